This is an optimization exercise on Yosys and OpenROAD, whose aim is small area, not a production implementation.
Where RTL was checked, it was by simulation tests only, not by an equivalence proof against the original.
Order is by start time. A run may have started before the one above it ended, and the first run may already hold edits.
Some runs may be left out. An edit can pass the tests and still lose a function that they never use.
The RTL of runs 2 and 8 was laid out without a check of its function.
Power is estimated from default activity; no workload was simulated.

[run.sh]
#!/bin/bash
# synth_recipe.tcl (not shown) runs the flow's synth.tcl, then flattens the netlist and writes it again
# the make line also repeats each setting of config.mk as NAME=value (left out here)
make -C /OpenROAD-flow-scripts/flow DESIGN_CONFIG=/design/flow/config.mk WORK_HOME=/design/flow/orfs CLKGATE_MAP_FILE= SYNTH_SCRIPT=/design/flow/synth_recipe.tcl finish
[config.mk]
export PLATFORM = sky130hd
export DESIGN_NAME = calculator
export DESIGN_NICKNAME = calculator
export VERILOG_FILES = /design/flow/design.v
export SDC_FILE = /design/flow/constraint.sdc
export NUM_CORES = 4
export LEC_CHECK = 0
export CAP_MARGIN = 20
export CORE_MARGIN = 2
export CORE_UTILIZATION = 40
export SLEW_MARGIN = 20
[constraint.sdc]
create_clock -name core_clock -period 10.0 [get_ports {clk_i}]
set_input_delay 2.0000 -clock core_clock [delete_from_list [all_inputs] [get_ports {clk_i}]]
set_output_delay 2.0000 -clock core_clock [all_outputs]
set_load 0.01 [all_outputs]
[design.v]
module calculator (
    input   logic           clk_i,
    input   logic           rst_i,
    input   logic [22:0]    buttons_i,
    output  logic [63:0]    display_segments_o,
    output  logic [36:0]    display_o,
    output  logic [7:0]     segments_cathode_o,
    output  logic [7:0]     segments_anode_o
);
logic [2:0]  cnt;            
logic        pnz;            
logic        d_err, d_sign;
logic [2:0]  d_exp;
logic [31:0] d_sig;
logic        u_sign;
logic [2:0]  u_exp;
logic [31:0] u_sig;          
logic [3:0]  cc;             
logic        dot, minus, pend, lock;
logic [3:0]  ph;             
logic        run;            
logic [3:0]  tmp;            
logic        cy;             
localparam logic [3:0] P_IDLE  = 4'd0,
                       P_DIGK = 4'd1,    
                       P_DIGC = 4'd2,    
                       P_CLR  = 4'd3,    
                       P_SWAP = 4'd4,    
                       P_ADD  = 4'd5,    
                       P_COMP = 4'd6,    
                       P_RSH  = 4'd7,    
                       P_LSH  = 4'd8;    
assign display_o = {d_err, d_sign, d_exp, d_sig};
wire any_btn = |buttons_i;
wire press   = any_btn && !pnz && (ph == P_IDLE) && !lock;
wire k_on   = buttons_i[22];
wire hi_nop = |buttons_i[21:16];
wire k_md   = !k_on && !hi_nop && (buttons_i[15] || buttons_i[14]);
wire above13 = k_on || hi_nop || buttons_i[15] || buttons_i[14];
wire k_sub  = !above13 && buttons_i[13];
wire k_add  = !above13 && !buttons_i[13] && buttons_i[12];
wire k_eq   = !above13 && !(|buttons_i[13:12]) && buttons_i[11];
wire k_dot  = !above13 && !(|buttons_i[13:11]) && buttons_i[10];
wire k_dig  = !above13 && !(|buttons_i[13:10]);
logic [3:0] kval;
always_comb begin
    kval = 4'd0;
    for (int i = 1; i <= 9; i++)
        if (buttons_i[i]) kval = 4'(10 - i);
end
wire [3:0] d_out = d_sig[3:0];
wire [3:0] u_out = u_sig[3:0];
wire       sub  = d_sign ^ u_sign;
wire [2:0] dd   = d_exp - u_exp;             
wire       d_lt = d_exp < u_exp;
wire [2:0] cnt_n = cnt + 3'd1;
logic [7:0] nz;
always_comb for (int k = 0; k < 8; k++) nz[k] = |d_sig[4*k +: 4];
wire d_zero = ~|nz;
logic [2:0] z;
always_comb begin
    logic stop;
    z = 3'd0;
    stop = 1'b0;
    for (int i = 0; i < 7; i++) begin
        if (!stop && (3'(i) < d_exp) && !nz[7-i]) z = 3'(i + 1);
        else stop = 1'b1;
    end
end
logic st;            
logic [2:0] fin;     
always_comb begin
    st  = 1'b0;
    fin = 3'd0;
    unique case (ph)
        P_DIGK, P_DIGC, P_CLR, P_SWAP: st = (cnt == 3'd0);
        P_ADD:  begin st = !d_lt && (cnt == dd); fin = dd; end
        P_COMP: begin st = (cnt == dd); fin = dd; end
        P_LSH:  st = (z != 3'd0) && (cnt == z);
        default: ;
    endcase
end
wire rot  = run || st;
wire last = rot && (cnt_n == fin);
wire first = st && !run;
logic       p_en, p_inv, q_u, q_t, cin;
always_comb begin
    p_en = 1'b0; p_inv = 1'b0; q_u = 1'b0; q_t = 1'b0; cin = 1'b0;
    unique case (ph)
        P_DIGK, P_DIGC: begin
            if (cnt == 3'(-cc[2:0])) q_t = 1'b1;
            else p_en = (cc[3:1] != 3'd0);
        end
        P_SWAP: q_u = 1'b1;
        P_ADD: if (run || !d_lt) begin
            p_en = 1'b1; p_inv = sub; q_u = (cnt >= dd); cin = run ? cy : sub;
        end
        P_COMP: begin p_en = 1'b1; p_inv = 1'b1; cin = run ? cy : 1'b1; end
        P_RSH:  cin = 1'b1;
        P_LSH:  p_en = 1'b1;
        default: ;
    endcase
end
wire [3:0] pd = p_en ? (p_inv ? 4'd9 - d_out : d_out) : 4'd0;
wire [3:0] qd = q_u ? u_out : (q_t ? tmp : 4'd0);
wire [4:0] s5 = {1'b0, pd} + {1'b0, qd} + {4'd0, cin};
wire       co = (s5 >= 5'd10);
wire [3:0] top_in = co ? 4'(s5 + 5'd6) : s5[3:0];
wire d_shift = rot || (ph == P_ADD && d_lt) || (ph == P_RSH);
logic [3:0] u_in;
always_comb begin
    u_in = u_out;
    if (rot && (ph == P_DIGC || ph == P_SWAP)) u_in = d_out;
    if (ph == P_CLR) u_in = 4'd0;
end
always_ff @(posedge clk_i) begin
    cnt <= rst_i ? 3'd0 : cnt_n;
    pnz <= !rst_i && any_btn;
    u_sig <= {u_in, u_sig[31:4]};
    if (d_shift) d_sig <= {top_in, d_sig[31:4]};
    if (rot) cy <= co;
end
always_ff @(posedge clk_i) begin
    if (rst_i) begin
        ph <= P_CLR;
        run <= 1'b0;
        d_err <= 1'b0; d_sign <= 1'b0; d_exp <= 3'd0;
        u_sign <= 1'b0; u_exp <= 3'd0;
        cc <= 4'd0;
        dot <= 1'b0; minus <= 1'b0; pend <= 1'b0; lock <= 1'b0;
    end else begin
        if (ph != P_IDLE) run <= rot && !last;
        if (press) begin
            if (k_on) begin
                ph <= P_CLR;
                d_err <= 1'b0; d_sign <= 1'b0; d_exp <= 3'd0;
                u_sign <= 1'b0; u_exp <= 3'd0;
                cc <= 4'd0;
                dot <= 1'b0; minus <= 1'b0; pend <= 1'b0;
            end else if (d_err) begin
            end else if (k_dig) begin
                if (cc != 4'd8) begin
                    tmp <= kval;
                    ph <= pend ? P_DIGC : P_DIGK;
                    if (pend) begin
                        u_sign <= d_sign;
                        u_exp <= d_exp;
                    end
                    if (cc == 4'd0) begin
                        d_sign <= 1'b0;
                        d_exp <= 3'd0;
                        if (kval != 4'd0) cc <= 4'd1;
                    end else begin
                        if (!dot) d_exp <= d_exp + 3'd1;
                        cc <= cc + 4'd1;
                    end
                end
            end else if (k_dot) begin
                if (!dot) begin
                    dot <= 1'b1;
                    if (cc == 4'd0) begin
                        tmp <= 4'd0;
                        ph <= P_DIGK;
                        d_sign <= 1'b0;
                        d_exp <= 3'd0;
                        cc <= 4'd1;
                    end
                end
            end else if (k_md) begin
                d_sign <= d_sign ^ minus;
                cc <= 4'd0;
                lock <= 1'b1;
            end else if (k_add || k_sub || k_eq) begin
                d_sign <= d_sign ^ minus;
                cc <= 4'd0;
                dot <= 1'b0;
                minus <= k_sub;
                pend <= !k_eq;
                if (pend) ph <= P_SWAP;
                else if (k_eq) ph <= P_ADD;
            end
        end
        unique case (ph)
            P_DIGK, P_DIGC, P_CLR: if (last) ph <= P_IDLE;
            P_SWAP: begin
                if (first) begin
                    d_sign <= u_sign; u_sign <= d_sign;
                    d_exp <= u_exp;   u_exp <= d_exp;
                end
                if (last) ph <= P_ADD;
            end
            P_ADD: begin
                if (!run && d_lt) d_exp <= d_exp + 3'd1;
                if (last) begin
                    if (sub) begin
                        if (co) begin
                            d_sign <= !d_sign;
                            ph <= P_LSH;
                        end else begin
                            ph <= P_COMP;
                        end
                    end else begin
                        ph <= co ? P_RSH : P_LSH;
                    end
                end
            end
            P_COMP: if (last) ph <= P_LSH;
            P_RSH: begin
                d_exp <= d_exp + 3'd1;
                if (d_exp == 3'd7) d_err <= 1'b1;
                ph <= P_IDLE;
            end
            P_LSH: begin
                if (!run) begin
                    if (d_zero) d_sign <= 1'b0;
                    if (z == 3'd0) ph <= P_IDLE;
                    else if (st) d_exp <= d_exp - z;
                end
                if (last) ph <= P_IDLE;
            end
            default: ;
        endcase
    end
end
wire [2:0] nfd = ~d_exp;         
logic [2:0] shamt;
always_comb begin
    if (cc != 4'd0) begin
        shamt = 3'(-cc[2:0]);
    end else begin
        shamt = nfd;
        for (int i = 7; i >= 0; i--)
            if (nz[i] && (3'(i) < nfd)) shamt = 3'(i);
    end
end
wire [2:0] dp = nfd - shamt;
wire [31:0] sh1 = shamt[2] ? {16'hffff, d_sig[31:16]} : d_sig;
wire [31:0] sh2 = shamt[1] ? {8'hff, sh1[31:8]} : sh1;
wire [31:0] sh3 = shamt[0] ? {4'hf, sh2[31:4]} : sh2;
function automatic logic [6:0] seg7(input logic [3:0] b);
    case (b)
        4'd0: seg7 = 7'b1111110;
        4'd1: seg7 = 7'b0110000;
        4'd2: seg7 = 7'b1101101;
        4'd3: seg7 = 7'b1111001;
        4'd4: seg7 = 7'b0110011;
        4'd5: seg7 = 7'b1011011;
        4'd6: seg7 = 7'b1011111;
        4'd7: seg7 = 7'b1110000;
        4'd8: seg7 = 7'b1111111;
        4'd9: seg7 = 7'b1111011;
        4'd15: seg7 = 7'b0000000;
        default: seg7 = 7'bxxxxxxx;
    endcase
endfunction
always_comb begin
    for (int i = 0; i < 8; i++)
        display_segments_o[8*i +: 8] = {3'(i) == dp, seg7(sh3[4*i +: 4])};
end
wire [3:0] cur = sh3[4*cnt +: 4];
assign segments_cathode_o = ~{cnt == dp, seg7(cur)};
always_comb
    for (int i = 0; i < 8; i++)
        segments_anode_o[i] = rst_i || (cnt != 3'(i));
endmodule
==> summary.txt, run 1 <==
Route
  – Antenna violation net count after detailed routing: 0
  – 1st-iter DRT viols: 764
  – Drt first pass iters: 5
  – Via count: 8481
  – Detailed-route vias per instance: 5.90
  – Per-cell routed wire length: 19.2 microns
  – Post-route DRC violation count: 0
  – Drt total wl: 27700 microns

Clock network
  – Clock tree from TritonCTS: done
  – Number of buffers created by CTS: 9
  – Clock sinks: 95
  – Clock latency reported for the late side of the worst-skew pair: 0.36 ns
  – Count of instances resized after the clock tree is built: 0
  – Cell at the root of the clock tree: clkbuf_16
  – H-tree depth: 3
  – Clock Path Buffers: 2
  – Register clock-pin slew on the reported worst setup and hold paths: 0.08 ns
  – Post-CTS Setup Inserts: 0
  – CTS Hold Bufs: 0

Logic synthesis
  – Gate count after technology mapping: 1051
  – Yosys top cell by area: dfxtp_1
  – Dominant synthesized flop cell: dfxtp_1
  – Mux share of post-synthesis cell area: 5.10%
  – Yosys warning count: 1
  – Top post-synthesis cells by count: nor2_1 (115), nand2_1 (84), ha_1 (78)
  – Number of enable flip-flop cells after synthesis: 37
  – Sequential share of the synthesized area: 26.7%
  – Most frequent cell after synthesis: nor2_1
  – Adder and majority gate portion of the synthesized area: 12.7%
  – Top-area cell type share of the netlist area: 13.7%
  – Count of unique library cells instantiated by Yosys: 97
  – Per-instance average area after synthesis: 8.09 sq um
  – Syn nets: 1159
  – Post-synth design cell area: 8510 sq um
  – Largest family of logic cells by synthesized area: compound AO/OA/AOI/OAI gates
  – Simple-Gate Fraction of Synth Area: 22.1%
  – Top cells by area, synth: dfxtp_1 (14%), edfxtp_1 (13%), ha_1 (11%)
  – Yosys reg bits: 95
  – Share of synthesized flip-flops with an asynchronous set or reset: 0%
  – Xor/xnor cell area share of the yosys netlist: 2.59%
  – Synthesized-area fraction occupied by ao, oa, aoi and oai cells: 24.6%

Min path
  – Hold Crit Start: u_sig[12]
  – Min-Delay Path Depth: 0
  – Endpoint of the worst hold path: u_sig[8]
  – Tightest Hold Check Type: register to register

Job
  – Max Cap Violations: 0

Place
  – GPL Wtd Cong: 0.945
  – Number of placed instances, taps included: 1422
  – Placed wire-length estimate: 20700 microns
  – Port bufs: 141

Setup path
  – Cell breakdown of the critical path: inv_1 -> ha_1 -> or3b_1 -> nand2_1 -> o31a_1 -> nor2_4 -> inv_4 -> o211ai_1 -> and2_1 -> a21o_1 -> inv_1 -> a21oi_1 -> nand2_1 -> nand4_1 -> inv_1 -> ha_1 -> o31a_1 -> a2bb2oi_1 -> nor2_1 -> clkdlybuf4s50_1
  – Worst stage delay on the critical path: 0.55 ns
  – Reg2Reg Launch Point: d_exp[0]
  – Arrival time worst endpoint: 5.35 ns
  – Endpoint of the most critical register-to-register path: ph[2]
  – Depth of the worst register-to-register path: 20
  – Timing startpoint of the critical path: cc[0]
  – Kind of end point of the critical path: output pin
  – Top fanout value on the critical path: 19
  – Slowest cell on the critical path: clkdlybuf4s50_1
  – Type of the setup path with the least slack: register to output pin
  – Crit path buf inv count: 5
  – Slack of the worst reg-to-reg path: 3.82 ns
  – Most common cell type on the critical path: inv_1
  – Worst setup SP type: register
  – Required @ worst endpoint: 8.00 ns
  – Top cell family by delay on the critical path: simple AND/OR/NAND/NOR gates

Global route
  – Wire length of the first global-routing pass: 43400 microns
  – Via count of the first global-routing pass: 7962
  – Total global-route track usage: 24.2%
  – Pin count of the biggest net entering global routing: 42
  – Global route overflow: 0
  – Initial antenna violation count: 0

STA
  – Smallest hold slack: 0.330 ns
  – Final number of hold-violating endpoints: 0
  – Min cycle time layout: 7.35 ns
  – Worst-Margin Slew: 0.941 ns
  – Final clock skew: 0.00706 ns
  – Period utilisation layout: 73.5%
  – Fmax achieved: 0.136 GHz
  – Rel. slew slack: 36.7%
  – Setup repair after global routing missed its margin: false
  – Final slew viol count: 0
  – Final Setup Violations: 0
  – Total Neg Setup Slack: 0 ns

Power
  – Peak VDD IR: 105 uV
  – Net switching power figure: 1.54 mW
  – Share of total power in sequential cells: 22.8%
  – Internal cell power: 1.75 mW
  – Switching portion of total power: 46.7%
  – Cell leakage power: 4.06 nW
  – Clock power frac: 10.9%
  – Pwr dens: 317 nW/um^2
  – Logic pwr share: 66.3%

Final layout
  – Number of standard cells in the layout, taps in and fillers out: 1438
  – Fraction of the core area covered by cells at the end of the flow: 49.5%
  – Synth-to-Final Area Change: 22.0%
  – Antenna diodes: 0
  – Number of filler instances in the final layout: 2082
  – Fraction of layout cells with a size suffix above 1: 6.45%
  – Total Nets Final: 1266

Floorplanning
  – Core region area: 21000 sq um
  – Number of placed I/O pins: 142
  – Height of the die: 150 microns
  – DIE AREA: 22400 sq um
  – Initial core utilization: 40.6%
  – Die Wd: 150 microns
  – Row count: 53

Outcome
  – Status: complete, no violations
## cell families after synthesis
group	count (synthesis)
buf+inv	121
xor+xnor	23
flops	95
mux	41
simple gates	378
compound gates	310
fa+ha+maj	83
## layout make-up
cell class	instances	area [sq um]	area share, %
Tap cell	275	344	3.32
Multi-Input combinational cell	835	5700	55.0
Clock inverter	7	91.3	0.880
Clock buffer	9	225	2.17
Sequential cell	95	2270	21.9
Inverter	66	253	2.44
Timing Repair Buffer	151	1490	14.3
## layout by cell type (no fill, tap or decap), drive strengths merged, types with 6 or more instances in the layout
master,count
mux2i,34
o211ai,6
nand4,9
clkbuf,9
a22o,11
and2,13
o21a,10
buf,10
clkdlybuf4s50,141
a21o,16
a21oi,76
nand2b,10
xor2,7
nor2,117
nor3,33
inv,70
a22oi,7
or4,9
or3,8
o21ai,75
xnor2,16
a221oi,8
nand2,86
dfxtp,58
o22ai,9
o21bai,7
a31oi,16
a211oi,14
nor4,20
edfxtp,37
nor2b,14
ha,78
nand3,37
mux2,6
## power by group through the flow
stage,clock [mW],sequential (mW),combinational [mW]
2_1_floorplan,0,0.659,1.22
3_3_place_gp,0,0.745,2.16
3_5_place_dp,0,0.748,2.17
4_1_cts,0.369,0.740,2.18
5_1_grt,0.382,0.758,2.39
6_report,0.360,0.749,2.18
## stage by stage
| stage | setup WS [ns] | area, sq um | power (mW) |
|---|---|---|---|
| after floorplan | 4.24 | 8510 | 1.88 |
| after global placement | 3.19 | 10100 | 2.91 |
| after detailed placement | 3.12 | 10100 | 2.91 |
| after CTS | 2.72 | 10400 | 3.29 |
| after global routing | 2.18 | 10400 | 3.53 |
| final | 2.65 | 10400 | 3.29 |
## flip-flops by register name, indices dropped and copies added, names as in the netlist
register	flops
lock	1
d_err	1
pend	1
cc	4
minus	1
d_exp	3
d_sign	1
cnt	3
cy	1
u_sign	1
pnz	1
ph	4
tmp	4
u_sig	32
u_exp	3
dot	1
d_sig	32
run	1
## worst register-to-register path: stages (launching register included)
cell,delay [ns]
dfxtp_1,0.72
inv_1,0.33
ha_1,0.32
fa_1,0.49
ha_1,0.32
a21o_1,0.11
a21oi_1,0.10
o21ai_0,0.17
and2_1,0.29
a22oi_1,0.13
fa_1,0.47
fa_1,0.42
xor2_1,0.26
ha_1,0.23
nand2_1,0.06
a21oi_1,0.50
inv_1,0.17
ha_1,0.35
o21ai_0,0.25
o21ai_0,0.13
a221oi_1,0.28
## layer usage
metal,vias to the layer above,global-route usage (%),part of all wire [%]
li1,4045,-,-
met1,4015,33.4,45
met2,368,39.7,46
met3,53,2.65,6.0
met4,0,7.78,2.7
met5,-,0,0
## worst max path at each step
| stage | depth (start not counted) | endpoint | slack, ns |
|---|---|---|---|
| floorplan | 15 | display_segments_o[15] | 4.24 |
| global placement | 16 | segments_cathode_o[2] | 3.19 |
| detailed placement | 19 | segments_cathode_o[2] | 3.12 |
| CTS | 16 | segments_cathode_o[2] | 2.72 |
| global route | 18 | segments_cathode_o[2] | 2.18 |
| finish | 20 | segments_cathode_o[2] | 2.65 |
==> inputs of run 2 (changes only) <==
--- a/design.v
+++ b/design.v
@@ -56,2 +56,10 @@
 wire [2:0] cnt_n = cnt + 3'd1;
+wire [7:1] ge;
+assign ge[1] = |d_exp;
+assign ge[2] = d_exp[2] | d_exp[1];
+assign ge[3] = d_exp[2] | (d_exp[1] & d_exp[0]);
+assign ge[4] = d_exp[2];
+assign ge[5] = d_exp[2] & (d_exp[1] | d_exp[0]);
+assign ge[6] = d_exp[2] & d_exp[1];
+assign ge[7] = &d_exp;
 logic [7:0] nz;
@@ -59,12 +67,14 @@
 wire d_zero = ~|nz;
-logic [2:0] z;
-always_comb begin
-    logic stop;
-    z = 3'd0;
-    stop = 1'b0;
-    for (int i = 0; i < 7; i++) begin
-        if (!stop && (3'(i) < d_exp) && !nz[7-i]) z = 3'(i + 1);
-        else stop = 1'b1;
-    end
-end
+wire [7:1] zl;       
+assign zl[1] = ge[1] & !nz[7];
+assign zl[2] = zl[1] & ge[2] & !nz[6];
+assign zl[3] = zl[2] & ge[3] & !nz[5];
+assign zl[4] = zl[3] & ge[4] & !nz[4];
+assign zl[5] = zl[4] & ge[5] & !nz[3];
+assign zl[6] = zl[5] & ge[6] & !nz[2];
+assign zl[7] = zl[6] & ge[7] & !nz[1];
+wire [2:0] z;
+assign z[0] = (zl[1] & !zl[2]) | (zl[3] & !zl[4]) | (zl[5] & !zl[6]) | zl[7];
+assign z[1] = (zl[2] & !zl[4]) | zl[6];
+assign z[2] = zl[4];
 logic st;            
@@ -78,3 +88,3 @@
         P_COMP: begin st = (cnt == dd); fin = dd; end
-        P_LSH:  st = (z != 3'd0) && (cnt == z);
+        P_LSH:  st = zl[1] && (cnt == z);
         default: ;
@@ -90,3 +100,3 @@
         P_DIGK, P_DIGC: begin
-            if (cnt == 3'(-cc[2:0])) q_t = 1'b1;
+            if (cnt == ncc) q_t = 1'b1;
             else p_en = (cc[3:1] != 3'd0);
@@ -103,7 +113,15 @@
 end
-wire [3:0] pd = p_en ? (p_inv ? 4'd9 - d_out : d_out) : 4'd0;
+logic [3:0] pd;
+assign pd[0] = p_en & (d_out[0] ^ p_inv);
+assign pd[1] = p_en & d_out[1];
+assign pd[2] = p_en & (d_out[2] ^ (p_inv & d_out[1]));
+assign pd[3] = p_en & (p_inv ? !(d_out[3] | d_out[2] | d_out[1]) : d_out[3]);
 wire [3:0] qd = q_u ? u_out : (q_t ? tmp : 4'd0);
 wire [4:0] s5 = {1'b0, pd} + {1'b0, qd} + {4'd0, cin};
-wire       co = (s5 >= 5'd10);
-wire [3:0] top_in = co ? 4'(s5 + 5'd6) : s5[3:0];
+wire       co = s5[4] | (s5[3] & (s5[2] | s5[1]));
+wire [3:0] top_in;
+assign top_in[0] = s5[0];
+assign top_in[1] = s5[1] ^ co;
+assign top_in[2] = s5[2] ^ (co & !s5[1]);
+assign top_in[3] = s5[3] ^ (co & (s5[2] | s5[1]));
 wire d_shift = rot || (ph == P_ADD && d_lt) || (ph == P_RSH);
@@ -225,16 +243,19 @@
 wire [2:0] nfd = ~d_exp;         
-logic [2:0] shamt;
-always_comb begin
-    if (cc != 4'd0) begin
-        shamt = 3'(-cc[2:0]);
-    end else begin
-        shamt = nfd;
-        for (int i = 7; i >= 0; i--)
-            if (nz[i] && (3'(i) < nfd)) shamt = 3'(i);
-    end
-end
+wire [7:0] m;
+assign m[7] = 1'b1;
+generate for (genvar i = 0; i < 7; i++) begin : g_m
+    assign m[i] = nz[i] | ge[7-i];
+end endgenerate
+wire [2:0] tz;
+assign tz[0] = !m[0] & (m[1] | (!m[2] & (m[3] | (!m[4] & (m[5] | !m[6])))));
+assign tz[1] = !m[0] & !m[1] & (m[2] | m[3] | (!m[4] & !m[5]));
+assign tz[2] = !m[0] & !m[1] & !m[2] & !m[3];
+wire typing = (cc != 4'd0);
+wire [2:0] ncc = 3'(-cc[2:0]);
+wire [2:0] shamt = typing ? ncc : tz;
 wire [2:0] dp = nfd - shamt;
-wire [31:0] sh1 = shamt[2] ? {16'hffff, d_sig[31:16]} : d_sig;
-wire [31:0] sh2 = shamt[1] ? {8'hff, sh1[31:8]} : sh1;
-wire [31:0] sh3 = shamt[0] ? {4'hf, sh2[31:4]} : sh2;
+localparam logic [3:0] BLANK = 4'd14;
+wire [31:0] sh1 = shamt[2] ? {{4{BLANK}}, d_sig[31:16]} : d_sig;
+wire [31:0] sh2 = shamt[1] ? {{2{BLANK}}, sh1[31:8]} : sh1;
+wire [31:0] sh3 = shamt[0] ? {BLANK, sh2[31:4]} : sh2;
 function automatic logic [6:0] seg7(input logic [3:0] b);
@@ -251,4 +272,8 @@
         4'd9: seg7 = 7'b1111011;
-        4'd15: seg7 = 7'b0000000;
-        default: seg7 = 7'bxxxxxxx;
+        4'd10: seg7 = 7'b1101101;
+        4'd11: seg7 = 7'b1100001;
+        4'd12: seg7 = 7'b0111011;
+        4'd13: seg7 = 7'b0011011;
+        4'd14: seg7 = 7'b0000000;
+        default: seg7 = 7'b0100000;
     endcase
==> flow/run.sh (new file) <==
#!/bin/bash
# Layout flow: the standard flow (standard.sh) with two changes:
#  - synthesis skips Yosys's extract_fa step (ORFS's synth.tcl otherwise unchanged,
#    the standard flow's synth_recipe.tcl wrapper otherwise unchanged);
#  - input/output ports are buffered with sky130_fd_sc_hd__buf_1 cells.
set -euo pipefail
W=$PWD
# synthesis script: ORFS's synth.tcl without the extract_fa call
sed 's/^\(\s*\)extract_fa /\1# extract_fa /' "$FLOW_HOME/scripts/synth.tcl" > "$W/synth_nofa.tcl"
grep -q '# extract_fa ' "$W/synth_nofa.tcl"
sed "s#source \$::env(SCRIPTS_DIR)/synth.tcl#source $W/synth_nofa.tcl#" "$W/synth_recipe.tcl" > "$W/synth_recipe_nofa.tcl"
grep -q "source $W/synth_nofa.tcl" "$W/synth_recipe_nofa.tcl"
# the standard flow, pointed at that synthesis script
sed "s#SYNTH_SCRIPT=[^ ]*#SYNTH_SCRIPT=$W/synth_recipe_nofa.tcl#" "$W/standard.sh" > "$W/standard_nofa.sh"
grep -q "SYNTH_SCRIPT=$W/synth_recipe_nofa.tcl" "$W/standard_nofa.sh"
export BUFFER_PORTS_ARGS="-buffer_cell sky130_fd_sc_hd__buf_1"
bash "$W/standard_nofa.sh" > "$W/flow.log" 2>&1
==> standard.sh (new file) <==
#!/bin/bash
# synth_recipe.tcl (not shown) runs the flow's synth.tcl, then flattens the netlist and writes it again
# the make line also repeats each setting of config.mk as NAME=value (left out here)
make -C /OpenROAD-flow-scripts/flow DESIGN_CONFIG=/design/flow/config.mk WORK_HOME=/design/flow/orfs CLKGATE_MAP_FILE= SYNTH_SCRIPT=/design/flow/synth_recipe.tcl "${@:-finish}"
removed: run.sh
==> run 2 against run 1 <==
  * Flip-flop and latch count did not move
  * Largest power group unchanged
  * Register-to-register slack improved by 1.4 ns
  * Via count rose by 2.6%
  * Worst hold slack got worse by 0.0022 ns
  * Sequential power fell by 25%
  * Largest cell class unchanged
  * Global-route usage rose by 0.96 points
  * Design area fell by 13%
  * Core utilization fell by 4.5 points
==> summary.txt, run 2 <==
Outcome
  – Status: complete, no violations

Route
  – Drt total wl: 27500 microns (-0.82%)
  – Per-cell routed wire length: 19.0 microns (-1.3%)
  – Antenna violation net count after detailed routing: 0 (unchanged)
  – Detailed-route vias per instance: 6.02 (+2.1%)
  – 1st-iter DRT viols: 824 (+7.9%)
  – Drt first pass iters: 5 (unchanged)
  – Post-route DRC violation count: 0 (unchanged)
  – Via count: 8704 (+2.6%)

STA
  – Period utilisation layout: 75.3% (+1.8 points)
  – Rel. slew slack: 26.4% (-10 points)
  – Setup repair after global routing missed its margin: false
  – Worst-Margin Slew: 1.10 ns (+0.163 ns)
  – Final number of hold-violating endpoints: 0 (unchanged)
  – Final slew viol count: 0 (unchanged)
  – Setup slack of the critical path after layout: 2.47 ns (-0.183 ns)
  – Final clock skew: 0.00631 ns (-0.000751 ns)
  – Final Setup Violations: 0 (unchanged)
  – Min cycle time layout: 7.53 ns (+0.183 ns)
  – Total Neg Setup Slack: 0 ns (unchanged)
  – Fmax achieved: 0.133 GHz (-2.4%)

Logic synthesis
  – Dominant synthesized flop cell: dfxtp_1
  – Share of synthesized flip-flops with an asynchronous set or reset: 0% (unchanged)
  – Count of unique library cells instantiated by Yosys: 94 (-3.1%)
  – Top cells by area, synth: dfxtp_1 (14%), edfxtp_1 (14%), nor2_1 (6.3%)
  – Top-area cell type share of the netlist area: 14.3% (+0.70 points)
  – Most frequent cell after synthesis: nor2_1
  – Post-synth design cell area: 8090 sq um (-4.9%)
  – Number of enable flip-flop cells after synthesis: 37 (unchanged)
  – Gate count after technology mapping: 1081 (+2.9%)
  – Yosys reg bits: 95 (unchanged)
  – Per-instance average area after synthesis: 7.49 sq um (-7.5%)
  – Top post-synthesis cells by count: nor2_1 (136), nand2_1 (112), a21oi_1 (95)
  – Yosys top cell by area: dfxtp_1
  – Syn nets: 1106 (-4.6%)
  – Sequential share of the synthesized area: 28.1% (+1.4 points)
  – Yosys warning count: 1 (unchanged)

Floorplanning
  – Initial core utilization: 40.4% (-0.21 points)
  – Row count: 52 (-1.9%)
  – DIE AREA: 21400 sq um (-4.7%)
  – Number of placed I/O pins: 142 (unchanged)
  – Die Wd: 146 microns (-2.4%)
  – Core region area: 20000 sq um (-4.4%)
  – Height of the die: 146 microns (-2.4%)

Clock network
  – Register clock-pin slew on the reported worst setup and hold paths: 0.08 ns (about the same)
  – Count of instances resized after the clock tree is built: 0 (unchanged)
  – Clock sinks: 95 (unchanged)
  – Number of buffers created by CTS: 9 (unchanged)
  – Clock tree from TritonCTS: done
  – Cell at the root of the clock tree: clkbuf_16
  – Clock latency reported for the late side of the worst-skew pair: 0.36 ns (about the same)
  – Clock Path Buffers: 2 (unchanged)
  – Post-CTS Setup Inserts: 0 (unchanged)
  – CTS Hold Bufs: 0 (unchanged)
  – H-tree depth: 3 (unchanged)

Final layout
  – Most common cell after layout, fill and taps aside: buf_1
  – Fraction of layout cells with a size suffix above 1: 5.53% (-0.92 points)
  – Total Nets Final: 1195 (-5.6%)
  – Synth-to-Final Area Change: 11.5%
  – Number of standard cells in the layout, taps in and fillers out: 1445 (+0.49%)
  – Largest registers: d_sig (32), u_sig (32)
  – Commonest cells after routing, fill and taps aside: buf_1 (141), nor2_1 (136), nand2_1 (112)
  – Antenna diodes: 0 (unchanged)

Place
  – GPL Wtd Cong: 0.927 (-1.9%)
  – Port bufs: 141 (unchanged)
  – Number of placed instances, taps included: 1429 (+0.49%)
  – Worst slack at placement: 2.82 ns (-0.302 ns)
  – Placed wire-length estimate: 20500 microns (-1.3%)

Setup path
  – Top cell family by delay on the critical path: simple AND/OR/NAND/NOR gates
  – Crit path buf inv count: 1 (-4)
  – Worst stage delay on the critical path: 0.72 ns (+0.17 ns)
  – Top fanout value on the critical path: 24 (+5)
  – Most common cell type on the critical path: a21oi_1
  – Required @ worst endpoint: 8.00 ns (about the same)
  – Slowest cell on the critical path: or4_1
  – Arrival time worst endpoint: 5.53 ns (+0.18 ns)
  – Worst setup SP type: register
  – Depth of the critical timing path with buffers and inverters included: 12 (-40%)
  – Cell breakdown of the critical path: or4_1 -> nor3_4 -> a211o_1 -> nand2_1 -> or3_1 -> a21oi_2 -> a21oi_1 -> a21oi_1 -> nor4b_2 -> or3b_1 -> mux2i_1 -> buf_1
  – Kind of end point of the critical path: output pin
  – Depth of the worst register-to-register path: 11 (-45%)
  – Type of the setup path with the least slack: register to output pin

Global route
  – Wire length of the first global-routing pass: 43600 microns (+0.40%)
  – Total global-route track usage: 25.2% (+0.96 points)
  – Global route overflow: 0 (unchanged)
  – Initial antenna violation count: 0 (unchanged)
  – Via count of the first global-routing pass: 7857 (-1.3%)
  – Pin count of the biggest net entering global routing: 39 (-7.1%)

Min path
  – Min-Delay Path Depth: 0 (unchanged)
  – Tightest Hold Check Type: register to register

Power
  – Logic pwr share: 50.6% (-16 points)
  – Internal cell power: 972 uW (-45%)
  – Cell leakage power: 3.02 nW (-26%)
  – Net switching power figure: 900 uW (-41%)
  – Final total power: 1.87 mW (-43%)
  – Pwr dens: 207 nW/um^2 (-35%)
  – Switching portion of total power: 48.1% (+1.4 points)
  – Share of total power in sequential cells: 30.2% (+7.4 points)
  – Clock power frac: 19.3% (+8.4 points)
  – Peak VDD IR: 143 uV (+36%)

Job
  – Max Cap Violations: 0 (unchanged)
-- run 2: changes by cell type in the layout (fill, tap and decap cells not counted), moves of 21 or more --
cell / before / now
ha_1: 78 / 0
inv_1: 63 / 23
a21oi_1: 72 / 95
clkdlybuf4s50_1: 141 / 0
buf_1: 0 / 141
nor2_1: 115 / 136
nand2_1: 84 / 112
-- run 2: logic make-up after synthesis --
kind of cell             count (synthesis)  share of synthesized area (%)
flip-flops                              95                           28.1
buffers and inverters                   96                           5.07
XOR/XNOR                                35                           3.96
AND/OR/NAND/NOR                        460                           28.0
AO/OA/AOI/OAI                          358                           29.6
multiplexers                            33                           4.73
adder cells (fa/ha/maj)                  4                          0.495
-- run 2: power groups by stage --
stage	clock network [mW]	logic [mW]	registers, mW
final	0.361	0.947	0.565
after global routing	0.387	1.04	0.572
after CTS	0.371	0.935	0.561
after detailed placement	0	0.932	0.569
after global placement	0	0.929	0.567
after floorplan	0	0.668	0.530
-- run 2: layout make-up --
| cell class | instances | area (sq um) |
|---|---|---|
| clock inverter | 7 | 91.3 |
| inverter | 25 | 93.8 |
| timing repair buffer | 149 | 589 |
| sequential | 95 | 2270 |
| multi-input combinational | 890 | 5420 |
| tap | 270 | 338 |
| clock buffer | 9 | 225 |
| fill | 2135 | 11000 |
-- run 2: layer usage --
metal / share of wire [%] / track usage, % / vias to the layer above
met5: 0 / 0 / -
met1: 45 / 35.3 / 4057
li1: - / - / 4215
met2: 45 / 40.0 / 384
met3: 7.4 / 3.94 / 48
met4: 2.8 / 8.11 / 0
-- run 2: path summary, 6_finish.rpt --
check / startpoint / endpoint / slack [ns]
setup / recovery: d_sig[13] / segments_cathode_o[6] / 2.47
hold / removal: u_sig[10] / u_sig[6] / 0.33
setup reg to reg: d_exp[1] / d_sig[29] / 5.20
hold reg to reg: u_sig[10] / u_sig[6] / 0.33
-- run 2: per-stage QoR --
stage / cell area [sq um] / utilization (%) / hold slack [ns]
2_1_floorplan: 8090 / - / 0.310
3_3_place_gp: 8700 / 43.4 / 0.310
3_5_place_dp: 8700 / 43.4 / 0.312
4_1_cts: 9020 / 45.0 / 0.329
5_1_grt: 9030 / 45.0 / 0.330
6_report: 9030 / 45.0 / 0.328
==> inputs of run 3 (changes only) <==
==> design.v (replaced) <==
module calc_keys (
    input  logic [22:0] b,
    output logic        k_on,
    output logic        k_md,        
    output logic        k_sub,
    output logic        k_add,
    output logic        k_eq,
    output logic        k_dot,
    output logic        k_dig,
    output logic [3:0]  kval         
);
    wire above13 = |b[22:14];
    assign k_on  = b[22];
    assign k_md  = !(|b[22:16]) && (b[15] || b[14]);
    assign k_sub = !above13 && b[13];
    assign k_add = !above13 && !b[13] && b[12];
    assign k_eq  = !above13 && !(|b[13:12]) && b[11];
    assign k_dot = !above13 && !(|b[13:11]) && b[10];
    assign k_dig = !above13 && !(|b[13:10]);
    always_comb begin
        kval = 4'd0;
        for (int i = 1; i <= 9; i++)
            if (b[i]) kval = 4'(10 - i);
    end
endmodule
module calc_bcd (
    input  logic [3:0] d,        
    input  logic       p_en,
    input  logic       p_inv,
    input  logic [3:0] q,
    input  logic       cin,
    output logic [3:0] s,
    output logic       co
);
    logic [3:0] p;
    assign p[0] = p_en & (d[0] ^ p_inv);
    assign p[1] = p_en & d[1];
    assign p[2] = p_en & (d[2] ^ (p_inv & d[1]));
    assign p[3] = p_en & (p_inv ? !(d[3] | d[2] | d[1]) : d[3]);
    wire [4:0] t = {1'b0, p} + {1'b0, q} + {4'd0, cin};
    assign co = t[4] | (t[3] & (t[2] | t[1]));
    assign s[0] = t[0];
    assign s[1] = t[1] ^ co;
    assign s[2] = t[2] ^ (co & !t[1]);
    assign s[3] = t[3] ^ (co & (t[2] | t[1]));
endmodule
module calc_disp (
    input  logic [31:0] sig,
    input  logic [2:0]  exp_i,
    input  logic [7:0]  nz,
    input  logic [7:1] ge,
    input  logic [3:0]  cc,
    input  logic [2:0]  cnt,
    output logic [63:0] segs,
    output logic [7:0]  cathode
);
    wire [2:0] nfd = ~exp_i;         
    wire [7:0] m;
    assign m[7] = 1'b1;
    for (genvar i = 0; i < 7; i++) begin : g_m
        assign m[i] = nz[i] | ge[7-i];
    end
    wire [2:0] tz;
    assign tz[0] = !m[0] & (m[1] | (!m[2] & (m[3] | (!m[4] & (m[5] | !m[6])))));
    assign tz[1] = !m[0] & !m[1] & (m[2] | m[3] | (!m[4] & !m[5]));
    assign tz[2] = !m[0] & !m[1] & !m[2] & !m[3];
    wire typing = (cc != 4'd0);
    wire [2:0] shamt = typing ? 3'(-cc[2:0]) : tz;
    wire [2:0] dp = nfd - shamt;
    localparam logic [3:0] BLANK = 4'd15;
    wire [31:0] sh1 = shamt[2] ? {{4{BLANK}}, sig[31:16]} : sig;
    wire [31:0] sh2 = shamt[1] ? {{2{BLANK}}, sh1[31:8]} : sh1;
    wire [31:0] sh3 = shamt[0] ? {BLANK, sh2[31:4]} : sh2;
    function automatic logic [6:0] seg7(input logic [3:0] b);
        case (b)
            4'd0: seg7 = 7'b1111110;
            4'd1: seg7 = 7'b0110000;
            4'd2: seg7 = 7'b1101101;
            4'd3: seg7 = 7'b1111001;
            4'd4: seg7 = 7'b0110011;
            4'd5: seg7 = 7'b1011011;
            4'd6: seg7 = 7'b1011111;
            4'd7: seg7 = 7'b1110000;
            4'd8: seg7 = 7'b1111111;
            4'd9: seg7 = 7'b1111011;
            BLANK: seg7 = 7'b0000000;
            default: seg7 = 7'bxxxxxxx;
        endcase
    endfunction
    always_comb
        for (int i = 0; i < 8; i++)
            segs[8*i +: 8] = {3'(i) == dp, seg7(sh3[4*i +: 4])};
    wire [3:0] cur = sh3[4*cnt +: 4];
    assign cathode = ~{cnt == dp, seg7(cur)};
endmodule
module calculator (
    input   logic           clk_i,
    input   logic           rst_i,
    input   logic [22:0]    buttons_i,
    output  logic [63:0]    display_segments_o,
    output  logic [36:0]    display_o,
    output  logic [7:0]     segments_cathode_o,
    output  logic [7:0]     segments_anode_o
);
logic [2:0]  cnt;            
logic        pnz;            
logic        d_err, d_sign;
logic [2:0]  d_exp;
logic [31:0] d_sig;
logic        u_sign;
logic [2:0]  u_exp;
logic [31:0] u_sig;          
logic [3:0]  cc;             
logic        dot, minus, pend, lock;
logic [3:0]  ph;             
logic        run;            
logic [3:0]  tmp;            
logic        cy;             
localparam logic [3:0] P_IDLE  = 4'd0,
                       P_DIGK = 4'd1,    
                       P_DIGC = 4'd2,    
                       P_CLR  = 4'd3,    
                       P_SWAP = 4'd4,    
                       P_ADD  = 4'd5,    
                       P_COMP = 4'd6,    
                       P_RSH  = 4'd7,    
                       P_LSH  = 4'd8;    
assign display_o = {d_err, d_sign, d_exp, d_sig};
logic k_on, k_md, k_sub, k_add, k_eq, k_dot, k_dig;
logic [3:0] kval;
calc_keys keys (
    .b(buttons_i), .k_on, .k_md, .k_sub, .k_add, .k_eq, .k_dot, .k_dig, .kval
);
wire any_btn = |buttons_i;
wire press   = any_btn && !pnz && (ph == P_IDLE) && !lock;
wire [3:0] d_out = d_sig[3:0];
wire [3:0] u_out = u_sig[3:0];
wire       sub  = d_sign ^ u_sign;
wire [2:0] dd   = d_exp - u_exp;             
wire       d_lt = d_exp < u_exp;
wire [2:0] cnt_n = cnt + 3'd1;
wire [2:0] ncc  = 3'(-cc[2:0]);
wire [7:1] ge;
assign ge[1] = |d_exp;
assign ge[2] = d_exp[2] | d_exp[1];
assign ge[3] = d_exp[2] | (d_exp[1] & d_exp[0]);
assign ge[4] = d_exp[2];
assign ge[5] = d_exp[2] & (d_exp[1] | d_exp[0]);
assign ge[6] = d_exp[2] & d_exp[1];
assign ge[7] = &d_exp;
logic [7:0] nz;
always_comb for (int k = 0; k < 8; k++) nz[k] = |d_sig[4*k +: 4];
wire d_zero = ~|nz;
wire [7:1] zl;       
assign zl[1] = ge[1] & !nz[7];
assign zl[2] = zl[1] & ge[2] & !nz[6];
assign zl[3] = zl[2] & ge[3] & !nz[5];
assign zl[4] = zl[3] & ge[4] & !nz[4];
assign zl[5] = zl[4] & ge[5] & !nz[3];
assign zl[6] = zl[5] & ge[6] & !nz[2];
assign zl[7] = zl[6] & ge[7] & !nz[1];
wire [2:0] z;
assign z[0] = (zl[1] & !zl[2]) | (zl[3] & !zl[4]) | (zl[5] & !zl[6]) | zl[7];
assign z[1] = (zl[2] & !zl[4]) | zl[6];
assign z[2] = zl[4];
logic st;            
logic [2:0] fin;     
always_comb begin
    st  = 1'b0;
    fin = 3'd0;
    unique case (ph)
        P_DIGK, P_DIGC, P_CLR, P_SWAP: st = (cnt == 3'd0);
        P_ADD:  begin st = !d_lt && (cnt == dd); fin = dd; end
        P_COMP: begin st = (cnt == dd); fin = dd; end
        P_LSH:  st = zl[1] && (cnt == z);
        default: ;
    endcase
end
wire rot  = run || st;
wire last = rot && (cnt_n == fin);
wire first = st && !run;
logic       p_en, p_inv, q_u, q_t, cin;
always_comb begin
    p_en = 1'b0; p_inv = 1'b0; q_u = 1'b0; q_t = 1'b0; cin = 1'b0;
    unique case (ph)
        P_DIGK, P_DIGC: begin
            if (cnt == ncc) q_t = 1'b1;
            else p_en = (cc[3:1] != 3'd0);
        end
        P_SWAP: q_u = 1'b1;
        P_ADD: if (run || !d_lt) begin
            p_en = 1'b1; p_inv = sub; q_u = (cnt >= dd); cin = run ? cy : sub;
        end
        P_COMP: begin p_en = 1'b1; p_inv = 1'b1; cin = run ? cy : 1'b1; end
        P_RSH:  cin = 1'b1;
        P_LSH:  p_en = 1'b1;
        default: ;
    endcase
end
wire [3:0] qd = q_u ? u_out : (q_t ? tmp : 4'd0);
logic [3:0] top_in;
logic       co;
calc_bcd bcd (.d(d_out), .p_en, .p_inv, .q(qd), .cin, .s(top_in), .co);
wire d_shift = rot || (ph == P_ADD && d_lt) || (ph == P_RSH);
logic [3:0] u_in;
always_comb begin
    u_in = u_out;
    if (rot && (ph == P_DIGC || ph == P_SWAP)) u_in = d_out;
    if (ph == P_CLR) u_in = 4'd0;
end
wire idle   = (ph == P_IDLE);
wire newnum = (cc == 4'd0);
wire pr     = press;                             
wire pe     = pr && !d_err;                      
wire e_on   = pr && k_on;
wire e_dig  = pe && k_dig && !cc[3];
wire e_dot  = pe && k_dot && !dot;
wire e_md   = pe && k_md;
wire e_op   = pe && (k_add || k_sub || k_eq);
wire is_dig  = (ph == P_DIGK) || (ph == P_DIGC) || (ph == P_CLR);
wire is_swap = (ph == P_SWAP);
wire is_add  = (ph == P_ADD);
wire is_comp = (ph == P_COMP);
wire is_rsh  = (ph == P_RSH);
wire is_lsh  = (ph == P_LSH);
wire swp     = is_swap && first;
wire a_last  = is_add && last;
wire lsh_go  = is_lsh && !run;
wire exp_clr = e_on || ((e_dig || e_dot) && newnum);
wire exp_inc = (e_dig && !newnum && !dot) || (is_add && !run && d_lt) || is_rsh;
wire exp_dec = lsh_go && st;
wire sgn_clr = exp_clr || (lsh_go && d_zero);
wire sgn_flp = ((e_op || e_md) && minus) || (a_last && sub && co);
wire u_ld    = (e_dig && pend) || swp;
logic [3:0] ph_n;
always_comb begin
    ph_n = ph;
    if (e_on) ph_n = P_CLR;
    if (e_dig) ph_n = pend ? P_DIGC : P_DIGK;
    if (e_dot && newnum) ph_n = P_DIGK;
    if (e_op && pend) ph_n = P_SWAP;
    if (e_op && !pend && k_eq) ph_n = P_ADD;
    if (is_dig && last) ph_n = P_IDLE;
    if (is_swap && last) ph_n = P_ADD;
    if (a_last) ph_n = sub ? (co ? P_LSH : P_COMP) : (co ? P_RSH : P_LSH);
    if (is_comp && last) ph_n = P_LSH;
    if (is_rsh) ph_n = P_IDLE;
    if ((lsh_go && (z == 3'd0)) || (is_lsh && last)) ph_n = P_IDLE;
end
always_ff @(posedge clk_i) begin
    cnt <= rst_i ? 3'd0 : cnt_n;
    pnz <= !rst_i && any_btn;
    u_sig <= {u_in, u_sig[31:4]};
    if (d_shift) d_sig <= {top_in, d_sig[31:4]};
    if (rot) cy <= co;
    if (pr) tmp <= k_dig ? kval : 4'd0;
end
always_ff @(posedge clk_i) begin
    if (rst_i) begin
        ph <= P_CLR;
        run <= 1'b0;
        d_err <= 1'b0; d_sign <= 1'b0; d_exp <= 3'd0;
        u_sign <= 1'b0; u_exp <= 3'd0;
        cc <= 4'd0;
        dot <= 1'b0; minus <= 1'b0; pend <= 1'b0; lock <= 1'b0;
    end else begin
        ph  <= ph_n;
        run <= rot && !last;
        if (exp_clr) d_exp <= 3'd0;
        else if (exp_inc) d_exp <= d_exp + 3'd1;
        else if (swp) d_exp <= u_exp;
        else if (exp_dec) d_exp <= d_exp - z;
        if (sgn_clr) d_sign <= 1'b0;
        else if (swp) d_sign <= u_sign;
        else if (sgn_flp) d_sign <= !d_sign;
        if (e_on) d_err <= 1'b0;
        else if (is_rsh && (d_exp == 3'd7)) d_err <= 1'b1;
        if (e_on) begin
            u_exp <= 3'd0; u_sign <= 1'b0;
        end else if (u_ld) begin
            u_exp <= d_exp; u_sign <= d_sign;
        end
        if (e_on || e_op || e_md) cc <= 4'd0;
        else if (e_dig) cc <= newnum ? {3'd0, kval != 4'd0} : cc + 4'd1;
        else if (e_dot && newnum) cc <= 4'd1;
        if (e_on || e_op) dot <= 1'b0;
        else if (e_dot) dot <= 1'b1;
        if (e_on) minus <= 1'b0;
        else if (e_op) minus <= k_sub;
        if (e_on) pend <= 1'b0;
        else if (e_op) pend <= !k_eq;
        if (e_md) lock <= 1'b1;
    end
end
calc_disp disp (
    .sig(d_sig), .exp_i(d_exp), .nz, .ge, .cc, .cnt,
    .segs(display_segments_o), .cathode(segments_cathode_o)
);
always_comb
    for (int i = 0; i < 8; i++)
        segments_anode_o[i] = rst_i || (cnt != 3'(i));
endmodule
==> flow/run.sh (replaced) <==
#!/bin/bash
# Layout flow: the standard flow (standard.sh) with these changes:
#  - synthesis (ORFS's synth.tcl inside the standard flow's synth_recipe.tcl wrapper) skips
#    Yosys's extract_fa step and maps the logic with the area-oriented ABC
#    script flow/area.abc instead of ORFS's ABC script;
#  - input/output ports are buffered with sky130_fd_sc_hd__buf_1 cells.
# Everything else (floorplan, power grid, placement, CTS, routing, finish)
# is the standard flow.
set -euo pipefail
W=$PWD
sed -e 's/^\(\s*\)extract_fa /\1# extract_fa /' \
    -e 's#^\(\s*\)log_cmd abc {\*}$abc_args#\1log_cmd abc -script '"$W"'/flow/area.abc {*}[lrange $abc_args 2 end]#' \
    "$FLOW_HOME/scripts/synth.tcl" > "$W/synth_area.tcl"
grep -q '# extract_fa ' "$W/synth_area.tcl"
grep -q "log_cmd abc -script $W/flow/area.abc" "$W/synth_area.tcl"
sed "s#source \$::env(SCRIPTS_DIR)/synth.tcl#source $W/synth_area.tcl#" "$W/synth_recipe.tcl" > "$W/synth_recipe_area.tcl"
grep -q "source $W/synth_area.tcl" "$W/synth_recipe_area.tcl"
sed "s#SYNTH_SCRIPT=[^ ]*#SYNTH_SCRIPT=$W/synth_recipe_area.tcl#" "$W/standard.sh" > "$W/standard_area.sh"
grep -q "SYNTH_SCRIPT=$W/synth_recipe_area.tcl" "$W/standard_area.sh"
export BUFFER_PORTS_ARGS="-buffer_cell sky130_fd_sc_hd__buf_1"
bash "$W/standard_area.sh" > "$W/flow.log" 2>&1
==> flow/area.abc (new file) <==
&get -n
&st
&deepsyn -T 20
&dch -f
&nf -a -R 1000
&put
topo
==> run 3 against run 2 <==
  * Worst hold slack worse by 0.0024 ns
  * Count of clock-buffer cells in the layout stayed put
  * Critical path type unchanged
  * First-iteration DRC count is 41% lower
  * Still clean on timing, DRC and antenna
==> summary.txt, run 3 <==
Logic synthesis
  – Top post-synthesis cells by count: nor2_1 (136), nand2_1 (79), a21oi_1 (69)
  – Sequential share of the synthesized area: 39.0% (+11 points)
  – Yosys reg bits: 95 (unchanged)
  – Largest family of logic cells by synthesized area: simple AND/OR/NAND/NOR gates
  – Gate count after technology mapping: 734 (-32%)
  – Count of unique library cells instantiated by Yosys: 56 (-40%)
  – Yosys warning count: 3 (+2)
  – Yosys top cell by area: dfxtp_1
  – Post-synth design cell area: 5820 sq um (-28%)
  – Mux share of post-synthesis cell area: 2.75% (-2.0 points)
  – Adder and majority gate portion of the synthesized area: 0.516% (+0.021 points)
  – Syn nets: 759 (-31%)
  – Top cells by area, synth: dfxtp_1 (20%), edfxtp_1 (19%), nor2_1 (8.8%)
  – Top-area cell type share of the netlist area: 19.9% (+5.6 points)
  – Xor/xnor cell area share of the yosys netlist: 4.36% (+0.40 points)
  – Dominant synthesized flop cell: dfxtp_1
  – Per-instance average area after synthesis: 7.93 sq um (+6.0%)
  – Share of synthesized flip-flops with an asynchronous set or reset: 0% (unchanged)
  – Number of enable flip-flop cells after synthesis: 37 (unchanged)
  – Simple-Gate Fraction of Synth Area: 26.6% (-1.5 points)
  – Most frequent cell after synthesis: nor2_1
  – Synthesized-area fraction occupied by ao, oa, aoi and oai cells: 24.4% (-5.3 points)

Power
  – Internal cell power: 810 uW (-17%)
  – Peak VDD IR: 141 uV (-1.4%)
  – Switching portion of total power: 40.8% (-7.3 points)
  – Clock power frac: 26.5% (+7.2 points)
  – Pwr dens: 197 nW/um^2 (-4.9%)
  – Final total power: 1.37 mW (-27%)
  – Cell leakage power: 2.47 nW (-18%)
  – Share of total power in sequential cells: 36.5% (+6.3 points)
  – Net switching power figure: 558 uW (-38%)
  – Logic pwr share: 37.0% (-14 points)

Final layout
  – Fraction of layout cells with a size suffix above 1: 2.58% (-3.0 points)
  – Total area of multi-input combinational cells: 3430 sq um (-37%)
  – Commonest cells after routing, fill and taps aside: buf_1 (141), nor2_1 (136), nand2_1 (79)
  – Antenna diodes: 0 (unchanged)
  – Number of filler instances in the final layout: 1444 (-32%)
  – Synth-to-Final Area Change: 19.0%
  – Number of standard cells in the layout, taps in and fillers out: 1077 (-25%)
  – Area taken by flip-flops and latches: 2270 sq um (unchanged)
  – Total Nets Final: 913 (-24%)
  – Fraction of the core area covered by cells at the end of the flow: 48.2% (+3.2 points)
  – Largest registers: d_sig (32), u_sig (32)
  – Most common cell after layout, fill and taps aside: buf_1

Setup path
  – Critical Path End: segments_cathode_o[4]
  – Depth of the worst register-to-register path: 23 (+12)
  – Timing startpoint of the critical path: d_sig[9]
  – Reg2Reg Launch Point: ph[2]
  – Arrival time worst endpoint: 5.47 ns (-0.06 ns)
  – Type of the setup path with the least slack: register to output pin
  – Endpoint of the most critical register-to-register path: d_sign
  – Top fanout value on the critical path: 22 (-8.3%)
  – Kind of end point of the critical path: output pin
  – Worst setup SP type: register
  – Required @ worst endpoint: 8.00 ns (about the same)
  – Slack of the worst reg-to-reg path: 3.86 ns (-1.34 ns)

STA
  – Fmax achieved: 0.134 GHz (+0.73%)
  – Total Neg Setup Slack: 0 ns (unchanged)
  – Final clock skew: 0.0108 ns (+0.00445 ns)
  – Final number of hold-violating endpoints: 0 (unchanged)
  – Worst-Margin Slew: 0.945 ns (-0.158 ns)
  – Setup slack of the critical path after layout: 2.53 ns (+0.0548 ns)
  – Rel. slew slack: 36.4% (+9.9 points)
  – Final slew viol count: 0 (unchanged)
  – Final Setup Violations: 0 (unchanged)
  – Setup repair after global routing missed its margin: false
  – Min cycle time layout: 7.47 ns (-0.0548 ns)
  – Period utilisation layout: 74.7% (-0.55 points)

Route
  – 1st-iter DRT viols: 490 (-41%)
  – Met2 wire length: 8610 microns (-30%)
  – Antenna violation net count after detailed routing: 0 (unchanged)
  – Per-cell routed wire length: 17.4 microns (-8.5%)
  – Drt first pass iters: 7 (+2)
  – Detailed-route vias per instance: 5.75 (-4.5%)
  – Drt total wl: 18700 microns (-32%)
  – Topmost layer with routed signal wires: met4
  – Via count: 6195 (-29%)
  – Wire length on met1: 8180 microns (-34%)
  – Met3 layer wire length in the routed design: 1530 microns (-25%)
  – Post-route DRC violation count: 0 (unchanged)

Min path
  – Tightest Hold Check Type: register to register

Global route
  – Global route overflow: 0 (unchanged)
  – Initial antenna violation count: 0 (unchanged)
  – Wire length of the first global-routing pass: 30100 microns (-31%)
  – Total global-route track usage: 24.1% (-1.2 points)
  – Pin count of the biggest net entering global routing: 47 (+21%)
  – Via count of the first global-routing pass: 5663 (-28%)

Clock network
  – Cell at the root of the clock tree: clkbuf_16
  – Clock latency reported for the late side of the worst-skew pair: 0.36 ns (about the same)
  – CTS Hold Bufs: 0 (unchanged)
  – H-tree depth: 3 (unchanged)
  – Count of instances resized after the clock tree is built: 0 (unchanged)
  – Post-CTS Setup Inserts: 0 (unchanged)
  – Register clock-pin slew on the reported worst setup and hold paths: 0.07 ns (about the same)
  – Clock tree from TritonCTS: done
  – Number of buffers created by CTS: 9 (unchanged)
  – Clock sinks: 95 (unchanged)
  – Clock Path Buffers: 2 (unchanged)

Floorplanning
  – Row count: 44 (-15%)
  – Die Wd: 125 microns (-15%)
  – Height of the die: 125 microns (-15%)
  – Core region area: 14400 sq um (-28%)
  – Number of placed I/O pins: 142 (unchanged)
  – DIE AREA: 15500 sq um (-27%)
  – Initial core utilization: 40.5% (+0.14 points)

Place
  – Placed wire-length estimate: 14200 microns (-31%)
  – Number of placed instances, taps included: 1061 (-26%)
  – GPL Wtd Cong: 0.945 (+1.9%)
  – Port bufs: 141 (unchanged)
  – Worst slack at placement: 3.01 ns (+0.192 ns)

Outcome
  – Status: complete, no violations

Job
  – Max Cap Violations: 0 (unchanged)
run 3: layout make-up:
cell class	count	area share (%)
Clock buffer	9	3.25
Sequential cell	95	32.8
Clock inverter	7	1.25
Inverter	33	1.79
Timing Repair Buffer	145	8.07
Multi-Input combinational cell	604	49.5
Tap cell	184	3.32
run 3: power by group through the flow:
stage | sequential [mW] | combinational (mW) | clock [mW]
2_1_floorplan | 0.492 | 0.320 | 0
3_3_place_gp | 0.504 | 0.504 | 0
3_5_place_dp | 0.505 | 0.502 | 0
4_1_cts | 0.496 | 0.504 | 0.372
5_1_grt | 0.503 | 0.561 | 0.384
6_report | 0.499 | 0.506 | 0.362
run 3: metal layers:
metal	vias up	track usage, %
met4	0	7.14
met3	37	5.28
met5	-	0
met1	2878	32.7
li1	3017	-
met2	263	38.5
run 3: how the worst min path moves through the flow:
| stage | start | end | slack, ns | cells after the start |
|---|---|---|---|---|
| after floorplan | u_sig[4] | u_sig[0] | 0.31 | 0 |
| after global placement | u_sig[30] | u_sig[26] | 0.31 | 0 |
| after detailed placement | u_sig[24] | u_sig[20] | 0.31 | 0 |
| after CTS | u_sig[29] | u_sig[25] | 0.33 | 0 |
| after global routing | u_sig[10] | u_sig[6] | 0.33 | 0 |
| final | u_sig[15] | u_sig[11] | 0.33 | 0 |
run 3: logic make-up after synthesis:
| family | Yosys count |
|---|---|
| buffers and inverters | 35 |
| XOR/XNOR | 29 |
| AND/OR/NAND/NOR | 337 |
| AO/OA/AOI/OAI | 221 |
| adder cells (fa/ha/maj) | 3 |
| flip-flops | 95 |
| multiplexers | 14 |
run 3: worst max-delay path, cell delays in order (launching register included):
cell and delay, ns:
edfxtp_1 0.48, nor4_1 0.63, nand2b_1 0.26, a211oi_1 0.28, o21ai_1 0.08, buf_4 0.21, or3_1 0.60, o22ai_1 0.32
nor2_1 0.06, a21oi_1 0.30, clkinv_1 0.21, a222oi_1 0.35, a21oi_1 0.22, o21ai_0 0.28, o31ai_1 0.13, or2_0 0.24
nand2_1 0.12, nor2_1 0.06, nor2_1 0.12, buf_1 0.15
run 3: metrics by stage:
step	hold slack [ns]	instance area, sq um
after global routing	0.334	6930
final	0.326	6930
after detailed placement	0.312	6610
after floorplan	0.310	5820
after global placement	0.310	6610
after CTS	0.328	6920
==> inputs of run 4 (changes only) <==
--- a/config.mk
+++ b/config.mk
@@ -10,2 +10,3 @@
 export CORE_UTILIZATION = 40
+export CTS_BUF_LIST = sky130_fd_sc_hd__clkbuf_8
 export SLEW_MARGIN = 20
==> run 4 against run 3 <==
  * Still clean on timing, DRC and antenna
  * Clock power shrank 25%
  * Via count about the same
  * Routed wire length shrank 0.19%
  * Largest power group unchanged
==> summary.txt, run 4 <==
Logic synthesis
  – Most frequent cell after synthesis: nor2_1
  – Top-area cell type share of the netlist area: 19.9% (unchanged)
  – Top cells by area, synth: dfxtp_1 (20%), edfxtp_1 (19%), nor2_1 (8.8%)
  – Share of synthesized flip-flops with an asynchronous set or reset: 0% (unchanged)
  – Sequential share of the synthesized area: 39.0% (unchanged)
  – Syn nets: 759 (unchanged)
  – Count of unique library cells instantiated by Yosys: 56 (unchanged)
  – Number of enable flip-flop cells after synthesis: 37 (unchanged)
  – Post-synth design cell area: 5820 sq um (unchanged)
  – Dominant synthesized flop cell: dfxtp_1
  – Yosys reg bits: 95 (unchanged)
  – Yosys top cell by area: dfxtp_1
  – Gate count after technology mapping: 734 (unchanged)
  – Yosys warning count: 3 (unchanged)
  – Per-instance average area after synthesis: 7.93 sq um (unchanged)
  – Top post-synthesis cells by count: nor2_1 (136), nand2_1 (79), a21oi_1 (69)

Setup path
  – Worst stage delay on the critical path: 0.62 ns (about the same)
  – Slack of the worst reg-to-reg path: 3.86 ns (about the same)
  – Top fanout value on the critical path: 22 (unchanged)
  – Crit path buf inv count: 3 (unchanged)
  – Worst setup SP type: register
  – Top cell family by delay on the critical path: simple AND/OR/NAND/NOR gates
  – Cell breakdown of the critical path: nor4_1 -> nand2b_1 -> a211oi_1 -> o21ai_1 -> buf_4 -> or3_1 -> o22ai_1 -> nor2_1 -> a21oi_1 -> clkinv_1 -> a222oi_1 -> a21oi_1 -> o21ai_0 -> o31ai_1 -> or2_0 -> nand2_1 -> nor2_1 -> nor2_1 -> buf_1
  – Most common cell type on the critical path: nor2_1
  – Type of the setup path with the least slack: register to output pin
  – Depth of the critical timing path with buffers and inverters included: 19 (unchanged)
  – Slowest cell on the critical path: nor4_1
  – Kind of end point of the critical path: output pin
  – Required @ worst endpoint: 8.00 ns (about the same)
  – Arrival time worst endpoint: 5.52 ns (+0.05 ns)
  – Depth of the worst register-to-register path: 23 (unchanged)

Power
  – Logic pwr share: 39.6% (+2.6 points)
  – Switching portion of total power: 42.8% (+2.0 points)
  – Net switching power figure: 546 uW (-2.0%)
  – Internal cell power: 731 uW (-9.7%)
  – Cell leakage power: 2.42 nW (-1.9%)
  – Clock power frac: 21.4% (-5.1 points)
  – Peak VDD IR: 130 uV (-7.5%)
  – Pwr dens: 187 nW/um^2 (-5.2%)
  – Share of total power in sequential cells: 39.0% (+2.5 points)

STA
  – Rel. slew slack: 34.8% (-1.6 points)
  – Setup repair after global routing missed its margin: false
  – Total Neg Setup Slack: 0 ns (unchanged)
  – Worst-Margin Slew: 0.969 ns (+0.0240 ns)
  – Fmax achieved: 0.133 GHz (-0.66%)
  – Min cycle time layout: 7.52 ns (+0.0498 ns)
  – Final number of hold-violating endpoints: 0 (unchanged)
  – Period utilisation layout: 75.2% (+0.50 points)
  – Final Setup Violations: 0 (unchanged)
  – Final clock skew: 0.0172 ns (+0.00645 ns)
  – Final slew viol count: 0 (unchanged)
  – Setup slack of the critical path after layout: 2.48 ns (-0.0498 ns)

Global route
  – Initial antenna violation count: 0 (unchanged)
  – Global route overflow: 0 (unchanged)
  – Via count of the first global-routing pass: 5635 (-0.49%)
  – Wire length of the first global-routing pass: 30000 microns (-0.30%)
  – Total global-route track usage: 24.1% (about the same)
  – Pin count of the biggest net entering global routing: 47 (unchanged)

Final layout
  – Commonest cells after routing, fill and taps aside: buf_1 (141), nor2_1 (136), nand2_1 (79)
  – Total Nets Final: 913 (unchanged)
  – Largest registers: d_sig (32), u_sig (32)
  – Antenna diodes: 0 (unchanged)
  – Number of filler instances in the final layout: 1462 (+1.2%)
  – Cell area after layout: 6830 sq um (-1.5%)
  – Fraction of layout cells with a size suffix above 1: 2.58% (unchanged)
  – Most common cell after layout, fill and taps aside: buf_1
  – Synth-to-Final Area Change: 17.3%

Place
  – Area post-placement: 6610 sq um (unchanged)
  – GPL Wtd Cong: 0.945 (unchanged)
  – Port bufs: 141 (unchanged)
  – Worst slack at placement: 3.01 ns (unchanged)
  – Placed wire-length estimate: 14200 microns (unchanged)

Floorplanning
  – Row count: 44 (unchanged)
  – Initial core utilization: 40.5% (unchanged)
  – Number of placed I/O pins: 142 (unchanged)
  – Height of the die: 125 microns (unchanged)
  – Die Wd: 125 microns (unchanged)
  – Core region area: 14400 sq um (unchanged)
  – DIE AREA: 15500 sq um (unchanged)

Route
  – Drt first pass iters: 6 (-1)
  – Detailed-route vias per instance: 5.75 (about the same)
  – Via count: 6189 (-0.097%)
  – Antenna violation net count after detailed routing: 0 (unchanged)
  – 1st-iter DRT viols: 525 (+7.1%)
  – Drt total wl: 18700 microns (-0.19%)
  – Per-cell routed wire length: 17.4 microns (-0.19%)
  – Post-route DRC violation count: 0 (unchanged)

Clock network
  – Count of instances resized after the clock tree is built: 0 (unchanged)
  – CTS Hold Bufs: 0 (unchanged)
  – Clock sinks: 95 (unchanged)
  – Register clock-pin slew on the reported worst setup and hold paths: 0.10 ns (+0.03 ns)
  – H-tree depth: 3 (unchanged)
  – Number of buffers created by CTS: 9 (unchanged)
  – Post-CTS Setup Inserts: 0 (unchanged)
  – Clock latency reported for the late side of the worst-skew pair: 0.39 ns (+0.03 ns)
  – Clock tree from TritonCTS: done
  – Clock Path Buffers: 2 (unchanged)
  – Cell at the root of the clock tree: clkbuf_8

Min path
  – Tightest Hold Check Type: register to register
  – Min-Delay Path Depth: 0 (unchanged)

Job
  – Max Cap Violations: 0 (unchanged)

Outcome
  – Status: complete, no violations
-- run 4: layout make-up --
class | count | area [sq um] | area share [%]
clock buffers | 9 | 124 | 1.81
clock inverters | 7 | 86.3 | 1.26
inverters | 33 | 124 | 1.81
multi-input cells | 604 | 3430 | 50.3
flip-flops and latches | 95 | 2270 | 33.3
well taps | 184 | 230 | 3.37
repair buffers | 145 | 559 | 8.19
-- run 4: final timing paths --
check	endpoint	startpoint
worst max-delay path	segments_cathode_o[4]	d_sig[9]
worst max register to register	d_sign	ph[2]
worst min register to register	u_sig[8]	u_sig[12]
worst min-delay path	u_sig[8]	u_sig[12]
-- run 4: stage by stage --
stage                     util, %  hold WS, ns  std cells  total power, mW
final                        47.5        0.334       1077             1.28
after CTS                    47.5        0.336       1077             1.28
after global placement       46.0        0.310       1061             1.01
after detailed placement     46.0        0.312       1061             1.01
after global routing         47.5        0.342       1077             1.36
after floorplan                 -        0.310        734            0.812
-- run 4: power by group through the flow --
stage                     clock [mW]  sequential, mW  combinational [mW]
after floorplan                    0           0.492               0.320
after global placement             0           0.504               0.504
after detailed placement           0           0.505               0.502
after CTS                      0.283           0.496               0.504
after global routing           0.296           0.503               0.561
final                          0.273           0.498               0.506
-- run 4: cell families after synthesis --
| logic type | synth area share, % |
|---|---|
| flops | 39.0 |
| fa+ha+maj | 0.516 |
| xor+xnor | 4.36 |
| simple gates | 26.6 |
| mux | 2.75 |
| compound gates | 24.4 |
| buf+inv | 2.38 |
-- run 4: per-layer routing --
metal	routed length (microns)	global-route usage (%)	part of all wire (%)	vias up
met5	0	0	0	-
met4	329	6.94	1.8	0
met3	1560	6.06	8.3	26
met2	8660	38.5	46	263
met1	8140	32.3	44	2896
li1	-	-	-	3004
==> inputs of run 5 (changes only) <==
--- a/design.v
+++ b/design.v
@@ -113,3 +113,3 @@
 logic [3:0]  cc;             
-logic        dot, minus, pend, lock;
+logic        dot, minus, pend;
 logic [3:0]  ph;             
@@ -126,3 +126,5 @@
                        P_RSH  = 4'd7,    
-                       P_LSH  = 4'd8;    
+                       P_LSHW = 4'd8,    
+                       P_LSH  = 4'd9,    
+                       P_LOCK = 4'd10;   
 assign display_o = {d_err, d_sign, d_exp, d_sig};
@@ -134,3 +136,5 @@
 wire any_btn = |buttons_i;
-wire press   = any_btn && !pnz && (ph == P_IDLE) && !lock;
+wire idle    = (ph == P_IDLE);
+wire pr      = any_btn && !pnz && idle;      
+wire pe      = pr && !d_err;                 
 wire [3:0] d_out = d_sig[3:0];
@@ -153,14 +157,11 @@
 wire d_zero = ~|nz;
-wire [7:1] zl;       
-assign zl[1] = ge[1] & !nz[7];
-assign zl[2] = zl[1] & ge[2] & !nz[6];
-assign zl[3] = zl[2] & ge[3] & !nz[5];
-assign zl[4] = zl[3] & ge[4] & !nz[4];
-assign zl[5] = zl[4] & ge[5] & !nz[3];
-assign zl[6] = zl[5] & ge[6] & !nz[2];
-assign zl[7] = zl[6] & ge[7] & !nz[1];
-wire [2:0] z;
-assign z[0] = (zl[1] & !zl[2]) | (zl[3] & !zl[4]) | (zl[5] & !zl[6]) | zl[7];
-assign z[1] = (zl[2] & !zl[4]) | zl[6];
-assign z[2] = zl[4];
+wire is_dig  = (ph == P_DIGK) || (ph == P_DIGC) || (ph == P_CLR);
+wire is_clr  = (ph == P_CLR);
+wire is_swap = (ph == P_SWAP);
+wire is_add  = (ph == P_ADD);
+wire is_comp = (ph == P_COMP);
+wire is_rsh  = (ph == P_RSH);
+wire is_lshw = (ph == P_LSHW);
+wire is_lsh  = (ph == P_LSH);
+wire lsh_skip = is_lsh && !run && ge[1] && !nz[~cnt];
 logic st;            
@@ -174,3 +175,3 @@
         P_COMP: begin st = (cnt == dd); fin = dd; end
-        P_LSH:  st = zl[1] && (cnt == z);
+        P_LSH:  st = !lsh_skip;
         default: ;
@@ -180,3 +181,2 @@
 wire last = rot && (cnt_n == fin);
-wire first = st && !run;
 logic       p_en, p_inv, q_u, q_t, cin;
@@ -203,3 +203,3 @@
 calc_bcd bcd (.d(d_out), .p_en, .p_inv, .q(qd), .cin, .s(top_in), .co);
-wire d_shift = rot || (ph == P_ADD && d_lt) || (ph == P_RSH);
+wire d_shift = rot || (is_add && d_lt) || is_rsh;
 logic [3:0] u_in;
@@ -207,9 +207,6 @@
     u_in = u_out;
-    if (rot && (ph == P_DIGC || ph == P_SWAP)) u_in = d_out;
-    if (ph == P_CLR) u_in = 4'd0;
-end
-wire idle   = (ph == P_IDLE);
+    if (rot && (ph == P_DIGC || is_swap)) u_in = d_out;
+    if (is_clr) u_in = 4'd0;
+end
 wire newnum = (cc == 4'd0);
-wire pr     = press;                             
-wire pe     = pr && !d_err;                      
 wire e_on   = pr && k_on;
@@ -219,17 +216,10 @@
 wire e_op   = pe && (k_add || k_sub || k_eq);
-wire is_dig  = (ph == P_DIGK) || (ph == P_DIGC) || (ph == P_CLR);
-wire is_swap = (ph == P_SWAP);
-wire is_add  = (ph == P_ADD);
-wire is_comp = (ph == P_COMP);
-wire is_rsh  = (ph == P_RSH);
-wire is_lsh  = (ph == P_LSH);
-wire swp     = is_swap && first;
-wire a_last  = is_add && last;
-wire lsh_go  = is_lsh && !run;
-wire exp_clr = e_on || ((e_dig || e_dot) && newnum);
+wire e_swp  = e_op && pend;                  
+wire a_last = is_add && last;
+wire exp_clr = is_clr || ((e_dig || e_dot) && newnum);
 wire exp_inc = (e_dig && !newnum && !dot) || (is_add && !run && d_lt) || is_rsh;
-wire exp_dec = lsh_go && st;
-wire sgn_clr = exp_clr || (lsh_go && d_zero);
-wire sgn_flp = ((e_op || e_md) && minus) || (a_last && sub && co);
-wire u_ld    = (e_dig && pend) || swp;
+wire exp_dec = lsh_skip;
+wire sgn_clr = exp_clr || (is_lshw && d_zero);
+wire sgn_flp = ((e_op && !pend) || e_md) && minus || (a_last && sub && co);
+wire u_ld    = (e_dig && pend) || e_swp;
 logic [3:0] ph_n;
@@ -240,3 +230,4 @@
     if (e_dot && newnum) ph_n = P_DIGK;
-    if (e_op && pend) ph_n = P_SWAP;
+    if (e_md) ph_n = P_LOCK;
+    if (e_swp) ph_n = P_SWAP;
     if (e_op && !pend && k_eq) ph_n = P_ADD;
@@ -244,6 +235,7 @@
     if (is_swap && last) ph_n = P_ADD;
-    if (a_last) ph_n = sub ? (co ? P_LSH : P_COMP) : (co ? P_RSH : P_LSH);
-    if (is_comp && last) ph_n = P_LSH;
+    if (a_last) ph_n = sub ? (co ? P_LSHW : P_COMP) : (co ? P_RSH : P_LSHW);
+    if (is_comp && last) ph_n = P_LSHW;
     if (is_rsh) ph_n = P_IDLE;
-    if ((lsh_go && (z == 3'd0)) || (is_lsh && last)) ph_n = P_IDLE;
+    if (is_lshw) ph_n = (ge[1] && !nz[7]) ? ((cnt_n == 3'd0) ? P_LSH : P_LSHW) : P_IDLE;
+    if (is_lsh && last) ph_n = P_IDLE;
 end
@@ -259,8 +251,4 @@
     if (rst_i) begin
-        ph <= P_CLR;
+        ph  <= P_CLR;
         run <= 1'b0;
-        d_err <= 1'b0; d_sign <= 1'b0; d_exp <= 3'd0;
-        u_sign <= 1'b0; u_exp <= 3'd0;
-        cc <= 4'd0;
-        dot <= 1'b0; minus <= 1'b0; pend <= 1'b0; lock <= 1'b0;
     end else begin
@@ -268,27 +256,28 @@
         run <= rot && !last;
-        if (exp_clr) d_exp <= 3'd0;
-        else if (exp_inc) d_exp <= d_exp + 3'd1;
-        else if (swp) d_exp <= u_exp;
-        else if (exp_dec) d_exp <= d_exp - z;
-        if (sgn_clr) d_sign <= 1'b0;
-        else if (swp) d_sign <= u_sign;
-        else if (sgn_flp) d_sign <= !d_sign;
-        if (e_on) d_err <= 1'b0;
-        else if (is_rsh && (d_exp == 3'd7)) d_err <= 1'b1;
-        if (e_on) begin
-            u_exp <= 3'd0; u_sign <= 1'b0;
-        end else if (u_ld) begin
-            u_exp <= d_exp; u_sign <= d_sign;
-        end
-        if (e_on || e_op || e_md) cc <= 4'd0;
-        else if (e_dig) cc <= newnum ? {3'd0, kval != 4'd0} : cc + 4'd1;
-        else if (e_dot && newnum) cc <= 4'd1;
-        if (e_on || e_op) dot <= 1'b0;
-        else if (e_dot) dot <= 1'b1;
-        if (e_on) minus <= 1'b0;
-        else if (e_op) minus <= k_sub;
-        if (e_on) pend <= 1'b0;
-        else if (e_op) pend <= !k_eq;
-        if (e_md) lock <= 1'b1;
-    end
+    end
+end
+always_ff @(posedge clk_i) begin
+    if (exp_clr) d_exp <= 3'd0;
+    else if (exp_inc) d_exp <= d_exp + 3'd1;
+    else if (exp_dec) d_exp <= d_exp - 3'd1;
+    else if (e_swp) d_exp <= u_exp;
+    if (sgn_clr) d_sign <= 1'b0;
+    else if (e_swp) d_sign <= u_sign;
+    else if (sgn_flp) d_sign <= !d_sign;
+    if (is_clr) d_err <= 1'b0;
+    else if (is_rsh && (d_exp == 3'd7)) d_err <= 1'b1;
+    if (is_clr) begin
+        u_exp <= 3'd0; u_sign <= 1'b0;
+    end else if (u_ld) begin
+        u_exp <= d_exp; u_sign <= d_sign ^ (e_op && minus);
+    end
+    if (is_clr || e_op || e_md) cc <= 4'd0;
+    else if (e_dig) cc <= newnum ? {3'd0, kval != 4'd0} : cc + 4'd1;
+    else if (e_dot && newnum) cc <= 4'd1;
+    if (is_clr || e_op) dot <= 1'b0;
+    else if (e_dot) dot <= 1'b1;
+    if (is_clr) minus <= 1'b0;
+    else if (e_op) minus <= k_sub;
+    if (is_clr) pend <= 1'b0;
+    else if (e_op) pend <= !k_eq;
 end
==> run 5 against run 4 <==
  * Fmax is 0.77% higher
  * Largest cell class unchanged
  * Critical path depth decreased by 5
  * Global-route usage grew 1.3 points
  * Via count is 0.55% higher
  * Largest power group unchanged
  * Cell count down 1.9%
  * Still clean
  * Sequential share of layout area rose by 0.24 points
  * Worst hold slack worse by 0.0064 ns
  * Highest routed layer unchanged
  * Design area is 1.6% lower
  * Register-to-register slack improved by 0.41 ns
==> summary.txt, run 5 <==
Outcome
  – Status: complete, no violations

Route
  – Met3 layer wire length in the routed design: 1220 microns (-21%)
  – Topmost layer with routed signal wires: met4
  – Detailed-route vias per instance: 5.89 (+2.5%)
  – 1st-iter DRT viols: 495 (-5.7%)
  – Via count: 6223 (+0.55%)
  – Wire length on met1: 8430 microns (+3.5%)
  – Met2 wire length: 9350 microns (+7.9%)
  – Post-route DRC violation count: 0 (unchanged)
  – Drt total wl: 19400 microns (+4.0%)
  – Drt first pass iters: 5 (-1)
  – Antenna violation net count after detailed routing: 0 (unchanged)
  – Per-cell routed wire length: 18.4 microns (+6.1%)

Clock network
  – Register clock-pin slew on the reported worst setup and hold paths: 0.09 ns (about the same)
  – CTS Hold Bufs: 0 (unchanged)
  – Clock Path Buffers: 2 (unchanged)
  – Post-CTS Setup Inserts: 0 (unchanged)
  – Clock latency reported for the late side of the worst-skew pair: 0.38 ns (about the same)
  – H-tree depth: 3 (unchanged)
  – Number of buffers created by CTS: 9 (unchanged)
  – Clock tree from TritonCTS: done
  – Cell at the root of the clock tree: clkbuf_8
  – Clock sinks: 94 (-1.1%)
  – Count of instances resized after the clock tree is built: 0 (unchanged)

Global route
  – Via count of the first global-routing pass: 5699 (+1.1%)
  – Total global-route track usage: 25.3% (+1.3 points)
  – Pin count of the biggest net entering global routing: 52 (+11%)
  – Wire length of the first global-routing pass: 29600 microns (-1.2%)
  – Global route overflow: 0 (unchanged)
  – Initial antenna violation count: 0 (unchanged)

Logic synthesis
  – Gate count after technology mapping: 716 (-2.5%)
  – Number of enable flip-flop cells after synthesis: 37 (unchanged)
  – Per-instance average area after synthesis: 7.99 sq um (+0.73%)
  – Top post-synthesis cells by count: nor2_1 (121), nand2_1 (79), a21oi_1 (65)
  – Most frequent cell after synthesis: nor2_1
  – Post-synth design cell area: 5720 sq um (-1.7%)
  – Top-area cell type share of the netlist area: 19.9% (about the same)
  – Yosys reg bits: 94 (-1.1%)
  – Share of synthesized flip-flops with an asynchronous set or reset: 0% (unchanged)
  – Syn nets: 741 (-2.4%)
  – Yosys top cell by area: dfxtp_1
  – Count of unique library cells instantiated by Yosys: 53 (-5.4%)
  – Yosys warning count: 3 (unchanged)
  – Sequential share of the synthesized area: 39.4% (+0.34 points)
  – Dominant synthesized flop cell: dfxtp_1
  – Top cells by area, synth: dfxtp_1 (20%), edfxtp_1 (19%), nor2_1 (7.9%)

STA
  – Min cycle time layout: 7.47 ns (-0.0574 ns)
  – Final Setup Violations: 0 (unchanged)
  – Setup slack of the critical path after layout: 2.53 ns (+0.0574 ns)
  – Fmax achieved: 0.134 GHz (+0.77%)
  – Final number of hold-violating endpoints: 0 (unchanged)
  – Total Neg Setup Slack: 0 ns (unchanged)
  – Final clock skew: 0.0121 ns (-0.00508 ns)
  – Rel. slew slack: 41.7% (+7.0 points)
  – Final slew viol count: 0 (unchanged)
  – Smallest hold slack: 0.328 ns (-0.00640 ns)
  – Setup repair after global routing missed its margin: false
  – Period utilisation layout: 74.7% (-0.57 points)
  – Worst-Margin Slew: 0.874 ns (-0.0956 ns)

Floorplanning
  – Height of the die: 124 microns (-0.85%)
  – Core region area: 13900 sq um (-3.0%)
  – Number of placed I/O pins: 142 (unchanged)
  – Die Wd: 124 microns (-0.85%)
  – DIE AREA: 15300 sq um (-1.7%)
  – Initial core utilization: 41.1% (+0.54 points)
  – Row count: 43 (-2.3%)

Setup path
  – Slowest cell on the critical path: a21oi_1
  – Top cell family by delay on the critical path: compound AO/OA/AOI/OAI gates
  – Depth of the worst register-to-register path: 17 (-26%)
  – Reg2Reg Launch Point: d_exp[1]
  – Worst setup SP type: register
  – Required @ worst endpoint: 8.00 ns (about the same)
  – Kind of end point of the critical path: output pin
  – Cell breakdown of the critical path: or4_1 -> nor3_1 -> o21ai_0 -> a21oi_1 -> nand2_1 -> o22a_1 -> o22ai_1 -> o22ai_1 -> a211oi_1 -> a21oi_1 -> or3_1 -> o211ai_1 -> o21ai_0 -> buf_1
  – Slack of the worst reg-to-reg path: 4.27 ns (+0.41 ns)
  – Top fanout value on the critical path: 16 (-27%)
  – Type of the setup path with the least slack: register to output pin
  – Arrival time worst endpoint: 5.47 ns (-0.05 ns)
  – Crit path buf inv count: 1 (-2)
  – Worst stage delay on the critical path: 0.71 ns (+0.09 ns)
  – Endpoint of the most critical register-to-register path: ph[3]

Job
  – Max Cap Violations: 0 (unchanged)

Final layout
  – Fraction of layout cells with a size suffix above 1: 2.51% (-0.064 points)
  – Number of standard cells in the layout, taps in and fillers out: 1056 (-1.9%)
  – Total Nets Final: 896 (-1.9%)
  – Commonest cells after routing, fill and taps aside: buf_1 (141), nor2_1 (121), nand2_1 (79)
  – Largest registers: d_sig (32), u_sig (32)
  – Most common cell after layout, fill and taps aside: buf_1
  – Synth-to-Final Area Change: 17.5%
  – Fraction of the core area covered by cells at the end of the flow: 48.2% (+0.70 points)
  – Antenna diodes: 0 (unchanged)
  – Cell area after layout: 6720 sq um (-1.6%)

Power
  – Peak VDD IR: 71.9 uV (-45%)
  – Pwr dens: 189 nW/um^2 (+1.0%)
  – Final total power: 1.27 mW (-0.58%)
  – Cell leakage power: 2.37 nW (-2.3%)

Place
  – Number of placed instances, taps included: 1040 (-2.0%)
  – Port bufs: 141 (unchanged)
  – Worst slack at placement: 3.00 ns (-0.00921 ns)
  – Placed wire-length estimate: 14900 microns (+4.9%)
  – Area post-placement: 6510 sq um (-1.6%)
  – GPL Wtd Cong: 0.965 (+2.1%)

Min path
  – Hold Crit Start: u_sig[20]
  – Min-Delay Path Depth: 0 (unchanged)
  – Endpoint of the worst hold path: u_sig[16]
  – Tightest Hold Check Type: register to register
-- run 5: report_power, final --
part | total (mW) | switching [mW] | internal, mW
clock | 0.269 | 0.147 | 0.122
combinational | 0.502 | 0.335 | 0.168
sequential | 0.499 | 0.0637 | 0.436
total | 1.27 | 0.545 | 0.725
-- run 5: kinds of logic (layout without fill, tap and decap cells) --
kind of cell             Yosys count  after routing  share of synthesized area (%)
AND/OR/NAND/NOR                  328            328                           26.4
flip-flops                        94             94                           39.4
adder cells (fa/ha/maj)            4              4                          0.700
buffers and inverters             29            189                           2.03
multiplexers                      19             19                           3.39
AO/OA/AOI/OAI                    221            221                           24.7
XOR/XNOR                          21             21                           3.48
-- run 5: how the worst max path moves through the flow --
stage                     startpoint               endpoint  cells past startpoint
after global routing       d_sig[11]  segments_cathode_o[5]                     16
after floorplan            d_sig[24]  segments_cathode_o[5]                     14
after detailed placement   d_sig[12]  segments_cathode_o[5]                     14
after CTS                  d_sig[12]  segments_cathode_o[5]                     14
final                      d_sig[12]  segments_cathode_o[5]                     14
after global placement     d_sig[12]  segments_cathode_o[5]                     14
-- run 5: final cells by class --
class                      instances  area, sq um
fill                            1351         7210
multi-input combinational        593         3360
sequential                        94         2250
timing repair buffer             146          567
tap                              180          225
clock buffer                       9          124
inverter                          27          101
clock inverter                     7         86.3
-- run 5: metal layers --
layer	vias up	global-route usage, %
met4	0	9.45
li1	2980	-
met2	249	43.6
met3	34	3.39
met5	-	0
met1	2960	32.4
==> inputs of run 6 (changes only) <==
--- a/config.mk
+++ b/config.mk
@@ -7,3 +7,3 @@
 export LEC_CHECK = 0
-export CAP_MARGIN = 20
+export CAP_MARGIN = 0
 export CORE_MARGIN = 2
@@ -11,2 +11,2 @@
 export CTS_BUF_LIST = sky130_fd_sc_hd__clkbuf_8
-export SLEW_MARGIN = 20
+export SLEW_MARGIN = 0
==> run 6 against run 5 <==
  * Design area did not move
  * Setup slack did not move
  * Combinational power barely moved
  * Core utilization did not move
  * Worst hold slack did not move
  * Synthesized cell count did not move
  * Fmax did not move
  * Non-clock buffer count did not move
  * Count of clock-buffer cells in the layout did not move
  * Total power did not move
==> summary.txt, run 6 <==
Outcome
  – Status: complete, no violations

Clock network
  – Number of buffers created by CTS: 9 (unchanged)
  – CTS Hold Bufs: 0 (unchanged)
  – Clock sinks: 94 (unchanged)
  – Count of instances resized after the clock tree is built: 0 (unchanged)
  – H-tree depth: 3 (unchanged)
  – Clock latency reported for the late side of the worst-skew pair: 0.38 ns (about the same)
  – Clock tree from TritonCTS: done
  – Cell at the root of the clock tree: clkbuf_8
  – Post-CTS Setup Inserts: 0 (unchanged)
  – Register clock-pin slew on the reported worst setup and hold paths: 0.09 ns (about the same)
  – Clock Path Buffers: 2 (unchanged)

Final layout
  – Most common cell after layout, fill and taps aside: buf_1
  – Antenna diodes: 0 (unchanged)
  – Commonest cells after routing, fill and taps aside: buf_1 (141), nor2_1 (121), nand2_1 (79)
  – Synth-to-Final Area Change: 17.5% (unchanged)
  – Largest registers: d_sig (32), u_sig (32)
  – Fraction of the core area covered by cells at the end of the flow: 48.2% (unchanged)
  – Fraction of layout cells with a size suffix above 1: 2.51% (unchanged)
  – Total Nets Final: 896 (unchanged)
  – Cell area after layout: 6720 sq um (unchanged)

Power
  – Pwr dens: 189 nW/um^2 (unchanged)
  – Cell leakage power: 2.37 nW (unchanged)
  – Peak VDD IR: 71.9 uV (unchanged)
  – Final total power: 1.27 mW (unchanged)
  – Net switching power figure: 545 uW (unchanged)
  – Logic pwr share: 39.5% (about the same)
  – Internal cell power: 725 uW (unchanged)
  – Share of total power in sequential cells: 39.3% (about the same)
  – Clock power frac: 21.1% (about the same)
  – Switching portion of total power: 42.9% (unchanged)

Route
  – Drt total wl: 19400 microns (unchanged)
  – Via count: 6223 (unchanged)
  – Drt first pass iters: 5 (unchanged)
  – Post-route DRC violation count: 0 (unchanged)
  – Per-cell routed wire length: 18.4 microns (unchanged)
  – Detailed-route vias per instance: 5.89 (unchanged)
  – 1st-iter DRT viols: 495 (unchanged)
  – Antenna violation net count after detailed routing: 0 (unchanged)

Setup path
  – Type of the setup path with the least slack: register to output pin
  – Worst setup SP type: register
  – Depth of the worst register-to-register path: 17 (unchanged)
  – Endpoint of the most critical register-to-register path: ph[3]
  – Arrival time worst endpoint: 5.47 ns (about the same)
  – Worst stage delay on the critical path: 0.71 ns (about the same)
  – Top fanout value on the critical path: 16 (unchanged)
  – Reg2Reg Launch Point: d_exp[1]
  – Required @ worst endpoint: 8.00 ns (about the same)
  – Slack of the worst reg-to-reg path: 4.27 ns (about the same)
  – Kind of end point of the critical path: output pin
  – Critical Path End: segments_cathode_o[5]
  – Cell breakdown of the critical path: or4_1 -> nor3_1 -> o21ai_0 -> a21oi_1 -> nand2_1 -> o22a_1 -> o22ai_1 -> o22ai_1 -> a211oi_1 -> a21oi_1 -> or3_1 -> o211ai_1 -> o21ai_0 -> buf_1
  – Slowest cell on the critical path: a21oi_1
  – Timing startpoint of the critical path: d_sig[12]

STA
  – Min cycle time layout: 7.47 ns (unchanged)
  – Setup repair after global routing missed its margin: false
  – Fmax achieved: 0.134 GHz (unchanged)
  – Final Setup Violations: 0 (unchanged)
  – Smallest hold slack: 0.328 ns (unchanged)
  – Final slew viol count: 0 (unchanged)
  – Final clock skew: 0.0121 ns (unchanged)
  – Total Neg Setup Slack: 0 ns (unchanged)
  – Final number of hold-violating endpoints: 0 (unchanged)
  – Rel. slew slack: 41.7% (unchanged)
  – Period utilisation layout: 74.7% (unchanged)
  – Worst-Margin Slew: 0.874 ns (unchanged)

Global route
  – Via count of the first global-routing pass: 5699 (unchanged)
  – Pin count of the biggest net entering global routing: 52 (unchanged)
  – Initial antenna violation count: 0 (unchanged)
  – Wire length of the first global-routing pass: 29600 microns (unchanged)
  – Global route overflow: 0 (unchanged)
  – Total global-route track usage: 25.3% (unchanged)

Logic synthesis
  – Per-instance average area after synthesis: 7.99 sq um (unchanged)
  – Share of synthesized flip-flops with an asynchronous set or reset: 0% (unchanged)
  – Post-synth design cell area: 5720 sq um (unchanged)
  – Gate count after technology mapping: 716 (unchanged)
  – Adder and majority gate portion of the synthesized area: 0.700% (unchanged)
  – Xor/xnor cell area share of the yosys netlist: 3.48% (unchanged)
  – Syn nets: 741 (unchanged)
  – Simple-Gate Fraction of Synth Area: 26.4% (unchanged)
  – Top post-synthesis cells by count: nor2_1 (121), nand2_1 (79), a21oi_1 (65)
  – Synthesized-area fraction occupied by ao, oa, aoi and oai cells: 24.7% (unchanged)
  – Yosys reg bits: 94 (unchanged)
  – Most frequent cell after synthesis: nor2_1
  – Dominant synthesized flop cell: dfxtp_1
  – Count of unique library cells instantiated by Yosys: 53 (unchanged)
  – Top-area cell type share of the netlist area: 19.9% (unchanged)
  – Yosys warning count: 3 (unchanged)
  – Largest family of logic cells by synthesized area: simple AND/OR/NAND/NOR gates
  – Yosys top cell by area: dfxtp_1
  – Number of enable flip-flop cells after synthesis: 37 (unchanged)
  – Sequential share of the synthesized area: 39.4% (unchanged)
  – Top cells by area, synth: dfxtp_1 (20%), edfxtp_1 (19%), nor2_1 (7.9%)
  – Mux share of post-synthesis cell area: 3.39% (unchanged)

Min path
  – Hold Crit Start: u_sig[20]
  – Tightest Hold Check Type: register to register

Floorplanning
  – Row count: 43 (unchanged)
  – Core region area: 13900 sq um (unchanged)
  – Height of the die: 124 microns (unchanged)
  – Die Wd: 124 microns (unchanged)
  – Initial core utilization: 41.1% (unchanged)
  – Number of placed I/O pins: 142 (unchanged)
  – DIE AREA: 15300 sq um (unchanged)

Place
  – GPL Wtd Cong: 0.965 (unchanged)
  – Area post-placement: 6510 sq um (unchanged)
  – Port bufs: 141 (unchanged)
  – Placed wire-length estimate: 14900 microns (unchanged)

Job
  – Max Cap Violations: 0 (unchanged)
==> run 6: metal layers <==
layer / part of all wire, % / global-route usage, % / vias up
li1: - / - / 2980
met1: 43 / 32.4 / 2960
met2: 48 / 43.6 / 249
met3: 6.3 / 3.39 / 34
met4: 2.2 / 9.45 / 0
met5: 0 / 0 / -
==> run 6: power by group through the flow <==
stage	combinational, mW	clock, mW	sequential (mW)
2_1_floorplan	0.320	0	0.489
3_3_place_gp	0.489	0	0.506
3_5_place_dp	0.499	0	0.505
4_1_cts	0.500	0.276	0.497
5_1_grt	0.563	0.290	0.502
6_report	0.502	0.269	0.499
==> run 6: layout make-up <==
cell class                      count  area [sq um]
Sequential cell                    94          2250
Clock buffer                        9           124
Clock inverter                      7          86.3
Inverter                           27           101
Tap cell                          180           225
Timing Repair Buffer              146           567
Multi-Input combinational cell    593          3360
Fill cell                        1351          7210
==> run 6: stage by stage <==
step | worst slack (ns) | cells
2_1_floorplan | 1.28 | 716
3_3_place_gp | 3.20 | 1040
3_5_place_dp | 3.00 | 1040
4_1_cts | 2.58 | 1056
5_1_grt | 1.98 | 1056
6_report | 2.53 | 1056
==> run 6: kinds of logic (layout without fill, tap and decap cells) <==
group,count (synthesis),after routing
adders and majority gates,4,4
AOI/OAI and AO/OA,221,221
muxes,19,19
buffers and inverters,29,189
xor gates and xnor gates,21,21
and+or+nand+nor,328,328
DFF,94,94
==> run 6: worst min path at each step <==
stage                      endpoint  slack, ns  cells past startpoint
final                     u_sig[16]       0.33                      0
after detailed placement  u_sig[20]       0.31                      0
after CTS                 u_sig[16]       0.33                      0
after floorplan            u_sig[0]       0.31                      0
after global placement    u_sig[22]       0.31                      0
after global routing       u_sig[8]       0.33                      0
==> run 6: worst max-delay path: cells and delay by family (launching register included) <==
| kind | cells | cell delay [ns] |
|---|---|---|
| and+or+nand+nor | 4 | 1.88 |
| AOI/OAI and AO/OA | 9 | 2.59 |
| buffers and inverters | 1 | 0.13 |
| DFF | 1 | 0.50 |
==> inputs of run 7 (changes only) <==
--- a/flow/run.sh
+++ b/flow/run.sh
@@ -5,3 +5,5 @@
 #    script flow/area.abc instead of ORFS's ABC script;
-#  - input/output ports are buffered with sky130_fd_sc_hd__buf_1 cells.
+#  - input/output ports are buffered with sky130_fd_sc_hd__buf_1 cells;
+#  - clock tree synthesis uses sky130_fd_sc_hd__clkbuf_8 buffers and inserts
+#    no dummy loads.
 # Everything else (floorplan, power grid, placement, CTS, routing, finish)
@@ -20,2 +22,3 @@
 export BUFFER_PORTS_ARGS="-buffer_cell sky130_fd_sc_hd__buf_1"
+export CTS_ARGS="-sink_clustering_enable -repair_clock_nets -buf_list sky130_fd_sc_hd__clkbuf_8 -dont_use_dummy_load"
 bash "$W/standard_area.sh" > "$W/flow.log" 2>&1
--- a/config.mk
+++ b/config.mk
@@ -7,3 +7,3 @@
 export LEC_CHECK = 0
-export CAP_MARGIN = 0
+export CAP_MARGIN = 20
 export CORE_MARGIN = 2
@@ -11,2 +11,2 @@
 export CTS_BUF_LIST = sky130_fd_sc_hd__clkbuf_8
-export SLEW_MARGIN = 0
+export SLEW_MARGIN = 20
==> run 7 against run 6 <==
  * Still clean
  * Count of clock-buffer cells in the layout is the same
  * Die area is the same
  * Non-clock buffer count is the same
  * Synthesized cell count is the same
  * Via count shrank 0.26%
  * Sequential power is essentially flat
  * Routed wire length shrank 0.10%
  * Cell count shrank 0.66%
  * Global-route usage grew 0.088 points
  * Sequential share of layout area grew 0.44 points
  * Clock skew grew 0.013 ns
  * Critical endpoint unchanged
  * Highest routed layer unchanged
==> summary.txt, run 7 <==
Outcome
  – Status: complete, no violations

Floorplanning
  – Initial core utilization: 41.1% (unchanged)
  – Height of the die: 124 microns (unchanged)
  – Die Wd: 124 microns (unchanged)
  – Row count: 43 (unchanged)
  – Number of placed I/O pins: 142 (unchanged)
  – Core region area: 13900 sq um (unchanged)
  – DIE AREA: 15300 sq um (unchanged)

Final layout
  – Number of filler instances in the final layout: 1354 (+0.22%)
  – Synth-to-Final Area Change: 15.9%
  – Fraction of the core area covered by cells at the end of the flow: 47.6% (-0.62 points)
  – Fraction of layout cells with a size suffix above 1: 1.73% (-0.79 points)
  – Largest registers: d_sig (32), u_sig (32)
  – Cell area after layout: 6630 sq um (-1.3%)
  – Antenna diodes: 0 (unchanged)
  – Commonest cells after routing, fill and taps aside: buf_1 (141), nor2_1 (121), nand2_1 (79)
  – Most common cell after layout, fill and taps aside: buf_1
  – Total Nets Final: 896 (unchanged)
  – Number of standard cells in the layout, taps in and fillers out: 1049 (-0.66%)

STA
  – Setup repair after global routing missed its margin: false
  – Final slew viol count: 0 (unchanged)
  – Smallest hold slack: 0.304 ns (-0.0240 ns)
  – Setup slack of the critical path after layout: 2.55 ns (+0.0123 ns)
  – Final number of hold-violating endpoints: 0 (unchanged)
  – Final Setup Violations: 0 (unchanged)
  – Min cycle time layout: 7.45 ns (-0.0123 ns)
  – Fmax achieved: 0.134 GHz (+0.16%)
  – Worst-Margin Slew: 0.887 ns (+0.0127 ns)
  – Period utilisation layout: 74.5% (-0.12 points)
  – Final clock skew: 0.0255 ns (+0.0134 ns)
  – Rel. slew slack: 40.9% (-0.85 points)
  – Total Neg Setup Slack: 0 ns (unchanged)

Power
  – Share of total power in sequential cells: 41.7% (+2.4 points)
  – Pwr dens: 181 nW/um^2 (-4.5%)
  – Internal cell power: 684 uW (-5.7%)
  – Logic pwr share: 42.0% (+2.5 points)
  – Switching portion of total power: 42.9% (about the same)
  – Net switching power figure: 514 uW (-5.7%)
  – Final total power: 1.20 mW (-5.7%)
  – Clock power frac: 16.4% (-4.7 points)
  – Cell leakage power: 2.32 nW (-1.9%)
  – Peak VDD IR: 66.8 uV (-7.1%)

Setup path
  – Top fanout value on the critical path: 16 (unchanged)
  – Worst stage delay on the critical path: 0.72 ns (about the same)
  – Cell breakdown of the critical path: or4_1 -> nor3_1 -> o21ai_0 -> a21oi_1 -> nand2_1 -> o22a_1 -> o22ai_1 -> o22ai_1 -> a211oi_1 -> a21oi_1 -> or3_1 -> o211ai_1 -> o21ai_0 -> buf_1
  – Slowest cell on the critical path: a21oi_1
  – Crit path buf inv count: 1 (unchanged)
  – Top cell family by delay on the critical path: compound AO/OA/AOI/OAI gates
  – Type of the setup path with the least slack: register to output pin
  – Kind of end point of the critical path: output pin
  – Arrival time worst endpoint: 5.45 ns (-0.02 ns)
  – Required @ worst endpoint: 8.00 ns (about the same)
  – Worst setup SP type: register

Logic synthesis
  – Gate count after technology mapping: 716 (unchanged)
  – Count of unique library cells instantiated by Yosys: 53 (unchanged)
  – Syn nets: 741 (unchanged)
  – Sequential share of the synthesized area: 39.4% (unchanged)
  – Dominant synthesized flop cell: dfxtp_1
  – Post-synth design cell area: 5720 sq um (unchanged)
  – Yosys warning count: 3 (unchanged)
  – Top cells by area, synth: dfxtp_1 (20%), edfxtp_1 (19%), nor2_1 (7.9%)
  – Share of synthesized flip-flops with an asynchronous set or reset: 0% (unchanged)
  – Per-instance average area after synthesis: 7.99 sq um (unchanged)
  – Top post-synthesis cells by count: nor2_1 (121), nand2_1 (79), a21oi_1 (65)
  – Top-area cell type share of the netlist area: 19.9% (unchanged)
  – Most frequent cell after synthesis: nor2_1
  – Number of enable flip-flop cells after synthesis: 37 (unchanged)
  – Yosys reg bits: 94 (unchanged)
  – Yosys top cell by area: dfxtp_1

Place
  – Number of placed instances, taps included: 1040 (unchanged)
  – Placed wire-length estimate: 14900 microns (unchanged)
  – Port bufs: 141 (unchanged)
  – Area post-placement: 6510 sq um (unchanged)
  – Worst slack at placement: 3.00 ns (unchanged)
  – GPL Wtd Cong: 0.965 (unchanged)

Route
  – Drt total wl: 19400 microns (-0.10%)
  – Drt first pass iters: 5 (unchanged)
  – Antenna violation net count after detailed routing: 0 (unchanged)
  – Post-route DRC violation count: 0 (unchanged)
  – Wire length on met1: 8400 microns (-0.38%)
  – Via count: 6207 (-0.26%)
  – Met3 layer wire length in the routed design: 1350 microns (+10%)
  – 1st-iter DRT viols: 524 (+5.9%)
  – Met2 wire length: 9250 microns (-1.1%)
  – Detailed-route vias per instance: 5.92 (+0.41%)
  – Per-cell routed wire length: 18.5 microns (+0.56%)
  – Topmost layer with routed signal wires: met4

Clock network
  – Clock Path Buffers: 2 (unchanged)
  – Count of instances resized after the clock tree is built: 0 (unchanged)
  – Clock sinks: 94 (unchanged)
  – Register clock-pin slew on the reported worst setup and hold paths: 0.09 ns (about the same)
  – Clock tree from TritonCTS: done
  – Number of buffers created by CTS: 9 (unchanged)
  – CTS Hold Bufs: 0 (unchanged)
  – Cell at the root of the clock tree: clkbuf_8
  – Post-CTS Setup Inserts: 0 (unchanged)
  – Clock latency reported for the late side of the worst-skew pair: 0.38 ns (about the same)
  – H-tree depth: 3 (unchanged)

Global route
  – Wire length of the first global-routing pass: 29700 microns (+0.12%)
  – Pin count of the biggest net entering global routing: 52 (unchanged)
  – Initial antenna violation count: 0 (unchanged)
  – Via count of the first global-routing pass: 5680 (-0.33%)
  – Global route overflow: 0 (unchanged)
  – Total global-route track usage: 25.4% (+0.088 points)

Min path
  – Tightest Hold Check Type: register to register

Job
  – Max Cap Violations: 0 (unchanged)
run 7: cell counts after synthesis:
No cell type changed its count.
run 7: power by group through the flow:
| stage | clock network [mW] | registers [mW] | logic [mW] |
|---|---|---|---|
| 2_1_floorplan | 0 | 0.489 | 0.320 |
| 3_3_place_gp | 0 | 0.506 | 0.489 |
| 3_5_place_dp | 0 | 0.505 | 0.499 |
| 4_1_cts | 0.203 | 0.497 | 0.500 |
| 5_1_grt | 0.218 | 0.502 | 0.563 |
| 6_report | 0.196 | 0.499 | 0.503 |
run 7: final timing paths:
path | startpoint | endpoint | slack (ns) | cells after the start
setup reg to reg | d_exp[0] | ph[3] | 4.14 | 17
setup / recovery | d_sig[10] | segments_cathode_o[5] | 2.55 | 14
hold / removal | u_sig[12] | u_sig[8] | 0.30 | 0
hold reg to reg | u_sig[12] | u_sig[8] | 0.30 | 0
run 7: final cells by class:
class	instances	area [sq um]	share of cell area [%]
multi-input cells	593	3360	50.7
repair buffers	146	567	8.54
well taps	180	225	3.39
flip-flops and latches	94	2250	33.9
inverters	27	101	1.53
clock buffers	9	124	1.87
run 7: cell families after synthesis:
logic type,synth area share [%]
AO/OA/AOI/OAI,24.7
multiplexers,3.39
XOR/XNOR,3.48
adder cells (fa/ha/maj),0.700
buffers and inverters,2.03
AND/OR/NAND/NOR,26.4
flip-flops,39.4
run 7: metal layers:
metal	GRT usage, %	vias to the layer above
met3	4.35	34
met4	8.74	0
met5	0	-
li1	-	2969
met2	43.3	283
met1	32.6	2921
==> inputs of run 8 (changes only) <==
--- a/design.v
+++ b/design.v
@@ -51,3 +51,3 @@
     input  logic [7:1] ge,
-    input  logic [3:0]  cc,
+    input  logic [3:0]  rem,
     input  logic [2:0]  cnt,
@@ -66,9 +66,13 @@
     assign tz[2] = !m[0] & !m[1] & !m[2] & !m[3];
-    wire typing = (cc != 4'd0);
-    wire [2:0] shamt = typing ? 3'(-cc[2:0]) : tz;
+    wire typing = !rem[3];
+    wire [2:0] shamt = typing ? rem[2:0] : tz;
     wire [2:0] dp = nfd - shamt;
     localparam logic [3:0] BLANK = 4'd15;
-    wire [31:0] sh1 = shamt[2] ? {{4{BLANK}}, sig[31:16]} : sig;
-    wire [31:0] sh2 = shamt[1] ? {{2{BLANK}}, sh1[31:8]} : sh1;
-    wire [31:0] sh3 = shamt[0] ? {BLANK, sh2[31:4]} : sh2;
+    wire [31:0] sh1 = {sig[31:16] | {16{shamt[2]}}, sig[15:0] | (sig[31:16] & {16{shamt[2]}})};
+    wire [31:0] sh2 = {sh1[31:24] | {8{shamt[1]}},
+                       shamt[1] ? sh1[31:16] : sh1[23:8],
+                       sh1[7:0] | (sh1[15:8] & {8{shamt[1]}})};
+    wire [31:0] sh3 = {sh2[31:28] | {4{shamt[0]}},
+                       shamt[0] ? sh2[31:8] : sh2[27:4],
+                       sh2[3:0] | (sh2[7:4] & {4{shamt[0]}})};
     function automatic logic [6:0] seg7(input logic [3:0] b);
@@ -112,3 +116,3 @@
 logic [31:0] u_sig;          
-logic [3:0]  cc;             
+logic [3:0]  rem;            
 logic        dot, minus, pend;
@@ -145,3 +149,2 @@
 wire [2:0] cnt_n = cnt + 3'd1;
-wire [2:0] ncc  = 3'(-cc[2:0]);
 wire [7:1] ge;
@@ -186,4 +189,4 @@
         P_DIGK, P_DIGC: begin
-            if (cnt == ncc) q_t = 1'b1;
-            else p_en = (cc[3:1] != 3'd0);
+            if (cnt == rem[2:0]) q_t = 1'b1;
+            else p_en = !rem[3] && (rem[2:0] != 3'd7);
         end
@@ -210,5 +213,5 @@
 end
-wire newnum = (cc == 4'd0);
+wire newnum = rem[3];
 wire e_on   = pr && k_on;
-wire e_dig  = pe && k_dig && !cc[3];
+wire e_dig  = pe && k_dig && (rem != 4'd0);
 wire e_dot  = pe && k_dot && !dot;
@@ -273,5 +276,5 @@
     end
-    if (is_clr || e_op || e_md) cc <= 4'd0;
-    else if (e_dig) cc <= newnum ? {3'd0, kval != 4'd0} : cc + 4'd1;
-    else if (e_dot && newnum) cc <= 4'd1;
+    if (is_clr || e_op || e_md) rem <= 4'd8;
+    else if (e_dig) rem <= newnum ? {kval == 4'd0, {3{kval != 4'd0}}} : rem - 4'd1;
+    else if (e_dot && newnum) rem <= 4'd7;
     if (is_clr || e_op) dot <= 1'b0;
@@ -284,3 +287,3 @@
 calc_disp disp (
-    .sig(d_sig), .exp_i(d_exp), .nz, .ge, .cc, .cnt,
+    .sig(d_sig), .exp_i(d_exp), .nz, .ge, .rem, .cnt,
     .segs(display_segments_o), .cathode(segments_cathode_o)
==> run 8 against run 7 <==
  * Still clean on timing, DRC and antenna
  * Core utilization barely moved
  * Clock power barely moved
  * Flip-flop and latch count did not move
  * Design area barely moved
  * Synthesized cell count fell by 0.56%
  * Total power rose by 5.5%
  * Setup slack improved by 0.42 ns
==> summary.txt, run 8 <==
Place
  – Area post-placement: 6510 sq um (about the same)
  – Worst slack at placement: 3.51 ns (+0.512 ns)
  – Placed wire-length estimate: 15000 microns (+0.40%)
  – Port bufs: 141 (unchanged)
  – GPL Wtd Cong: 0.919 (-4.7%)
  – Number of placed instances, taps included: 1036 (-0.38%)

STA
  – Smallest hold slack: 0.325 ns (+0.0207 ns)
  – Rel. slew slack: 33.5% (-7.4 points)
  – Setup slack of the critical path after layout: 2.97 ns (+0.422 ns)
  – Fmax achieved: 0.142 GHz (+6.0%)
  – Final number of hold-violating endpoints: 0 (unchanged)
  – Period utilisation layout: 70.3% (-4.2 points)
  – Setup repair after global routing missed its margin: false
  – Final slew viol count: 0 (unchanged)
  – Final Setup Violations: 0 (unchanged)
  – Worst-Margin Slew: 0.994 ns (+0.108 ns)
  – Min cycle time layout: 7.03 ns (-0.422 ns)
  – Total Neg Setup Slack: 0 ns (unchanged)
  – Final clock skew: 0.0216 ns (-0.00391 ns)

Route
  – Drt first pass iters: 6 (+1)
  – Per-cell routed wire length: 18.6 microns (+0.68%)
  – Detailed-route vias per instance: 5.92 (about the same)
  – 1st-iter DRT viols: 703 (+34%)
  – Drt total wl: 19500 microns (+0.29%)
  – Post-route DRC violation count: 0 (unchanged)
  – Via count: 6183 (-0.39%)
  – Antenna violation net count after detailed routing: 0 (unchanged)

Setup path
  – Most common cell type on the critical path: nor2_1
  – Top fanout value on the critical path: 12 (-4)
  – Cell breakdown of the critical path: nor4_1 -> nand2_1 -> nor3_1 -> nor2_1 -> a21oi_1 -> a21oi_1 -> o21ai_0 -> o22ai_1 -> a221oi_1 -> nor2_1 -> a41oi_1 -> nor2_1 -> o21ai_0 -> nand3_1 -> buf_1
  – Worst stage delay on the critical path: 0.71 ns (about the same)
  – Kind of end point of the critical path: output pin
  – Arrival time worst endpoint: 5.03 ns (-0.42 ns)
  – Crit path buf inv count: 1 (unchanged)
  – Required @ worst endpoint: 8.00 ns (about the same)
  – Slowest cell on the critical path: a21oi_1
  – Slack of the worst reg-to-reg path: 4.66 ns (+0.52 ns)
  – Worst setup SP type: register
  – Top cell family by delay on the critical path: compound AO/OA/AOI/OAI gates
  – Type of the setup path with the least slack: register to output pin

Clock network
  – Count of instances resized after the clock tree is built: 0 (unchanged)
  – Number of buffers created by CTS: 9 (unchanged)
  – Post-CTS Setup Inserts: 0 (unchanged)
  – CTS Hold Bufs: 0 (unchanged)
  – Clock latency reported for the late side of the worst-skew pair: 0.37 ns (about the same)
  – Register clock-pin slew on the reported worst setup and hold paths: 0.09 ns (about the same)
  – Clock tree from TritonCTS: done
  – Clock sinks: 94 (unchanged)
  – Clock Path Buffers: 2 (unchanged)
  – H-tree depth: 3 (unchanged)
  – Cell at the root of the clock tree: clkbuf_8

Logic synthesis
  – Sequential share of the synthesized area: 39.3% (-0.043 points)
  – Top-area cell type share of the netlist area: 19.9% (-0.022 points)
  – Post-synth design cell area: 5730 sq um (+0.11%)
  – Syn nets: 737 (-0.54%)
  – Yosys top cell by area: dfxtp_1
  – Top post-synthesis cells by count: nor2_1 (112), nand2_1 (89), a21oi_1 (64)
  – Share of synthesized flip-flops with an asynchronous set or reset: 0% (unchanged)
  – Count of unique library cells instantiated by Yosys: 54 (+1.9%)
  – Dominant synthesized flop cell: dfxtp_1
  – Number of enable flip-flop cells after synthesis: 37 (unchanged)
  – Yosys reg bits: 94 (unchanged)
  – Yosys warning count: 3 (unchanged)
  – Gate count after technology mapping: 712 (-0.56%)
  – Per-instance average area after synthesis: 8.04 sq um (+0.67%)
  – Top cells by area, synth: dfxtp_1 (20%), edfxtp_1 (19%), nor2_1 (7.3%)
  – Most frequent cell after synthesis: nor2_1

Final layout
  – Number of filler instances in the final layout: 1395 (+3.0%)
  – Fraction of layout cells with a size suffix above 1: 1.85% (+0.12 points)
  – Most common cell after layout, fill and taps aside: buf_1
  – Total area of multi-input combinational cells: 3400 sq um (+1.0%)
  – Antenna diodes: 0 (unchanged)
  – Cell area after layout: 6640 sq um (about the same)
  – Total Nets Final: 892 (-0.45%)
  – Number of standard cells in the layout, taps in and fillers out: 1045 (-0.38%)
  – Largest registers: d_sig (32), u_sig (32)
  – Fraction of the core area covered by cells at the end of the flow: 47.6% (about the same)
  – Synth-to-Final Area Change: 15.9% (about the same)
  – Area taken by flip-flops and latches: 2250 sq um (unchanged)
  – Commonest cells after routing, fill and taps aside: buf_1 (141), nor2_1 (112), nand2_1 (89)

Power
  – Pwr dens: 190 nW/um^2 (+5.4%)
  – Peak VDD IR: 63.1 uV (-5.5%)
  – Cell leakage power: 2.38 nW (+2.5%)
  – Final total power: 1.26 mW (+5.5%)

Global route
  – Via count of the first global-routing pass: 5739 (+1.0%)
  – Global route overflow: 0 (unchanged)
  – Initial antenna violation count: 0 (unchanged)
  – Wire length of the first global-routing pass: 29900 microns (+0.75%)
  – Total global-route track usage: 25.2% (-0.18 points)
  – Pin count of the biggest net entering global routing: 33 (-37%)

Outcome
  – Status: complete, no violations

Floorplanning
  – Initial core utilization: 41.1% (+0.045 points)
  – Core region area: 13900 sq um (unchanged)
  – Row count: 43 (unchanged)
  – Height of the die: 124 microns (about the same)
  – DIE AREA: 15300 sq um (+0.10%)
  – Die Wd: 124 microns (about the same)
  – Number of placed I/O pins: 142 (unchanged)

Job
  – Max Cap Violations: 0 (unchanged)

Min path
  – Tightest Hold Check Type: register to register
[run 8: logic make-up (layout without fill, tap and decap cells)]
kind of cell	count (synthesis)	count (layout)	synth area share [%]
simple gates	341	341	27.9
compound gates	209	209	23.6
flops	94	94	39.3
xor+xnor	29	29	4.43
buf+inv	21	174	1.51
mux	17	17	3.04
fa+ha+maj	1	1	0.175
[run 8: cell type report]
type                       count  area share, %
tap                          180           3.39
inverter                      19           1.07
multi-input combinational    597           51.2
timing repair buffer         146           8.54
sequential                    94           33.9
clock buffer                   9           1.87
[run 8: worst paths after layout]
path                                from               endpoint  cells after the start
worst max-delay path            d_sig[9]  segments_cathode_o[3]                     15
worst min-delay path            u_sig[5]               u_sig[1]                      0
worst max register to register  d_exp[1]                 d_sign                     23
worst min register to register  u_sig[5]               u_sig[1]                      0
[run 8: power breakdown]
part	internal, mW	total, mW	switching (mW)
clock network	0.0808	0.197	0.116
registers	0.444	0.512	0.0681
logic	0.186	0.555	0.369
[run 8: layer usage]
| layer | vias to the layer above | part of all wire (%) | wire (microns) | global-route usage, % |
|---|---|---|---|---|
| li1 | 2922 | - | - | - |
| met1 | 2973 | 45 | 8720 | 34.3 |
| met2 | 263 | 47 | 9100 | 41.2 |
| met3 | 25 | 7.0 | 1370 | 4.44 |
| met4 | 0 | 1.4 | 279 | 7.32 |
| met5 | - | 0 | 0 | 0 |
==> inputs of run 9 (changes only) <==
--- a/design.v
+++ b/design.v
@@ -249,3 +249,3 @@
     if (d_shift) d_sig <= {top_in, d_sig[31:4]};
-    if (rot) cy <= co;
+    cy <= co;
     if (pr) tmp <= k_dig ? kval : 4'd0;
==> run 9 against run 8 <==
  * Worst hold slack got worse by 0.0072 ns
  * Combinational power shrank 11%
  * Cell count increased by 2.1%
  * Fmax fell by 4.4%
  * Largest power group is now registers
==> summary.txt, run 9 <==
STA
  – Total Neg Setup Slack: 0 ns (unchanged)
  – Rel. slew slack: 28.3% (-5.2 points)
  – Setup repair after global routing missed its margin: false
  – Fmax achieved: 0.136 GHz (-4.4%)
  – Worst-Margin Slew: 1.05 ns (+0.0542 ns)
  – Final Setup Violations: 0 (unchanged)
  – Smallest hold slack: 0.318 ns (-0.00719 ns)
  – Period utilisation layout: 73.6% (+3.3 points)
  – Final clock skew: 0.0228 ns (+0.00119 ns)
  – Final number of hold-violating endpoints: 0 (unchanged)
  – Min cycle time layout: 7.36 ns (+0.326 ns)
  – Final slew viol count: 0 (unchanged)
  – Setup slack of the critical path after layout: 2.64 ns (-0.326 ns)

Setup path
  – Top fanout value on the critical path: 21 (+9)
  – Kind of end point of the critical path: output pin
  – Required @ worst endpoint: 8.00 ns (about the same)
  – Worst setup SP type: register
  – Arrival time worst endpoint: 5.36 ns (+0.33 ns)
  – Type of the setup path with the least slack: register to output pin

Floorplanning
  – Core region area: 13900 sq um (-0.39%)
  – Height of the die: 123 microns (-0.38%)
  – Number of placed I/O pins: 142 (unchanged)
  – Initial core utilization: 40.9% (-0.17 points)
  – DIE AREA: 15200 sq um (-0.76%)
  – Row count: 43 (unchanged)
  – Die Wd: 123 microns (-0.38%)

Logic synthesis
  – Number of enable flip-flop cells after synthesis: 36 (-2.7%)
  – Top cells by area, synth: dfxtp_1 (20%), edfxtp_1 (19%), nor2_1 (8.2%)
  – Syn nets: 759 (+3.0%)
  – Top-area cell type share of the netlist area: 20.4% (+0.51 points)
  – Count of unique library cells instantiated by Yosys: 49 (-9.3%)
  – Dominant synthesized flop cell: dfxtp_1
  – Yosys reg bits: 94 (unchanged)
  – Post-synth design cell area: 5680 sq um (-0.79%)
  – Gate count after technology mapping: 734 (+3.1%)
  – Top post-synthesis cells by count: nor2_1 (124), nand2_1 (108), a21oi_1 (66)
  – Share of synthesized flip-flops with an asynchronous set or reset: 0% (unchanged)
  – Yosys warning count: 3 (unchanged)
  – Most frequent cell after synthesis: nor2_1
  – Per-instance average area after synthesis: 7.74 sq um (-3.8%)
  – Yosys top cell by area: dfxtp_1
  – Sequential share of the synthesized area: 39.5% (+0.14 points)

Final layout
  – Commonest cells after routing, fill and taps aside: buf_1 (141), nor2_1 (124), nand2_1 (108)
  – Antenna diodes: 0 (unchanged)
  – Largest registers: d_sig (32), u_sig (32)
  – Total Nets Final: 914 (+2.5%)
  – Synth-to-Final Area Change: 15.9% (about the same)
  – Most common cell after layout, fill and taps aside: buf_1
  – Fraction of layout cells with a size suffix above 1: 1.58% (-0.27 points)

Power
  – Peak VDD IR: 120 uV (+90%)
  – Cell leakage power: 2.31 nW (-2.8%)
  – Share of total power in sequential cells: 41.8% (+1.3 points)
  – Pwr dens: 181 nW/um^2 (-5.0%)
  – Internal cell power: 683 uW (-4.0%)
  – Logic pwr share: 41.6% (-2.3 points)
  – Net switching power figure: 509 uW (-8.0%)
  – Clock power frac: 16.6% (+1.0 points)
  – Switching portion of total power: 42.7% (-1.0 points)

Route
  – Post-route DRC violation count: 0 (unchanged)
  – Via count: 6150 (-0.53%)
  – Per-cell routed wire length: 17.2 microns (-7.5%)
  – 1st-iter DRT viols: 488 (-31%)
  – Detailed-route vias per instance: 5.76 (-2.6%)
  – Drt first pass iters: 5 (-1)
  – Antenna violation net count after detailed routing: 0 (unchanged)
  – Drt total wl: 18400 microns (-5.5%)

Clock network
  – CTS Hold Bufs: 0 (unchanged)
  – H-tree depth: 3 (unchanged)
  – Clock latency reported for the late side of the worst-skew pair: 0.38 ns (about the same)
  – Cell at the root of the clock tree: clkbuf_8
  – Post-CTS Setup Inserts: 0 (unchanged)
  – Clock Path Buffers: 2 (unchanged)
  – Number of buffers created by CTS: 9 (unchanged)
  – Count of instances resized after the clock tree is built: 0 (unchanged)
  – Clock sinks: 94 (unchanged)
  – Clock tree from TritonCTS: done
  – Register clock-pin slew on the reported worst setup and hold paths: 0.08 ns (about the same)

Place
  – Worst slack at placement: 3.14 ns (-0.372 ns)
  – Port bufs: 141 (unchanged)
  – Placed wire-length estimate: 14000 microns (-6.4%)
  – GPL Wtd Cong: 0.897 (-2.4%)

Global route
  – Global route overflow: 0 (unchanged)
  – Total global-route track usage: 24.6% (-0.65 points)
  – Wire length of the first global-routing pass: 28600 microns (-4.3%)
  – Initial antenna violation count: 0 (unchanged)
  – Pin count of the biggest net entering global routing: 33 (unchanged)
  – Via count of the first global-routing pass: 5426 (-5.5%)

Job
  – Max Cap Violations: 0 (unchanged)

Min path
  – Tightest Hold Check Type: register to register

Outcome
  – Status: complete, no violations
## run 9: layout make-up
class | instances | area (sq um)
timing repair buffer | 146 | 567
tap | 180 | 225
multi-input combinational | 614 | 3340
sequential | 94 | 2240
clock buffer | 9 | 124
inverter | 24 | 90.1
fill | 1438 | 7300
## run 9: metrics by stage
step | area (sq um) | std cells | util (%) | total power, mW
2_1_floorplan | 5680 | 734 | - | 0.802
3_3_place_gp | 6460 | 1058 | 46.5 | 0.997
3_5_place_dp | 6460 | 1058 | 46.5 | 0.996
4_1_cts | 6580 | 1067 | 47.4 | 1.19
5_1_grt | 6580 | 1067 | 47.4 | 1.28
6_report | 6580 | 1067 | 47.4 | 1.19
## run 9: critical path, stage by stage (launching register included)
cell	delay [ns]
edfxtp_1	0.55
or4_1	0.61
or3_1	0.37
a21oi_1	0.16
o21ai_0	0.09
a211o_1	0.34
a21boi_1	0.13
buf_4	0.23
nor2_1	0.33
nand2_1	0.20
o22a_1	0.32
a221oi_1	0.34
a21oi_1	0.13
nand3b_1	0.24
nor2_1	0.16
a22oi_1	0.11
nand2_1	0.10
or2_0	0.13
nand3_1	0.14
nand3_1	0.12
nand2_1	0.05
buf_1	0.12
## run 9: metal layers
metal / track usage [%] / wire length, microns / vias to the layer above / part of all wire (%)
li1: - / - / 3013 / -
met1: 33.7 / 8140 / 2851 / 44
met2: 38.9 / 8430 / 251 / 46
met3: 4.52 / 1440 / 35 / 7.8
met4: 8.66 / 380 / 0 / 2.1
met5: 0 / 0 / - / 0
## run 9: cell families after synthesis
kind of cell | synth area share, %
compound gates | 25.6
xor+xnor | 3.70
buf+inv | 1.85
flops | 39.5
mux | 1.06
simple gates | 28.3
## run 9: power groups by stage
stage               Clock (mW)  Sequential [mW]  Combinational, mW
floorplan                    0            0.489              0.313
global placement             0            0.503              0.494
detailed placement           0            0.504              0.492
CTS                      0.205            0.495              0.494
global route             0.222            0.501              0.557
finish                   0.197            0.498              0.495
## run 9: worst paths after layout
| path | startpoint | end | slack, ns | cells past startpoint |
|---|---|---|---|---|
| worst max-delay path | d_sig[17] | segments_cathode_o[5] | 2.64 | 21 |
| worst min-delay path | u_sig[6] | u_sig[2] | 0.32 | 0 |
| worst max register to register | d_exp[1] | ph[3] | 4.46 | 21 |
| worst min register to register | u_sig[6] | u_sig[2] | 0.32 | 0 |
==> inputs of run 10 (changes only) <==
--- a/flow/run.sh
+++ b/flow/run.sh
@@ -3,4 +3,5 @@
 #  - synthesis (ORFS's synth.tcl inside the standard flow's synth_recipe.tcl wrapper) skips
-#    Yosys's extract_fa step and maps the logic with the area-oriented ABC
-#    script flow/area.abc instead of ORFS's ABC script;
+#    Yosys's extract_fa step and maps the logic with area-oriented ABC scripts
+#    (flow/area_s*.abc, which differ only in the random seed of &deepsyn),
+#    keeping the mapping with the smallest cell area (flow/abc_best.tcl);
 #  - input/output ports are buffered with sky130_fd_sc_hd__buf_1 cells;
@@ -8,4 +9,4 @@
 #    no dummy loads.
-# Everything else (floorplan, power grid, placement, CTS, routing, finish)
-# is the standard flow.
+# Everything else (floorplan, power grid, placement, routing, finish) is
+# the standard flow.
 set -euo pipefail
@@ -13,6 +14,6 @@
 sed -e 's/^\(\s*\)extract_fa /\1# extract_fa /' \
-    -e 's#^\(\s*\)log_cmd abc {\*}$abc_args#\1log_cmd abc -script '"$W"'/flow/area.abc {*}[lrange $abc_args 2 end]#' \
+    -e 's#^\(\s*\)log_cmd abc {\*}$abc_args#\1source '"$W"'/flow/abc_best.tcl\n\1abc_best [lsort [glob '"$W"'/flow/area_s*.abc]] $lib_args [lrange $abc_args 2 end]#' \
     "$FLOW_HOME/scripts/synth.tcl" > "$W/synth_area.tcl"
 grep -q '# extract_fa ' "$W/synth_area.tcl"
-grep -q "log_cmd abc -script $W/flow/area.abc" "$W/synth_area.tcl"
+grep -q "abc_best \[lsort" "$W/synth_area.tcl"
 sed "s#source \$::env(SCRIPTS_DIR)/synth.tcl#source $W/synth_area.tcl#" "$W/synth_recipe.tcl" > "$W/synth_recipe_area.tcl"
==> flow/abc_best.tcl (new file) <==
# Map the logic with each ABC script in abc_scripts and keep the mapping
# with the smallest cell area.
proc abc_best {abc_scripts lib_args other_args} {
  design -save abc_best_pre
  set best_area -1
  set best_script ""
  foreach script $abc_scripts {
    design -load abc_best_pre
    log_cmd abc -script $script {*}$other_args
    set st [tee -q -s result.string stat {*}$lib_args]
    if {![regexp {Chip area for module '[^']*': ([0-9.]+)} $st -> area]} {
      error "abc_best: no area reported for $script"
    }
    puts "abc_best: $script area $area"
    if {$best_area < 0 || $area < $best_area} {
      set best_area $area
      set best_script $script
      design -save abc_best_keep
    }
  }
  design -load abc_best_keep
  puts "abc_best: kept $best_script area $best_area"
}
==> flow/area_s0.abc (new file) <==
&get -n
&st
&deepsyn -T 20 -S 0
&dch -f
&nf -a -R 1000
&put
topo
==> flow/area_s1.abc (new file) <==
&get -n
&st
&deepsyn -T 20 -S 1
&dch -f
&nf -a -R 1000
&put
topo
==> flow/area_s2.abc (new file) <==
&get -n
&st
&deepsyn -T 20 -S 2
&dch -f
&nf -a -R 1000
&put
topo
==> flow/area_s3.abc (new file) <==
&get -n
&st
&deepsyn -T 20 -S 3
&dch -f
&nf -a -R 1000
&put
topo
removed: flow/area.abc
==> run 10 against run 9 <==
  * First-iteration DRC count increased by 19%
  * Critical endpoint is now segments_cathode_o[2]
  * Clock skew grew 0.0059 ns
  * Total power is 0.14% lower
  * Flip-flop and latch count did not move
  * Global-route usage shrank 0.28 points
==> summary.txt, run 10 <==
Floorplanning
  – Row count: 43 (unchanged)
  – Initial core utilization: 40.7% (-0.20 points)
  – Core region area: 13800 sq um (-0.78%)
  – Die Wd: 122 microns (-0.61%)
  – Height of the die: 122 microns (-0.61%)
  – DIE AREA: 15000 sq um (-1.2%)
  – Number of placed I/O pins: 142 (unchanged)

Clock network
  – Count of instances resized after the clock tree is built: 0 (unchanged)
  – Clock sinks: 94 (unchanged)
  – Register clock-pin slew on the reported worst setup and hold paths: 0.09 ns (about the same)
  – H-tree depth: 3 (unchanged)
  – Clock tree from TritonCTS: done
  – Clock Path Buffers: 2 (unchanged)
  – CTS Hold Bufs: 0 (unchanged)
  – Clock latency reported for the late side of the worst-skew pair: 0.37 ns (about the same)
  – Cell at the root of the clock tree: clkbuf_8
  – Number of buffers created by CTS: 9 (unchanged)
  – Post-CTS Setup Inserts: 0 (unchanged)

Final layout
  – Antenna diodes: 0 (unchanged)
  – Number of filler instances in the final layout: 1421 (-1.2%)
  – Most common cell after layout, fill and taps aside: buf_1
  – Total Nets Final: 883 (-3.4%)
  – Total area of multi-input combinational cells: 3260 sq um (-2.3%)
  – Cell area after layout: 6510 sq um (-1.1%)
  – Synth-to-Final Area Change: 16.1%
  – Fraction of layout cells with a size suffix above 1: 1.64% (+0.057 points)
  – Commonest cells after routing, fill and taps aside: buf_1 (141), nor2_1 (99), nand2_1 (78)
  – Area taken by flip-flops and latches: 2240 sq um (unchanged)
  – Number of standard cells in the layout, taps in and fillers out: 1036 (-2.9%)
  – Largest registers: d_sig (32), u_sig (32)

STA
  – Fmax achieved: 0.136 GHz (about the same)
  – Worst-Margin Slew: 1.01 ns (-0.0342 ns)
  – Final clock skew: 0.0288 ns (+0.00595 ns)
  – Final number of hold-violating endpoints: 0 (unchanged)
  – Final slew viol count: 0 (unchanged)
  – Setup repair after global routing missed its margin: false
  – Total Neg Setup Slack: 0 ns (unchanged)
  – Period utilisation layout: 73.5% (about the same)
  – Min cycle time layout: 7.35 ns (-0.00497 ns)
  – Final Setup Violations: 0 (unchanged)
  – Rel. slew slack: 31.7% (+3.4 points)

Logic synthesis
  – Top cells by area, synth: dfxtp_1 (21%), edfxtp_1 (19%), a21oi_1 (6.7%)
  – Share of synthesized flip-flops with an asynchronous set or reset: 0% (unchanged)
  – Number of enable flip-flop cells after synthesis: 36 (unchanged)
  – Gate count after technology mapping: 703 (-4.2%)
  – Count of unique library cells instantiated by Yosys: 53 (+8.2%)
  – Dominant synthesized flop cell: dfxtp_1
  – Top post-synthesis cells by count: nor2_1 (99), nand2_1 (78), a21oi_1 (75)
  – Most frequent cell after synthesis: nor2_1
  – Sequential share of the synthesized area: 40.0% (+0.50 points)
  – Yosys top cell by area: dfxtp_1
  – Top-area cell type share of the netlist area: 20.7% (+0.26 points)
  – Yosys warning count: 3 (unchanged)
  – Syn nets: 728 (-4.1%)
  – Per-instance average area after synthesis: 7.98 sq um (+3.1%)
  – Post-synth design cell area: 5610 sq um (-1.3%)
  – Yosys reg bits: 94 (unchanged)

Place
  – Placed wire-length estimate: 14200 microns (+1.5%)
  – GPL Wtd Cong: 0.927 (+3.3%)
  – Port bufs: 141 (unchanged)
  – Number of placed instances, taps included: 1027 (-2.9%)
  – Area post-placement: 6390 sq um (-1.1%)

Power
  – Switching portion of total power: 42.7% (about the same)
  – Internal cell power: 681 uW (-0.20%)
  – Logic pwr share: 42.1% (+0.5 points)
  – Cell leakage power: 2.26 nW (-2.3%)
  – Pwr dens: 183 nW/um^2 (+0.96%)
  – Share of total power in sequential cells: 41.2% (-0.6 points)
  – Clock power frac: 16.7% (about the same)
  – Net switching power figure: 508 uW (about the same)
  – Peak VDD IR: 65.2 uV (-46%)

Route
  – Topmost layer with routed signal wires: met4
  – Drt total wl: 18600 microns (+0.91%)
  – Antenna violation net count after detailed routing: 0 (unchanged)
  – 1st-iter DRT viols: 579 (+19%)
  – Met3 layer wire length in the routed design: 1470 microns (+2.0%)
  – Post-route DRC violation count: 0 (unchanged)
  – Drt first pass iters: 5 (unchanged)
  – Per-cell routed wire length: 17.9 microns (+3.9%)
  – Via count: 6120 (-0.49%)
  – Met2 wire length: 8760 microns (+3.9%)
  – Wire length on met1: 7910 microns (-2.9%)
  – Detailed-route vias per instance: 5.91 (+2.5%)

Global route
  – Pin count of the biggest net entering global routing: 34 (+3.0%)
  – Wire length of the first global-routing pass: 28200 microns (-1.4%)
  – Via count of the first global-routing pass: 5491 (+1.2%)
  – Initial antenna violation count: 0 (unchanged)
  – Total global-route track usage: 24.3% (-0.28 points)
  – Global route overflow: 0 (unchanged)

Outcome
  – Status: complete, no violations

Setup path
  – Arrival time worst endpoint: 5.35 ns (about the same)
  – Kind of end point of the critical path: output pin
  – Type of the setup path with the least slack: register to output pin
  – Depth of the worst register-to-register path: 21 (unchanged)
  – Worst setup SP type: register
  – Required @ worst endpoint: 8.00 ns (about the same)
  – Top fanout value on the critical path: 18 (-14%)

Min path
  – Min-Delay Path Depth: 0 (unchanged)
  – Tightest Hold Check Type: register to register

Job
  – Max Cap Violations: 0 (unchanged)
## run 10: cell count changes after synthesis, moves of 9 or more
cell     previous run  this run
a21oi_1            66        75
nand2_1           108        78
nor2_1            124        99
nor2b_1             6        16
nor4_1             15         5
## run 10: power groups by stage
stage          Clock [mW]  Combinational (mW)  Sequential, mW
4_1_cts             0.206               0.496           0.488
5_1_grt             0.220               0.555           0.494
2_1_floorplan           0               0.310           0.486
3_3_place_gp            0               0.486           0.496
3_5_place_dp            0               0.494           0.496
6_report            0.198               0.501           0.490
## run 10: cells by family (layout without fill, tap and decap cells)
family	count (synthesis)	count (layout)	share of synthesized area [%]
AND/OR/NAND/NOR	309	309	25.8
AO/OA/AOI/OAI	232	232	25.6
flip-flops	94	94	40.0
XOR/XNOR	29	29	4.53
buffers and inverters	27	180	1.94
multiplexers	11	11	1.98
adder cells (fa/ha/maj)	1	1	0.178
## run 10: per-layer routing
| layer | GRT usage, % | vias to the layer above |
|---|---|---|
| met5 | 0 | - |
| met4 | 7.04 | 0 |
| met3 | 5.20 | 39 |
| met2 | 40.2 | 254 |
| met1 | 32.0 | 2923 |
| li1 | - | 2904 |
## run 10: worst paths after layout
| kind | start | endpoint | slack [ns] |
|---|---|---|---|
| worst max-delay path | d_sig[24] | segments_cathode_o[2] | 2.65 |
| worst min-delay path | u_sig[11] | u_sig[7] | 0.33 |
| worst max register to register | cnt[1] | ph[1] | 4.11 |
| worst min register to register | u_sig[11] | u_sig[7] | 0.33 |
## run 10: critical path: stages, from the launching register on
cell	delay, ns
edfxtp_1	0.59
or4_1	0.69
a21boi_0	0.20
o21ai_0	0.09
o21ai_0	0.10
a221oi_1	0.10
nor3_1	0.28
clkinv_1	0.15
a21oi_1	0.16
buf_4	0.27
nand3_1	0.18
o22ai_1	0.48
a21oi_1	0.16
a31oi_1	0.48
clkinv_1	0.13
nor2_1	0.18
nand2_1	0.12
a21oi_1	0.19
or2_0	0.15
nand2b_1	0.11
buf_1	0.16
## run 10: area by class of cell
cell class	instances	area share (%)
multi-input cells	582	50.1
flip-flops and latches	94	34.4
repair buffers	146	8.70
well taps	180	3.46
clock buffers	9	1.90
inverters	25	1.44
## run 10: metrics by stage
stage / worst slack, ns / power (mW) / hold WS [ns] / util [%]
final: 2.65 / 1.19 / 0.325 / 47.3
after global routing: 2.15 / 1.27 / 0.333 / 47.3
after CTS: 2.75 / 1.19 / 0.324 / 47.3
after detailed placement: 3.15 / 0.990 / 0.312 / 46.4
after global placement: 3.34 / 0.981 / 0.311 / 46.4
after floorplan: 3.45 / 0.796 / 0.310 / -
==> inputs of run 11 (changes only) <==
==> flow/area_s0.abc (replaced) <==
&get -n
&st
&deepsyn -T 10 -S 0
&dch -f
&nf -a -R 1000
&put
topo
==> flow/area_s1.abc (replaced) <==
&get -n
&st
&deepsyn -T 10 -S 1
&dch -f
&nf -a -R 1000
&put
topo
==> flow/area_s2.abc (replaced) <==
&get -n
&st
&deepsyn -T 10 -S 2
&dch -f
&nf -a -R 1000
&put
topo
==> flow/area_s3.abc (replaced) <==
&get -n
&st
&deepsyn -T 10 -S 3
&dch -f
&nf -a -R 1000
&put
topo
==> flow/area_s4.abc (new file) <==
&get -n
&st
&deepsyn -T 10 -S 4
&dch -f
&nf -a -R 1000
&put
topo
==> flow/area_s5.abc (new file) <==
&get -n
&st
&deepsyn -T 10 -S 5
&dch -f
&nf -a -R 1000
&put
topo
==> flow/area_s6.abc (new file) <==
&get -n
&st
&deepsyn -T 10 -S 6
&dch -f
&nf -a -R 1000
&put
topo
==> flow/area_s7.abc (new file) <==
&get -n
&st
&deepsyn -T 10 -S 7
&dch -f
&nf -a -R 1000
&put
topo
==> run 11 against run 10 <==
  * Still clean
  * Die area fell by 0.43%
  * Critical path depth fell by 1
  * First-iteration DRC count fell by 1.2%
  * Setup slack improved by 0.25 ns
  * Worst hold slack got worse by 0.010 ns
  * Largest cell class unchanged
==> summary.txt, run 11 <==
Setup path
  – Top cell family by delay on the critical path: simple AND/OR/NAND/NOR gates
  – Timing startpoint of the critical path: d_sig[1]
  – Slack of the worst reg-to-reg path: 3.94 ns (-0.17 ns)
  – Reg2Reg Launch Point: d_exp[1]
  – Crit path buf inv count: 3 (-1)
  – Slowest cell on the critical path: nor4_1
  – Endpoint of the most critical register-to-register path: d_sign
  – Arrival time worst endpoint: 5.10 ns (-0.25 ns)
  – Top fanout value on the critical path: 13 (-5)
  – Worst stage delay on the critical path: 0.56 ns (-0.13 ns)
  – Type of the setup path with the least slack: register to output pin
  – Depth of the critical timing path with buffers and inverters included: 19 (-5.0%)
  – Most common cell type on the critical path: nand2_1
  – Worst setup SP type: register
  – Kind of end point of the critical path: output pin
  – Depth of the worst register-to-register path: 21 (unchanged)
  – Cell breakdown of the critical path: nor4_1 -> nand2_1 -> nor2_1 -> nand2_1 -> o21ai_1 -> buf_4 -> clkinv_1 -> nand2_1 -> or2_0 -> o22a_1 -> a22o_1 -> a221oi_1 -> a21oi_1 -> or2_0 -> a21oi_1 -> o21ai_0 -> nand2_1 -> o21ai_0 -> buf_1
  – Required @ worst endpoint: 8.00 ns (about the same)

Clock network
  – Clock latency reported for the late side of the worst-skew pair: 0.37 ns (about the same)
  – Clock tree from TritonCTS: done
  – Number of buffers created by CTS: 9 (unchanged)
  – Register clock-pin slew on the reported worst setup and hold paths: 0.10 ns (about the same)
  – Cell at the root of the clock tree: clkbuf_8
  – Post-CTS Setup Inserts: 0 (unchanged)
  – Count of instances resized after the clock tree is built: 0 (unchanged)
  – Clock Path Buffers: 2 (unchanged)
  – CTS Hold Bufs: 0 (unchanged)
  – H-tree depth: 3 (unchanged)
  – Clock sinks: 94 (unchanged)

Place
  – Port bufs: 141 (unchanged)
  – Placed wire-length estimate: 13300 microns (-6.3%)
  – Worst slack at placement: 3.40 ns (+0.249 ns)
  – GPL Wtd Cong: 0.913 (-1.5%)

Final layout
  – Number of filler instances in the final layout: 1402 (-1.3%)
  – Area taken by flip-flops and latches: 2240 sq um (unchanged)
  – Most common cell after layout, fill and taps aside: buf_1
  – Largest registers: d_sig (32), u_sig (32)
  – Antenna diodes: 0 (unchanged)
  – Synth-to-Final Area Change: 16.5%
  – Commonest cells after routing, fill and taps aside: buf_1 (141), nor2_1 (102), nand2_1 (74)
  – Total area of multi-input combinational cells: 3260 sq um (about the same)
  – Total Nets Final: 870 (-1.5%)
  – Fraction of layout cells with a size suffix above 1: 1.90% (+0.26 points)

STA
  – Period utilisation layout: 71.0% (-2.5 points)
  – Smallest hold slack: 0.315 ns (-0.0101 ns)
  – Fmax achieved: 0.141 GHz (+3.6%)
  – Rel. slew slack: 35.6% (+3.9 points)
  – Worst-Margin Slew: 0.964 ns (-0.0500 ns)
  – Min cycle time layout: 7.10 ns (-0.253 ns)
  – Final Setup Violations: 0 (unchanged)
  – Setup slack of the critical path after layout: 2.90 ns (+0.253 ns)
  – Final number of hold-violating endpoints: 0 (unchanged)
  – Total Neg Setup Slack: 0 ns (unchanged)
  – Final slew viol count: 0 (unchanged)
  – Final clock skew: 0.0321 ns (+0.00334 ns)
  – Setup repair after global routing missed its margin: false

Logic synthesis
  – Yosys top cell by area: dfxtp_1
  – Per-instance average area after synthesis: 8.10 sq um (+1.4%)
  – Xor/xnor cell area share of the yosys netlist: 3.92% (-0.61 points)
  – Top cells by area, synth: dfxtp_1 (21%), edfxtp_1 (19%), nor2_1 (6.9%)
  – Number of enable flip-flop cells after synthesis: 36 (unchanged)
  – Yosys reg bits: 94 (unchanged)
  – Simple-Gate Fraction of Synth Area: 25.5% (-0.31 points)
  – Synthesized-area fraction occupied by ao, oa, aoi and oai cells: 24.5% (-1.1 points)
  – Most frequent cell after synthesis: nor2_1
  – Top post-synthesis cells by count: nor2_1 (102), nand2_1 (74), a21oi_1 (70)
  – Adder and majority gate portion of the synthesized area: 0.358% (+0.18 points)
  – Yosys warning count: 3 (unchanged)
  – Dominant synthesized flop cell: dfxtp_1
  – Share of synthesized flip-flops with an asynchronous set or reset: 0% (unchanged)
  – Syn nets: 715 (-1.8%)
  – Mux share of post-synthesis cell area: 3.67% (+1.7 points)
  – Top-area cell type share of the netlist area: 20.8% (+0.093 points)
  – Count of unique library cells instantiated by Yosys: 48 (-9.4%)
  – Largest family of logic cells by synthesized area: simple AND/OR/NAND/NOR gates
  – Gate count after technology mapping: 690 (-1.8%)
  – Sequential share of the synthesized area: 40.1% (+0.18 points)
  – Post-synth design cell area: 5590 sq um (-0.45%)

Power
  – Peak VDD IR: 64.0 uV (-1.8%)
  – Logic pwr share: 45.6% (+3.5 points)
  – Switching portion of total power: 44.5% (+1.8 points)
  – Cell leakage power: 2.24 nW (-0.94%)
  – Pwr dens: 203 nW/um^2 (+11%)
  – Share of total power in sequential cells: 39.9% (-1.3 points)
  – Clock power frac: 14.6% (-2.1 points)
  – Net switching power figure: 588 uW (+16%)
  – Internal cell power: 733 uW (+7.7%)

Route
  – Detailed-route vias per instance: 5.85 (-0.98%)
  – Per-cell routed wire length: 17.1 microns (-4.4%)
  – Antenna violation net count after detailed routing: 0 (unchanged)
  – Via count: 5984 (-2.2%)
  – Drt total wl: 17500 microns (-5.6%)
  – Drt first pass iters: 5 (unchanged)
  – 1st-iter DRT viols: 572 (-1.2%)
  – Post-route DRC violation count: 0 (unchanged)

Min path
  – Endpoint of the worst hold path: u_sig[16]
  – Min-Delay Path Depth: 0 (unchanged)
  – Hold Crit Start: u_sig[20]
  – Tightest Hold Check Type: register to register

Job
  – Max Cap Violations: 0 (unchanged)

Global route
  – Total global-route track usage: 22.8% (-1.5 points)
  – Via count of the first global-routing pass: 5263 (-4.2%)
  – Initial antenna violation count: 0 (unchanged)
  – Pin count of the biggest net entering global routing: 49 (+44%)
  – Wire length of the first global-routing pass: 26900 microns (-4.6%)
  – Global route overflow: 0 (unchanged)

Floorplanning
  – Core region area: 13800 sq um (unchanged)
  – Number of placed I/O pins: 142 (unchanged)
  – Height of the die: 122 microns (-0.22%)
  – DIE AREA: 14900 sq um (-0.43%)
  – Die Wd: 122 microns (-0.22%)
  – Row count: 43 (unchanged)
  – Initial core utilization: 40.6% (-0.18 points)

Outcome
  – Status: complete, no violations
## run 11: cell count changes in the layout (fill, tap and decap cells not counted), moves of 7 or more
cell	change
nand2b_1	-11
nor4_1	+10
xnor2_1	-7
or2_0	+10
## run 11: per-stage QoR
stage	std cells	total power [mW]	area [sq um]	util [%]
floorplan	690	0.900	5590	-
global placement	1014	1.11	6390	46.4
detailed placement	1014	1.13	6390	46.4
CTS	1023	1.32	6510	47.3
global route	1023	1.42	6510	47.3
finish	1023	1.32	6510	47.3
## run 11: worst register-to-register path: stages (launching register included)
cell       delay, ns
dfxtp_1         0.54
clkinv_1        0.31
nor2_1          0.19
o21ai_0         0.15
a21oi_1         0.26
o21ai_0         0.23
o21ai_0         0.73
xor2_1          0.20
nand2_1         0.11
maj3_1          0.40
maj3_1          0.40
xnor2_1         0.28
o21ai_0         0.19
a21boi_0        0.17
nor3_1          0.24
o21ai_0         0.27
a2111oi_0       0.57
o21ai_0         0.33
mux2i_1         0.22
nand2_1         0.07
nand2_1         0.06
a21oi_1         0.06
## run 11: power groups by stage
stage	clock, mW	combinational, mW	sequential [mW]
6_report	0.193	0.602	0.527
3_3_place_gp	0	0.584	0.529
4_1_cts	0.198	0.596	0.524
3_5_place_dp	0	0.594	0.532
5_1_grt	0.215	0.670	0.533
2_1_floorplan	0	0.381	0.519
## run 11: worst max path at each step
| stage | slack [ns] | end |
|---|---|---|
| floorplan | 0.89 | segments_cathode_o[2] |
| global placement | 3.52 | segments_cathode_o[2] |
| detailed placement | 3.40 | segments_cathode_o[5] |
| CTS | 3.01 | segments_cathode_o[5] |
| global route | 2.40 | segments_cathode_o[5] |
| finish | 2.90 | segments_cathode_o[5] |
## run 11: cells by family after synthesis
logic type | count (synthesis)
DFF | 94
and+or+nand+nor | 306
adders and majority gates | 2
buffers and inverters | 27
xor gates and xnor gates | 25
muxes | 20
AOI/OAI and AO/OA | 216
## run 11: routing by layer
layer / track usage (%) / part of all wire [%]
met1: 32.0 / 46
met2: 35.9 / 45
met4: 6.11 / 1.7
met3: 4.35 / 7.0
met5: 0 / 0
## run 11: final cells by class
type,count,area share [%]
multi-input combinational,569,50.0
clock buffer,9,1.90
sequential,94,34.4
tap,180,3.46
inverter,25,1.44
timing repair buffer,146,8.71
==> inputs of run 12 (changes only) <==
--- a/flow/run.sh
+++ b/flow/run.sh
@@ -23,3 +23,3 @@
 export BUFFER_PORTS_ARGS="-buffer_cell sky130_fd_sc_hd__buf_1"
-export CTS_ARGS="-sink_clustering_enable -repair_clock_nets -buf_list sky130_fd_sc_hd__clkbuf_8 -dont_use_dummy_load"
+export CTS_ARGS="-sink_clustering_enable -repair_clock_nets -buf_list {sky130_fd_sc_hd__clkbuf_4 sky130_fd_sc_hd__clkbuf_8} -dont_use_dummy_load"
 bash "$W/standard_area.sh" > "$W/flow.log" 2>&1
==> run 12 against run 11 <==
  * Cell count unchanged
  * Core utilization unchanged
  * Design area did not move
  * Critical path depth did not move
  * First-iteration DRC count unchanged
  * Setup slack did not move
  * Worst hold slack stayed put
  * Critical endpoint unchanged
  * Highest routed layer unchanged
==> summary.txt, run 12 <==
Final layout
  – Cell area after layout: 6510 sq um (unchanged)
  – Antenna diodes: 0 (unchanged)
  – Most common cell after layout, fill and taps aside: buf_1
  – Fraction of layout cells with a size suffix above 1: 1.90% (unchanged)
  – Synth-to-Final Area Change: 16.5% (unchanged)
  – Commonest cells after routing, fill and taps aside: buf_1 (141), nor2_1 (102), nand2_1 (74)
  – Largest registers: d_sig (32), u_sig (32)
  – Total Nets Final: 870 (unchanged)

Logic synthesis
  – Mux share of post-synthesis cell area: 3.67% (unchanged)
  – Dominant synthesized flop cell: dfxtp_1
  – Adder and majority gate portion of the synthesized area: 0.358% (unchanged)
  – Most frequent cell after synthesis: nor2_1
  – Post-synth design cell area: 5590 sq um (unchanged)
  – Largest family of logic cells by synthesized area: simple AND/OR/NAND/NOR gates
  – Top post-synthesis cells by count: nor2_1 (102), nand2_1 (74), a21oi_1 (70)
  – Yosys warning count: 3 (unchanged)
  – Share of synthesized flip-flops with an asynchronous set or reset: 0% (unchanged)
  – Yosys reg bits: 94 (unchanged)
  – Count of unique library cells instantiated by Yosys: 48 (unchanged)
  – Simple-Gate Fraction of Synth Area: 25.5% (unchanged)
  – Syn nets: 715 (unchanged)
  – Per-instance average area after synthesis: 8.10 sq um (unchanged)
  – Synthesized-area fraction occupied by ao, oa, aoi and oai cells: 24.5% (unchanged)
  – Xor/xnor cell area share of the yosys netlist: 3.92% (unchanged)
  – Top cells by area, synth: dfxtp_1 (21%), edfxtp_1 (19%), nor2_1 (6.9%)
  – Top-area cell type share of the netlist area: 20.8% (unchanged)
  – Number of enable flip-flop cells after synthesis: 36 (unchanged)
  – Gate count after technology mapping: 690 (unchanged)
  – Yosys top cell by area: dfxtp_1
  – Sequential share of the synthesized area: 40.1% (unchanged)

Route
  – Antenna violation net count after detailed routing: 0 (unchanged)
  – Detailed-route vias per instance: 5.85 (unchanged)
  – Via count: 5984 (unchanged)
  – Drt first pass iters: 5 (unchanged)
  – 1st-iter DRT viols: 572 (unchanged)
  – Post-route DRC violation count: 0 (unchanged)
  – Drt total wl: 17500 microns (unchanged)
  – Per-cell routed wire length: 17.1 microns (unchanged)

Floorplanning
  – DIE AREA: 14900 sq um (unchanged)
  – Height of the die: 122 microns (unchanged)
  – Initial core utilization: 40.6% (unchanged)
  – Row count: 43 (unchanged)
  – Core region area: 13800 sq um (unchanged)
  – Die Wd: 122 microns (unchanged)
  – Number of placed I/O pins: 142 (unchanged)

Clock network
  – Number of buffers created by CTS: 9 (unchanged)
  – Cell at the root of the clock tree: clkbuf_8
  – Count of instances resized after the clock tree is built: 0 (unchanged)
  – Post-CTS Setup Inserts: 0 (unchanged)
  – Clock tree from TritonCTS: done
  – Clock latency reported for the late side of the worst-skew pair: 0.37 ns (about the same)
  – Register clock-pin slew on the reported worst setup and hold paths: 0.10 ns (about the same)
  – Clock sinks: 94 (unchanged)
  – CTS Hold Bufs: 0 (unchanged)
  – Clock Path Buffers: 2 (unchanged)
  – H-tree depth: 3 (unchanged)

Setup path
  – Kind of end point of the critical path: output pin
  – Top fanout value on the critical path: 13 (unchanged)
  – Type of the setup path with the least slack: register to output pin
  – Arrival time worst endpoint: 5.10 ns (about the same)
  – Worst setup SP type: register
  – Required @ worst endpoint: 8.00 ns (about the same)

Job
  – Max Cap Violations: 0 (unchanged)

Place
  – GPL Wtd Cong: 0.913 (unchanged)
  – Area post-placement: 6390 sq um (unchanged)
  – Placed wire-length estimate: 13300 microns (unchanged)
  – Port bufs: 141 (unchanged)

Global route
  – Pin count of the biggest net entering global routing: 49 (unchanged)
  – Initial antenna violation count: 0 (unchanged)
  – Via count of the first global-routing pass: 5263 (unchanged)
  – Wire length of the first global-routing pass: 26900 microns (unchanged)
  – Global route overflow: 0 (unchanged)
  – Total global-route track usage: 22.8% (unchanged)

STA
  – Total Neg Setup Slack: 0 ns (unchanged)
  – Final slew viol count: 0 (unchanged)
  – Setup repair after global routing missed its margin: false
  – Min cycle time layout: 7.10 ns (unchanged)
  – Final number of hold-violating endpoints: 0 (unchanged)
  – Fmax achieved: 0.141 GHz (unchanged)
  – Period utilisation layout: 71.0% (unchanged)
  – Final clock skew: 0.0321 ns (unchanged)
  – Final Setup Violations: 0 (unchanged)
  – Rel. slew slack: 35.6% (unchanged)
  – Worst-Margin Slew: 0.964 ns (unchanged)

Power
  – Peak VDD IR: 64.0 uV (unchanged)
  – Cell leakage power: 2.24 nW (unchanged)
  – Final total power: 1.32 mW (unchanged)
  – Pwr dens: 203 nW/um^2 (unchanged)

Outcome
  – Status: complete, no violations

Min path
  – Tightest Hold Check Type: register to register
run 12: worst max-delay path, stage by stage (launching register included):
cell,delay [ns]
edfxtp_1,0.51
nor4_1,0.56
nand2_1,0.22
nor2_1,0.21
nand2_1,0.08
o21ai_1,0.47
buf_4,0.32
clkinv_1,0.10
nand2_1,0.18
or2_0,0.27
o22a_1,0.36
a22o_1,0.20
a221oi_1,0.05
a21oi_1,0.37
or2_0,0.22
a21oi_1,0.08
o21ai_0,0.11
nand2_1,0.10
o21ai_0,0.17
buf_1,0.17
run 12: stage by stage:
step | hold slack (ns) | utilization, % | instances | setup WS, ns
6_report | 0.315 | 47.3 | 1023 | 2.90
5_1_grt | 0.324 | 47.3 | 1023 | 2.40
4_1_cts | 0.311 | 47.3 | 1023 | 3.01
3_5_place_dp | 0.312 | 46.4 | 1014 | 3.40
3_3_place_gp | 0.312 | 46.4 | 1014 | 3.52
2_1_floorplan | 0.310 | - | 690 | 0.891
run 12: worst paths after layout:
| kind | startpoint | to | slack [ns] | cells past startpoint |
|---|---|---|---|---|
| hold reg to reg | u_sig[20] | u_sig[16] | 0.32 | 0 |
| setup / recovery | d_sig[1] | segments_cathode_o[5] | 2.90 | 19 |
| hold / removal | u_sig[20] | u_sig[16] | 0.32 | 0 |
| setup reg to reg | d_exp[1] | d_sign | 3.94 | 21 |
run 12: per-layer routing:
metal,vias to the layer above,part of all wire [%],track usage (%)
met4,0,1.7,6.11
met3,31,7.0,4.35
met1,2827,46,32.0
li1,2864,-,-
met5,-,0,0
met2,262,45,35.9
run 12: kinds of logic (layout without fill, tap and decap cells):
family          after synthesis  count (layout)
simple gates                306             306
compound gates              216             216
flops                        94              94
buf+inv                      27             180
xor+xnor                     25              25
mux                          20              20
fa+ha+maj                     2               2
run 12: final cells by class:
cell class / instances / area, sq um
fill: 1402 / 7260
multi-input combinational: 569 / 3260
sequential: 94 / 2240
timing repair buffer: 146 / 567
tap: 180 / 225
clock buffer: 9 / 124
inverter: 25 / 93.8
run 12: report_power, final:
| group | internal (mW) | total [mW] | switching (mW) |
|---|---|---|---|
| registers | 0.453 | 0.527 | 0.0737 |
| clock network | 0.0807 | 0.193 | 0.112 |
| logic | 0.199 | 0.602 | 0.403 |
| total | 0.733 | 1.32 | 0.588 |
==> inputs of run 13 (changes only) <==
--- a/flow/run.sh
+++ b/flow/run.sh
@@ -23,3 +23,3 @@
 export BUFFER_PORTS_ARGS="-buffer_cell sky130_fd_sc_hd__buf_1"
-export CTS_ARGS="-sink_clustering_enable -repair_clock_nets -buf_list {sky130_fd_sc_hd__clkbuf_4 sky130_fd_sc_hd__clkbuf_8} -dont_use_dummy_load"
+export CTS_ARGS="-sink_clustering_enable -repair_clock_nets -buf_list sky130_fd_sc_hd__clkbuf_8 -dont_use_dummy_load"
 bash "$W/standard_area.sh" > "$W/flow.log" 2>&1
--- a/config.mk
+++ b/config.mk
@@ -9,3 +9,3 @@
 export CORE_MARGIN = 2
-export CORE_UTILIZATION = 40
+export CORE_UTILIZATION = 55
 export CTS_BUF_LIST = sky130_fd_sc_hd__clkbuf_8
==> run 13 against run 12 <==
  * Clock skew fell by 0.0031 ns
  * Design area is 0.92% lower
  * Via count grew 0.35%
  * Non-clock buffer count shrank 1
  * Synthesized cell count stayed put
  * Die area down 26%
  * Highest routed layer unchanged
  * First-iteration DRC count rose by 4.5%
==> summary.txt, run 13 <==
Clock network
  – CTS Hold Bufs: 0 (unchanged)
  – Cell at the root of the clock tree: clkbuf_8
  – Clock Path Buffers: 2 (unchanged)
  – H-tree depth: 3 (unchanged)
  – Clock latency reported for the late side of the worst-skew pair: 0.37 ns (about the same)
  – Count of instances resized after the clock tree is built: 0 (unchanged)
  – Post-CTS Setup Inserts: 0 (unchanged)
  – Number of buffers created by CTS: 9 (unchanged)
  – Clock tree from TritonCTS: done
  – Clock sinks: 94 (unchanged)
  – Register clock-pin slew on the reported worst setup and hold paths: 0.10 ns (about the same)

Power
  – Pwr dens: 205 nW/um^2 (+0.93%)
  – Share of total power in sequential cells: 39.8% (about the same)
  – Logic pwr share: 45.5% (about the same)
  – Peak VDD IR: 143 uV (+120%)
  – Clock power frac: 14.8% (+0.2 points)
  – Cell leakage power: 2.23 nW (-0.21%)
  – Switching portion of total power: 44.5% (about the same)
  – Net switching power figure: 589 uW (about the same)
  – Internal cell power: 733 uW (about the same)

Logic synthesis
  – Syn nets: 715 (unchanged)
  – Gate count after technology mapping: 690 (unchanged)
  – Number of enable flip-flop cells after synthesis: 36 (unchanged)
  – Sequential share of the synthesized area: 40.1% (unchanged)
  – Post-synth design cell area: 5590 sq um (unchanged)
  – Count of unique library cells instantiated by Yosys: 48 (unchanged)
  – Most frequent cell after synthesis: nor2_1
  – Top post-synthesis cells by count: nor2_1 (102), nand2_1 (74), a21oi_1 (70)
  – Yosys warning count: 3 (unchanged)
  – Per-instance average area after synthesis: 8.10 sq um (unchanged)
  – Dominant synthesized flop cell: dfxtp_1
  – Yosys reg bits: 94 (unchanged)
  – Share of synthesized flip-flops with an asynchronous set or reset: 0% (unchanged)
  – Top cells by area, synth: dfxtp_1 (21%), edfxtp_1 (19%), nor2_1 (6.9%)
  – Yosys top cell by area: dfxtp_1
  – Top-area cell type share of the netlist area: 20.8% (unchanged)

Setup path
  – Top fanout value on the critical path: 31 (+18)
  – Worst stage delay on the critical path: 0.73 ns (+0.17 ns)
  – Kind of end point of the critical path: output pin
  – Type of the setup path with the least slack: register to output pin
  – Slowest cell on the critical path: nor4_1
  – Arrival time worst endpoint: 5.07 ns (-0.03 ns)
  – Cell breakdown of the critical path: nor4_1 -> and3_1 -> nand2_1 -> a21oi_2 -> buf_4 -> or2_0 -> nor2_1 -> a21oi_1 -> nor2_1 -> a21oi_1 -> clkinv_1 -> a22oi_1 -> a21oi_1 -> a21oi_1 -> or2_0 -> a21oi_1 -> o21ai_0 -> nand2_1 -> or2_0 -> buf_1
  – Top cell family by delay on the critical path: simple AND/OR/NAND/NOR gates
  – Worst setup SP type: register
  – Crit path buf inv count: 3 (unchanged)
  – Required @ worst endpoint: 8.00 ns (about the same)
  – Most common cell type on the critical path: a21oi_1
  – Slack of the worst reg-to-reg path: 3.85 ns (-0.09 ns)

Global route
  – Total global-route track usage: 30.5% (+7.7 points)
  – Initial antenna violation count: 0 (unchanged)
  – Pin count of the biggest net entering global routing: 49 (unchanged)
  – Wire length of the first global-routing pass: 27000 microns (+0.38%)
  – Via count of the first global-routing pass: 5359 (+1.8%)
  – Global route overflow: 0 (unchanged)

Floorplanning
  – Row count: 36 (-16%)
  – Height of the die: 105 microns (-14%)
  – Core region area: 9820 sq um (-29%)
  – Die Wd: 105 microns (-14%)
  – DIE AREA: 11000 sq um (-26%)
  – Initial core utilization: 56.9% (+16 points)
  – Number of placed I/O pins: 142 (unchanged)

Final layout
  – Most common cell after layout, fill and taps aside: buf_1
  – Fraction of the core area covered by cells at the end of the flow: 65.7% (+18 points)
  – Total Nets Final: 869 (-0.11%)
  – Commonest cells after routing, fill and taps aside: buf_1 (141), nor2_1 (102), nand2_1 (74)
  – Synth-to-Final Area Change: 15.5%
  – Fraction of layout cells with a size suffix above 1: 1.90% (+0.0023 points)
  – Antenna diodes: 0 (unchanged)
  – Largest registers: d_sig (32), u_sig (32)

Place
  – Port bufs: 141 (unchanged)
  – Placed wire-length estimate: 12700 microns (-4.6%)
  – GPL Wtd Cong: 0.920 (+0.79%)

Min path
  – Tightest Hold Check Type: register to register

Outcome
  – Status: complete, no violations

STA
  – Rel. slew slack: 33.9% (-1.7 points)
  – Final Setup Violations: 0 (unchanged)
  – Final slew viol count: 0 (unchanged)
  – Fmax achieved: 0.141 GHz (+0.46%)
  – Min cycle time layout: 7.07 ns (-0.0327 ns)
  – Worst-Margin Slew: 0.990 ns (+0.0257 ns)
  – Setup repair after global routing missed its margin: false
  – Final number of hold-violating endpoints: 0 (unchanged)
  – Period utilisation layout: 70.7% (-0.33 points)
  – Total Neg Setup Slack: 0 ns (unchanged)
  – Final clock skew: 0.0290 ns (-0.00312 ns)

Route
  – Detailed-route vias per instance: 6.16 (+5.3%)
  – Antenna violation net count after detailed routing: 0 (unchanged)
  – Per-cell routed wire length: 17.2 microns (+0.65%)
  – Drt first pass iters: 6 (+1)
  – 1st-iter DRT viols: 598 (+4.5%)
  – Via count: 6005 (+0.35%)
  – Drt total wl: 16800 microns (-4.1%)
  – Post-route DRC violation count: 0 (unchanged)

Job
  – Max Cap Violations: 0 (unchanged)
## run 13: path summary, 6_finish.rpt
kind	start	end	cells past startpoint
hold reg to reg	u_sig[22]	u_sig[18]	0
hold / removal	u_sig[22]	u_sig[18]	0
setup reg to reg	d_exp[1]	d_sign	21
setup / recovery	d_sig[13]	segments_cathode_o[2]	20
## run 13: layer usage
metal | GRT usage (%) | routed length, microns | up-vias
met5 | 0 | 0 | -
met1 | 43.1 | 7280 | 2804
li1 | - | - | 2862
met4 | 8.86 | 302 | 0
met2 | 47.2 | 7570 | 304
met3 | 6.61 | 1640 | 35
## run 13: power by group through the flow
stage          Combinational (mW)  Clock [mW]  Sequential (mW)
3_3_place_gp                0.580           0            0.528
4_1_cts                     0.594       0.198            0.522
6_report                    0.601       0.195            0.526
5_1_grt                     0.659       0.212            0.531
2_1_floorplan               0.381           0            0.519
3_5_place_dp                0.592           0            0.531
## run 13: per-stage QoR
stage	power (mW)	hold slack [ns]	worst slack (ns)	cell area, sq um	cells
2_1_floorplan	0.900	0.310	0.891	5590	690
4_1_cts	1.31	0.316	3.06	6440	975
3_3_place_gp	1.11	0.312	3.71	6320	966
3_5_place_dp	1.12	0.312	3.47	6320	966
6_report	1.32	0.318	2.93	6450	975
5_1_grt	1.40	0.323	2.61	6450	975
## run 13: layout make-up
class                           instances  area, sq um
Fill cell                             873         3370
Inverter                               25         93.8
Clock buffer                            9          124
Sequential cell                        94         2240
Timing Repair Buffer                  145          559
Tap cell                              133          166
Multi-Input combinational cell        569         3260
## run 13: kinds of logic after synthesis
| kind of cell | Yosys count | synth area share (%) |
|---|---|---|
| and+or+nand+nor | 306 | 25.5 |
| AOI/OAI and AO/OA | 216 | 24.5 |
| DFF | 94 | 40.1 |
| buffers and inverters | 27 | 1.95 |
| xor gates and xnor gates | 25 | 3.92 |
| muxes | 20 | 3.67 |
| adders and majority gates | 2 | 0.358 |

==> afterwards: timing with drivers on the ports <==
Ports are ideal in the flow. The routed layouts listed here were re-timed in OpenROAD. Step 1 (the two cells are an assumption about what drives the block):
set clk [get_ports {clk_i}]
set_driving_cell -lib_cell sky130_fd_sc_hd__clkbuf_16 $clk
set_driving_cell -lib_cell sky130_fd_sc_hd__buf_2 [delete_from_list [all_inputs] $clk]
Step 2 times the ports against the registers' clock, not the clock port: input delays grow and output delays shrink by t, the midpoint of the rising clock arrivals with the driver on. a / b / c = ideal / step 1 / step 2; a / b = the first two.
run | t (ns) | setup slack, ns | worst slew at a driven data input, ns
run 1 | 0.391 | 2.655 / 2.616 / 3.007 | 0.03
run 2 | 0.391 | 2.472 / 2.434 / 2.825 | 0.03
run 3 | 0.394 | 2.527 / 2.485 / 2.879 | 0.03
run 4 | 0.420 | 2.477 / 2.440 / 2.860 | 0.03
run 5 | 0.413 | 2.534 / 2.497 / 2.910 | 0.03
run 6 | 0.413 | 2.534 / 2.497 / 2.910 | 0.03
run 7 | 0.406 | 2.547 / 2.509 / 2.915 | 0.03
run 8 | 0.394 | 2.968 / 2.932 / 3.326 | 0.04
run 9 | 0.405 | 2.642 / 2.607 / 3.012 | 0.04
run 10 | 0.395 | 2.647 / 2.610 / 3.005 | 0.04
run 11 | 0.387 | 2.900 / 2.865 / 3.252 | 0.04
run 12 | 0.387 | 2.900 / 2.865 / 3.252 | 0.04
run 13 | 0.385 | 2.933 / 2.900 / 3.285 | 0.03
After both steps every run listed still meets setup and hold.
